From an optimization exercise on the open Yosys and OpenROAD flow, aimed at small area, a short achievable clock period and few clock cycles; shortcuts taken in it are not production practice.
At most, simulation tests tie the RTL to the original design; equivalence was not proved.
The runs stand in the order in which they began. Some may have run side by side, so a run need not build on the results above it, and the first need not be the original design.
Some runs may be left out. An edit can pass the tests and still lose a function that they never use.
Only the layout flow was run in runs 1, 2 and 4; the RTL was not checked for function there.
Power and IR drop assume default switching activity.

### run.sh
#!/bin/bash
# synth_recipe.tcl (not shown) runs the flow's synth.tcl, then flattens the netlist and writes it again
# the make line also repeats each setting of config.mk as NAME=value (left out here)
make -C /OpenROAD-flow-scripts/flow DESIGN_CONFIG=/design/flow/config.mk WORK_HOME=/design/flow/orfs CLKGATE_MAP_FILE= SYNTH_SCRIPT=/design/flow/synth_recipe.tcl finish
### config.mk
export PLATFORM = sky130hd
export DESIGN_NAME = mandel_engine
export DESIGN_NICKNAME = mandel_engine
export VERILOG_FILES = /design/flow/design.v
export SDC_FILE = /design/flow/constraint.sdc
export NUM_CORES = 4
export LEC_CHECK = 0
export CAP_MARGIN = 20
export CORE_MARGIN = 2
export CORE_UTILIZATION = 40
export PLACE_DENSITY = 0.6
export SLEW_MARGIN = 20
### constraint.sdc
create_clock -name core_clock -period 15.0 [get_ports {clk}]
set_input_delay 3.0000 -clock core_clock [delete_from_list [all_inputs] [get_ports {clk}]]
set_output_delay 3.0000 -clock core_clock [all_outputs]
set_load 0.01 [all_outputs]
### design.v
module pixel_to_complex #(
    parameter int WORD_LENGTH = 32,
    parameter int FRAC = 28,
    parameter int SCREEN_WIDTH = 960,
    parameter int SCREEN_HEIGHT = 720
)(
    input  logic [31:0] ZOOM,
    input  logic signed [WORD_LENGTH-1:0] real_center,
    input  logic signed [WORD_LENGTH-1:0] imag_center,
    input  logic clk,
    input  logic rst,
    input  logic [10:0] x,
    input  logic [10:0] y,
    output logic signed [WORD_LENGTH-1:0] real_part,
    output logic signed [WORD_LENGTH-1:0] im_part
);
    logic signed [WORD_LENGTH-1:0] step_real, step_imag;
    logic signed [WORD_LENGTH-1:0] real_min, imag_max;
    logic signed [24:0] step_real_h, step_imag_h;
    logic signed [6:0]  step_real_l, step_imag_l;
    logic signed [WORD_LENGTH-1:0] real_width, imag_height;
    always_comb begin
        real_width = (3 * (1 <<< FRAC)) >>> ZOOM;
        imag_height = (2 * (1 <<< FRAC)) >>> ZOOM;
        real_min = real_center - (real_width >>> 1);
        imag_max = imag_center + (imag_height >>> 1);
        step_real = real_width / SCREEN_WIDTH;
        step_imag = imag_height / SCREEN_HEIGHT;
        step_real_h = step_real >>> 7;
        step_real_l = step_real[6:0];
        step_imag_h = step_imag >>> 7;
        step_imag_l = step_imag[6:0];
    end
    logic signed [42:0] dsp_prod_re, dsp_prod_im;
    logic signed [17:0] fabric_prod_re, fabric_prod_im;
    logic signed [WORD_LENGTH-1:0] real_min_reg, imag_max_reg;
    always_ff @(posedge clk) begin
        if (rst) begin
            real_part <= 0;
            im_part <= 0;
        end else begin
            dsp_prod_re    <= x * step_real_h;
            fabric_prod_re <= x * step_real_l;
            dsp_prod_im    <= y * step_imag_h;
            fabric_prod_im <= y * step_imag_l;
            real_min_reg   <= real_min;
            imag_max_reg   <= imag_max;
            real_part <= real_min_reg + ((dsp_prod_re << 7) + fabric_prod_re);
            im_part   <= imag_max_reg - ((dsp_prod_im << 7) + fabric_prod_im);
        end
    end
endmodule
module depth_engine #(
    parameter FRAC = 28,
    parameter WORD_LENGTH = 32
)(
    input logic                          sysclk,
    input logic                          start,
    input logic                          reset,
    input logic                          fifo_full,
    input logic [9:0]                   max_iter,   
    input logic signed [WORD_LENGTH-1:0] re_c,
    input logic signed [WORD_LENGTH-1:0] im_c,
    output logic [9:0]                  final_depth,
    output logic                         done,
    output logic                         fifo_wen,       
    output logic                         written  
);
typedef enum logic [2:0] {
    IDLE       = 3'd0,
    WAIT_1     = 3'd1,
    ITERATING  = 3'd2,
    FINISHED   = 3'd3,
    WAIT_FIFO  = 3'd4,
    WAIT_2     = 3'd5
} my_states;
my_states current_state, next_state;
logic signed [WORD_LENGTH-1:0] re_z;
logic signed [WORD_LENGTH-1:0] im_z;
logic signed [2*WORD_LENGTH-1:0] re_z_2;
logic signed [2*WORD_LENGTH-1:0] im_z_2;
logic signed [2*WORD_LENGTH-1:0] cp;   
logic [9:0] depth;   
localparam logic [2*WORD_LENGTH-1:0] THRESHOLD = (64'd4 << (2*FRAC));
always_ff @(posedge sysclk) begin
    if(reset) begin
        current_state <= IDLE;
        re_z <= 0;
        im_z <= 0;
        depth <= 0;
        done <= 0;
        final_depth <= 0;
        fifo_wen <= 0;
        written <= 0;
    end
    else begin
        current_state <= next_state;
        case(current_state)
            IDLE: begin
                done <= 0;
                re_z <= 0;
                im_z <= 0;
                depth <= 0;
            end
            ITERATING: begin
                re_z <= ((re_z_2 - im_z_2) >>> FRAC) + re_c;
                im_z <= (cp >>> FRAC) + im_c;
                depth <= depth + 1;
                done <= 0;
            end
        FINISHED: begin
            done <= 1;
            final_depth <= depth;
            if(fifo_full) begin
                fifo_wen <= 0;  
            end else begin
                fifo_wen <= 1;  
                written <= 1;  
            end
        end
        WAIT_FIFO: begin
            fifo_wen <= 0; 
            written <= 0;  
        end
            default: begin
                re_z <= re_z;
                im_z <= im_z;
                depth <= depth;
                done <= 1'b0;
                final_depth <= final_depth;
            end
        endcase
    end
end
always_comb begin
    re_z_2 = re_z * re_z;
    im_z_2 = im_z * im_z;
    cp = (re_z * im_z) << 1;   
end
logic escaped;
always_comb begin
    escaped = (re_z_2 + im_z_2) > THRESHOLD;
    next_state = current_state;
    case(current_state)
        IDLE: begin
            if(start) next_state = WAIT_1;
        end
        WAIT_1: next_state = WAIT_2; 
        WAIT_2: next_state = ITERATING;
        ITERATING: begin
            if(escaped || (depth >= max_iter)) next_state = FINISHED;
            else next_state = WAIT_1;
        end
        FINISHED: begin
            if(fifo_full) next_state = FINISHED; 
            else next_state = WAIT_FIFO;  
        end
        WAIT_FIFO: begin
            next_state = IDLE;
        end      
        default: next_state = IDLE;
    endcase
end
endmodule
module mandel_engine (
    input  logic        clk,
    input  logic        reset,
    input  logic        start,
    input  logic [10:0] x,
    input  logic [10:0] y,
    input  logic [31:0] zoom,
    input  logic [31:0] real_center,
    input  logic [31:0] imag_center,
    input  logic [9:0]  max_iter,
    input  logic        stall,
    output logic        valid,
    output logic [9:0]  depth
);
    logic signed [31:0] re_c, im_c;
    logic engine_done, engine_written;
    pixel_to_complex #(
        .WORD_LENGTH(32),
        .FRAC(28),
        .SCREEN_WIDTH(960),
        .SCREEN_HEIGHT(720)
    ) mapper (
        .ZOOM(zoom),
        .real_center(real_center),
        .imag_center(imag_center),
        .clk(clk),
        .rst(reset),
        .x(x),
        .y(y),
        .real_part(re_c),
        .im_part(im_c)
    );
    depth_engine #(
        .FRAC(28),
        .WORD_LENGTH(32)
    ) engine (
        .sysclk(clk),
        .start(start),
        .reset(reset),
        .fifo_full(stall),
        .max_iter(max_iter),
        .re_c(re_c),
        .im_c(im_c),
        .final_depth(depth),
        .done(engine_done),
        .fifo_wen(valid),
        .written(engine_written)
    );
endmodule
==> summary.txt, run 1 <==
Detailed routing
  • DRC Markers: 0
  • Drt pass-1 iters: 6
  • Drt initial violations: 6459
  • Vias per cell: 5.08
  • DRT Wirelength: 407000 microns
  • Via Count: 97.3k
  • Antenna Violating Nets Remaining: 0
  • WL per Instance: 21.2 microns

Yosys
  • Seq/Total Area, Yosys: 0.0554
  • Synthesized instance count: 14.8k
  • EDFF count, synth: 150
  • Share of the synthesized area in the top cell type: 0.498
  • Cell with the most instances after synthesis: inv_1
  • #FFs+latches synth: 302
  • Ys Warns: 2
  • Synth cell types: 107
  • Post-synth ARST share: 0
  • Predominant post-synthesis flop cell: dfxtp_1
  • Post-Syn Area: 136000 sq um
  • Syn avg cell area: 9.23 sq um
  • Largest cells by area after synthesis: fa_1 50%, inv_1 10%, ha_1 9.9%
  • Post-synth top cells: 3636 x inv_1, 3392 x fa_1, 1861 x nand2_1
  • Synth area leader: fa_1

Timing
  • Pins over their slew limit: 0
  • RSZ-0062 raised after global routing: no
  • Final hold violation count: 0
  • Slew @ Worst Pin: 1.16 ns
  • Setup ws final: 1.00 ns
  • Final Setup Violations: 0
  • Relative slew slack: 0.227
  • Max Fclk: 71.5 MHz
  • Post-route clock period utilization: 0.933
  • Fin crit period: 14.00 ns
  • Setup TNS: 0 ns
  • Setup Skew: 0.0321 ns

Global route
  • Vias in the first global route: 105k
  • Largest net degree at the start of global routing: 81
  • Number of antenna violations at the first check in global routing: 31
  • First-pass GRT wire length: 637000 microns
  • Overflow after GRT: 0
  • Global Route Usage Sum: 0.242

Power
  • Gate power share: 0.367
  • Sw frac: 0.396
  • Clock Power Share: 0.320
  • Sequential power share: 0.314
  • P_leak: 79.2 nW
  • Peak supply drop: 0.0000754 V
  • Pint: 2.03 mW
  • PD cells: 23.2 nW/um^2
  • Power Total: 3.35 mW
  • Psw: 1.33 mW

Worst hold path
  • Worst Hold Class: flop to flop

CTS
  • CTS tree: done
  • Clk sink count: 302
  • Clk slew on worst S/H paths: 0.07 ns
  • # H-tree levels: 2
  • Hold_buf cts: 0
  • Clock latency on the worst-skew pair: 0.67 ns
  • Root Driver: clkbuf_16
  • Post_cts resized: 0
  • Clock Path Buffers: 3
  • Setup bufs post-CTS: 0
  • TritonCTS buffer count: 41

Placement
  • DP Wirelength: 338000 microns
  • Routability-driven placement congestion ratio: 0.963
  • Port bufs: 142
  • Post-DP Area: 143000 sq um
  • Setup WS pre-CTS: 1.29 ns

Job
  • Max cap viols: 0

Finish
  • Final core utilization: 0.425
  • Reg area: 7630 sq um
  • Design area: 144000 sq um
  • Fill cell count: 33.9k
  • Footprint of the multi-input gates: 113000 sq um
  • Area Overhead vs Synth: 5.91%
  • Layout cell share with drive strength beyond 1: 0.0311
  • Nets: 19.2k

Worst setup path
  • Crit-path most repeated cell: fa_1
  • Critical-path top delay cell: dfxtp_2
  • Crit end category: flop
  • Req. time, crit path: 15.54 ns
  • Slowest stage delay, CP: 0.71 ns
  • Critical Path Start Type: flop
  • Worst setup path category: flop to flop
  • Critical Path Fanout Max: 39
  • CP arrival: 14.53 ns

Die
  • Die Y: 588 microns
  • CORE AREA: 340000 sq um
  • DIE AREA: 345000 sq um
  • Initial core utilization: 0.401
  • Standard-cell rows: 214
  • Num ports: 143
  • Die X-Extent: 588 microns

Status
  • Run status: no timing/DRC/antenna violations
worst paths after layout:
check                                           from                                   end  slack (ns)  depth (start not counted)
hold reg to reg   engine.final_depth[1]$_SDFFE_PP0P_    engine.final_depth[1]$_SDFFE_PP0P_        0.46                          2
hold / removal    engine.final_depth[1]$_SDFFE_PP0P_    engine.final_depth[1]$_SDFFE_PP0P_        0.46                          2
setup / recovery        engine.re_z[12]$_SDFFE_PP0P_  engine.current_state[1]$_SDFFE_PP0P_        1.00                         42
setup reg to reg        engine.re_z[12]$_SDFFE_PP0P_  engine.current_state[1]$_SDFFE_PP0P_        1.00                         42
critical path, delay by kind of cell, from the launching register on:
family	cells	cell delay, ns
AOI/OAI and AO/OA	18	4.92
xor gates and xnor gates	1	0.14
adders and majority gates	10	5.30
buffers and inverters	6	0.94
DFF	1	0.71
and+or+nand+nor	7	1.80
cells in the final DEF (no fill, tap or decap), drive strengths merged, types with 70 or more instances in the layout:
cell type      synthesis  final
o21bai                70     70
fa                  3392   3392
o21ai                257    257
a21o                 165    165
edfxtp               150    150
xor2                 112    112
buf                   45    213
nor3                 102    102
nand3                100    100
ha                  1078   1078
a21oi                404    404
nor2                 574    574
nor2b                106    106
nand2b               131    131
and2                 721    721
clkdlybuf4s50          0    141
dfxtp                152    152
nand2               1861   1861
and3                  70     70
o21a                  77     77
inv                 3646   3651
xnor2                376    376
per-stage QoR:
| stage | hold slack (ns) | std cells |
|---|---|---|
| 2_1_floorplan | 0.473 | 14800 |
| 3_3_place_gp | 0.447 | 19100 |
| 3_5_place_dp | 0.454 | 19100 |
| 4_1_cts | 0.463 | 19100 |
| 5_1_grt | 0.485 | 19100 |
| 6_report | 0.457 | 19100 |
final cells by class:
class,count,share of cell area
Multi-Input combinational cell,10200,0.781
Inverter,3661,0.0952
Sequential cell,302,0.0529
Tap cell,4536,0.0393
Timing Repair Buffer,354,0.0213
Clock buffer,53,0.00792
Clock inverter,22,0.00166
Antenna cell,10,0.000173
kinds of logic after synthesis:
| group | after synthesis | share of synthesized area |
|---|---|---|
| adders and majority gates | 4470 | 0.597 |
| buffers and inverters | 4268 | 0.118 |
| and+or+nand+nor | 3849 | 0.131 |
| AOI/OAI and AO/OA | 1362 | 0.0658 |
| xor gates and xnor gates | 489 | 0.0315 |
| DFF | 302 | 0.0554 |
| muxes | 17 | 0.00128 |
| other | 2 | 0.0000551 |
power by group through the flow:
stage | clock network [mW] | logic, mW | registers [mW]
global route | 1.13 | 1.34 | 1.05
floorplan | 0 | 0.812 | 1.00
global placement | 0 | 1.22 | 1.06
detailed placement | 0 | 1.21 | 1.06
CTS | 1.10 | 1.22 | 1.05
finish | 1.07 | 1.23 | 1.05
per-layer routing:
layer	track usage	part of all wire	vias to the layer above	routed length, microns
li1	-	-	43500	-
met1	0.316	0.41	50600	167000
met2	0.416	0.49	2700	199000
met3	0.0339	0.061	556	24800
met4	0.0747	0.038	24	15500
met5	0	0.00038	-	156
==> run 2: too many edits to list; what changed since run 1 <==
design.v: 213 -> 6740 lines; modules unchanged: 0
  pixel_to_complex: edited, 52 -> 1561 lines, not shown
  mandel_step: new, 5092 lines, shown in part
  depth_engine: edited, 112 -> 54 lines
  fa: new, 4 lines
  ha: new, 4 lines
  mandel_engine: edited, 49 -> 25 lines
==> module mandel_step as of run 2, first 54 of 5092 lines <==
module mandel_step (
    input  logic [31:0] re_z,
    input  logic [31:0] im_z,
    input  logic [31:0] re_c,
    input  logic [31:0] im_c,
    output logic [31:0] re_next,
    output logic [31:0] im_next,
    output logic        escaped
);
    wire s0 = re_z[0] & re_z[1];
    wire s1 = re_z[0] & re_z[2];
    wire s2 = re_z[0] & re_z[3];
    wire s3 = re_z[0] & re_z[4];
    wire s4 = re_z[0] & re_z[5];
    wire s5 = re_z[0] & re_z[6];
    wire s6 = re_z[0] & re_z[7];
    wire s7 = re_z[0] & re_z[8];
    wire s8 = re_z[0] & re_z[9];
    wire s9 = re_z[0] & re_z[10];
    wire s10 = re_z[0] & re_z[11];
    wire s11 = re_z[0] & re_z[12];
    wire s12 = re_z[0] & re_z[13];
    wire s13 = re_z[0] & re_z[14];
    wire s14 = re_z[0] & re_z[15];
    wire s15 = re_z[0] & re_z[16];
    wire s16 = re_z[0] & re_z[17];
    wire s17 = re_z[0] & re_z[18];
    wire s18 = re_z[0] & re_z[19];
    wire s19 = re_z[0] & re_z[20];
    wire s20 = re_z[0] & re_z[21];
    wire s21 = re_z[0] & re_z[22];
    wire s22 = re_z[0] & re_z[23];
    wire s23 = re_z[0] & re_z[24];
    wire s24 = re_z[0] & re_z[25];
    wire s25 = re_z[0] & re_z[26];
    wire s26 = re_z[0] & re_z[27];
    wire s27 = re_z[0] & re_z[28];
    wire s28 = re_z[0] & re_z[29];
    wire s29 = re_z[0] & re_z[30];
    wire s30 = re_z[1] & re_z[2];
    wire s31 = re_z[1] & re_z[3];
    wire s32 = re_z[1] & re_z[4];
    wire s33 = re_z[1] & re_z[5];
    wire s34 = re_z[1] & re_z[6];
    wire s35 = re_z[1] & re_z[7];
    wire s36 = re_z[1] & re_z[8];
    wire s37 = re_z[1] & re_z[9];
    wire s38 = re_z[1] & re_z[10];
    wire s39 = re_z[1] & re_z[11];
    wire s40 = re_z[1] & re_z[12];
    wire s41 = re_z[1] & re_z[13];
    wire s42 = re_z[1] & re_z[14];
    wire s43 = re_z[1] & re_z[15];
    wire s44 = re_z[1] & re_z[16];
==> module depth_engine as of run 2 <==
module depth_engine (
    input  logic        clk,
    input  logic        reset,
    input  logic        start,
    input  logic        stall,
    input  logic [9:0]  max_iter,
    input  logic [31:0] re_c,
    input  logic [31:0] im_c,
    output logic        valid,
    output logic [9:0]  depth
);
    logic [31:0] re_z, im_z, re_cr, im_cr;
    logic [9:0]  count;
    logic        running, hold;
    logic [31:0] re_next, im_next;
    logic        escaped;
    mandel_step step (
        .re_z(re_z), .im_z(im_z), .re_c(re_cr), .im_c(im_cr),
        .re_next(re_next), .im_next(im_next), .escaped(escaped)
    );
    wire active = start | running;
    wire term   = (running & escaped) | (count >= max_iter);
    always_ff @(posedge clk) begin
        re_cr <= re_c;
        im_cr <= im_c;
        re_z  <= running ? re_next : re_c;
        im_z  <= running ? im_next : im_c;
    end
    always_ff @(posedge clk) begin
        if (reset) begin
            count   <= '0;
            running <= 1'b0;
            hold    <= 1'b0;
            valid   <= 1'b0;
        end else begin
            valid <= 1'b0;
            if (active) begin
                count   <= count + 10'd1;
                running <= ~term;
                if (term) begin
                    hold  <= stall;
                    valid <= ~stall;
                end
            end else begin
                if (hold) begin
                    hold  <= stall;
                    valid <= ~stall;
                end
                if (valid) count <= '0;
            end
        end
    end
    assign depth = count;
endmodule
==> module fa as of run 2 <==
module fa (input logic a, input logic b, input logic c, output logic s, output logic co);
    assign s  = a ^ b ^ c;
    assign co = (a & b) | (a & c) | (b & c);
endmodule
==> module ha as of run 2 <==
module ha (input logic a, input logic b, output logic s, output logic co);
    assign s  = a ^ b;
    assign co = a & b;
endmodule
==> module mandel_engine as of run 2 <==
module mandel_engine (
    input  logic        clk,
    input  logic        reset,
    input  logic        start,
    input  logic [10:0] x,
    input  logic [10:0] y,
    input  logic [31:0] zoom,
    input  logic [31:0] real_center,
    input  logic [31:0] imag_center,
    input  logic [9:0]  max_iter,
    input  logic        stall,
    output logic        valid,
    output logic [9:0]  depth
);
    logic signed [31:0] re_c, im_c;
    pixel_to_complex mapper (
        .zoom(zoom), .real_center(real_center), .imag_center(imag_center),
        .x(x), .y(y), .re_c(re_c), .im_c(im_c)
    );
    depth_engine engine (
        .clk(clk), .reset(reset), .start(start), .stall(stall),
        .max_iter(max_iter), .re_c(re_c), .im_c(im_c),
        .valid(valid), .depth(depth)
    );
endmodule
--- a/config.mk
+++ b/config.mk
@@ -11,2 +11,4 @@
 export PLACE_DENSITY = 0.6
 export SLEW_MARGIN = 20
+export SYNTH_HIERARCHICAL = 1
+export SYNTH_MINIMUM_KEEP_SIZE = 0
==> run 2 against run 1 <==
  * Fmax grew 31%
  * Largest cell class unchanged
  * Still clean
  * Register-to-register slack gained 3.7 ns
  * Cell count shrank 49%
  * Synthesized cell count shrank 49%
  * Critical path type is now input port to flop
  * Highest routed layer unchanged
==> summary.txt, run 2 <==
Yosys
  • Post-synth ARST share: 0 (unchanged)
  • Synth area leader: fa_1 (unchanged)
  • #FFs+latches synth: 141 (was 302)
  • Syn avg cell area: 10.5 sq um (was 9.23 sq um)
  • Seq/Total Area, Yosys: 0.0360 (was 0.0554)
  • Post-Syn Area: 78400 sq um (was 136000 sq um)
  • Share of the synthesized area in the top cell type: 0.522 (was 0.498)
  • Largest cells by area after synthesis: fa_1 52%, and2_1 8.0%, ha_1 7.1% (was fa_1 50%, inv_1 10%, ha_1 9.9%)
  • Predominant post-synthesis flop cell: dfxtp_1 (unchanged)
  • Synth cell types: 89 (was 107)
  • Ys Warns: 8 (was 2)
  • Cell with the most instances after synthesis: fa_1 (was inv_1)
  • EDFF count, synth: 0 (was 150)
  • Post-synth top cells: 2043 x fa_1, 1003 x and2_1, 571 x clkbuf_1 (was 3636 x inv_1, 3392 x fa_1, 1861 x nand2_1)
  • Synthesized instance count: 7476 (was 14.8k)

Worst setup path
  • Crit end category: flop (unchanged)
  • Reg-to-Reg End: engine.valid$_SDFF_PP0_ (was engine.current_state[1]$_SDFFE_PP0P_)
  • Worst setup path category: input port to flop (was flop to flop)
  • Launching point of the worst reg2reg path: engine.re_z[7]$_DFF_P_ (was engine.re_z[12]$_SDFFE_PP0P_)
  • Worst path cell trace: clkdlybuf4s50_1, nor4_1, nand4_1, nor3_2, buf_4, nand2_1, nor2_1, fa_1, fa_1, fa_1, fa_1, fa_1, ha_1, nand2_1, o21ai_0, o211ai_1, o21ai_0, nand2_1, o21ai_0, and4_1, nor3_1, mux2_2
  • CP Buf/Inv Count: 2 (was 6)
  • R2R setup slack: 4.75 ns (was 1.00 ns)
  • Slowest stage delay, CP: 0.70 ns (was 0.71 ns)
  • Critical-path top delay cell: nand2_1 (was dfxtp_2)
  • Req. time, crit path: 15.39 ns (was 15.54 ns)
  • Critical Path Start Type: input port (was flop)
  • Critical path's top delay family: simple AND/OR/NAND/NOR gates (was adder cells)
  • Critical Path Fanout Max: 56 (was 39)
  • Critical Path Stages: 22 (was 42)
  • CP arrival: 11.04 ns (was 14.53 ns)
  • FF-to-FF path depth: 24 (was 42)
  • Crit-path most repeated cell: fa_1 (unchanged)

CTS
  • Setup bufs post-CTS: 0 (unchanged)
  • Clk slew on worst S/H paths: 0.07 ns (about the same)
  • CTS tree: done (unchanged)
  • Post_cts resized: 0 (unchanged)
  • Clock Path Buffers: 2 (was 3)
  • Root Driver: clkbuf_16 (unchanged)
  • Clk sink count: 141 (was 302)
  • Clock latency on the worst-skew pair: 0.54 ns (was 0.67 ns)
  • # H-tree levels: 4 (was 2)
  • TritonCTS buffer count: 17 (was 41)
  • Hold_buf cts: 0 (unchanged)

Placement
  • Post-DP Area: 82200 sq um (was 143000 sq um)
  • Routability-driven placement congestion ratio: 0.965 (was 0.963)
  • DP Wirelength: 199000 microns (was 338000 microns)
  • Dpl cells: 9823 (was 19.1k)
  • Port bufs: 142 (unchanged)

Timing
  • Relative slew slack: 0.201 (was 0.227)
  • Setup TNS: 0 ns (unchanged)
  • Final Setup Violations: 0 (unchanged)
  • Pins over their slew limit: 0 (unchanged)
  • Final hold violation count: 0 (unchanged)
  • Max Fclk: 93.9 MHz (was 71.5 MHz)
  • Post-route clock period utilization: 0.710 (was 0.933)
  • Slew @ Worst Pin: 1.20 ns (was 1.16 ns)
  • Worst Hold Slack: 0.519 ns (was 0.457 ns)
  • Fin crit period: 10.65 ns (was 14.00 ns)
  • Setup Skew: 0.0399 ns (was 0.0321 ns)
  • RSZ-0062 raised after global routing: no (unchanged)

Worst hold path
  • Hold Path Depth: 2 (unchanged)
  • Hold path endpoint: engine.valid$_SDFF_PP0_ (was engine.final_depth[1]$_SDFFE_PP0P_)
  • Hold_sp: engine.hold$_SDFFE_PP0P_ (was engine.final_depth[1]$_SDFFE_PP0P_)
  • Worst Hold Class: flop to flop (unchanged)

Job
  • Max cap viols: 0 (unchanged)

Detailed routing
  • Antenna Violating Nets Remaining: 0 (unchanged)
  • Routed length on met3: 24800 microns (about the same)
  • Drt pass-1 iters: 7 (was 6)
  • DRT Wirelength: 275000 microns (was 407000 microns)
  • Drt initial violations: 5664 (was 6459)
  • WL met1: 109000 microns (was 167000 microns)
  • DRC Markers: 0 (unchanged)
  • WL per Instance: 27.9 microns (was 21.2 microns)
  • Routed length on met2: 129000 microns (was 199000 microns)
  • Via Count: 58.9k (was 97.3k)
  • Vias per cell: 5.98 (was 5.08)
  • Top routing layer in use: met5 (unchanged)

Global route
  • Number of antenna violations at the first check in global routing: 3 (was 31)
  • Vias in the first global route: 66.6k (was 105k)
  • Overflow after GRT: 0 (unchanged)
  • First-pass GRT wire length: 420000 microns (was 637000 microns)
  • Global Route Usage Sum: 0.281 (was 0.242)
  • Largest net degree at the start of global routing: 81 (unchanged)

Finish
  • Design area: 82800 sq um (was 144000 sq um)
  • Fill cell count: 18.8k (was 33.9k)
  • Final std cells w/o fill: 9858 (was 19.1k)
  • Area Overhead vs Synth: 5.67% (was 5.91%)
  • Most common cell after layout, fill and taps aside: fa_1 (was inv_1)
  • Most frequent cells in the layout: 2043 x fa_1, 1003 x and2_1, 555 x xnor2_1 (was 3635 x inv_1, 3388 x fa_1, 1861 x nand2_1)
  • Nets: 9838 (was 19.2k)
  • Layout cell share with drive strength beyond 1: 0.0492 (was 0.0311)

Die
  • Num ports: 143 (unchanged)
  • CORE AREA: 195000 sq um (was 340000 sq um)
  • DIE AREA: 200000 sq um (was 345000 sq um)
  • Die X-Extent: 447 microns (was 588 microns)
  • Initial core utilization: 0.402 (was 0.401)
  • Standard-cell rows: 162 (was 214)
  • Die Y: 447 microns (was 588 microns)

Status
  • Run status: no timing/DRC/antenna violations (unchanged)
==> run 2: changes by cell type in the layout (fill, tap and decap cells not counted), sizes merged, moves of 66 or more <==
cell	delta
a22oi	+414
edfxtp	-150
ha	-633
fa	-1349
inv	-3466
nor2b	-80
xnor2	+179
buf	-66
a21oi	-188
nand2	-1341
o21ai	-113
and2	+283
nand2b	-116
nor2	-342
==> run 2: per-layer routing <==
| metal | global-route usage | vias to the layer above |
|---|---|---|
| li1 | - | 23900 |
| met1 | 0.363 | 31200 |
| met2 | 0.459 | 3168 |
| met3 | 0.0597 | 689 |
| met4 | 0.111 | 2 |
| met5 | 0 | - |
==> run 2: layout make-up <==
cell class,instances,area [sq um],share of cell area
Multi-Input combinational cell,6592,72800,0.879
Tap cell,2624,3280,0.0396
Sequential cell,141,2940,0.0355
Timing Repair Buffer,289,2520,0.0305
Inverter,177,664,0.00802
Clock buffer,20,458,0.00553
Clock inverter,12,121,0.00147
Antenna cell,3,7.51,0.0000906
==> run 2: cell families after synthesis <==
| family | count (synthesis) | share of synthesized area |
|---|---|---|
| adders and majority gates | 2488 | 0.593 |
| and+or+nand+nor | 2105 | 0.143 |
| AOI/OAI and AO/OA | 1194 | 0.105 |
| buffers and inverters | 829 | 0.0404 |
| xor gates and xnor gates | 644 | 0.0719 |
| DFF | 141 | 0.0360 |
| muxes | 72 | 0.0102 |
| other | 3 | 0.000144 |
==> run 2: worst max-delay path by stage <==
| stage | start | to | slack [ns] |
|---|---|---|---|
| floorplan | zoom[1] | engine.im_z[29]$_DFF_P_ | 5.72 |
| global placement | zoom[1] | engine.im_z[29]$_DFF_P_ | 3.84 |
| detailed placement | zoom[1] | engine.im_z[29]$_DFF_P_ | 3.94 |
| CTS | zoom[1] | engine.im_z[29]$_DFF_P_ | 4.50 |
| global route | zoom[11] | engine.re_z[31]$_DFF_P_ | 3.81 |
| finish | zoom[26] | engine.re_z[31]$_DFF_P_ | 4.35 |
==> run 2: worst register-to-register path: cells and delay by family (launching register included) <==
kind                     cells  cell delay, ns
XOR/XNOR                     1            0.59
AND/OR/NAND/NOR              7            2.51
AO/OA/AOI/OAI                5            1.17
flip-flops                   1            0.67
buffers and inverters        1            0.77
adder cells (fa/ha/maj)     10            4.41
==> run 2: metrics by stage <==
| step | setup slack (ns) | util |
|---|---|---|
| 2_1_floorplan | 5.72 | - |
| 3_3_place_gp | 3.84 | 0.422 |
| 3_5_place_dp | 3.94 | 0.422 |
| 4_1_cts | 4.50 | 0.425 |
| 5_1_grt | 3.81 | 0.425 |
| 6_report | 4.35 | 0.425 |
==> run 2: per-module statistics from Yosys (local to each module, per instance), a selection <==
module            copies in the design  flip-flops and latches
depth_engine                         1                     141
pixel_to_complex                     1                       0
mandel_step                          1                       0
fa                                2041                       0
ha                                 177                       0
Power of run 2 is not shown: default switching activity piles up to over one toggle a cycle in this logic, so the estimate is an artifact.
==> inputs of run 3 (changes only) <==
--- a/design.v
+++ b/design.v
@@ -5,10 +5,13 @@
     input  logic [10:0] x,
     input  logic [10:0] y,
-    output logic [31:0] re_c,
-    output logic [31:0] im_c
+    output logic [31:0] op_re_a,
+    output logic [31:0] op_re_b,
+    output logic [31:0] add_re,
+    output logic [31:0] op_im_a,
+    output logic [31:0] op_im_b,
+    output logic [31:0] add_im
 );
     logic        big;
     logic [19:0] step_re, step_im;
-    logic [31:0] half_re, half_im;
     logic        b_re, b_im;
     always_comb begin
@@ -16,6 +19,4 @@
         step_re = big ? 20'd0 : 20'(20'd838860 >> zoom[4:0]);
         step_im = big ? 20'd0 : 20'(20'd745654 >> zoom[4:0]);
-        half_re = big ? 32'd0 : (32'd402653184 >> zoom[4:0]);
-        half_im = big ? 32'd0 : (32'd268435456 >> zoom[4:0]);
     end
     always_comb begin
@@ -95,1468 +96,275 @@
         if (big) b_im = 1'b0;
     end
-    wire m0 = x[0] & step_re[0];
-    wire m1 = x[0] & step_re[1];
-    wire m2 = x[0] & step_re[2];
-    wire m3 = x[0] & step_re[3];
-    wire m4 = x[0] & step_re[4];
-    wire m5 = x[0] & step_re[5];
-    wire m6 = x[0] & step_re[6];
-    wire m7 = x[0] & step_re[7];
-    wire m8 = x[0] & step_re[8];
-    wire m9 = x[0] & step_re[9];
-    wire m10 = x[0] & step_re[10];
-    wire m11 = x[0] & step_re[11];
-    wire m12 = x[0] & step_re[12];
-    wire m13 = x[0] & step_re[13];
-    wire m14 = x[0] & step_re[14];
-    wire m15 = x[0] & step_re[15];
-    wire m16 = x[0] & step_re[16];
-    wire m17 = x[0] & step_re[17];
-    wire m18 = x[0] & step_re[18];
-    wire m19 = x[0] & step_re[19];
-    wire m20 = x[1] & step_re[0];
-    wire m21 = x[1] & step_re[1];
-    wire m22 = x[1] & step_re[2];
-    wire m23 = x[1] & step_re[3];
-    wire m24 = x[1] & step_re[4];
-    wire m25 = x[1] & step_re[5];
-    wire m26 = x[1] & step_re[6];
-    wire m27 = x[1] & step_re[7];
-    wire m28 = x[1] & step_re[8];
-    wire m29 = x[1] & step_re[9];
-    wire m30 = x[1] & step_re[10];
-    wire m31 = x[1] & step_re[11];
-    wire m32 = x[1] & step_re[12];
-    wire m33 = x[1] & step_re[13];
-    wire m34 = x[1] & step_re[14];
-    wire m35 = x[1] & step_re[15];
-    wire m36 = x[1] & step_re[16];
-    wire m37 = x[1] & step_re[17];
-    wire m38 = x[1] & step_re[18];
-    wire m39 = x[1] & step_re[19];
-    wire m40 = x[2] & step_re[0];
-    wire m41 = x[2] & step_re[1];
-    wire m42 = x[2] & step_re[2];
-    wire m43 = x[2] & step_re[3];
-    wire m44 = x[2] & step_re[4];
-    wire m45 = x[2] & step_re[5];
-    wire m46 = x[2] & step_re[6];
-    wire m47 = x[2] & step_re[7];
-    wire m48 = x[2] & step_re[8];
-    wire m49 = x[2] & step_re[9];
-    wire m50 = x[2] & step_re[10];
-    wire m51 = x[2] & step_re[11];
-    wire m52 = x[2] & step_re[12];
-    wire m53 = x[2] & step_re[13];
-    wire m54 = x[2] & step_re[14];
-    wire m55 = x[2] & step_re[15];
-    wire m56 = x[2] & step_re[16];
-    wire m57 = x[2] & step_re[17];
-    wire m58 = x[2] & step_re[18];
-    wire m59 = x[2] & step_re[19];
-    wire m60 = x[3] & step_re[0];
-    wire m61 = x[3] & step_re[1];
-    wire m62 = x[3] & step_re[2];
-    wire m63 = x[3] & step_re[3];
-    wire m64 = x[3] & step_re[4];
-    wire m65 = x[3] & step_re[5];
-    wire m66 = x[3] & step_re[6];
-    wire m67 = x[3] & step_re[7];
-    wire m68 = x[3] & step_re[8];
-    wire m69 = x[3] & step_re[9];
-    wire m70 = x[3] & step_re[10];
-    wire m71 = x[3] & step_re[11];
-    wire m72 = x[3] & step_re[12];
-    wire m73 = x[3] & step_re[13];
-    wire m74 = x[3] & step_re[14];
-    wire m75 = x[3] & step_re[15];
-    wire m76 = x[3] & step_re[16];
-    wire m77 = x[3] & step_re[17];
-    wire m78 = x[3] & step_re[18];
-    wire m79 = x[3] & step_re[19];
-    wire m80 = x[4] & step_re[0];
-    wire m81 = x[4] & step_re[1];
-    wire m82 = x[4] & step_re[2];
-    wire m83 = x[4] & step_re[3];
-    wire m84 = x[4] & step_re[4];
-    wire m85 = x[4] & step_re[5];
-    wire m86 = x[4] & step_re[6];
-    wire m87 = x[4] & step_re[7];
-    wire m88 = x[4] & step_re[8];
-    wire m89 = x[4] & step_re[9];
-    wire m90 = x[4] & step_re[10];
-    wire m91 = x[4] & step_re[11];
-    wire m92 = x[4] & step_re[12];
-    wire m93 = x[4] & step_re[13];
-    wire m94 = x[4] & step_re[14];
-    wire m95 = x[4] & step_re[15];
-    wire m96 = x[4] & step_re[16];
-    wire m97 = x[4] & step_re[17];
-    wire m98 = x[4] & step_re[18];
-    wire m99 = x[4] & step_re[19];
-    wire m100 = x[5] & step_re[0];
-    wire m101 = x[5] & step_re[1];
-    wire m102 = x[5] & step_re[2];
-    wire m103 = x[5] & step_re[3];
-    wire m104 = x[5] & step_re[4];
-    wire m105 = x[5] & step_re[5];
-    wire m106 = x[5] & step_re[6];
-    wire m107 = x[5] & step_re[7];
-    wire m108 = x[5] & step_re[8];
-    wire m109 = x[5] & step_re[9];
-    wire m110 = x[5] & step_re[10];
-    wire m111 = x[5] & step_re[11];
-    wire m112 = x[5] & step_re[12];
-    wire m113 = x[5] & step_re[13];
-    wire m114 = x[5] & step_re[14];
-    wire m115 = x[5] & step_re[15];
-    wire m116 = x[5] & step_re[16];
-    wire m117 = x[5] & step_re[17];
-    wire m118 = x[5] & step_re[18];
-    wire m119 = x[5] & step_re[19];
-    wire m120 = x[6] & step_re[0];
-    wire m121 = x[6] & step_re[1];
-    wire m122 = x[6] & step_re[2];
-    wire m123 = x[6] & step_re[3];
-    wire m124 = x[6] & step_re[4];
-    wire m125 = x[6] & step_re[5];
-    wire m126 = x[6] & step_re[6];
-    wire m127 = x[6] & step_re[7];
-    wire m128 = x[6] & step_re[8];
-    wire m129 = x[6] & step_re[9];
-    wire m130 = x[6] & step_re[10];
-    wire m131 = x[6] & step_re[11];
-    wire m132 = x[6] & step_re[12];
-    wire m133 = x[6] & step_re[13];
-    wire m134 = x[6] & step_re[14];
-    wire m135 = x[6] & step_re[15];
-    wire m136 = x[6] & step_re[16];
-    wire m137 = x[6] & step_re[17];
-    wire m138 = x[6] & step_re[18];
-    wire m139 = x[6] & step_re[19];
-    wire m140 = x[7] & step_re[0];
-    wire m141 = x[7] & step_re[1];
-    wire m142 = x[7] & step_re[2];
-    wire m143 = x[7] & step_re[3];
-    wire m144 = x[7] & step_re[4];
-    wire m145 = x[7] & step_re[5];
-    wire m146 = x[7] & step_re[6];
-    wire m147 = x[7] & step_re[7];
-    wire m148 = x[7] & step_re[8];
-    wire m149 = x[7] & step_re[9];
-    wire m150 = x[7] & step_re[10];
-    wire m151 = x[7] & step_re[11];
-    wire m152 = x[7] & step_re[12];
-    wire m153 = x[7] & step_re[13];
-    wire m154 = x[7] & step_re[14];
-    wire m155 = x[7] & step_re[15];
-    wire m156 = x[7] & step_re[16];
-    wire m157 = x[7] & step_re[17];
-    wire m158 = x[7] & step_re[18];
-    wire m159 = x[7] & step_re[19];
-    wire m160 = x[8] & step_re[0];
-    wire m161 = x[8] & step_re[1];
-    wire m162 = x[8] & step_re[2];
-    wire m163 = x[8] & step_re[3];
-    wire m164 = x[8] & step_re[4];
-    wire m165 = x[8] & step_re[5];
-    wire m166 = x[8] & step_re[6];
-    wire m167 = x[8] & step_re[7];
-    wire m168 = x[8] & step_re[8];
-    wire m169 = x[8] & step_re[9];
-    wire m170 = x[8] & step_re[10];
-    wire m171 = x[8] & step_re[11];
-    wire m172 = x[8] & step_re[12];
-    wire m173 = x[8] & step_re[13];
-    wire m174 = x[8] & step_re[14];
-    wire m175 = x[8] & step_re[15];
-    wire m176 = x[8] & step_re[16];
-    wire m177 = x[8] & step_re[17];
-    wire m178 = x[8] & step_re[18];
-    wire m179 = x[8] & step_re[19];
-    wire m180 = x[9] & step_re[0];
-    wire m181 = x[9] & step_re[1];
-    wire m182 = x[9] & step_re[2];
-    wire m183 = x[9] & step_re[3];
-    wire m184 = x[9] & step_re[4];
-    wire m185 = x[9] & step_re[5];
-    wire m186 = x[9] & step_re[6];
-    wire m187 = x[9] & step_re[7];
-    wire m188 = x[9] & step_re[8];
-    wire m189 = x[9] & step_re[9];
-    wire m190 = x[9] & step_re[10];
-    wire m191 = x[9] & step_re[11];
-    wire m192 = x[9] & step_re[12];
-    wire m193 = x[9] & step_re[13];
-    wire m194 = x[9] & step_re[14];
-    wire m195 = x[9] & step_re[15];
-    wire m196 = x[9] & step_re[16];
-    wire m197 = x[9] & step_re[17];
-    wire m198 = x[9] & step_re[18];
-    wire m199 = x[9] & step_re[19];
-    wire m200 = x[10] & step_re[0];
-    wire m201 = x[10] & step_re[1];
-    wire m202 = x[10] & step_re[2];
-    wire m203 = x[10] & step_re[3];
-    wire m204 = x[10] & step_re[4];
-    wire m205 = x[10] & step_re[5];
-    wire m206 = x[10] & step_re[6];
-    wire m207 = x[10] & step_re[7];
-    wire m208 = x[10] & step_re[8];
-    wire m209 = x[10] & step_re[9];
-    wire m210 = x[10] & step_re[10];
-    wire m211 = x[10] & step_re[11];
-    wire m212 = x[10] & step_re[12];
-    wire m213 = x[10] & step_re[13];
-    wire m214 = x[10] & step_re[14];
-    wire m215 = x[10] & step_re[15];
-    wire m216 = x[10] & step_re[16];
-    wire m217 = x[10] & step_re[17];
-    wire m218 = x[10] & step_re[18];
-    wire m219 = x[10] & step_re[19];
-    wire m220, m221;
-    fa um220 (.a(real_center[18]), .b(1'b1), .c(m18), .s(m220), .co(m221));
-    wire m222, m223;
-    fa um222 (.a(real_center[19]), .b(1'b1), .c(m19), .s(m222), .co(m223));
-    wire m224, m225;
-    ha um224 (.a(real_center[20]), .b(1'b1), .s(m224), .co(m225));
-    wire m226, m227;
-    ha um226 (.a(real_center[7]), .b(m7), .s(m226), .co(m227));
-    wire m228, m229;
-    fa um228 (.a(real_center[8]), .b(m8), .c(m27), .s(m228), .co(m229));
-    wire m230, m231;
-    ha um230 (.a(m46), .b(m65), .s(m230), .co(m231));
-    wire m232, m233;
-    fa um232 (.a(real_center[9]), .b(m9), .c(m28), .s(m232), .co(m233));
-    wire m234, m235;
-    fa um234 (.a(m47), .b(m66), .c(m85), .s(m234), .co(m235));
-    wire m236, m237;
-    ha um236 (.a(m104), .b(m123), .s(m236), .co(m237));
-    wire m238, m239;
-    fa um238 (.a(real_center[10]), .b(m10), .c(m29), .s(m238), .co(m239));
-    wire m240, m241;
-    fa um240 (.a(m48), .b(m67), .c(m86), .s(m240), .co(m241));
-    wire m242, m243;
-    fa um242 (.a(m105), .b(m124), .c(m143), .s(m242), .co(m243));
-    wire m244, m245;
-    ha um244 (.a(m162), .b(m181), .s(m244), .co(m245));
-    wire m246, m247;
-    fa um246 (.a(real_center[11]), .b(m11), .c(m30), .s(m246), .co(m247));
-    wire m248, m249;
-    fa um248 (.a(m49), .b(m68), .c(m87), .s(m248), .co(m249));
-    wire m250, m251;
-    fa um250 (.a(m106), .b(m125), .c(m144), .s(m250), .co(m251));
-    wire m252, m253;
-    fa um252 (.a(m163), .b(m182), .c(m201), .s(m252), .co(m253));
-    wire m254, m255;
-    fa um254 (.a(real_center[12]), .b(m12), .c(m31), .s(m254), .co(m255));
-    wire m256, m257;
-    fa um256 (.a(m50), .b(m69), .c(m88), .s(m256), .co(m257));
-    wire m258, m259;
-    fa um258 (.a(m107), .b(m126), .c(m145), .s(m258), .co(m259));
-    wire m260, m261;
-    fa um260 (.a(m164), .b(m183), .c(m202), .s(m260), .co(m261));
-    wire m262, m263;
-    fa um262 (.a(real_center[13]), .b(m13), .c(m32), .s(m262), .co(m263));
-    wire m264, m265;
-    fa um264 (.a(m51), .b(m70), .c(m89), .s(m264), .co(m265));
-    wire m266, m267;
-    fa um266 (.a(m108), .b(m127), .c(m146), .s(m266), .co(m267));
-    wire m268, m269;
-    fa um268 (.a(m165), .b(m184), .c(m203), .s(m268), .co(m269));
-    wire m270, m271;
-    fa um270 (.a(real_center[14]), .b(m14), .c(m33), .s(m270), .co(m271));
-    wire m272, m273;
-    fa um272 (.a(m52), .b(m71), .c(m90), .s(m272), .co(m273));
-    wire m274, m275;
-    fa um274 (.a(m109), .b(m128), .c(m147), .s(m274), .co(m275));
-    wire m276, m277;
-    fa um276 (.a(m166), .b(m185), .c(m204), .s(m276), .co(m277));
-    wire m278, m279;
-    fa um278 (.a(real_center[15]), .b(m15), .c(m34), .s(m278), .co(m279));
-    wire m280, m281;
-    fa um280 (.a(m53), .b(m72), .c(m91), .s(m280), .co(m281));
-    wire m282, m283;
-    fa um282 (.a(m110), .b(m129), .c(m148), .s(m282), .co(m283));
-    wire m284, m285;
-    fa um284 (.a(m167), .b(m186), .c(m205), .s(m284), .co(m285));
-    wire m286, m287;
-    fa um286 (.a(real_center[16]), .b(m16), .c(m35), .s(m286), .co(m287));
-    wire m288, m289;
-    fa um288 (.a(m54), .b(m73), .c(m92), .s(m288), .co(m289));
-    wire m290, m291;
-    fa um290 (.a(m111), .b(m130), .c(m149), .s(m290), .co(m291));
-    wire m292, m293;
-    fa um292 (.a(m168), .b(m187), .c(m206), .s(m292), .co(m293));
-    wire m294, m295;
-    fa um294 (.a(real_center[17]), .b(m17), .c(m36), .s(m294), .co(m295));
-    wire m296, m297;
-    fa um296 (.a(m55), .b(m74), .c(m93), .s(m296), .co(m297));
-    wire m298, m299;
-    fa um298 (.a(m112), .b(m131), .c(m150), .s(m298), .co(m299));
-    wire m300, m301;
-    fa um300 (.a(m169), .b(m188), .c(m207), .s(m300), .co(m301));
-    wire m302, m303;
-    fa um302 (.a(m37), .b(m56), .c(m75), .s(m302), .co(m303));
-    wire m304, m305;
-    fa um304 (.a(m94), .b(m113), .c(m132), .s(m304), .co(m305));
-    wire m306, m307;
-    fa um306 (.a(m151), .b(m170), .c(m189), .s(m306), .co(m307));
-    wire m308, m309;
-    fa um308 (.a(m208), .b(~half_re[18]), .c(~b_re), .s(m308), .co(m309));
-    wire m310, m311;
-    fa um310 (.a(m38), .b(m57), .c(m76), .s(m310), .co(m311));
-    wire m312, m313;
-    fa um312 (.a(m95), .b(m114), .c(m133), .s(m312), .co(m313));
-    wire m314, m315;
-    fa um314 (.a(m152), .b(m171), .c(m190), .s(m314), .co(m315));
-    wire m316, m317;
-    fa um316 (.a(m209), .b(~half_re[19]), .c(m221), .s(m316), .co(m317));
-    wire m318, m319;
-    fa um318 (.a(m39), .b(m58), .c(m77), .s(m318), .co(m319));
-    wire m320, m321;
-    fa um320 (.a(m96), .b(m115), .c(m134), .s(m320), .co(m321));
-    wire m322, m323;
-    fa um322 (.a(m153), .b(m172), .c(m191), .s(m322), .co(m323));
-    wire m324, m325;
-    fa um324 (.a(m210), .b(~half_re[20]), .c(m224), .s(m324), .co(m325));
-    wire m326, m327;
-    fa um326 (.a(real_center[21]), .b(1'b1), .c(m225), .s(m326), .co(m327));
-    wire m328, m329;
-    fa um328 (.a(m59), .b(m78), .c(m97), .s(m328), .co(m329));
-    wire m330, m331;
-    fa um330 (.a(m116), .b(m135), .c(m154), .s(m330), .co(m331));
-    wire m332, m333;
-    fa um332 (.a(m173), .b(m192), .c(m211), .s(m332), .co(m333));
-    wire m334, m335;
-    fa um334 (.a(real_center[22]), .b(1'b1), .c(m79), .s(m334), .co(m335));
-    wire m336, m337;
-    fa um336 (.a(m98), .b(m117), .c(m136), .s(m336), .co(m337));
-    wire m338, m339;
-    fa um338 (.a(m155), .b(m174), .c(m193), .s(m338), .co(m339));
-    wire m340, m341;
-    fa um340 (.a(real_center[23]), .b(1'b1), .c(m99), .s(m340), .co(m341));
-    wire m342, m343;
-    fa um342 (.a(m118), .b(m137), .c(m156), .s(m342), .co(m343));
-    wire m344, m345;
-    fa um344 (.a(real_center[24]), .b(1'b1), .c(m119), .s(m344), .co(m345));
-    wire m346, m347;
-    ha um346 (.a(real_center[4]), .b(m4), .s(m346), .co(m347));
-    wire m348, m349;
-    fa um348 (.a(real_center[5]), .b(m5), .c(m24), .s(m348), .co(m349));
-    wire m350, m351;
-    ha um350 (.a(m43), .b(m62), .s(m350), .co(m351));
-    wire m352, m353;
-    fa um352 (.a(real_center[6]), .b(m6), .c(m25), .s(m352), .co(m353));
-    wire m354, m355;
-    fa um354 (.a(m44), .b(m63), .c(m82), .s(m354), .co(m355));
-    wire m356, m357;
-    ha um356 (.a(m101), .b(m120), .s(m356), .co(m357));
-    wire m358, m359;
-    fa um358 (.a(m26), .b(m45), .c(m64), .s(m358), .co(m359));
-    wire m360, m361;
-    fa um360 (.a(m83), .b(m102), .c(m121), .s(m360), .co(m361));
-    wire m362, m363;
-    fa um362 (.a(m140), .b(~half_re[7]), .c(m226), .s(m362), .co(m363));
-    wire m364, m365;
-    fa um364 (.a(m84), .b(m103), .c(m122), .s(m364), .co(m365));
-    wire m366, m367;
-    fa um366 (.a(m141), .b(m160), .c(~half_re[8]), .s(m366), .co(m367));
-    wire m368, m369;
-    fa um368 (.a(m227), .b(m228), .c(m230), .s(m368), .co(m369));
-    wire m370, m371;
-    fa um370 (.a(m142), .b(m161), .c(m180), .s(m370), .co(m371));
-    wire m372, m373;
-    fa um372 (.a(~half_re[9]), .b(m229), .c(m231), .s(m372), .co(m373));
-    wire m374, m375;
-    fa um374 (.a(m232), .b(m234), .c(m236), .s(m374), .co(m375));
-    wire m376, m377;
-    fa um376 (.a(m200), .b(~half_re[10]), .c(m233), .s(m376), .co(m377));
-    wire m378, m379;
-    fa um378 (.a(m235), .b(m237), .c(m238), .s(m378), .co(m379));
-    wire m380, m381;
-    fa um380 (.a(m240), .b(m242), .c(m244), .s(m380), .co(m381));
-    wire m382, m383;
-    fa um382 (.a(~half_re[11]), .b(m239), .c(m241), .s(m382), .co(m383));
-    wire m384, m385;
-    fa um384 (.a(m243), .b(m245), .c(m246), .s(m384), .co(m385));
-    wire m386, m387;
-    fa um386 (.a(m248), .b(m250), .c(m252), .s(m386), .co(m387));
-    wire m388, m389;
-    fa um388 (.a(~half_re[12]), .b(m247), .c(m249), .s(m388), .co(m389));
-    wire m390, m391;
-    fa um390 (.a(m251), .b(m253), .c(m254), .s(m390), .co(m391));
-    wire m392, m393;
-    fa um392 (.a(m256), .b(m258), .c(m260), .s(m392), .co(m393));
-    wire m394, m395;
-    fa um394 (.a(~half_re[13]), .b(m255), .c(m257), .s(m394), .co(m395));
-    wire m396, m397;
-    fa um396 (.a(m259), .b(m261), .c(m262), .s(m396), .co(m397));
-    wire m398, m399;
-    fa um398 (.a(m264), .b(m266), .c(m268), .s(m398), .co(m399));
-    wire m400, m401;
-    fa um400 (.a(~half_re[14]), .b(m263), .c(m265), .s(m400), .co(m401));
-    wire m402, m403;
-    fa um402 (.a(m267), .b(m269), .c(m270), .s(m402), .co(m403));
-    wire m404, m405;
-    fa um404 (.a(m272), .b(m274), .c(m276), .s(m404), .co(m405));
-    wire m406, m407;
-    fa um406 (.a(~half_re[15]), .b(m271), .c(m273), .s(m406), .co(m407));
-    wire m408, m409;
-    fa um408 (.a(m275), .b(m277), .c(m278), .s(m408), .co(m409));
-    wire m410, m411;
-    fa um410 (.a(m280), .b(m282), .c(m284), .s(m410), .co(m411));
-    wire m412, m413;
-    fa um412 (.a(~half_re[16]), .b(m279), .c(m281), .s(m412), .co(m413));
-    wire m414, m415;
-    fa um414 (.a(m283), .b(m285), .c(m286), .s(m414), .co(m415));
-    wire m416, m417;
-    fa um416 (.a(m288), .b(m290), .c(m292), .s(m416), .co(m417));
-    wire m418, m419;
-    fa um418 (.a(~half_re[17]), .b(m287), .c(m289), .s(m418), .co(m419));
-    wire m420, m421;
-    fa um420 (.a(m291), .b(m293), .c(m294), .s(m420), .co(m421));
-    wire m422, m423;
-    fa um422 (.a(m296), .b(m298), .c(m300), .s(m422), .co(m423));
-    wire m424, m425;
-    fa um424 (.a(m295), .b(m297), .c(m299), .s(m424), .co(m425));
-    wire m426, m427;
-    fa um426 (.a(m301), .b(m220), .c(m302), .s(m426), .co(m427));
-    wire m428, m429;
-    fa um428 (.a(m304), .b(m306), .c(m308), .s(m428), .co(m429));
-    wire m430, m431;
-    fa um430 (.a(m303), .b(m305), .c(m307), .s(m430), .co(m431));
-    wire m432, m433;
-    fa um432 (.a(m222), .b(m310), .c(m312), .s(m432), .co(m433));
-    wire m434, m435;
-    fa um434 (.a(m314), .b(m309), .c(m316), .s(m434), .co(m435));
-    wire m436, m437;
-    fa um436 (.a(m311), .b(m313), .c(m315), .s(m436), .co(m437));
-    wire m438, m439;
-    fa um438 (.a(m223), .b(m318), .c(m320), .s(m438), .co(m439));
-    wire m440, m441;
-    fa um440 (.a(m322), .b(m324), .c(m317), .s(m440), .co(m441));
-    wire m442, m443;
-    fa um442 (.a(~half_re[21]), .b(m319), .c(m321), .s(m442), .co(m443));
-    wire m444, m445;
-    fa um444 (.a(m323), .b(m325), .c(m326), .s(m444), .co(m445));
-    wire m446, m447;
-    fa um446 (.a(m328), .b(m330), .c(m332), .s(m446), .co(m447));
-    wire m448, m449;
-    fa um448 (.a(m212), .b(~half_re[22]), .c(m327), .s(m448), .co(m449));
-    wire m450, m451;
-    fa um450 (.a(m329), .b(m331), .c(m333), .s(m450), .co(m451));
-    wire m452, m453;
-    fa um452 (.a(m334), .b(m336), .c(m338), .s(m452), .co(m453));
-    wire m454, m455;
-    fa um454 (.a(m175), .b(m194), .c(m213), .s(m454), .co(m455));
-    wire m456, m457;
-    fa um456 (.a(~half_re[23]), .b(m335), .c(m337), .s(m456), .co(m457));
-    wire m458, m459;
-    fa um458 (.a(m339), .b(m340), .c(m342), .s(m458), .co(m459));
-    wire m460, m461;
-    fa um460 (.a(m138), .b(m157), .c(m176), .s(m460), .co(m461));
-    wire m462, m463;
-    fa um462 (.a(m195), .b(m214), .c(~half_re[24]), .s(m462), .co(m463));
-    wire m464, m465;
-    fa um464 (.a(m341), .b(m343), .c(m344), .s(m464), .co(m465));
-    wire m466, m467;
-    fa um466 (.a(real_center[25]), .b(1'b1), .c(m139), .s(m466), .co(m467));
-    wire m468, m469;
-    fa um468 (.a(m158), .b(m177), .c(m196), .s(m468), .co(m469));
-    wire m470, m471;
-    fa um470 (.a(m215), .b(~half_re[25]), .c(m345), .s(m470), .co(m471));
-    wire m472, m473;
-    fa um472 (.a(real_center[26]), .b(1'b1), .c(m159), .s(m472), .co(m473));
-    wire m474, m475;
-    fa um474 (.a(m178), .b(m197), .c(m216), .s(m474), .co(m475));
-    wire m476, m477;
-    fa um476 (.a(real_center[27]), .b(1'b1), .c(m179), .s(m476), .co(m477));
-    wire m478, m479;
-    ha um478 (.a(real_center[2]), .b(m2), .s(m478), .co(m479));
-    wire m480, m481;
-    fa um480 (.a(real_center[3]), .b(m3), .c(m22), .s(m480), .co(m481));
-    wire m482, m483;
-    ha um482 (.a(m41), .b(m60), .s(m482), .co(m483));
-    wire m484, m485;
-    fa um484 (.a(m23), .b(m42), .c(m61), .s(m484), .co(m485));
-    wire m486, m487;
-    fa um486 (.a(m80), .b(~half_re[4]), .c(m346), .s(m486), .co(m487));
-    wire m488, m489;
-    fa um488 (.a(m81), .b(m100), .c(~half_re[5]), .s(m488), .co(m489));
-    wire m490, m491;
-    fa um490 (.a(m347), .b(m348), .c(m350), .s(m490), .co(m491));
-    wire m492, m493;
-    fa um492 (.a(~half_re[6]), .b(m349), .c(m351), .s(m492), .co(m493));
-    wire m494, m495;
-    fa um494 (.a(m352), .b(m354), .c(m356), .s(m494), .co(m495));
-    wire m496, m497;
-    fa um496 (.a(m353), .b(m355), .c(m357), .s(m496), .co(m497));
-    wire m498, m499;
-    fa um498 (.a(m358), .b(m360), .c(m362), .s(m498), .co(m499));
-    wire m500, m501;
-    fa um500 (.a(m359), .b(m361), .c(m364), .s(m500), .co(m501));
-    wire m502, m503;
-    fa um502 (.a(m366), .b(m363), .c(m368), .s(m502), .co(m503));
-    wire m504, m505;
-    fa um504 (.a(m365), .b(m367), .c(m370), .s(m504), .co(m505));
-    wire m506, m507;
-    fa um506 (.a(m369), .b(m372), .c(m374), .s(m506), .co(m507));
-    wire m508, m509;
-    fa um508 (.a(m371), .b(m373), .c(m375), .s(m508), .co(m509));
-    wire m510, m511;
-    fa um510 (.a(m376), .b(m378), .c(m380), .s(m510), .co(m511));
-    wire m512, m513;
-    fa um512 (.a(m377), .b(m379), .c(m381), .s(m512), .co(m513));
-    wire m514, m515;
-    fa um514 (.a(m382), .b(m384), .c(m386), .s(m514), .co(m515));
-    wire m516, m517;
-    fa um516 (.a(m383), .b(m385), .c(m387), .s(m516), .co(m517));
-    wire m518, m519;
-    fa um518 (.a(m388), .b(m390), .c(m392), .s(m518), .co(m519));
-    wire m520, m521;
-    fa um520 (.a(m389), .b(m391), .c(m393), .s(m520), .co(m521));
-    wire m522, m523;
-    fa um522 (.a(m394), .b(m396), .c(m398), .s(m522), .co(m523));
-    wire m524, m525;
-    fa um524 (.a(m395), .b(m397), .c(m399), .s(m524), .co(m525));
-    wire m526, m527;
-    fa um526 (.a(m400), .b(m402), .c(m404), .s(m526), .co(m527));
-    wire m528, m529;
-    fa um528 (.a(m401), .b(m403), .c(m405), .s(m528), .co(m529));
-    wire m530, m531;
-    fa um530 (.a(m406), .b(m408), .c(m410), .s(m530), .co(m531));
-    wire m532, m533;
-    fa um532 (.a(m407), .b(m409), .c(m411), .s(m532), .co(m533));
-    wire m534, m535;
-    fa um534 (.a(m412), .b(m414), .c(m416), .s(m534), .co(m535));
-    wire m536, m537;
-    fa um536 (.a(m413), .b(m415), .c(m417), .s(m536), .co(m537));
-    wire m538, m539;
-    fa um538 (.a(m418), .b(m420), .c(m422), .s(m538), .co(m539));
-    wire m540, m541;
-    fa um540 (.a(m419), .b(m421), .c(m423), .s(m540), .co(m541));
-    wire m542, m543;
-    fa um542 (.a(m424), .b(m426), .c(m428), .s(m542), .co(m543));
-    wire m544, m545;
-    fa um544 (.a(m425), .b(m427), .c(m430), .s(m544), .co(m545));
-    wire m546, m547;
-    fa um546 (.a(m432), .b(m429), .c(m434), .s(m546), .co(m547));
-    wire m548, m549;
-    fa um548 (.a(m431), .b(m433), .c(m436), .s(m548), .co(m549));
-    wire m550, m551;
-    fa um550 (.a(m438), .b(m435), .c(m440), .s(m550), .co(m551));
-    wire m552, m553;
-    fa um552 (.a(m437), .b(m439), .c(m442), .s(m552), .co(m553));
-    wire m554, m555;
-    fa um554 (.a(m444), .b(m446), .c(m441), .s(m554), .co(m555));
-    wire m556, m557;
-    fa um556 (.a(m443), .b(m445), .c(m447), .s(m556), .co(m557));
-    wire m558, m559;
-    fa um558 (.a(m448), .b(m450), .c(m452), .s(m558), .co(m559));
-    wire m560, m561;
-    fa um560 (.a(m454), .b(m449), .c(m451), .s(m560), .co(m561));
-    wire m562, m563;
-    fa um562 (.a(m453), .b(m456), .c(m458), .s(m562), .co(m563));
-    wire m564, m565;
-    fa um564 (.a(m455), .b(m460), .c(m462), .s(m564), .co(m565));
-    wire m566, m567;
-    fa um566 (.a(m457), .b(m459), .c(m464), .s(m566), .co(m567));
-    wire m568, m569;
-    fa um568 (.a(m461), .b(m463), .c(m466), .s(m568), .co(m569));
-    wire m570, m571;
-    fa um570 (.a(m468), .b(m465), .c(m470), .s(m570), .co(m571));
-    wire m572, m573;
-    fa um572 (.a(~half_re[26]), .b(m467), .c(m469), .s(m572), .co(m573));
-    wire m574, m575;
-    fa um574 (.a(m472), .b(m474), .c(m471), .s(m574), .co(m575));
-    wire m576, m577;
-    fa um576 (.a(m198), .b(m217), .c(~half_re[27]), .s(m576), .co(m577));
-    wire m578, m579;
-    fa um578 (.a(m473), .b(m475), .c(m476), .s(m578), .co(m579));
-    wire m580, m581;
-    fa um580 (.a(real_center[28]), .b(1'b1), .c(m199), .s(m580), .co(m581));
-    wire m582, m583;
-    fa um582 (.a(m218), .b(~half_re[28]), .c(m477), .s(m582), .co(m583));
-    wire m584, m585;
-    fa um584 (.a(real_center[29]), .b(1'b1), .c(m219), .s(m584), .co(m585));
-    wire m586, m587;
-    ha um586 (.a(real_center[0]), .b(1'b1), .s(m586), .co(m587));
-    wire m588, m589;
-    fa um588 (.a(real_center[1]), .b(m1), .c(m20), .s(m588), .co(m589));
-    wire m590, m591;
-    fa um590 (.a(m21), .b(m40), .c(~half_re[2]), .s(m590), .co(m591));
-    wire m592, m593;
-    fa um592 (.a(~half_re[3]), .b(m479), .c(m480), .s(m592), .co(m593));
-    wire m594, m595;
-    fa um594 (.a(m481), .b(m483), .c(m484), .s(m594), .co(m595));
-    wire m596, m597;
-    fa um596 (.a(m485), .b(m488), .c(m487), .s(m596), .co(m597));
-    wire m598, m599;
-    fa um598 (.a(m489), .b(m491), .c(m492), .s(m598), .co(m599));
-    wire m600, m601;
-    fa um600 (.a(m493), .b(m495), .c(m496), .s(m600), .co(m601));
-    wire m602, m603;
-    fa um602 (.a(m497), .b(m500), .c(m499), .s(m602), .co(m603));
-    wire m604, m605;
-    fa um604 (.a(m501), .b(m504), .c(m503), .s(m604), .co(m605));
-    wire m606, m607;
-    fa um606 (.a(m505), .b(m507), .c(m508), .s(m606), .co(m607));
-    wire m608, m609;
-    fa um608 (.a(m509), .b(m511), .c(m512), .s(m608), .co(m609));
-    wire m610, m611;
-    fa um610 (.a(m513), .b(m515), .c(m516), .s(m610), .co(m611));
-    wire m612, m613;
-    fa um612 (.a(m517), .b(m519), .c(m520), .s(m612), .co(m613));
-    wire m614, m615;
-    fa um614 (.a(m521), .b(m523), .c(m524), .s(m614), .co(m615));
-    wire m616, m617;
-    fa um616 (.a(m525), .b(m527), .c(m528), .s(m616), .co(m617));
-    wire m618, m619;
-    fa um618 (.a(m529), .b(m531), .c(m532), .s(m618), .co(m619));
-    wire m620, m621;
-    fa um620 (.a(m533), .b(m535), .c(m536), .s(m620), .co(m621));
-    wire m622, m623;
-    fa um622 (.a(m537), .b(m539), .c(m540), .s(m622), .co(m623));
-    wire m624, m625;
-    fa um624 (.a(m541), .b(m544), .c(m543), .s(m624), .co(m625));
-    wire m626, m627;
-    fa um626 (.a(m545), .b(m548), .c(m547), .s(m626), .co(m627));
-    wire m628, m629;
-    fa um628 (.a(m549), .b(m552), .c(m551), .s(m628), .co(m629));
-    wire m630, m631;
-    fa um630 (.a(m553), .b(m556), .c(m558), .s(m630), .co(m631));
-    wire m632, m633;
-    fa um632 (.a(m557), .b(m559), .c(m560), .s(m632), .co(m633));
-    wire m634, m635;
-    fa um634 (.a(m564), .b(m561), .c(m563), .s(m634), .co(m635));
-    wire m636, m637;
-    fa um636 (.a(m565), .b(m568), .c(m567), .s(m636), .co(m637));
-    wire m638, m639;
-    fa um638 (.a(m569), .b(m572), .c(m571), .s(m638), .co(m639));
-    wire m640, m641;
-    fa um640 (.a(m576), .b(m573), .c(m578), .s(m640), .co(m641));
-    wire m642, m643;
-    fa um642 (.a(m577), .b(m580), .c(m579), .s(m642), .co(m643));
-    wire m644, m645;
-    fa um644 (.a(~half_re[29]), .b(m581), .c(m584), .s(m644), .co(m645));
-    wire m646, m647;
-    fa um646 (.a(real_center[30]), .b(1'b1), .c(~half_re[30]), .s(m646), .co(m647));
-    wire m648, m649;
-    ha um648 (.a(real_center[31]), .b(1'b1), .s(m648), .co(m649));
-    wire m650, m651;
-    ha um650 (.a(m0), .b(~half_re[0]), .s(m650), .co(m651));
-    wire m652, m653;
-    fa um652 (.a(m587), .b(~half_re[1]), .c(m588), .s(m652), .co(m653));
-    wire m654, m655;
-    fa um654 (.a(m589), .b(m478), .c(m590), .s(m654), .co(m655));
-    wire m656, m657;
-    fa um656 (.a(m591), .b(m482), .c(m592), .s(m656), .co(m657));
-    wire m658, m659;
-    fa um658 (.a(m593), .b(m486), .c(m594), .s(m658), .co(m659));
-    wire m660, m661;
-    fa um660 (.a(m595), .b(m490), .c(m596), .s(m660), .co(m661));
-    wire m662, m663;
-    fa um662 (.a(m494), .b(m597), .c(m598), .s(m662), .co(m663));
-    wire m664, m665;
-    fa um664 (.a(m599), .b(m498), .c(m600), .s(m664), .co(m665));
-    wire m666, m667;
-    fa um666 (.a(m601), .b(m502), .c(m602), .s(m666), .co(m667));
-    wire m668, m669;
-    fa um668 (.a(m506), .b(m603), .c(m604), .s(m668), .co(m669));
-    wire m670, m671;
-    fa um670 (.a(m510), .b(m605), .c(m606), .s(m670), .co(m671));
-    wire m672, m673;
-    fa um672 (.a(m514), .b(m607), .c(m608), .s(m672), .co(m673));
-    wire m674, m675;
-    fa um674 (.a(m518), .b(m609), .c(m610), .s(m674), .co(m675));
-    wire m676, m677;
-    fa um676 (.a(m522), .b(m611), .c(m612), .s(m676), .co(m677));
-    wire m678, m679;
-    fa um678 (.a(m526), .b(m613), .c(m614), .s(m678), .co(m679));
-    wire m680, m681;
-    fa um680 (.a(m530), .b(m615), .c(m616), .s(m680), .co(m681));
-    wire m682, m683;
-    fa um682 (.a(m534), .b(m617), .c(m618), .s(m682), .co(m683));
-    wire m684, m685;
-    fa um684 (.a(m538), .b(m619), .c(m620), .s(m684), .co(m685));
-    wire m686, m687;
-    fa um686 (.a(m621), .b(m542), .c(m622), .s(m686), .co(m687));
-    wire m688, m689;
-    fa um688 (.a(m623), .b(m546), .c(m624), .s(m688), .co(m689));
-    wire m690, m691;
-    fa um690 (.a(m550), .b(m625), .c(m626), .s(m690), .co(m691));
-    wire m692, m693;
-    fa um692 (.a(m554), .b(m627), .c(m628), .s(m692), .co(m693));
-    wire m694, m695;
-    fa um694 (.a(m555), .b(m630), .c(m629), .s(m694), .co(m695));
-    wire m696, m697;
-    fa um696 (.a(m562), .b(m631), .c(m632), .s(m696), .co(m697));
-    wire m698, m699;
-    fa um698 (.a(m566), .b(m633), .c(m634), .s(m698), .co(m699));
-    wire m700, m701;
-    fa um700 (.a(m570), .b(m635), .c(m636), .s(m700), .co(m701));
-    wire m702, m703;
-    fa um702 (.a(m574), .b(m637), .c(m638), .s(m702), .co(m703));
-    wire m704, m705;
-    fa um704 (.a(m575), .b(m640), .c(m639), .s(m704), .co(m705));
-    wire m706, m707;
-    fa um706 (.a(m582), .b(m641), .c(m642), .s(m706), .co(m707));
-    wire m708, m709;
-    fa um708 (.a(m583), .b(m644), .c(m643), .s(m708), .co(m709));
-    wire m710, m711;
-    fa um710 (.a(m585), .b(m646), .c(m645), .s(m710), .co(m711));
-    wire m712, m713;
-    fa um712 (.a(~half_re[31]), .b(m648), .c(m647), .s(m712), .co(m713));
-    wire m714 = ~(y[0] & step_im[0]);
-    wire m715 = ~(y[0] & step_im[1]);
-    wire m716 = ~(y[0] & step_im[2]);
-    wire m717 = ~(y[0] & step_im[3]);
-    wire m718 = ~(y[0] & step_im[4]);
-    wire m719 = ~(y[0] & step_im[5]);
-    wire m720 = ~(y[0] & step_im[6]);
-    wire m721 = ~(y[0] & step_im[7]);
-    wire m722 = ~(y[0] & step_im[8]);
-    wire m723 = ~(y[0] & step_im[9]);
-    wire m724 = ~(y[0] & step_im[10]);
-    wire m725 = ~(y[0] & step_im[11]);
-    wire m726 = ~(y[0] & step_im[12]);
-    wire m727 = ~(y[0] & step_im[13]);
-    wire m728 = ~(y[0] & step_im[14]);
-    wire m729 = ~(y[0] & step_im[15]);
-    wire m730 = ~(y[0] & step_im[16]);
-    wire m731 = ~(y[0] & step_im[17]);
-    wire m732 = ~(y[0] & step_im[18]);
-    wire m733 = ~(y[0] & step_im[19]);
-    wire m734 = ~(y[1] & step_im[0]);
-    wire m735 = ~(y[1] & step_im[1]);
-    wire m736 = ~(y[1] & step_im[2]);
-    wire m737 = ~(y[1] & step_im[3]);
-    wire m738 = ~(y[1] & step_im[4]);
-    wire m739 = ~(y[1] & step_im[5]);
-    wire m740 = ~(y[1] & step_im[6]);
-    wire m741 = ~(y[1] & step_im[7]);
-    wire m742 = ~(y[1] & step_im[8]);
-    wire m743 = ~(y[1] & step_im[9]);
-    wire m744 = ~(y[1] & step_im[10]);
-    wire m745 = ~(y[1] & step_im[11]);
-    wire m746 = ~(y[1] & step_im[12]);
-    wire m747 = ~(y[1] & step_im[13]);
-    wire m748 = ~(y[1] & step_im[14]);
-    wire m749 = ~(y[1] & step_im[15]);
-    wire m750 = ~(y[1] & step_im[16]);
-    wire m751 = ~(y[1] & step_im[17]);
-    wire m752 = ~(y[1] & step_im[18]);
-    wire m753 = ~(y[1] & step_im[19]);
-    wire m754 = ~(y[2] & step_im[0]);
-    wire m755 = ~(y[2] & step_im[1]);
-    wire m756 = ~(y[2] & step_im[2]);
-    wire m757 = ~(y[2] & step_im[3]);
-    wire m758 = ~(y[2] & step_im[4]);
-    wire m759 = ~(y[2] & step_im[5]);
-    wire m760 = ~(y[2] & step_im[6]);
-    wire m761 = ~(y[2] & step_im[7]);
-    wire m762 = ~(y[2] & step_im[8]);
-    wire m763 = ~(y[2] & step_im[9]);
-    wire m764 = ~(y[2] & step_im[10]);
-    wire m765 = ~(y[2] & step_im[11]);
-    wire m766 = ~(y[2] & step_im[12]);
-    wire m767 = ~(y[2] & step_im[13]);
-    wire m768 = ~(y[2] & step_im[14]);
-    wire m769 = ~(y[2] & step_im[15]);
-    wire m770 = ~(y[2] & step_im[16]);
-    wire m771 = ~(y[2] & step_im[17]);
-    wire m772 = ~(y[2] & step_im[18]);
-    wire m773 = ~(y[2] & step_im[19]);
-    wire m774 = ~(y[3] & step_im[0]);
-    wire m775 = ~(y[3] & step_im[1]);
-    wire m776 = ~(y[3] & step_im[2]);
-    wire m777 = ~(y[3] & step_im[3]);
-    wire m778 = ~(y[3] & step_im[4]);
-    wire m779 = ~(y[3] & step_im[5]);
-    wire m780 = ~(y[3] & step_im[6]);
-    wire m781 = ~(y[3] & step_im[7]);
-    wire m782 = ~(y[3] & step_im[8]);
-    wire m783 = ~(y[3] & step_im[9]);
-    wire m784 = ~(y[3] & step_im[10]);
-    wire m785 = ~(y[3] & step_im[11]);
-    wire m786 = ~(y[3] & step_im[12]);
-    wire m787 = ~(y[3] & step_im[13]);
-    wire m788 = ~(y[3] & step_im[14]);
-    wire m789 = ~(y[3] & step_im[15]);
-    wire m790 = ~(y[3] & step_im[16]);
-    wire m791 = ~(y[3] & step_im[17]);
-    wire m792 = ~(y[3] & step_im[18]);
-    wire m793 = ~(y[3] & step_im[19]);
-    wire m794 = ~(y[4] & step_im[0]);
-    wire m795 = ~(y[4] & step_im[1]);
-    wire m796 = ~(y[4] & step_im[2]);
-    wire m797 = ~(y[4] & step_im[3]);
-    wire m798 = ~(y[4] & step_im[4]);
-    wire m799 = ~(y[4] & step_im[5]);
-    wire m800 = ~(y[4] & step_im[6]);
-    wire m801 = ~(y[4] & step_im[7]);
-    wire m802 = ~(y[4] & step_im[8]);
-    wire m803 = ~(y[4] & step_im[9]);
-    wire m804 = ~(y[4] & step_im[10]);
-    wire m805 = ~(y[4] & step_im[11]);
-    wire m806 = ~(y[4] & step_im[12]);
-    wire m807 = ~(y[4] & step_im[13]);
-    wire m808 = ~(y[4] & step_im[14]);
-    wire m809 = ~(y[4] & step_im[15]);
-    wire m810 = ~(y[4] & step_im[16]);
-    wire m811 = ~(y[4] & step_im[17]);
-    wire m812 = ~(y[4] & step_im[18]);
-    wire m813 = ~(y[4] & step_im[19]);
-    wire m814 = ~(y[5] & step_im[0]);
-    wire m815 = ~(y[5] & step_im[1]);
-    wire m816 = ~(y[5] & step_im[2]);
-    wire m817 = ~(y[5] & step_im[3]);
-    wire m818 = ~(y[5] & step_im[4]);
-    wire m819 = ~(y[5] & step_im[5]);
-    wire m820 = ~(y[5] & step_im[6]);
-    wire m821 = ~(y[5] & step_im[7]);
-    wire m822 = ~(y[5] & step_im[8]);
-    wire m823 = ~(y[5] & step_im[9]);
-    wire m824 = ~(y[5] & step_im[10]);
-    wire m825 = ~(y[5] & step_im[11]);
-    wire m826 = ~(y[5] & step_im[12]);
-    wire m827 = ~(y[5] & step_im[13]);
-    wire m828 = ~(y[5] & step_im[14]);
-    wire m829 = ~(y[5] & step_im[15]);
-    wire m830 = ~(y[5] & step_im[16]);
-    wire m831 = ~(y[5] & step_im[17]);
-    wire m832 = ~(y[5] & step_im[18]);
-    wire m833 = ~(y[5] & step_im[19]);
-    wire m834 = ~(y[6] & step_im[0]);
-    wire m835 = ~(y[6] & step_im[1]);
-    wire m836 = ~(y[6] & step_im[2]);
-    wire m837 = ~(y[6] & step_im[3]);
-    wire m838 = ~(y[6] & step_im[4]);
-    wire m839 = ~(y[6] & step_im[5]);
-    wire m840 = ~(y[6] & step_im[6]);
-    wire m841 = ~(y[6] & step_im[7]);
-    wire m842 = ~(y[6] & step_im[8]);
-    wire m843 = ~(y[6] & step_im[9]);
-    wire m844 = ~(y[6] & step_im[10]);
-    wire m845 = ~(y[6] & step_im[11]);
-    wire m846 = ~(y[6] & step_im[12]);
-    wire m847 = ~(y[6] & step_im[13]);
-    wire m848 = ~(y[6] & step_im[14]);
-    wire m849 = ~(y[6] & step_im[15]);
-    wire m850 = ~(y[6] & step_im[16]);
-    wire m851 = ~(y[6] & step_im[17]);
-    wire m852 = ~(y[6] & step_im[18]);
-    wire m853 = ~(y[6] & step_im[19]);
-    wire m854 = ~(y[7] & step_im[0]);
-    wire m855 = ~(y[7] & step_im[1]);
-    wire m856 = ~(y[7] & step_im[2]);
-    wire m857 = ~(y[7] & step_im[3]);
-    wire m858 = ~(y[7] & step_im[4]);
-    wire m859 = ~(y[7] & step_im[5]);
-    wire m860 = ~(y[7] & step_im[6]);
-    wire m861 = ~(y[7] & step_im[7]);
-    wire m862 = ~(y[7] & step_im[8]);
-    wire m863 = ~(y[7] & step_im[9]);
-    wire m864 = ~(y[7] & step_im[10]);
-    wire m865 = ~(y[7] & step_im[11]);
-    wire m866 = ~(y[7] & step_im[12]);
-    wire m867 = ~(y[7] & step_im[13]);
-    wire m868 = ~(y[7] & step_im[14]);
-    wire m869 = ~(y[7] & step_im[15]);
-    wire m870 = ~(y[7] & step_im[16]);
-    wire m871 = ~(y[7] & step_im[17]);
-    wire m872 = ~(y[7] & step_im[18]);
-    wire m873 = ~(y[7] & step_im[19]);
-    wire m874 = ~(y[8] & step_im[0]);
-    wire m875 = ~(y[8] & step_im[1]);
-    wire m876 = ~(y[8] & step_im[2]);
-    wire m877 = ~(y[8] & step_im[3]);
-    wire m878 = ~(y[8] & step_im[4]);
-    wire m879 = ~(y[8] & step_im[5]);
-    wire m880 = ~(y[8] & step_im[6]);
-    wire m881 = ~(y[8] & step_im[7]);
-    wire m882 = ~(y[8] & step_im[8]);
-    wire m883 = ~(y[8] & step_im[9]);
-    wire m884 = ~(y[8] & step_im[10]);
-    wire m885 = ~(y[8] & step_im[11]);
-    wire m886 = ~(y[8] & step_im[12]);
-    wire m887 = ~(y[8] & step_im[13]);
-    wire m888 = ~(y[8] & step_im[14]);
-    wire m889 = ~(y[8] & step_im[15]);
-    wire m890 = ~(y[8] & step_im[16]);
-    wire m891 = ~(y[8] & step_im[17]);
-    wire m892 = ~(y[8] & step_im[18]);
-    wire m893 = ~(y[8] & step_im[19]);
-    wire m894 = ~(y[9] & step_im[0]);
-    wire m895 = ~(y[9] & step_im[1]);
-    wire m896 = ~(y[9] & step_im[2]);
-    wire m897 = ~(y[9] & step_im[3]);
-    wire m898 = ~(y[9] & step_im[4]);
-    wire m899 = ~(y[9] & step_im[5]);
-    wire m900 = ~(y[9] & step_im[6]);
-    wire m901 = ~(y[9] & step_im[7]);
-    wire m902 = ~(y[9] & step_im[8]);
-    wire m903 = ~(y[9] & step_im[9]);
-    wire m904 = ~(y[9] & step_im[10]);
-    wire m905 = ~(y[9] & step_im[11]);
-    wire m906 = ~(y[9] & step_im[12]);
-    wire m907 = ~(y[9] & step_im[13]);
-    wire m908 = ~(y[9] & step_im[14]);
-    wire m909 = ~(y[9] & step_im[15]);
-    wire m910 = ~(y[9] & step_im[16]);
-    wire m911 = ~(y[9] & step_im[17]);
-    wire m912 = ~(y[9] & step_im[18]);
-    wire m913 = ~(y[9] & step_im[19]);
-    wire m914 = ~(y[10] & step_im[0]);
-    wire m915 = ~(y[10] & step_im[1]);
-    wire m916 = ~(y[10] & step_im[2]);
-    wire m917 = ~(y[10] & step_im[3]);
-    wire m918 = ~(y[10] & step_im[4]);
-    wire m919 = ~(y[10] & step_im[5]);
-    wire m920 = ~(y[10] & step_im[6]);
-    wire m921 = ~(y[10] & step_im[7]);
-    wire m922 = ~(y[10] & step_im[8]);
-    wire m923 = ~(y[10] & step_im[9]);
-    wire m924 = ~(y[10] & step_im[10]);
-    wire m925 = ~(y[10] & step_im[11]);
-    wire m926 = ~(y[10] & step_im[12]);
-    wire m927 = ~(y[10] & step_im[13]);
-    wire m928 = ~(y[10] & step_im[14]);
-    wire m929 = ~(y[10] & step_im[15]);
-    wire m930 = ~(y[10] & step_im[16]);
-    wire m931 = ~(y[10] & step_im[17]);
-    wire m932 = ~(y[10] & step_im[18]);
-    wire m933 = ~(y[10] & step_im[19]);
-    wire m934, m935;
-    ha um934 (.a(imag_center[10]), .b(1'b1), .s(m934), .co(m935));
-    wire m936, m937;
-    ha um936 (.a(imag_center[11]), .b(m725), .s(m936), .co(m937));
-    wire m938, m939;
-    ha um938 (.a(imag_center[12]), .b(m726), .s(m938), .co(m939));
-    wire m940, m941;
-    ha um940 (.a(imag_center[13]), .b(m727), .s(m940), .co(m941));
-    wire m942, m943;
-    ha um942 (.a(imag_center[14]), .b(m728), .s(m942), .co(m943));
-    wire m944, m945;
-    ha um944 (.a(imag_center[15]), .b(m729), .s(m944), .co(m945));
-    wire m946, m947;
-    ha um946 (.a(imag_center[16]), .b(m730), .s(m946), .co(m947));
-    wire m948, m949;
-    ha um948 (.a(imag_center[17]), .b(m731), .s(m948), .co(m949));
-    wire m950, m951;
-    fa um950 (.a(imag_center[18]), .b(m732), .c(m751), .s(m950), .co(m951));
-    wire m952, m953;
-    ha um952 (.a(imag_center[19]), .b(m733), .s(m952), .co(m953));
-    wire m954, m955;
-    ha um954 (.a(imag_center[20]), .b(1'b1), .s(m954), .co(m955));
-    wire m956, m957;
-    ha um956 (.a(imag_center[6]), .b(1'b1), .s(m956), .co(m957));
-    wire m958, m959;
-    fa um958 (.a(imag_center[7]), .b(1'b1), .c(m721), .s(m958), .co(m959));
-    wire m960, m961;
-    ha um960 (.a(m740), .b(m759), .s(m960), .co(m961));
-    wire m962, m963;
-    fa um962 (.a(imag_center[8]), .b(1'b1), .c(m722), .s(m962), .co(m963));
-    wire m964, m965;
-    fa um964 (.a(m741), .b(m760), .c(m779), .s(m964), .co(m965));
-    wire m966, m967;
-    ha um966 (.a(m798), .b(m817), .s(m966), .co(m967));
-    wire m968, m969;
-    fa um968 (.a(imag_center[9]), .b(1'b1), .c(m723), .s(m968), .co(m969));
-    wire m970, m971;
-    fa um970 (.a(m742), .b(m761), .c(m780), .s(m970), .co(m971));
-    wire m972, m973;
-    fa um972 (.a(m799), .b(m818), .c(m837), .s(m972), .co(m973));
-    wire m974, m975;
-    ha um974 (.a(m856), .b(m875), .s(m974), .co(m975));
-    wire m976, m977;
-    fa um976 (.a(m724), .b(m743), .c(m762), .s(m976), .co(m977));
-    wire m978, m979;
-    fa um978 (.a(m781), .b(m800), .c(m819), .s(m978), .co(m979));
-    wire m980, m981;
-    fa um980 (.a(m838), .b(m857), .c(m876), .s(m980), .co(m981));
-    wire m982, m983;
-    fa um982 (.a(m895), .b(m914), .c(half_im[10]), .s(m982), .co(m983));
-    wire m984, m985;
-    fa um984 (.a(m935), .b(m744), .c(m763), .s(m984), .co(m985));
-    wire m986, m987;
-    fa um986 (.a(m782), .b(m801), .c(m820), .s(m986), .co(m987));
-    wire m988, m989;
-    fa um988 (.a(m839), .b(m858), .c(m877), .s(m988), .co(m989));
-    wire m990, m991;
-    fa um990 (.a(m896), .b(m915), .c(half_im[11]), .s(m990), .co(m991));
-    wire m992, m993;
-    fa um992 (.a(m745), .b(m764), .c(m783), .s(m992), .co(m993));
-    wire m994, m995;
-    fa um994 (.a(m802), .b(m821), .c(m840), .s(m994), .co(m995));
-    wire m996, m997;
-    fa um996 (.a(m859), .b(m878), .c(m897), .s(m996), .co(m997));
-    wire m998, m999;
-    fa um998 (.a(m916), .b(half_im[12]), .c(m937), .s(m998), .co(m999));
-    wire m1000, m1001;
-    fa um1000 (.a(m746), .b(m765), .c(m784), .s(m1000), .co(m1001));
-    wire m1002, m1003;
-    fa um1002 (.a(m803), .b(m822), .c(m841), .s(m1002), .co(m1003));
-    wire m1004, m1005;
-    fa um1004 (.a(m860), .b(m879), .c(m898), .s(m1004), .co(m1005));
-    wire m1006, m1007;
-    fa um1006 (.a(m917), .b(half_im[13]), .c(m939), .s(m1006), .co(m1007));
-    wire m1008, m1009;
-    fa um1008 (.a(m747), .b(m766), .c(m785), .s(m1008), .co(m1009));
-    wire m1010, m1011;
-    fa um1010 (.a(m804), .b(m823), .c(m842), .s(m1010), .co(m1011));
-    wire m1012, m1013;
-    fa um1012 (.a(m861), .b(m880), .c(m899), .s(m1012), .co(m1013));
-    wire m1014, m1015;
-    fa um1014 (.a(m918), .b(half_im[14]), .c(m941), .s(m1014), .co(m1015));
-    wire m1016, m1017;
-    fa um1016 (.a(m748), .b(m767), .c(m786), .s(m1016), .co(m1017));
-    wire m1018, m1019;
-    fa um1018 (.a(m805), .b(m824), .c(m843), .s(m1018), .co(m1019));
-    wire m1020, m1021;
-    fa um1020 (.a(m862), .b(m881), .c(m900), .s(m1020), .co(m1021));
-    wire m1022, m1023;
-    fa um1022 (.a(m919), .b(half_im[15]), .c(m943), .s(m1022), .co(m1023));
-    wire m1024, m1025;
-    fa um1024 (.a(m749), .b(m768), .c(m787), .s(m1024), .co(m1025));
-    wire m1026, m1027;
-    fa um1026 (.a(m806), .b(m825), .c(m844), .s(m1026), .co(m1027));
-    wire m1028, m1029;
-    fa um1028 (.a(m863), .b(m882), .c(m901), .s(m1028), .co(m1029));
-    wire m1030, m1031;
-    fa um1030 (.a(m920), .b(half_im[16]), .c(m945), .s(m1030), .co(m1031));
-    wire m1032, m1033;
-    fa um1032 (.a(m750), .b(m769), .c(m788), .s(m1032), .co(m1033));
-    wire m1034, m1035;
-    fa um1034 (.a(m807), .b(m826), .c(m845), .s(m1034), .co(m1035));
-    wire m1036, m1037;
-    fa um1036 (.a(m864), .b(m883), .c(m902), .s(m1036), .co(m1037));
-    wire m1038, m1039;
-    fa um1038 (.a(m921), .b(half_im[17]), .c(m947), .s(m1038), .co(m1039));
-    wire m1040, m1041;
-    fa um1040 (.a(m770), .b(m789), .c(m808), .s(m1040), .co(m1041));
-    wire m1042, m1043;
-    fa um1042 (.a(m827), .b(m846), .c(m865), .s(m1042), .co(m1043));
-    wire m1044, m1045;
-    fa um1044 (.a(m884), .b(m903), .c(m922), .s(m1044), .co(m1045));
-    wire m1046, m1047;
-    fa um1046 (.a(half_im[18]), .b(m949), .c(b_im), .s(m1046), .co(m1047));
-    wire m1048, m1049;
-    fa um1048 (.a(m752), .b(m771), .c(m790), .s(m1048), .co(m1049));
-    wire m1050, m1051;
-    fa um1050 (.a(m809), .b(m828), .c(m847), .s(m1050), .co(m1051));
-    wire m1052, m1053;
-    fa um1052 (.a(m866), .b(m885), .c(m904), .s(m1052), .co(m1053));
-    wire m1054, m1055;
-    fa um1054 (.a(m923), .b(half_im[19]), .c(m951), .s(m1054), .co(m1055));
-    wire m1056, m1057;
-    fa um1056 (.a(m753), .b(m772), .c(m791), .s(m1056), .co(m1057));
-    wire m1058, m1059;
-    fa um1058 (.a(m810), .b(m829), .c(m848), .s(m1058), .co(m1059));
-    wire m1060, m1061;
-    fa um1060 (.a(m867), .b(m886), .c(m905), .s(m1060), .co(m1061));
-    wire m1062, m1063;
-    fa um1062 (.a(m924), .b(half_im[20]), .c(m954), .s(m1062), .co(m1063));
-    wire m1064, m1065;
-    fa um1064 (.a(imag_center[21]), .b(m955), .c(m773), .s(m1064), .co(m1065));
-    wire m1066, m1067;
-    fa um1066 (.a(m792), .b(m811), .c(m830), .s(m1066), .co(m1067));
-    wire m1068, m1069;
-    fa um1068 (.a(m849), .b(m868), .c(m887), .s(m1068), .co(m1069));
-    wire m1070, m1071;
-    ha um1070 (.a(m906), .b(m925), .s(m1070), .co(m1071));
-    wire m1072, m1073;
-    fa um1072 (.a(imag_center[22]), .b(m793), .c(m812), .s(m1072), .co(m1073));
-    wire m1074, m1075;
-    fa um1074 (.a(m831), .b(m850), .c(m869), .s(m1074), .co(m1075));
-    wire m1076, m1077;
-    ha um1076 (.a(m888), .b(m907), .s(m1076), .co(m1077));
-    wire m1078, m1079;
-    fa um1078 (.a(imag_center[23]), .b(m813), .c(m832), .s(m1078), .co(m1079));
-    wire m1080, m1081;
-    ha um1080 (.a(m851), .b(m870), .s(m1080), .co(m1081));
-    wire m1082, m1083;
-    ha um1082 (.a(imag_center[24]), .b(m833), .s(m1082), .co(m1083));
-    wire m1084, m1085;
-    ha um1084 (.a(imag_center[3]), .b(1'b1), .s(m1084), .co(m1085));
-    wire m1086, m1087;
-    fa um1086 (.a(imag_center[4]), .b(1'b1), .c(m718), .s(m1086), .co(m1087));
-    wire m1088, m1089;
-    ha um1088 (.a(m737), .b(m756), .s(m1088), .co(m1089));
-    wire m1090, m1091;
-    fa um1090 (.a(imag_center[5]), .b(1'b1), .c(m719), .s(m1090), .co(m1091));
-    wire m1092, m1093;
-    fa um1092 (.a(m738), .b(m757), .c(m776), .s(m1092), .co(m1093));
-    wire m1094, m1095;
-    ha um1094 (.a(m795), .b(m814), .s(m1094), .co(m1095));
-    wire m1096, m1097;
-    fa um1096 (.a(m720), .b(m739), .c(m758), .s(m1096), .co(m1097));
-    wire m1098, m1099;
-    fa um1098 (.a(m777), .b(m796), .c(m815), .s(m1098), .co(m1099));
-    wire m1100, m1101;
-    fa um1100 (.a(m834), .b(half_im[6]), .c(m956), .s(m1100), .co(m1101));
-    wire m1102, m1103;
-    fa um1102 (.a(m957), .b(m778), .c(m797), .s(m1102), .co(m1103));
-    wire m1104, m1105;
-    fa um1104 (.a(m816), .b(m835), .c(m854), .s(m1104), .co(m1105));
-    wire m1106, m1107;
-    fa um1106 (.a(half_im[7]), .b(m958), .c(m960), .s(m1106), .co(m1107));
-    wire m1108, m1109;
-    fa um1108 (.a(m836), .b(m855), .c(m874), .s(m1108), .co(m1109));
-    wire m1110, m1111;
-    fa um1110 (.a(half_im[8]), .b(m959), .c(m961), .s(m1110), .co(m1111));
-    wire m1112, m1113;
-    fa um1112 (.a(m962), .b(m964), .c(m966), .s(m1112), .co(m1113));
-    wire m1114, m1115;
-    fa um1114 (.a(m894), .b(half_im[9]), .c(m963), .s(m1114), .co(m1115));
-    wire m1116, m1117;
-    fa um1116 (.a(m965), .b(m967), .c(m968), .s(m1116), .co(m1117));
-    wire m1118, m1119;
-    fa um1118 (.a(m970), .b(m972), .c(m974), .s(m1118), .co(m1119));
-    wire m1120, m1121;
-    fa um1120 (.a(m934), .b(m969), .c(m971), .s(m1120), .co(m1121));
-    wire m1122, m1123;
-    fa um1122 (.a(m973), .b(m975), .c(m976), .s(m1122), .co(m1123));
-    wire m1124, m1125;
-    fa um1124 (.a(m978), .b(m980), .c(m982), .s(m1124), .co(m1125));
-    wire m1126, m1127;
-    fa um1126 (.a(m977), .b(m979), .c(m981), .s(m1126), .co(m1127));
-    wire m1128, m1129;
-    fa um1128 (.a(m983), .b(m936), .c(m984), .s(m1128), .co(m1129));
-    wire m1130, m1131;
-    fa um1130 (.a(m986), .b(m988), .c(m990), .s(m1130), .co(m1131));
-    wire m1132, m1133;
-    fa um1132 (.a(m985), .b(m987), .c(m989), .s(m1132), .co(m1133));
-    wire m1134, m1135;
-    fa um1134 (.a(m991), .b(m938), .c(m992), .s(m1134), .co(m1135));
-    wire m1136, m1137;
-    fa um1136 (.a(m994), .b(m996), .c(m998), .s(m1136), .co(m1137));
-    wire m1138, m1139;
-    fa um1138 (.a(m993), .b(m995), .c(m997), .s(m1138), .co(m1139));
-    wire m1140, m1141;
-    fa um1140 (.a(m940), .b(m1000), .c(m1002), .s(m1140), .co(m1141));
-    wire m1142, m1143;
-    fa um1142 (.a(m1004), .b(m999), .c(m1006), .s(m1142), .co(m1143));
-    wire m1144, m1145;
-    fa um1144 (.a(m1001), .b(m1003), .c(m1005), .s(m1144), .co(m1145));
-    wire m1146, m1147;
-    fa um1146 (.a(m942), .b(m1008), .c(m1010), .s(m1146), .co(m1147));
-    wire m1148, m1149;
-    fa um1148 (.a(m1012), .b(m1007), .c(m1014), .s(m1148), .co(m1149));
-    wire m1150, m1151;
-    fa um1150 (.a(m1009), .b(m1011), .c(m1013), .s(m1150), .co(m1151));
-    wire m1152, m1153;
-    fa um1152 (.a(m944), .b(m1016), .c(m1018), .s(m1152), .co(m1153));
-    wire m1154, m1155;
-    fa um1154 (.a(m1020), .b(m1015), .c(m1022), .s(m1154), .co(m1155));
-    wire m1156, m1157;
-    fa um1156 (.a(m1017), .b(m1019), .c(m1021), .s(m1156), .co(m1157));
-    wire m1158, m1159;
-    fa um1158 (.a(m946), .b(m1024), .c(m1026), .s(m1158), .co(m1159));
-    wire m1160, m1161;
-    fa um1160 (.a(m1028), .b(m1023), .c(m1030), .s(m1160), .co(m1161));
-    wire m1162, m1163;
-    fa um1162 (.a(m1025), .b(m1027), .c(m1029), .s(m1162), .co(m1163));
-    wire m1164, m1165;
-    fa um1164 (.a(m948), .b(m1032), .c(m1034), .s(m1164), .co(m1165));
-    wire m1166, m1167;
-    fa um1166 (.a(m1036), .b(m1031), .c(m1038), .s(m1166), .co(m1167));
-    wire m1168, m1169;
-    fa um1168 (.a(m1033), .b(m1035), .c(m1037), .s(m1168), .co(m1169));
-    wire m1170, m1171;
-    fa um1170 (.a(m950), .b(m1040), .c(m1042), .s(m1170), .co(m1171));
-    wire m1172, m1173;
-    fa um1172 (.a(m1044), .b(m1039), .c(m1046), .s(m1172), .co(m1173));
-    wire m1174, m1175;
-    fa um1174 (.a(m1041), .b(m1043), .c(m1045), .s(m1174), .co(m1175));
-    wire m1176, m1177;
-    fa um1176 (.a(m952), .b(m1048), .c(m1050), .s(m1176), .co(m1177));
-    wire m1178, m1179;
-    fa um1178 (.a(m1052), .b(m1047), .c(m1054), .s(m1178), .co(m1179));
-    wire m1180, m1181;
-    fa um1180 (.a(m1049), .b(m1051), .c(m1053), .s(m1180), .co(m1181));
-    wire m1182, m1183;
-    fa um1182 (.a(m953), .b(m1056), .c(m1058), .s(m1182), .co(m1183));
-    wire m1184, m1185;
-    fa um1184 (.a(m1060), .b(m1062), .c(m1055), .s(m1184), .co(m1185));
-    wire m1186, m1187;
-    fa um1186 (.a(half_im[21]), .b(m1057), .c(m1059), .s(m1186), .co(m1187));
-    wire m1188, m1189;
-    fa um1188 (.a(m1061), .b(m1063), .c(m1064), .s(m1188), .co(m1189));
-    wire m1190, m1191;
-    fa um1190 (.a(m1066), .b(m1068), .c(m1070), .s(m1190), .co(m1191));
-    wire m1192, m1193;
-    fa um1192 (.a(m926), .b(half_im[22]), .c(m1065), .s(m1192), .co(m1193));
-    wire m1194, m1195;
-    fa um1194 (.a(m1067), .b(m1069), .c(m1071), .s(m1194), .co(m1195));
-    wire m1196, m1197;
-    fa um1196 (.a(m1072), .b(m1074), .c(m1076), .s(m1196), .co(m1197));
-    wire m1198, m1199;
-    fa um1198 (.a(m889), .b(m908), .c(m927), .s(m1198), .co(m1199));
-    wire m1200, m1201;
-    fa um1200 (.a(half_im[23]), .b(m1073), .c(m1075), .s(m1200), .co(m1201));
-    wire m1202, m1203;
-    fa um1202 (.a(m1077), .b(m1078), .c(m1080), .s(m1202), .co(m1203));
-    wire m1204, m1205;
-    fa um1204 (.a(m852), .b(m871), .c(m890), .s(m1204), .co(m1205));
-    wire m1206, m1207;
-    fa um1206 (.a(m909), .b(m928), .c(half_im[24]), .s(m1206), .co(m1207));
-    wire m1208, m1209;
-    fa um1208 (.a(m1079), .b(m1081), .c(m1082), .s(m1208), .co(m1209));
-    wire m1210, m1211;
-    fa um1210 (.a(imag_center[25]), .b(m853), .c(m872), .s(m1210), .co(m1211));
-    wire m1212, m1213;
-    fa um1212 (.a(m891), .b(m910), .c(m929), .s(m1212), .co(m1213));
-    wire m1214, m1215;
-    ha um1214 (.a(half_im[25]), .b(m1083), .s(m1214), .co(m1215));
-    wire m1216, m1217;
-    fa um1216 (.a(imag_center[26]), .b(m873), .c(m892), .s(m1216), .co(m1217));
-    wire m1218, m1219;
-    ha um1218 (.a(m911), .b(m930), .s(m1218), .co(m1219));
-    wire m1220, m1221;
-    ha um1220 (.a(imag_center[27]), .b(m893), .s(m1220), .co(m1221));
-    wire m1222, m1223;
-    ha um1222 (.a(imag_center[1]), .b(1'b1), .s(m1222), .co(m1223));
-    wire m1224, m1225;
-    fa um1224 (.a(imag_center[2]), .b(1'b1), .c(m716), .s(m1224), .co(m1225));
-    wire m1226, m1227;
-    ha um1226 (.a(m735), .b(m754), .s(m1226), .co(m1227));
-    wire m1228, m1229;
-    fa um1228 (.a(m717), .b(m736), .c(m755), .s(m1228), .co(m1229));
-    wire m1230, m1231;
-    fa um1230 (.a(m774), .b(half_im[3]), .c(m1084), .s(m1230), .co(m1231));
-    wire m1232, m1233;
-    fa um1232 (.a(m1085), .b(m775), .c(m794), .s(m1232), .co(m1233));
-    wire m1234, m1235;
-    fa um1234 (.a(half_im[4]), .b(m1086), .c(m1088), .s(m1234), .co(m1235));
-    wire m1236, m1237;
-    fa um1236 (.a(half_im[5]), .b(m1087), .c(m1089), .s(m1236), .co(m1237));
-    wire m1238, m1239;
-    fa um1238 (.a(m1090), .b(m1092), .c(m1094), .s(m1238), .co(m1239));
-    wire m1240, m1241;
-    fa um1240 (.a(m1091), .b(m1093), .c(m1095), .s(m1240), .co(m1241));
-    wire m1242, m1243;
-    fa um1242 (.a(m1096), .b(m1098), .c(m1100), .s(m1242), .co(m1243));
-    wire m1244, m1245;
-    fa um1244 (.a(m1097), .b(m1099), .c(m1101), .s(m1244), .co(m1245));
-    wire m1246, m1247;
-    fa um1246 (.a(m1102), .b(m1104), .c(m1106), .s(m1246), .co(m1247));
-    wire m1248, m1249;
-    fa um1248 (.a(m1103), .b(m1105), .c(m1108), .s(m1248), .co(m1249));
-    wire m1250, m1251;
-    fa um1250 (.a(m1107), .b(m1110), .c(m1112), .s(m1250), .co(m1251));
-    wire m1252, m1253;
-    fa um1252 (.a(m1109), .b(m1111), .c(m1113), .s(m1252), .co(m1253));
-    wire m1254, m1255;
-    fa um1254 (.a(m1114), .b(m1116), .c(m1118), .s(m1254), .co(m1255));
-    wire m1256, m1257;
-    fa um1256 (.a(m1115), .b(m1117), .c(m1119), .s(m1256), .co(m1257));
-    wire m1258, m1259;
-    fa um1258 (.a(m1120), .b(m1122), .c(m1124), .s(m1258), .co(m1259));
-    wire m1260, m1261;
-    fa um1260 (.a(m1121), .b(m1123), .c(m1125), .s(m1260), .co(m1261));
-    wire m1262, m1263;
-    fa um1262 (.a(m1126), .b(m1128), .c(m1130), .s(m1262), .co(m1263));
-    wire m1264, m1265;
-    fa um1264 (.a(m1127), .b(m1129), .c(m1131), .s(m1264), .co(m1265));
-    wire m1266, m1267;
-    fa um1266 (.a(m1132), .b(m1134), .c(m1136), .s(m1266), .co(m1267));
-    wire m1268, m1269;
-    fa um1268 (.a(m1133), .b(m1135), .c(m1138), .s(m1268), .co(m1269));
-    wire m1270, m1271;
-    fa um1270 (.a(m1140), .b(m1137), .c(m1142), .s(m1270), .co(m1271));
-    wire m1272, m1273;
-    fa um1272 (.a(m1139), .b(m1141), .c(m1144), .s(m1272), .co(m1273));
-    wire m1274, m1275;
-    fa um1274 (.a(m1146), .b(m1143), .c(m1148), .s(m1274), .co(m1275));
-    wire m1276, m1277;
-    fa um1276 (.a(m1145), .b(m1147), .c(m1150), .s(m1276), .co(m1277));
-    wire m1278, m1279;
-    fa um1278 (.a(m1152), .b(m1149), .c(m1154), .s(m1278), .co(m1279));
-    wire m1280, m1281;
-    fa um1280 (.a(m1151), .b(m1153), .c(m1156), .s(m1280), .co(m1281));
-    wire m1282, m1283;
-    fa um1282 (.a(m1158), .b(m1155), .c(m1160), .s(m1282), .co(m1283));
-    wire m1284, m1285;
-    fa um1284 (.a(m1157), .b(m1159), .c(m1162), .s(m1284), .co(m1285));
-    wire m1286, m1287;
-    fa um1286 (.a(m1164), .b(m1161), .c(m1166), .s(m1286), .co(m1287));
-    wire m1288, m1289;
-    fa um1288 (.a(m1163), .b(m1165), .c(m1168), .s(m1288), .co(m1289));
-    wire m1290, m1291;
-    fa um1290 (.a(m1170), .b(m1167), .c(m1172), .s(m1290), .co(m1291));
-    wire m1292, m1293;
-    fa um1292 (.a(m1169), .b(m1171), .c(m1174), .s(m1292), .co(m1293));
-    wire m1294, m1295;
-    fa um1294 (.a(m1176), .b(m1173), .c(m1178), .s(m1294), .co(m1295));
-    wire m1296, m1297;
-    fa um1296 (.a(m1175), .b(m1177), .c(m1180), .s(m1296), .co(m1297));
-    wire m1298, m1299;
-    fa um1298 (.a(m1182), .b(m1179), .c(m1184), .s(m1298), .co(m1299));
-    wire m1300, m1301;
-    fa um1300 (.a(m1181), .b(m1183), .c(m1186), .s(m1300), .co(m1301));
-    wire m1302, m1303;
-    fa um1302 (.a(m1188), .b(m1190), .c(m1185), .s(m1302), .co(m1303));
-    wire m1304, m1305;
-    fa um1304 (.a(m1187), .b(m1189), .c(m1191), .s(m1304), .co(m1305));
-    wire m1306, m1307;
-    fa um1306 (.a(m1192), .b(m1194), .c(m1196), .s(m1306), .co(m1307));
-    wire m1308, m1309;
-    fa um1308 (.a(m1198), .b(m1193), .c(m1195), .s(m1308), .co(m1309));
-    wire m1310, m1311;
-    fa um1310 (.a(m1197), .b(m1200), .c(m1202), .s(m1310), .co(m1311));
-    wire m1312, m1313;
-    fa um1312 (.a(m1199), .b(m1204), .c(m1206), .s(m1312), .co(m1313));
-    wire m1314, m1315;
-    fa um1314 (.a(m1201), .b(m1203), .c(m1208), .s(m1314), .co(m1315));
-    wire m1316, m1317;
-    fa um1316 (.a(m1205), .b(m1207), .c(m1210), .s(m1316), .co(m1317));
-    wire m1318, m1319;
-    fa um1318 (.a(m1212), .b(m1209), .c(m1214), .s(m1318), .co(m1319));
-    wire m1320, m1321;
-    fa um1320 (.a(half_im[26]), .b(m1211), .c(m1213), .s(m1320), .co(m1321));
-    wire m1322, m1323;
-    fa um1322 (.a(m1216), .b(m1218), .c(m1215), .s(m1322), .co(m1323));
-    wire m1324, m1325;
-    fa um1324 (.a(m912), .b(m931), .c(half_im[27]), .s(m1324), .co(m1325));
-    wire m1326, m1327;
-    fa um1326 (.a(m1217), .b(m1219), .c(m1220), .s(m1326), .co(m1327));
-    wire m1328, m1329;
-    fa um1328 (.a(imag_center[28]), .b(m913), .c(m932), .s(m1328), .co(m1329));
-    wire m1330, m1331;
-    ha um1330 (.a(half_im[28]), .b(m1221), .s(m1330), .co(m1331));
-    wire m1332, m1333;
-    ha um1332 (.a(imag_center[29]), .b(m933), .s(m1332), .co(m1333));
-    wire m1334, m1335;
-    ha um1334 (.a(imag_center[0]), .b(1'b1), .s(m1334), .co(m1335));
-    wire m1336, m1337;
-    fa um1336 (.a(m715), .b(m734), .c(half_im[1]), .s(m1336), .co(m1337));
-    wire m1338, m1339;
-    fa um1338 (.a(m1223), .b(half_im[2]), .c(m1224), .s(m1338), .co(m1339));
-    wire m1340, m1341;
-    fa um1340 (.a(m1225), .b(m1227), .c(m1228), .s(m1340), .co(m1341));
-    wire m1342, m1343;
-    fa um1342 (.a(m1229), .b(m1231), .c(m1232), .s(m1342), .co(m1343));
-    wire m1344, m1345;
-    fa um1344 (.a(m1233), .b(m1235), .c(m1236), .s(m1344), .co(m1345));
-    wire m1346, m1347;
-    fa um1346 (.a(m1237), .b(m1239), .c(m1240), .s(m1346), .co(m1347));
-    wire m1348, m1349;
-    fa um1348 (.a(m1241), .b(m1243), .c(m1244), .s(m1348), .co(m1349));
-    wire m1350, m1351;
-    fa um1350 (.a(m1245), .b(m1248), .c(m1247), .s(m1350), .co(m1351));
-    wire m1352, m1353;
-    fa um1352 (.a(m1249), .b(m1251), .c(m1252), .s(m1352), .co(m1353));
-    wire m1354, m1355;
-    fa um1354 (.a(m1253), .b(m1255), .c(m1256), .s(m1354), .co(m1355));
-    wire m1356, m1357;
-    fa um1356 (.a(m1257), .b(m1259), .c(m1260), .s(m1356), .co(m1357));
-    wire m1358, m1359;
-    fa um1358 (.a(m1261), .b(m1263), .c(m1264), .s(m1358), .co(m1359));
-    wire m1360, m1361;
-    fa um1360 (.a(m1265), .b(m1268), .c(m1267), .s(m1360), .co(m1361));
-    wire m1362, m1363;
-    fa um1362 (.a(m1269), .b(m1272), .c(m1271), .s(m1362), .co(m1363));
-    wire m1364, m1365;
-    fa um1364 (.a(m1273), .b(m1276), .c(m1275), .s(m1364), .co(m1365));
-    wire m1366, m1367;
-    fa um1366 (.a(m1277), .b(m1280), .c(m1279), .s(m1366), .co(m1367));
-    wire m1368, m1369;
-    fa um1368 (.a(m1281), .b(m1284), .c(m1283), .s(m1368), .co(m1369));
-    wire m1370, m1371;
-    fa um1370 (.a(m1285), .b(m1288), .c(m1287), .s(m1370), .co(m1371));
-    wire m1372, m1373;
-    fa um1372 (.a(m1289), .b(m1292), .c(m1291), .s(m1372), .co(m1373));
-    wire m1374, m1375;
-    fa um1374 (.a(m1293), .b(m1296), .c(m1295), .s(m1374), .co(m1375));
-    wire m1376, m1377;
-    fa um1376 (.a(m1297), .b(m1300), .c(m1299), .s(m1376), .co(m1377));
-    wire m1378, m1379;
-    fa um1378 (.a(m1301), .b(m1304), .c(m1306), .s(m1378), .co(m1379));
-    wire m1380, m1381;
-    fa um1380 (.a(m1305), .b(m1307), .c(m1308), .s(m1380), .co(m1381));
-    wire m1382, m1383;
-    fa um1382 (.a(m1312), .b(m1309), .c(m1311), .s(m1382), .co(m1383));
-    wire m1384, m1385;
-    fa um1384 (.a(m1313), .b(m1316), .c(m1315), .s(m1384), .co(m1385));
-    wire m1386, m1387;
-    fa um1386 (.a(m1317), .b(m1320), .c(m1319), .s(m1386), .co(m1387));
-    wire m1388, m1389;
-    fa um1388 (.a(m1324), .b(m1321), .c(m1326), .s(m1388), .co(m1389));
-    wire m1390, m1391;
-    fa um1390 (.a(m1325), .b(m1328), .c(m1327), .s(m1390), .co(m1391));
-    wire m1392, m1393;
-    fa um1392 (.a(half_im[29]), .b(m1329), .c(m1332), .s(m1392), .co(m1393));
-    wire m1394, m1395;
-    ha um1394 (.a(imag_center[30]), .b(half_im[30]), .s(m1394), .co(m1395));
-    wire m1396, m1397;
-    ha um1396 (.a(imag_center[31]), .b(1'b1), .s(m1396), .co(m1397));
-    wire m1398, m1399;
-    ha um1398 (.a(m714), .b(half_im[0]), .s(m1398), .co(m1399));
-    wire m1400, m1401;
-    fa um1400 (.a(m1335), .b(m1222), .c(m1336), .s(m1400), .co(m1401));
-    wire m1402, m1403;
-    fa um1402 (.a(m1337), .b(m1226), .c(m1338), .s(m1402), .co(m1403));
-    wire m1404, m1405;
-    fa um1404 (.a(m1230), .b(m1339), .c(m1340), .s(m1404), .co(m1405));
-    wire m1406, m1407;
-    fa um1406 (.a(m1341), .b(m1234), .c(m1342), .s(m1406), .co(m1407));
-    wire m1408, m1409;
-    fa um1408 (.a(m1343), .b(m1238), .c(m1344), .s(m1408), .co(m1409));
-    wire m1410, m1411;
-    fa um1410 (.a(m1242), .b(m1345), .c(m1346), .s(m1410), .co(m1411));
-    wire m1412, m1413;
-    fa um1412 (.a(m1347), .b(m1246), .c(m1348), .s(m1412), .co(m1413));
-    wire m1414, m1415;
-    fa um1414 (.a(m1349), .b(m1250), .c(m1350), .s(m1414), .co(m1415));
-    wire m1416, m1417;
-    fa um1416 (.a(m1254), .b(m1351), .c(m1352), .s(m1416), .co(m1417));
-    wire m1418, m1419;
-    fa um1418 (.a(m1258), .b(m1353), .c(m1354), .s(m1418), .co(m1419));
-    wire m1420, m1421;
-    fa um1420 (.a(m1262), .b(m1355), .c(m1356), .s(m1420), .co(m1421));
-    wire m1422, m1423;
-    fa um1422 (.a(m1357), .b(m1266), .c(m1358), .s(m1422), .co(m1423));
-    wire m1424, m1425;
-    fa um1424 (.a(m1359), .b(m1270), .c(m1360), .s(m1424), .co(m1425));
-    wire m1426, m1427;
-    fa um1426 (.a(m1274), .b(m1361), .c(m1362), .s(m1426), .co(m1427));
-    wire m1428, m1429;
-    fa um1428 (.a(m1278), .b(m1363), .c(m1364), .s(m1428), .co(m1429));
-    wire m1430, m1431;
-    fa um1430 (.a(m1282), .b(m1365), .c(m1366), .s(m1430), .co(m1431));
-    wire m1432, m1433;
-    fa um1432 (.a(m1286), .b(m1367), .c(m1368), .s(m1432), .co(m1433));
-    wire m1434, m1435;
-    fa um1434 (.a(m1290), .b(m1369), .c(m1370), .s(m1434), .co(m1435));
-    wire m1436, m1437;
-    fa um1436 (.a(m1294), .b(m1371), .c(m1372), .s(m1436), .co(m1437));
-    wire m1438, m1439;
-    fa um1438 (.a(m1298), .b(m1373), .c(m1374), .s(m1438), .co(m1439));
-    wire m1440, m1441;
-    fa um1440 (.a(m1302), .b(m1375), .c(m1376), .s(m1440), .co(m1441));
-    wire m1442, m1443;
-    fa um1442 (.a(m1303), .b(m1378), .c(m1377), .s(m1442), .co(m1443));
-    wire m1444, m1445;
-    fa um1444 (.a(m1310), .b(m1379), .c(m1380), .s(m1444), .co(m1445));
-    wire m1446, m1447;
-    fa um1446 (.a(m1314), .b(m1381), .c(m1382), .s(m1446), .co(m1447));
-    wire m1448, m1449;
-    fa um1448 (.a(m1318), .b(m1383), .c(m1384), .s(m1448), .co(m1449));
-    wire m1450, m1451;
-    fa um1450 (.a(m1322), .b(m1385), .c(m1386), .s(m1450), .co(m1451));
-    wire m1452, m1453;
-    fa um1452 (.a(m1323), .b(m1388), .c(m1387), .s(m1452), .co(m1453));
-    wire m1454, m1455;
-    fa um1454 (.a(m1330), .b(m1389), .c(m1390), .s(m1454), .co(m1455));
-    wire m1456, m1457;
-    fa um1456 (.a(m1331), .b(m1392), .c(m1391), .s(m1456), .co(m1457));
-    wire m1458, m1459;
-    fa um1458 (.a(m1333), .b(m1394), .c(m1393), .s(m1458), .co(m1459));
-    wire m1460, m1461;
-    fa um1460 (.a(half_im[31]), .b(m1396), .c(m1395), .s(m1460), .co(m1461));
-    assign re_c = {m711, m709, m707, m705, m703, m701, m699, m697, m695, m693, m691, m689, m687, m685, m683, m681, m679, m677, m675, m673, m671, m669, m667, m665, m663, m661, m659, m657, m655, m653, m651, m586} + {m712, m710, m708, m706, m704, m702, m700, m698, m696, m694, m692, m690, m688, m686, m684, m682, m680, m678, m676, m674, m672, m670, m668, m666, m664, m662, m660, m658, m656, m654, m652, m650};
-    assign im_c = {m1459, m1457, m1455, m1453, m1451, m1449, m1447, m1445, m1443, m1441, m1439, m1437, m1435, m1433, m1431, m1429, m1427, m1425, m1423, m1421, m1419, m1417, m1415, m1413, m1411, m1409, m1407, m1405, m1403, m1401, m1399, m1334} + {m1460, m1458, m1456, m1454, m1452, m1450, m1448, m1446, m1444, m1442, m1440, m1438, m1436, m1434, m1432, m1430, m1428, m1426, m1424, m1422, m1420, m1418, m1416, m1414, m1412, m1410, m1408, m1406, m1404, m1402, m1400, m1398};
+    assign op_re_a = {1'b0, step_re, 11'd0};
+    assign op_re_b = {5'd0, x, 16'd0};
+    assign op_im_a = {1'b0, step_im, 11'd0};
+    assign op_im_b = -{5'd0, y, 16'd0};
+    logic [31:0] off_re, off_im;
+    always_comb begin
+        case ({big, zoom[4:0], b_re})
+            7'd0: off_re = 32'he8000000;
+            7'd1: off_re = 32'he7fc0000;
+            7'd2: off_re = 32'hf4000000;
+            7'd3: off_re = 32'hf3fc0000;
+            7'd4: off_re = 32'hfa000000;
+            7'd5: off_re = 32'hf9fc0000;
+            7'd6: off_re = 32'hfd000000;
+            7'd7: off_re = 32'hfcfc0000;
+            7'd8: off_re = 32'hfe800000;
+            7'd9: off_re = 32'hfe7c0000;
+            7'd10: off_re = 32'hff400000;
+            7'd11: off_re = 32'hff3c0000;
+            7'd12: off_re = 32'hffa00000;
+            7'd13: off_re = 32'hff9c0000;
+            7'd14: off_re = 32'hffd00000;
+            7'd15: off_re = 32'hffcc0000;
+            7'd16: off_re = 32'hffe80000;
+            7'd17: off_re = 32'hffe40000;
+            7'd18: off_re = 32'hfff40000;
+            7'd19: off_re = 32'hfff00000;
+            7'd20: off_re = 32'hfffa0000;
+            7'd21: off_re = 32'hfff60000;
+            7'd22: off_re = 32'hfffd0000;
+            7'd23: off_re = 32'hfff90000;
+            7'd24: off_re = 32'hfffe8000;
+            7'd25: off_re = 32'hfffa8000;
+            7'd26: off_re = 32'hffff4000;
+            7'd27: off_re = 32'hfffb4000;
+            7'd28: off_re = 32'hffffa000;
+            7'd29: off_re = 32'hfffba000;
+            7'd30: off_re = 32'hffffd000;
+            7'd31: off_re = 32'hfffbd000;
+            7'd32: off_re = 32'hffffe800;
+            7'd33: off_re = 32'hfffbe800;
+            7'd34: off_re = 32'hfffff400;
+            7'd35: off_re = 32'hfffbf400;
+            7'd36: off_re = 32'hfffffa00;
+            7'd37: off_re = 32'hfffbfa00;
+            7'd38: off_re = 32'hfffffd00;
+            7'd39: off_re = 32'hfffbfd00;
+            7'd40: off_re = 32'hfffffe80;
+            7'd41: off_re = 32'hfffbfe80;
+            7'd42: off_re = 32'hffffff40;
+            7'd43: off_re = 32'hfffbff40;
+            7'd44: off_re = 32'hffffffa0;
+            7'd45: off_re = 32'hfffbffa0;
+            7'd46: off_re = 32'hffffffd0;
+            7'd47: off_re = 32'hfffbffd0;
+            7'd48: off_re = 32'hffffffe8;
+            7'd49: off_re = 32'hfffbffe8;
+            7'd50: off_re = 32'hfffffff4;
+            7'd51: off_re = 32'hfffbfff4;
+            7'd52: off_re = 32'hfffffffa;
+            7'd53: off_re = 32'hfffbfffa;
+            7'd54: off_re = 32'hfffffffd;
+            7'd55: off_re = 32'hfffbfffd;
+            7'd56: off_re = 32'hffffffff;
+            7'd57: off_re = 32'hfffbffff;
+            7'd58: off_re = 32'h00000000;
+            7'd59: off_re = 32'hfffc0000;
+            7'd60: off_re = 32'h00000000;
+            7'd61: off_re = 32'hfffc0000;
+            7'd62: off_re = 32'h00000000;
+            7'd63: off_re = 32'hfffc0000;
+            7'd64: off_re = 32'h00000000;
+            7'd65: off_re = 32'hfffc0000;
+            7'd66: off_re = 32'h00000000;
+            7'd67: off_re = 32'hfffc0000;
+            7'd68: off_re = 32'h00000000;
+            7'd69: off_re = 32'hfffc0000;
+            7'd70: off_re = 32'h00000000;
+            7'd71: off_re = 32'hfffc0000;
+            7'd72: off_re = 32'h00000000;
+            7'd73: off_re = 32'hfffc0000;
+            7'd74: off_re = 32'h00000000;
+            7'd75: off_re = 32'hfffc0000;
+            7'd76: off_re = 32'h00000000;
+            7'd77: off_re = 32'hfffc0000;
+            7'd78: off_re = 32'h00000000;
+            7'd79: off_re = 32'hfffc0000;
+            7'd80: off_re = 32'h00000000;
+            7'd81: off_re = 32'hfffc0000;
+            7'd82: off_re = 32'h00000000;
+            7'd83: off_re = 32'hfffc0000;
+            7'd84: off_re = 32'h00000000;
+            7'd85: off_re = 32'hfffc0000;
+            7'd86: off_re = 32'h00000000;
+            7'd87: off_re = 32'hfffc0000;
+            7'd88: off_re = 32'h00000000;
+            7'd89: off_re = 32'hfffc0000;
+            7'd90: off_re = 32'h00000000;
+            7'd91: off_re = 32'hfffc0000;
+            7'd92: off_re = 32'h00000000;
+            7'd93: off_re = 32'hfffc0000;
+            7'd94: off_re = 32'h00000000;
+            7'd95: off_re = 32'hfffc0000;
+            7'd96: off_re = 32'h00000000;
+            7'd97: off_re = 32'hfffc0000;
+            7'd98: off_re = 32'h00000000;
+            7'd99: off_re = 32'hfffc0000;
+            7'd100: off_re = 32'h00000000;
+            7'd101: off_re = 32'hfffc0000;
+            7'd102: off_re = 32'h00000000;
+            7'd103: off_re = 32'hfffc0000;
+            7'd104: off_re = 32'h00000000;
+            7'd105: off_re = 32'hfffc0000;
+            7'd106: off_re = 32'h00000000;
+            7'd107: off_re = 32'hfffc0000;
+            7'd108: off_re = 32'h00000000;
+            7'd109: off_re = 32'hfffc0000;
+            7'd110: off_re = 32'h00000000;
+            7'd111: off_re = 32'hfffc0000;
+            7'd112: off_re = 32'h00000000;
+            7'd113: off_re = 32'hfffc0000;
+            7'd114: off_re = 32'h00000000;
+            7'd115: off_re = 32'hfffc0000;
+            7'd116: off_re = 32'h00000000;
+            7'd117: off_re = 32'hfffc0000;
+            7'd118: off_re = 32'h00000000;
+            7'd119: off_re = 32'hfffc0000;
+            7'd120: off_re = 32'h00000000;
+            7'd121: off_re = 32'hfffc0000;
+            7'd122: off_re = 32'h00000000;
+            7'd123: off_re = 32'hfffc0000;
+            7'd124: off_re = 32'h00000000;
+            7'd125: off_re = 32'hfffc0000;
+            7'd126: off_re = 32'h00000000;
+            7'd127: off_re = 32'hfffc0000;
+            default: off_re = 32'h0;
+        endcase
+        case ({big, zoom[4:0], b_im})
+            7'd0: off_im = 32'h10000000;
+            7'd1: off_im = 32'h10040000;
+            7'd2: off_im = 32'h08000000;
+            7'd3: off_im = 32'h08040000;
+            7'd4: off_im = 32'h04000000;
+            7'd5: off_im = 32'h04040000;
+            7'd6: off_im = 32'h02000000;
+            7'd7: off_im = 32'h02040000;
+            7'd8: off_im = 32'h01000000;
+            7'd9: off_im = 32'h01040000;
+            7'd10: off_im = 32'h00800000;
+            7'd11: off_im = 32'h00840000;
+            7'd12: off_im = 32'h00400000;
+            7'd13: off_im = 32'h00440000;
+            7'd14: off_im = 32'h00200000;
+            7'd15: off_im = 32'h00240000;
+            7'd16: off_im = 32'h00100000;
+            7'd17: off_im = 32'h00140000;
+            7'd18: off_im = 32'h00080000;
+            7'd19: off_im = 32'h000c0000;
+            7'd20: off_im = 32'h00040000;
+            7'd21: off_im = 32'h00080000;
+            7'd22: off_im = 32'h00020000;
+            7'd23: off_im = 32'h00060000;
+            7'd24: off_im = 32'h00010000;
+            7'd25: off_im = 32'h00050000;
+            7'd26: off_im = 32'h00008000;
+            7'd27: off_im = 32'h00048000;
+            7'd28: off_im = 32'h00004000;
+            7'd29: off_im = 32'h00044000;
+            7'd30: off_im = 32'h00002000;
+            7'd31: off_im = 32'h00042000;
+            7'd32: off_im = 32'h00001000;
+            7'd33: off_im = 32'h00041000;
+            7'd34: off_im = 32'h00000800;
+            7'd35: off_im = 32'h00040800;
+            7'd36: off_im = 32'h00000400;
+            7'd37: off_im = 32'h00040400;
+            7'd38: off_im = 32'h00000200;
+            7'd39: off_im = 32'h00040200;
+            7'd40: off_im = 32'h00000100;
+            7'd41: off_im = 32'h00040100;
+            7'd42: off_im = 32'h00000080;
+            7'd43: off_im = 32'h00040080;
+            7'd44: off_im = 32'h00000040;
+            7'd45: off_im = 32'h00040040;
+            7'd46: off_im = 32'h00000020;
+            7'd47: off_im = 32'h00040020;
+            7'd48: off_im = 32'h00000010;
+            7'd49: off_im = 32'h00040010;
+            7'd50: off_im = 32'h00000008;
+            7'd51: off_im = 32'h00040008;
+            7'd52: off_im = 32'h00000004;
+            7'd53: off_im = 32'h00040004;
+            7'd54: off_im = 32'h00000002;
+            7'd55: off_im = 32'h00040002;
+            7'd56: off_im = 32'h00000001;
+            7'd57: off_im = 32'h00040001;
+            7'd58: off_im = 32'h00000000;
+            7'd59: off_im = 32'h00040000;
+            7'd60: off_im = 32'h00000000;
+            7'd61: off_im = 32'h00040000;
+            7'd62: off_im = 32'h00000000;
+            7'd63: off_im = 32'h00040000;
+            7'd64: off_im = 32'h00000000;
+            7'd65: off_im = 32'h00040000;
+            7'd66: off_im = 32'h00000000;
+            7'd67: off_im = 32'h00040000;
+            7'd68: off_im = 32'h00000000;
+            7'd69: off_im = 32'h00040000;
+            7'd70: off_im = 32'h00000000;
+            7'd71: off_im = 32'h00040000;
+            7'd72: off_im = 32'h00000000;
+            7'd73: off_im = 32'h00040000;
+            7'd74: off_im = 32'h00000000;
+            7'd75: off_im = 32'h00040000;
+            7'd76: off_im = 32'h00000000;
+            7'd77: off_im = 32'h00040000;
+            7'd78: off_im = 32'h00000000;
+            7'd79: off_im = 32'h00040000;
+            7'd80: off_im = 32'h00000000;
+            7'd81: off_im = 32'h00040000;
+            7'd82: off_im = 32'h00000000;
+            7'd83: off_im = 32'h00040000;
+            7'd84: off_im = 32'h00000000;
+            7'd85: off_im = 32'h00040000;
+            7'd86: off_im = 32'h00000000;
+            7'd87: off_im = 32'h00040000;
+            7'd88: off_im = 32'h00000000;
+            7'd89: off_im = 32'h00040000;
+            7'd90: off_im = 32'h00000000;
+            7'd91: off_im = 32'h00040000;
+            7'd92: off_im = 32'h00000000;
+            7'd93: off_im = 32'h00040000;
+            7'd94: off_im = 32'h00000000;
+            7'd95: off_im = 32'h00040000;
+            7'd96: off_im = 32'h00000000;
+            7'd97: off_im = 32'h00040000;
+            7'd98: off_im = 32'h00000000;
+            7'd99: off_im = 32'h00040000;
+            7'd100: off_im = 32'h00000000;
+            7'd101: off_im = 32'h00040000;
+            7'd102: off_im = 32'h00000000;
+            7'd103: off_im = 32'h00040000;
+            7'd104: off_im = 32'h00000000;
+            7'd105: off_im = 32'h00040000;
+            7'd106: off_im = 32'h00000000;
+            7'd107: off_im = 32'h00040000;
+            7'd108: off_im = 32'h00000000;
+            7'd109: off_im = 32'h00040000;
+            7'd110: off_im = 32'h00000000;
+            7'd111: off_im = 32'h00040000;
+            7'd112: off_im = 32'h00000000;
+            7'd113: off_im = 32'h00040000;
+            7'd114: off_im = 32'h00000000;
+            7'd115: off_im = 32'h00040000;
+            7'd116: off_im = 32'h00000000;
+            7'd117: off_im = 32'h00040000;
+            7'd118: off_im = 32'h00000000;
+            7'd119: off_im = 32'h00040000;
+            7'd120: off_im = 32'h00000000;
+            7'd121: off_im = 32'h00040000;
+            7'd122: off_im = 32'h00000000;
+            7'd123: off_im = 32'h00040000;
+            7'd124: off_im = 32'h00000000;
+            7'd125: off_im = 32'h00040000;
+            7'd126: off_im = 32'h00000000;
+            7'd127: off_im = 32'h00040000;
+            default: off_im = 32'h0;
+        endcase
+    end
+    assign add_re  = real_center + off_re;
+    assign add_im  = imag_center + off_im;
 endmodule
 module mandel_step (
@@ -6658,6 +5466,10 @@
     input  logic        stall,
     input  logic [9:0]  max_iter,
-    input  logic [31:0] re_c,
-    input  logic [31:0] im_c,
+    input  logic [31:0] op_re_a,
+    input  logic [31:0] op_re_b,
+    input  logic [31:0] add_re,
+    input  logic [31:0] op_im_a,
+    input  logic [31:0] op_im_b,
+    input  logic [31:0] add_im,
     output logic        valid,
     output logic [9:0]  depth
@@ -6665,5 +5477,5 @@
     logic [31:0] re_z, im_z, re_cr, im_cr;
     logic [9:0]  count;
-    logic        running, hold;
+    logic        running, map1, map2, hold;
     logic [31:0] re_next, im_next;
     logic        escaped;
@@ -6675,8 +5487,21 @@
     wire term   = (running & escaped) | (count >= max_iter);
     always_ff @(posedge clk) begin
-        re_cr <= re_c;
-        im_cr <= im_c;
-        re_z  <= running ? re_next : re_c;
-        im_z  <= running ? im_next : im_c;
+        if (running) begin
+            re_z <= re_next;
+            im_z <= im_next;
+        end else if (map2) begin
+            re_z <= re_cr;
+            im_z <= im_next;
+        end else if (map1) begin
+            re_z <= op_im_a;
+            im_z <= op_im_b;
+        end else begin
+            re_z <= op_re_a;
+            im_z <= op_re_b;
+        end
+        if (map1) re_cr <= im_next;
+        if (map2) im_cr <= im_next;
+        else if (map1) im_cr <= add_im;
+        else if (!running) im_cr <= add_re;
     end
     always_ff @(posedge clk) begin
@@ -6684,14 +5509,21 @@
             count   <= '0;
             running <= 1'b0;
+            map1    <= 1'b0;
+            map2    <= 1'b0;
             hold    <= 1'b0;
             valid   <= 1'b0;
         end else begin
             valid <= 1'b0;
+            map1  <= 1'b0;
+            map2  <= map1;
+            if (map2) running <= 1'b1;
             if (active) begin
-                count   <= count + 10'd1;
-                running <= ~term;
+                count <= count + 10'd1;
                 if (term) begin
-                    hold  <= stall;
-                    valid <= ~stall;
+                    running <= 1'b0;
+                    hold    <= stall;
+                    valid   <= ~stall;
+                end else if (start) begin
+                    map1 <= 1'b1;
                 end
             end else begin
@@ -6728,12 +5560,16 @@
     output logic [9:0]  depth
 );
-    logic signed [31:0] re_c, im_c;
+    logic [31:0] op_re_a, op_re_b, add_re, op_im_a, op_im_b, add_im;
     pixel_to_complex mapper (
         .zoom(zoom), .real_center(real_center), .imag_center(imag_center),
-        .x(x), .y(y), .re_c(re_c), .im_c(im_c)
+        .x(x), .y(y),
+        .op_re_a(op_re_a), .op_re_b(op_re_b), .add_re(add_re),
+        .op_im_a(op_im_a), .op_im_b(op_im_b), .add_im(add_im)
     );
     depth_engine engine (
         .clk(clk), .reset(reset), .start(start), .stall(stall),
-        .max_iter(max_iter), .re_c(re_c), .im_c(im_c),
+        .max_iter(max_iter),
+        .op_re_a(op_re_a), .op_re_b(op_re_b), .add_re(add_re),
+        .op_im_a(op_im_a), .op_im_b(op_im_b), .add_im(add_im),
         .valid(valid), .depth(depth)
     );
--- a/config.mk
+++ b/config.mk
@@ -8,6 +8,7 @@
 export CAP_MARGIN = 20
 export CORE_MARGIN = 2
-export CORE_UTILIZATION = 40
-export PLACE_DENSITY = 0.6
+export CORE_UTILIZATION = 50
+export PLACE_DENSITY = 0.65
+export SETUP_SLACK_MARGIN = 5
 export SLEW_MARGIN = 20
 export SYNTH_HIERARCHICAL = 1
==> run 3 against run 2 <==
  * Synthesized area fell by 13%
  * Sequential share of layout area rose by 1.5 points
  * Fmax rose by 9.0%
  * Critical path depth rose by 3
  * Hold slack got worse by 0.022 ns
  * Largest cell class unchanged
  * Non-clock buffer count fell by 13
  * Highest routed layer unchanged
  * Setup slack improved by 0.88 ns
  * Global-route usage rose by 5.4 points
==> summary.txt, run 3 <==
Status
  • Run status: no timing/DRC/antenna violations (unchanged)

Detailed routing
  • Antenna Violating Nets Remaining: 0 (unchanged)
  • DRT Wirelength: 230000 microns (was 275000 microns)
  • Via Count: 52.3k (was 58.9k)
  • DRC Markers: 0 (unchanged)
  • Drt initial violations: 4566 (was 5664)
  • WL per Instance: 27.8 microns (was 27.9 microns)
  • Vias per cell: 6.32 (was 5.98)
  • Drt pass-1 iters: 6 (was 7)

Worst setup path
  • Critical Path Fanout Max: 39 (was 56)
  • CP arrival: 10.20 ns (was 11.04 ns)
  • Critical Path Start Type: flop (was input port)
  • Worst setup path category: flop to flop (was input port to flop)
  • Crit end category: flop (unchanged)
  • Req. time, crit path: 15.43 ns (was 15.39 ns)

Yosys
  • Largest cells by area after synthesis: fa_1 46%, and2_1 8.4%, ha_1 7.4% (was fa_1 52%, and2_1 8.0%, ha_1 7.1%)
  • Post-synth top cells: 1577 x fa_1, 922 x and2_1, 549 x xnor2_1 (was 2043 x fa_1, 1003 x and2_1, 571 x clkbuf_1)
  • Predominant post-synthesis flop cell: dfxtp_1 (unchanged)
  • Synth cell types: 87 (was 89)
  • Share of the synthesized area in the top cell type: 0.462 (was 0.522)
  • Post-Syn Area: 68300 sq um (was 78400 sq um)
  • Syn avg cell area: 10.1 sq um (was 10.5 sq um)
  • Seq/Total Area, Yosys: 0.0513 (was 0.0360)
  • EDFF count, synth: 64 (was 0)
  • Synth area leader: fa_1 (unchanged)
  • Synthesized instance count: 6742 (was 7476)
  • Post-synth ARST share: 0 (unchanged)
  • Ys Warns: 8 (unchanged)
  • #FFs+latches synth: 143 (was 141)
  • Cell with the most instances after synthesis: fa_1 (unchanged)

Timing
  • Slew @ Worst Pin: 1.21 ns (was 1.20 ns)
  • Post-route clock period utilization: 0.651 (was 0.710)
  • Setup TNS: 0 ns (unchanged)
  • Fin crit period: 9.77 ns (was 10.65 ns)
  • Final hold violation count: 0 (unchanged)
  • RSZ-0062 raised after global routing: no (unchanged)
  • Max Fclk: 102 MHz (was 93.9 MHz)
  • Final Setup Violations: 0 (unchanged)
  • Pins over their slew limit: 0 (unchanged)
  • Setup Skew: 0.0164 ns (was 0.0399 ns)
  • Relative slew slack: 0.192 (was 0.201)

CTS
  • TritonCTS buffer count: 17 (unchanged)
  • # H-tree levels: 4 (unchanged)
  • Hold_buf cts: 0 (unchanged)
  • Root Driver: clkbuf_16 (unchanged)
  • Clock Path Buffers: 2 (unchanged)
  • Setup bufs post-CTS: 0 (unchanged)
  • Clk slew on worst S/H paths: 0.08 ns (was 0.07 ns)
  • Clock latency on the worst-skew pair: 0.51 ns (was 0.54 ns)
  • Clk sink count: 143 (was 141)
  • CTS tree: done (unchanged)
  • Post_cts resized: 0 (unchanged)

Global route
  • First-pass GRT wire length: 353000 microns (was 420000 microns)
  • Number of antenna violations at the first check in global routing: 6 (was 3)
  • Global Route Usage Sum: 0.334 (was 0.281)
  • Largest net degree at the start of global routing: 80 (was 81)
  • Met1 Use GR: 0.406 (was 0.363)
  • Vias in the first global route: 57.6k (was 66.6k)
  • GR peak layer: met2 (unchanged)
  • Met2 Use GR: 0.559 (was 0.459)
  • Overflow after GRT: 0 (unchanged)
  • Met3 Usage GRT: 0.0644 (was 0.0597)

Die
  • Die Y: 374 microns (was 447 microns)
  • Standard-cell rows: 135 (was 162)
  • Num ports: 143 (unchanged)
  • CORE AREA: 136000 sq um (was 195000 sq um)
  • Die X-Extent: 374 microns (was 447 microns)
  • Initial core utilization: 0.504 (was 0.402)
  • DIE AREA: 140000 sq um (was 200000 sq um)

Placement
  • DP Wirelength: 164000 microns (was 199000 microns)
  • Port bufs: 142 (unchanged)
  • Post-DP Area: 70800 sq um (was 82200 sq um)
  • Routability-driven placement congestion ratio: 0.963 (was 0.965)

Finish
  • Layout cell share with drive strength beyond 1: 0.0428 (was 0.0492)
  • Fill cell count: 12.2k (was 18.8k)
  • Design area: 71400 sq um (was 82800 sq um)
  • Area Overhead vs Synth: 4.48% (was 5.67%)
  • Nets: 8600 (was 9838)
  • Most common cell after layout, fill and taps aside: fa_1 (unchanged)
  • Most frequent cells in the layout: 1577 x fa_1, 922 x and2_1, 549 x xnor2_1 (was 2043 x fa_1, 1003 x and2_1, 555 x xnor2_1)

Worst hold path
  • Worst Hold Class: flop to flop (unchanged)

Job
  • Max cap viols: 0 (unchanged)
-- run 3: cell types whose count changed in the layout (fill, tap and decap cells not counted), moves of 37 or more --
cell      delta
fa_1       -466
nand2_1    -141
mux2i_1     +98
and2_1      -81
o21ai_0     +78
and3_1      -70
edfxtp_1    +64
dfxtp_1     -62
mux2_2      -62
ha_1        -37
-- run 3: path summary, 6_finish.rpt --
kind / depth (start not counted) / from / slack [ns] / end
min: 2 / engine.hold$_SDFFE_PP0P_ / 0.50 / engine.hold$_SDFFE_PP0P_
min reg2reg: 2 / engine.hold$_SDFFE_PP0P_ / 0.50 / engine.hold$_SDFFE_PP0P_
max: 25 / engine.re_z[14]$_DFF_P_ / 5.23 / engine.hold$_SDFFE_PP0P_
max reg2reg: 25 / engine.re_z[14]$_DFF_P_ / 5.23 / engine.hold$_SDFFE_PP0P_
-- run 3: Yosys stat by module (local to each module, per instance), a selection --
module,cell area [sq um],flip-flops and latches,copies in the design,cells inside
pixel_to_complex,5630,0,1,857
fa,20.0,0,1575,1
mandel_step,23200,0,1,3549
depth_engine,6350,143,1,629
ha,12.5,0,132,1
-- run 3: worst max-delay path, stage by stage (launching register included) --
cell and delay (ns):
dfxtp_2 0.75, buf_4 0.61, fa_1 0.52, fa_1 0.41, fa_1 0.44, fa_1 0.43
fa_1 0.51, fa_1 0.46, fa_1 0.43, fa_1 0.52, fa_1 0.42, ha_1 0.32
a21o_1 0.19, a21o_1 0.17, a21o_1 0.17, a21oi_1 0.14, nor2b_1 0.06, o21ai_0 0.16
nand2b_1 0.07, a221o_1 0.34, a211oi_1 0.85, xnor2_1 0.48, a221oi_2 0.36, o21ai_1 0.14
or4_1 0.53, a31oi_1 0.16
-- run 3: logic make-up after synthesis --
group                      count (synthesis)  share of synthesized area
other                                      2                   0.000110
adders and majority gates               1982                      0.536
buffers and inverters                    841                     0.0506
AOI/OAI and AO/OA                       1245                      0.123
and+or+nand+nor                         1778                      0.141
muxes                                    106                     0.0156
xor gates and xnor gates                 645                     0.0827
DFF                                      143                     0.0513
-- run 3: per-stage QoR --
step | cells | hold slack (ns) | worst slack, ns | utilization
6_report | 8283 | 0.498 | 5.23 | 0.527
3_3_place_gp | 8248 | 0.494 | 5.36 | 0.522
3_5_place_dp | 8248 | 0.486 | 5.37 | 0.522
2_1_floorplan | 6856 | 0.460 | 7.17 | -
5_1_grt | 8280 | 0.508 | 5.03 | 0.526
4_1_cts | 8280 | 0.495 | 5.35 | 0.526
-- run 3: area by class of cell --
cell class / instances / area, sq um / area share
Clock inverter: 11 / 87.6 / 0.00123
Sequential cell: 143 / 3630 / 0.0508
Antenna cell: 3 / 7.51 / 0.000105
Multi-Input combinational cell: 5872 / 61900 / 0.867
Inverter: 176 / 661 / 0.00925
Timing Repair Buffer: 276 / 2430 / 0.0340
Tap cell: 1781 / 2230 / 0.0312
Clock buffer: 21 / 493 / 0.00690
-- run 3: metal layers --
layer,share of wire,vias up
met5,0.00039,-
met4,0.067,9
met3,0.088,719
met2,0.48,2858
met1,0.36,27100
li1,-,21600
Testbench counts for the RTL of run 3, summed over its fixed seeds: cycles 76,739.
Power of run 3 is left out for the same reason.
## Run 4: large edit since run 3, in outline
design.v: 5576 -> 5690 lines; modules unchanged: 4
  mandel_step: edited, 5092 -> 5203 lines, shown in part
  depth_engine: edited, 78 -> 81 lines
==> module mandel_step as of run 4, first 60 of 5203 lines <==
module mandel_step (
    input  logic [31:0] re_z,
    input  logic [31:0] im_z,
    input  logic [31:0] re_c,
    input  logic [31:0] im_c,
    output logic [31:0] re_next,
    output logic [31:0] im_next,
    output logic        escaped
);
    wire s0 = ~re_z[0];
    wire s1 = ~re_z[1];
    wire s2 = ~re_z[2];
    wire s3 = ~re_z[3];
    wire s4 = ~re_z[4];
    wire s5 = ~re_z[5];
    wire s6 = ~re_z[6];
    wire s7 = ~re_z[7];
    wire s8 = ~re_z[8];
    wire s9 = ~re_z[9];
    wire s10 = ~re_z[10];
    wire s11 = ~re_z[11];
    wire s12 = ~re_z[12];
    wire s13 = ~re_z[13];
    wire s14 = ~re_z[14];
    wire s15 = ~re_z[15];
    wire s16 = ~re_z[16];
    wire s17 = ~re_z[17];
    wire s18 = ~re_z[18];
    wire s19 = ~re_z[19];
    wire s20 = ~re_z[20];
    wire s21 = ~re_z[21];
    wire s22 = ~re_z[22];
    wire s23 = ~re_z[23];
    wire s24 = ~re_z[24];
    wire s25 = ~re_z[25];
    wire s26 = ~re_z[26];
    wire s27 = ~re_z[27];
    wire s28 = ~re_z[28];
    wire s29 = ~re_z[29];
    wire s30 = ~re_z[30];
    wire s31 = ~(re_z[0] & re_z[1]);
    wire s32 = ~(re_z[0] & re_z[2]);
    wire s33 = ~(re_z[0] & re_z[3]);
    wire s34 = ~(re_z[0] & re_z[4]);
    wire s35 = ~(re_z[0] & re_z[5]);
    wire s36 = ~(re_z[0] & re_z[6]);
    wire s37 = ~(re_z[0] & re_z[7]);
    wire s38 = ~(re_z[0] & re_z[8]);
    wire s39 = ~(re_z[0] & re_z[9]);
    wire s40 = ~(re_z[0] & re_z[10]);
    wire s41 = ~(re_z[0] & re_z[11]);
    wire s42 = ~(re_z[0] & re_z[12]);
    wire s43 = ~(re_z[0] & re_z[13]);
    wire s44 = ~(re_z[0] & re_z[14]);
    wire s45 = ~(re_z[0] & re_z[15]);
    wire s46 = ~(re_z[0] & re_z[16]);
    wire s47 = ~(re_z[0] & re_z[17]);
    wire s48 = ~(re_z[0] & re_z[18]);
    wire s49 = ~(re_z[0] & re_z[19]);
    wire s50 = ~(re_z[0] & re_z[20]);
==> module depth_engine, changes in run 4 <==
@@ -23,6 +23,7 @@
         .re_next(re_next), .im_next(im_next), .escaped(escaped)
     );
+    logic escv;
     wire active = start | running;
-    wire term   = (running & escaped) | (count >= max_iter);
+    wire term   = escv | (count >= max_iter);
     always_ff @(posedge clk) begin
         if (running) begin
@@ -47,4 +48,5 @@
         if (reset) begin
             count   <= '0;
+            escv    <= 1'b0;
             running <= 1'b0;
             map1    <= 1'b0;
@@ -57,6 +59,7 @@
             map2  <= map1;
             if (map2) running <= 1'b1;
+            escv  <= running & ~term & escaped;
             if (active) begin
-                count <= count + 10'd1;
+                if (!escv) count <= count + 10'd1;
                 if (term) begin
                     running <= 1'b0;
==> run 4 against run 3 <==
  * Register-to-register slack improved by 0.20 ns
  * Fmax rose by 2.1%
  * Largest cell class unchanged
  * Critical endpoint is now engine.re_z[28]$_DFF_P_
  * Highest routed layer unchanged
  * Hold slack worse by 0.022 ns
  * Synthesized area shrank 1.1%
==> summary.txt, run 4 <==
Detailed routing
  • Antenna Violating Nets Remaining: 0 (unchanged)
  • Vias per cell: 6.51 (was 6.32)
  • Drt pass-1 iters: 9 (was 6)
  • DRT Wirelength: 255000 microns (was 230000 microns)
  • Via Count: 55.9k (was 52.3k)
  • DRC Markers: 0 (unchanged)
  • WL per Instance: 29.7 microns (was 27.8 microns)
  • Drt initial violations: 6381 (was 4566)

Timing
  • Final hold violation count: 0 (unchanged)
  • Final Setup Violations: 0 (unchanged)
  • Setup ws final: 5.43 ns (was 5.23 ns)
  • RSZ-0062 raised after global routing: no (unchanged)
  • Max Fclk: 105 MHz (was 102 MHz)
  • Pins over their slew limit: 0 (unchanged)
  • Setup TNS: 0 ns (unchanged)
  • Fin crit period: 9.57 ns (was 9.77 ns)
  • Post-route clock period utilization: 0.638 (was 0.651)
  • Relative slew slack: 0.163 (was 0.192)
  • Setup Skew: 0.0198 ns (was 0.0164 ns)
  • Slew @ Worst Pin: 1.25 ns (was 1.21 ns)

Finish
  • Area Overhead vs Synth: 4.35% (was 4.48%)
  • Design area: 70600 sq um (was 71400 sq um)
  • Layout cell share with drive strength beyond 1: 0.0409 (was 0.0428)
  • Nets: 8934 (was 8600)
  • Most common cell after layout, fill and taps aside: fa_1 (unchanged)
  • Final core utilization: 0.527 (about the same)
  • Most frequent cells in the layout: 1532 x fa_1, 1167 x nand2_1, 599 x xnor2_1 (was 1577 x fa_1, 922 x and2_1, 549 x xnor2_1)

CTS
  • TritonCTS buffer count: 17 (unchanged)
  • Root Driver: clkbuf_16 (unchanged)
  • Post_cts resized: 0 (unchanged)
  • Clk sink count: 144 (was 143)
  • Setup bufs post-CTS: 0 (unchanged)
  • Clock latency on the worst-skew pair: 0.51 ns (about the same)
  • Clock Path Buffers: 2 (unchanged)
  • CTS tree: done (unchanged)
  • Hold_buf cts: 0 (unchanged)
  • # H-tree levels: 4 (unchanged)
  • Clk slew on worst S/H paths: 0.08 ns (about the same)

Worst hold path
  • Worst Hold Class: flop to flop (unchanged)
  • Hold Path Depth: 2 (unchanged)

Status
  • Run status: no timing/DRC/antenna violations (unchanged)

Placement
  • Port bufs: 142 (unchanged)
  • Routability-driven placement congestion ratio: 1.01 (was 0.963)
  • Setup WS pre-CTS: 5.65 ns (was 5.37 ns)
  • DP Wirelength: 188000 microns (was 164000 microns)
  • Post-DP Area: 69900 sq um (was 70800 sq um)

Yosys
  • Post-Syn Area: 67600 sq um (was 68300 sq um)
  • Largest cells by area after synthesis: fa_1 45%, ha_1 8.6%, xnor2_1 7.8% (was fa_1 46%, and2_1 8.4%, ha_1 7.4%)
  • Share of the synthesized area in the top cell type: 0.454 (was 0.462)
  • Seq/Total Area, Yosys: 0.0521 (was 0.0513)
  • Ys Warns: 8 (unchanged)
  • Syn avg cell area: 9.51 sq um (was 10.1 sq um)
  • Cell with the most instances after synthesis: fa_1 (unchanged)
  • Synth cell types: 91 (was 87)
  • EDFF count, synth: 64 (unchanged)
  • Post-synth ARST share: 0 (unchanged)
  • Predominant post-synthesis flop cell: dfxtp_1 (unchanged)
  • Post-synth top cells: 1532 x fa_1, 1167 x nand2_1, 602 x xnor2_1 (was 1577 x fa_1, 922 x and2_1, 549 x xnor2_1)
  • #FFs+latches synth: 144 (was 143)
  • Synthesized instance count: 7110 (was 6742)
  • Synth area leader: fa_1 (unchanged)

Worst setup path
  • CP arrival: 9.99 ns (was 10.20 ns)
  • Crit end category: flop (unchanged)
  • Critical Path Fanout Max: 30 (was 39)
  • Worst setup path category: flop to flop (unchanged)
  • FF-to-FF path depth: 22 (was 25)
  • Critical Path Start Type: flop (unchanged)
  • Req. time, crit path: 15.42 ns (was 15.43 ns)

Die
  • Die Y: 372 microns (was 374 microns)
  • DIE AREA: 138000 sq um (was 140000 sq um)
  • CORE AREA: 134000 sq um (was 136000 sq um)
  • Initial core utilization: 0.505 (was 0.504)
  • Die X-Extent: 372 microns (was 374 microns)
  • Num ports: 143 (unchanged)
  • Standard-cell rows: 134 (was 135)

Global route
  • First-pass GRT wire length: 383000 microns (was 353000 microns)
  • Vias in the first global route: 59.8k (was 57.6k)
  • Global Route Usage Sum: 0.376 (was 0.334)
  • Number of antenna violations at the first check in global routing: 14 (was 6)
  • Largest net degree at the start of global routing: 91 (was 80)
  • Overflow after GRT: 0 (unchanged)

Job
  • Max cap viols: 0 (unchanged)
## run 4: cell types whose count changed in the layout (fill, tap and decap cells not counted), moves of 57 or more
| cell | previous run | this run |
|---|---|---|
| o21ai_1 | 10 | 88 |
| and2_1 | 922 | 19 |
| nor2_1 | 205 | 303 |
| nand2_1 | 378 | 1167 |
| inv_1 | 174 | 379 |
| xor2_1 | 96 | 39 |
| ha_1 | 402 | 466 |
## run 4: worst max-delay path, cell delays in order, from the launching register on
cell	delay, ns
dfxtp_2	1.09
buf_4	0.67
nand2_1	0.18
fa_1	0.54
fa_1	0.59
fa_1	0.45
fa_1	0.52
fa_1	0.67
inv_1	0.09
fa_1	0.46
fa_1	0.52
fa_1	0.42
ha_1	0.45
nand3_1	0.15
nor3_1	0.48
nand4_1	0.16
a211oi_1	0.72
o21ai_1	0.33
o21ai_0	0.39
a2111oi_0	0.18
a311oi_1	0.22
nand2_1	0.07
o21ai_1	0.12
## run 4: cells by family after synthesis
family	count (synthesis)	synth area share
compound gates	1346	0.133
fa+ha+maj	1999	0.540
buf+inv	1047	0.0627
flops	144	0.0521
simple gates	1827	0.114
xor+xnor	642	0.0832
other cells	2	0.000111
mux	103	0.0153
## run 4: per-module statistics from Yosys, one instance, submodules excluded, excerpt
module,cells inside,area [sq um],times used,flip-flops and latches
fa,1,20.0,1530,0
depth_engine,631,6420,1,144
mandel_step,3944,23100,1,0
ha,1,12.5,154,0
pixel_to_complex,851,5580,1,0
## run 4: metal layers
metal | GRT usage | vias to the layer above | wire [microns]
met2 | 0.590 | 3725 | 115000
li1 | - | 22800 | -
met5 | 0 | - | 145
met4 | 0.230 | 14 | 19200
met3 | 0.111 | 1008 | 29900
met1 | 0.455 | 28400 | 90300
## run 4: cell type report
type                       instances  area [sq um]
antenna                           13          32.5
clock buffer                      19           475
clock inverter                    13           136
fill                           12100         63200
inverter                         382          1430
multi-input combinational       5979         60200
sequential                       144          3630
tap                             1768          2210
timing repair buffer             279          2450
## run 4: final timing paths
check	start	to	slack, ns
min reg2reg	engine.running$_SDFF_PP0_	engine.escv$_SDFF_PP0_	0.48
max reg2reg	engine.re_z[11]$_DFF_P_	engine.re_z[28]$_DFF_P_	5.43
max	engine.re_z[11]$_DFF_P_	engine.re_z[28]$_DFF_P_	5.43
min	engine.running$_SDFF_PP0_	engine.escv$_SDFF_PP0_	0.48
## run 4: stage by stage
stage,std cells,hold WS (ns)
final,8597,0.476
after global routing,8584,0.509
after CTS,8583,0.478
after detailed placement,8551,0.463
after global placement,8550,0.476
after floorplan,7170,0.460
Power of run 4 is left out for the same reason.
## Run 5: large edit since run 4, in outline
design.v: 5690 -> 5508 lines; modules unchanged: 2
  pixel_to_complex: edited, 369 -> 175 lines
  mandel_step: edited, 5203 -> 5195 lines, shown in part
  depth_engine: edited, 81 -> 98 lines
  mandel_engine: edited, 29 -> 32 lines
==> module pixel_to_complex as of run 5 <==
module pixel_to_complex (
    input  logic [31:0] zoom,
    input  logic [31:0] real_center,
    input  logic [31:0] imag_center,
    input  logic [10:0] x,
    input  logic [10:0] y,
    output logic [31:0] op_re_a,
    output logic [31:0] op_re_b,
    output logic [31:0] add_re,
    output logic [31:0] op_im_a,
    output logic [31:0] op_im_b,
    output logic [31:0] add_im,
    output logic        b_re,
    output logic        b_im
);
    logic        big;
    logic [19:0] step_re, step_im;
    always_comb begin
        big     = |zoom[31:5];
        step_re = big ? 20'd0 : 20'(20'd838860 >> zoom[4:0]);
        step_im = big ? 20'd0 : 20'(20'd745654 >> zoom[4:0]);
    end
    always_comb begin
        case (zoom[4:0])
            5'd0: b_re = x >= 11'd1725;
            5'd1: b_re = x >= 11'd1286;
            5'd2: b_re = 1'b0;
            5'd3: b_re = 1'b0;
            5'd4: b_re = x >= 11'd1725;
            5'd5: b_re = x >= 11'd1286;
            5'd6: b_re = 1'b0;
            5'd7: b_re = 1'b0;
            5'd8: b_re = x >= 11'd1725;
            5'd9: b_re = x >= 11'd1286;
            5'd10: b_re = 1'b0;
            5'd11: b_re = 1'b0;
            5'd12: b_re = x >= 11'd1725;
            5'd13: b_re = x >= 11'd1286;
            5'd14: b_re = 1'b0;
            5'd15: b_re = 1'b0;
            5'd16: b_re = 1'b0;
            5'd17: b_re = 1'b0;
            5'd18: b_re = 1'b0;
            5'd19: b_re = 1'b0;
            5'd20: b_re = 1'b0;
            5'd21: b_re = 1'b0;
            5'd22: b_re = 1'b0;
            5'd23: b_re = 1'b0;
            5'd24: b_re = 1'b0;
            5'd25: b_re = 1'b0;
            5'd26: b_re = 1'b0;
            5'd27: b_re = 1'b0;
            5'd28: b_re = 1'b0;
            5'd29: b_re = 1'b0;
            5'd30: b_re = 1'b0;
            5'd31: b_re = 1'b0;
            default: b_re = 1'b0;
        endcase
        if (big) b_re = 1'b0;
    end
    always_comb begin
        case (zoom[4:0])
            5'd0: b_im = 1'b0;
            5'd1: b_im = y >= 11'd1441;
            5'd2: b_im = 1'b0;
            5'd3: b_im = 1'b0;
            5'd4: b_im = 1'b0;
            5'd5: b_im = 1'b0;
            5'd6: b_im = 1'b0;
            5'd7: b_im = y >= 11'd2017;
            5'd8: b_im = y >= 11'd1366;
            5'd9: b_im = 1'b0;
            5'd10: b_im = y >= 11'd1490;
            5'd11: b_im = y >= 11'd1214;
            5'd12: b_im = 1'b0;
            5'd13: b_im = y >= 11'd1441;
            5'd14: b_im = 1'b0;
            5'd15: b_im = 1'b0;
            5'd16: b_im = 1'b0;
            5'd17: b_im = 1'b0;
            5'd18: b_im = 1'b0;
            5'd19: b_im = 1'b0;
            5'd20: b_im = 1'b0;
            5'd21: b_im = 1'b0;
            5'd22: b_im = 1'b0;
            5'd23: b_im = 1'b0;
            5'd24: b_im = 1'b0;
            5'd25: b_im = 1'b0;
            5'd26: b_im = 1'b0;
            5'd27: b_im = 1'b0;
            5'd28: b_im = 1'b0;
            5'd29: b_im = 1'b0;
            5'd30: b_im = 1'b0;
            5'd31: b_im = 1'b0;
            default: b_im = 1'b0;
        endcase
        if (big) b_im = 1'b0;
    end
    assign op_re_a = {1'b0, step_re, 11'd0};
    assign op_re_b = {5'd0, x, 16'd0};
    assign op_im_a = {1'b0, step_im, 11'd0};
    assign op_im_b = -{5'd0, y, 16'd0};
    logic [31:0] off_re, off_im;
    always_comb begin
        case ({big, zoom[4:0]})
            6'd0: begin off_re = 32'he8000000; off_im = 32'h10000000; end
            6'd1: begin off_re = 32'hf4000000; off_im = 32'h08000000; end
            6'd2: begin off_re = 32'hfa000000; off_im = 32'h04000000; end
            6'd3: begin off_re = 32'hfd000000; off_im = 32'h02000000; end
            6'd4: begin off_re = 32'hfe800000; off_im = 32'h01000000; end
            6'd5: begin off_re = 32'hff400000; off_im = 32'h00800000; end
            6'd6: begin off_re = 32'hffa00000; off_im = 32'h00400000; end
            6'd7: begin off_re = 32'hffd00000; off_im = 32'h00200000; end
            6'd8: begin off_re = 32'hffe80000; off_im = 32'h00100000; end
            6'd9: begin off_re = 32'hfff40000; off_im = 32'h00080000; end
            6'd10: begin off_re = 32'hfffa0000; off_im = 32'h00040000; end
            6'd11: begin off_re = 32'hfffd0000; off_im = 32'h00020000; end
            6'd12: begin off_re = 32'hfffe8000; off_im = 32'h00010000; end
            6'd13: begin off_re = 32'hffff4000; off_im = 32'h00008000; end
            6'd14: begin off_re = 32'hffffa000; off_im = 32'h00004000; end
            6'd15: begin off_re = 32'hffffd000; off_im = 32'h00002000; end
            6'd16: begin off_re = 32'hffffe800; off_im = 32'h00001000; end
            6'd17: begin off_re = 32'hfffff400; off_im = 32'h00000800; end
            6'd18: begin off_re = 32'hfffffa00; off_im = 32'h00000400; end
            6'd19: begin off_re = 32'hfffffd00; off_im = 32'h00000200; end
            6'd20: begin off_re = 32'hfffffe80; off_im = 32'h00000100; end
            6'd21: begin off_re = 32'hffffff40; off_im = 32'h00000080; end
            6'd22: begin off_re = 32'hffffffa0; off_im = 32'h00000040; end
            6'd23: begin off_re = 32'hffffffd0; off_im = 32'h00000020; end
            6'd24: begin off_re = 32'hffffffe8; off_im = 32'h00000010; end
            6'd25: begin off_re = 32'hfffffff4; off_im = 32'h00000008; end
            6'd26: begin off_re = 32'hfffffffa; off_im = 32'h00000004; end
            6'd27: begin off_re = 32'hfffffffd; off_im = 32'h00000002; end
            6'd28: begin off_re = 32'hffffffff; off_im = 32'h00000001; end
            6'd29: begin off_re = 32'h00000000; off_im = 32'h00000000; end
            6'd30: begin off_re = 32'h00000000; off_im = 32'h00000000; end
            6'd31: begin off_re = 32'h00000000; off_im = 32'h00000000; end
            6'd32: begin off_re = 32'h00000000; off_im = 32'h00000000; end
            6'd33: begin off_re = 32'h00000000; off_im = 32'h00000000; end
            6'd34: begin off_re = 32'h00000000; off_im = 32'h00000000; end
            6'd35: begin off_re = 32'h00000000; off_im = 32'h00000000; end
            6'd36: begin off_re = 32'h00000000; off_im = 32'h00000000; end
            6'd37: begin off_re = 32'h00000000; off_im = 32'h00000000; end
            6'd38: begin off_re = 32'h00000000; off_im = 32'h00000000; end
            6'd39: begin off_re = 32'h00000000; off_im = 32'h00000000; end
            6'd40: begin off_re = 32'h00000000; off_im = 32'h00000000; end
            6'd41: begin off_re = 32'h00000000; off_im = 32'h00000000; end
            6'd42: begin off_re = 32'h00000000; off_im = 32'h00000000; end
            6'd43: begin off_re = 32'h00000000; off_im = 32'h00000000; end
            6'd44: begin off_re = 32'h00000000; off_im = 32'h00000000; end
            6'd45: begin off_re = 32'h00000000; off_im = 32'h00000000; end
            6'd46: begin off_re = 32'h00000000; off_im = 32'h00000000; end
            6'd47: begin off_re = 32'h00000000; off_im = 32'h00000000; end
            6'd48: begin off_re = 32'h00000000; off_im = 32'h00000000; end
            6'd49: begin off_re = 32'h00000000; off_im = 32'h00000000; end
            6'd50: begin off_re = 32'h00000000; off_im = 32'h00000000; end
            6'd51: begin off_re = 32'h00000000; off_im = 32'h00000000; end
            6'd52: begin off_re = 32'h00000000; off_im = 32'h00000000; end
            6'd53: begin off_re = 32'h00000000; off_im = 32'h00000000; end
            6'd54: begin off_re = 32'h00000000; off_im = 32'h00000000; end
            6'd55: begin off_re = 32'h00000000; off_im = 32'h00000000; end
            6'd56: begin off_re = 32'h00000000; off_im = 32'h00000000; end
            6'd57: begin off_re = 32'h00000000; off_im = 32'h00000000; end
            6'd58: begin off_re = 32'h00000000; off_im = 32'h00000000; end
            6'd59: begin off_re = 32'h00000000; off_im = 32'h00000000; end
            6'd60: begin off_re = 32'h00000000; off_im = 32'h00000000; end
            6'd61: begin off_re = 32'h00000000; off_im = 32'h00000000; end
            6'd62: begin off_re = 32'h00000000; off_im = 32'h00000000; end
            6'd63: begin off_re = 32'h00000000; off_im = 32'h00000000; end
            default: begin off_re = 32'h0; off_im = 32'h0; end
        endcase
    end
    assign add_re  = real_center + off_re;
    assign add_im  = imag_center + off_im;
endmodule
==> module mandel_step, changes in run 5, first 44 of 7232 lines <==
@@ -4,4 +4,6 @@
     input  logic [31:0] re_c,
     input  logic [31:0] im_c,
+    input  logic        corr1,
+    input  logic        corr2,
     output logic [31:0] re_next,
     output logic [31:0] im_next,
@@ -1064,4138 +1066,4128 @@
     wire s1054 = im_z[31] & im_z[30];
     wire s1055 = ~im_z[31];
-    wire s1056, s1057;
-    ha us1056 (.a(s12), .b(s53), .s(s1056), .co(s1057));
-    wire s1058, s1059;
-    ha us1058 (.a(s54), .b(s82), .s(s1058), .co(s1059));
-    wire s1060, s1061;
-    fa us1060 (.a(s13), .b(s55), .c(s83), .s(s1060), .co(s1061));
-    wire s1062, s1063;
-    ha us1062 (.a(s110), .b(s136), .s(s1062), .co(s1063));
-    wire s1064, s1065;
-    fa us1064 (.a(s56), .b(s84), .c(s111), .s(s1064), .co(s1065));
-    wire s1066, s1067;
-    ha us1066 (.a(s137), .b(s162), .s(s1066), .co(s1067));
-    wire s1068, s1069;
-    fa us1068 (.a(s14), .b(s57), .c(s85), .s(s1068), .co(s1069));
-    wire s1070, s1071;
-    fa us1070 (.a(s112), .b(s138), .c(s163), .s(s1070), .co(s1071));
-    wire s1072, s1073;
-    ha us1072 (.a(s187), .b(s210), .s(s1072), .co(s1073));
-    wire s1074, s1075;
-    fa us1074 (.a(s58), .b(s86), .c(s113), .s(s1074), .co(s1075));
-    wire s1076, s1077;
-    fa us1076 (.a(s139), .b(s164), .c(s188), .s(s1076), .co(s1077));
-    wire s1078, s1079;
-    ha us1078 (.a(s211), .b(s233), .s(s1078), .co(s1079));
-    wire s1080, s1081;
-    fa us1080 (.a(s15), .b(s59), .c(s87), .s(s1080), .co(s1081));
-    wire s1082, s1083;
-    fa us1082 (.a(s114), .b(s140), .c(s165), .s(s1082), .co(s1083));
-    wire s1084, s1085;
-    fa us1084 (.a(s189), .b(s212), .c(s234), .s(s1084), .co(s1085));
-    wire s1086, s1087;
-    ha us1086 (.a(s255), .b(s275), .s(s1086), .co(s1087));
+    wire s1056 = ~re_c[0];
+    wire s1057 = ~re_c[1];
==> module depth_engine, changes in run 5 <==
@@ -11,4 +11,6 @@
     input  logic [31:0] op_im_b,
     input  logic [31:0] add_im,
+    input  logic        b_re,
+    input  logic        b_im,
     output logic        valid,
     output logic [9:0]  depth
@@ -19,11 +21,26 @@
     logic [31:0] re_next, im_next;
     logic        escaped;
+    logic b_re_r, b_im_r;
+    always_ff @(posedge clk) begin
+        b_re_r <= b_re;
+        b_im_r <= b_im;
+    end
     mandel_step step (
         .re_z(re_z), .im_z(im_z), .re_c(re_cr), .im_c(im_cr),
+        .corr1(~(map1 & b_re_r)), .corr2(map2 & b_im_r),
         .re_next(re_next), .im_next(im_next), .escaped(escaped)
     );
     logic escv;
+    logic [31:0] re_s, im_s;
+    wire periodic = running & (count != 10'd1) & (re_z == re_s) & (im_z == im_s);
+    wire save     = running & ((count[2:0] == 3'd0) | (count == 10'd1));
     wire active = start | running;
-    wire term   = escv | (count >= max_iter);
+    wire term   = escv | periodic | (count >= max_iter);
+    always_ff @(posedge clk) begin
+        if (save) begin
+            re_s <= re_z;
+            im_s <= im_z;
+        end
+    end
     always_ff @(posedge clk) begin
         if (running) begin
@@ -61,5 +78,5 @@
             escv  <= running & ~term & escaped;
             if (active) begin
-                if (!escv) count <= count + 10'd1;
+                if (!escv) count <= periodic ? max_iter + 10'd1 : count + 10'd1;
                 if (term) begin
                     running <= 1'b0;
==> module mandel_engine, changes in run 5 <==
@@ -14,9 +14,11 @@
 );
     logic [31:0] op_re_a, op_re_b, add_re, op_im_a, op_im_b, add_im;
+    logic        b_re, b_im;
     pixel_to_complex mapper (
         .zoom(zoom), .real_center(real_center), .imag_center(imag_center),
         .x(x), .y(y),
         .op_re_a(op_re_a), .op_re_b(op_re_b), .add_re(add_re),
-        .op_im_a(op_im_a), .op_im_b(op_im_b), .add_im(add_im)
+        .op_im_a(op_im_a), .op_im_b(op_im_b), .add_im(add_im),
+        .b_re(b_re), .b_im(b_im)
     );
     depth_engine engine (
@@ -25,4 +27,5 @@
         .op_re_a(op_re_a), .op_re_b(op_re_b), .add_re(add_re),
         .op_im_a(op_im_a), .op_im_b(op_im_b), .add_im(add_im),
+        .b_re(b_re), .b_im(b_im),
         .valid(valid), .depth(depth)
     );
==> run 5 against run 4 <==
  * Register-to-register slack worse by 0.19 ns
  * Synthesized cell count up 1.9%
  * Cell area increased by 4.3%
  * Highest routed layer unchanged
  * Critical path depth grew 1
  * Setup slack lost 0.19 ns
  * Utilization about the same
  * Critical path type unchanged
  * Hold slack got worse by 0.038 ns
==> summary.txt, run 5 <==
Status
  • Run status: no timing/DRC/antenna violations (unchanged)

Detailed routing
  • DRT Wirelength: 269000 microns (was 255000 microns)
  • Antenna Violating Nets Remaining: 0 (unchanged)
  • DRC Markers: 0 (unchanged)
  • Drt initial violations: 6684 (was 6381)
  • Drt pass-1 iters: 8 (was 9)
  • Via Count: 57.5k (was 55.9k)
  • Vias per cell: 6.50 (was 6.51)
  • WL per Instance: 30.5 microns (was 29.7 microns)

Timing
  • Pins over their slew limit: 0 (unchanged)
  • Max Fclk: 102 MHz (was 105 MHz)
  • Setup TNS: 0 ns (unchanged)
  • Final hold violation count: 0 (unchanged)
  • Relative slew slack: 0.152 (was 0.163)
  • RSZ-0062 raised after global routing: no (unchanged)
  • Final Setup Violations: 0 (unchanged)
  • Fin crit period: 9.76 ns (was 9.57 ns)
  • Setup Skew: 0.0299 ns (was 0.0198 ns)
  • Slew @ Worst Pin: 1.26 ns (was 1.25 ns)
  • Post-route clock period utilization: 0.651 (was 0.638)
  • Setup ws final: 5.24 ns (was 5.43 ns)

Worst setup path
  • Worst setup path category: flop to flop (unchanged)
  • Critical Path Start Type: flop (unchanged)
  • Slowest stage delay, CP: 0.86 ns (was 1.09 ns)
  • Critical-path top delay cell: a2111oi_0 (was dfxtp_2)
  • CP arrival: 10.26 ns (was 9.99 ns)
  • Crit-path most repeated cell: fa_1 (unchanged)
  • Worst path cell trace: buf_4, nand2_1, fa_1, fa_1, fa_1, fa_1, fa_1, fa_1, fa_1, fa_1, ha_1, a21o_1, a21o_1, a21oi_1, o211ai_1, a2111oi_0, nor2_1, nand2_1, o211ai_1, a21oi_1, xnor2_1, nand2_1, nor3_1 (was buf_4, nand2_1, fa_1, fa_1, fa_1, fa_1, fa_1, inv_1, fa_1, fa_1, fa_1, ha_1, nand3_1, nor3_1, nand4_1, a211oi_1, o21ai_1, o21ai_0, a2111oi_0, a311oi_1, nand2_1, o21ai_1)
  • Req. time, crit path: 15.50 ns (was 15.42 ns)
  • Crit end category: flop (unchanged)
  • Critical Path Fanout Max: 43 (was 30)

CTS
  • TritonCTS buffer count: 28 (was 17)
  • CTS tree: done (unchanged)
  • Clock latency on the worst-skew pair: 0.60 ns (was 0.51 ns)
  • Clk sink count: 210 (was 144)
  • Post_cts resized: 0 (unchanged)
  • Setup bufs post-CTS: 0 (unchanged)
  • Clock Path Buffers: 3 (was 2)
  • # H-tree levels: 1 (was 4)
  • Root Driver: clkbuf_16 (unchanged)
  • Hold_buf cts: 0 (unchanged)
  • Clk slew on worst S/H paths: 0.06 ns (was 0.08 ns)

Die
  • Die X-Extent: 379 microns (was 372 microns)
  • CORE AREA: 140000 sq um (was 134000 sq um)
  • DIE AREA: 144000 sq um (was 138000 sq um)
  • Initial core utilization: 0.504 (was 0.505)
  • Standard-cell rows: 137 (was 134)
  • Die Y: 379 microns (was 372 microns)
  • Num ports: 143 (unchanged)

Placement
  • Dpl cells: 8795 (was 8551)
  • Port bufs: 142 (unchanged)
  • Setup WS pre-CTS: 5.47 ns (was 5.65 ns)
  • DP Wirelength: 197000 microns (was 188000 microns)
  • Routability-driven placement congestion ratio: 1.01 (about the same)

Yosys
  • Predominant post-synthesis flop cell: edfxtp_1 (was dfxtp_1)
  • Post-synth ARST share: 0 (unchanged)
  • Seq/Total Area, Yosys: 0.0780 (was 0.0521)
  • #FFs+latches synth: 210 (was 144)
  • Largest cells by area after synthesis: fa_1 45%, xnor2_1 8.0%, ha_1 7.2% (was fa_1 45%, ha_1 8.6%, xnor2_1 7.8%)
  • Share of the synthesized area in the top cell type: 0.447 (was 0.454)
  • EDFF count, synth: 128 (was 64)
  • Post-Syn Area: 70300 sq um (was 67600 sq um)
  • Synthesized instance count: 7244 (was 7110)
  • Syn avg cell area: 9.70 sq um (was 9.51 sq um)
  • Synth cell types: 103 (was 91)
  • Cell with the most instances after synthesis: fa_1 (unchanged)
  • Synth area leader: fa_1 (unchanged)
  • Ys Warns: 8 (unchanged)
  • Post-synth top cells: 1569 x fa_1, 1197 x nand2_1, 638 x xnor2_1 (was 1532 x fa_1, 1167 x nand2_1, 602 x xnor2_1)

Global route
  • Number of antenna violations at the first check in global routing: 19 (was 14)
  • First-pass GRT wire length: 401000 microns (was 383000 microns)
  • Global Route Usage Sum: 0.381 (was 0.376)
  • Largest net degree at the start of global routing: 87 (was 91)
  • Vias in the first global route: 62.1k (was 59.8k)
  • Overflow after GRT: 0 (unchanged)

Finish
  • Nets: 9056 (was 8934)
  • Most common cell after layout, fill and taps aside: fa_1 (unchanged)
  • Final std cells w/o fill: 8849 (was 8597)
  • Area Overhead vs Synth: 4.71% (was 4.35%)
  • Layout cell share with drive strength beyond 1: 0.0458 (was 0.0409)
  • Most frequent cells in the layout: 1569 x fa_1, 1197 x nand2_1, 637 x xnor2_1 (was 1532 x fa_1, 1167 x nand2_1, 599 x xnor2_1)
  • Fill cell count: 12.7k (was 12.1k)
  • Final core utilization: 0.527 (about the same)

Worst hold path
  • Worst Hold Class: flop to flop (unchanged)

Job
  • Max cap viols: 0 (unchanged)
-- run 5: logic make-up (layout without fill, tap and decap cells) --
group,count (synthesis),after routing,synth area share
AO/OA/AOI/OAI,1352,1352,0.129
XOR/XNOR,697,697,0.0869
adder cells (fa/ha/maj),1975,1975,0.519
buffers and inverters,1062,729,0.0613
flip-flops,210,210,0.0780
multiplexers,103,103,0.0147
other,2,64,0.000107
AND/OR/NAND/NOR,1843,1843,0.111
-- run 5: critical path, delay by kind of cell, from the launching register on --
family / cells / cell delay, ns
fa+ha+maj: 9 / 4.21
compound gates: 7 / 2.30
simple gates: 5 / 1.22
flops: 1 / 0.78
buf+inv: 1 / 0.76
xor+xnor: 1 / 0.34
-- run 5: area by class of cell --
| cell class | count | area (sq um) | area share |
|---|---|---|---|
| Tap cell | 1876 | 2350 | 0.0319 |
| Multi-Input combinational cell | 6032 | 60800 | 0.826 |
| Inverter | 398 | 1490 | 0.0203 |
| Sequential cell | 210 | 5600 | 0.0760 |
| Clock buffer | 40 | 827 | 0.0112 |
| Clock inverter | 12 | 85.1 | 0.00116 |
| Timing Repair Buffer | 279 | 2450 | 0.0333 |
| Antenna cell | 2 | 5.00 | 0.0000680 |
-- run 5: layer usage --
layer | vias up | global-route usage | wire length, microns
met5 | - | 0 | 176
met4 | 26 | 0.284 | 25900
met3 | 1245 | 0.109 | 32100
met2 | 4044 | 0.596 | 121000
met1 | 29000 | 0.447 | 90400
li1 | 23200 | - | -
-- run 5: per-module statistics from Yosys, one instance, submodules excluded, a selection --
module            area [sq um]  flip-flops and latches  cells
fa                        20.0                       0      1
ha                        12.5                       0      1
pixel_to_complex          5720                       0    881
depth_engine              9550                     210    870
mandel_step              22400                       0   3826
-- run 5: worst paths after layout --
path | startpoint | cells after the start | slack, ns | endpoint
setup / recovery | engine.re_z[21]$_DFF_P_ | 23 | 5.24 | engine.escv$_SDFF_PP0_
hold / removal | engine.im_z[2]$_DFF_P_ | 0 | 0.44 | engine.im_s[2]$_DFFE_PP_
setup reg to reg | engine.re_z[21]$_DFF_P_ | 23 | 5.24 | engine.escv$_SDFF_PP0_
hold reg to reg | engine.im_z[2]$_DFF_P_ | 0 | 0.44 | engine.im_s[2]$_DFFE_PP_
-- run 5: per-stage QoR --
stage | hold WS (ns) | area (sq um)
global placement | 0.411 | 72700
finish | 0.438 | 73600
global route | 0.464 | 73600
floorplan | 0.428 | 70500
detailed placement | 0.419 | 72700
CTS | 0.433 | 73600
Testbench counts for the RTL of run 5, summed over its fixed seeds: cycles 49,389.
Power of run 5 is left out for the same reason.
==> inputs of run 6 (changes only) <==
==> flow/run.sh (new file) <==
#!/bin/bash
set -euo pipefail
export SETUP_SLACK_MARGIN=7
bash standard.sh > standard.log 2>&1
==> standard.sh (new file) <==
#!/bin/bash
# synth_recipe.tcl (not shown) runs the flow's synth.tcl, then flattens the netlist and writes it again
# the make line also repeats each setting of config.mk as NAME=value (left out here)
make -C /OpenROAD-flow-scripts/flow DESIGN_CONFIG=/design/flow/config.mk WORK_HOME=/design/flow/orfs CLKGATE_MAP_FILE= SYNTH_SCRIPT=/design/flow/synth_recipe.tcl "${@:-finish}"
--- a/config.mk
+++ b/config.mk
@@ -10,5 +10,4 @@
 export CORE_UTILIZATION = 50
 export PLACE_DENSITY = 0.65
-export SETUP_SLACK_MARGIN = 5
 export SLEW_MARGIN = 20
 export SYNTH_HIERARCHICAL = 1
removed: run.sh
==> run 6 against run 5 <==
  * Cell area increased by 3.2%
  * Fmax rose by 23%
  * Largest cell class unchanged
  * Highest routed layer unchanged
  * Clock skew increased by 0.0039 ns
==> summary.txt, run 6 <==
Status
  • Run status: no timing/DRC/antenna violations (unchanged)

Finish
  • Layout cell share with drive strength beyond 1: 0.0669 (was 0.0458)
  • Most common cell after layout, fill and taps aside: fa_1 (unchanged)
  • Area Overhead vs Synth: 8.07% (was 4.71%)
  • Nets: 9155 (was 9056)
  • Final std cells w/o fill: 8960 (was 8849)
  • Design area: 76000 sq um (was 73600 sq um)
  • Final core utilization: 0.544 (was 0.527)
  • Most frequent cells in the layout: 1565 x fa_1, 1193 x nand2_1, 634 x xnor2_1 (was 1569 x fa_1, 1197 x nand2_1, 637 x xnor2_1)

Global route
  • Overflow after GRT: 0 (unchanged)
  • Global Route Usage Sum: 0.388 (was 0.381)
  • Largest net degree at the start of global routing: 87 (unchanged)
  • Vias in the first global route: 62.3k (was 62.1k)
  • Number of antenna violations at the first check in global routing: 20 (was 19)
  • First-pass GRT wire length: 406000 microns (was 401000 microns)

Yosys
  • Ys Warns: 8 (unchanged)
  • Cell with the most instances after synthesis: fa_1 (unchanged)
  • Synth area leader: fa_1 (unchanged)
  • Seq/Total Area, Yosys: 0.0780 (unchanged)
  • Share of the synthesized area in the top cell type: 0.447 (unchanged)
  • EDFF count, synth: 128 (unchanged)
  • Synth cell types: 103 (unchanged)
  • Post-synth ARST share: 0 (unchanged)
  • Post-Syn Area: 70300 sq um (unchanged)
  • Post-synth top cells: 1569 x fa_1, 1197 x nand2_1, 638 x xnor2_1 (unchanged)
  • Predominant post-synthesis flop cell: edfxtp_1 (unchanged)
  • #FFs+latches synth: 210 (unchanged)
  • Syn avg cell area: 9.70 sq um (unchanged)
  • Synthesized instance count: 7244 (unchanged)
  • Largest cells by area after synthesis: fa_1 45%, xnor2_1 8.0%, ha_1 7.2% (unchanged)

Timing
  • Final Setup Violations: 0 (unchanged)
  • Setup TNS: 0 ns (unchanged)
  • Post-route clock period utilization: 0.529 (was 0.651)
  • Fin crit period: 7.93 ns (was 9.76 ns)
  • Setup Skew: 0.0338 ns (was 0.0299 ns)
  • RSZ-0062 raised after global routing: yes (was no)
  • Pins over their slew limit: 0 (unchanged)
  • Final hold violation count: 0 (unchanged)
  • Relative slew slack: 0.119 (was 0.152)
  • Max Fclk: 126 MHz (was 102 MHz)
  • Slew @ Worst Pin: 1.31 ns (was 1.26 ns)

Die
  • Die Y: 379 microns (unchanged)
  • Standard-cell rows: 137 (unchanged)
  • Initial core utilization: 0.504 (unchanged)
  • CORE AREA: 140000 sq um (unchanged)
  • DIE AREA: 144000 sq um (unchanged)
  • Num ports: 143 (unchanged)
  • Die X-Extent: 379 microns (unchanged)

Placement
  • DP Wirelength: 197000 microns (unchanged)
  • Post-DP Area: 72700 sq um (unchanged)
  • Dpl cells: 8795 (unchanged)
  • Routability-driven placement congestion ratio: 1.01 (unchanged)
  • Port bufs: 142 (unchanged)

Detailed routing
  • Vias per cell: 6.53 (was 6.50)
  • DRT Wirelength: 280000 microns (was 269000 microns)
  • DRC Markers: 0 (unchanged)
  • Via Count: 58.5k (was 57.5k)
  • WL per Instance: 31.2 microns (was 30.5 microns)
  • Drt initial violations: 7086 (was 6684)
  • Drt pass-1 iters: 10 (was 8)
  • Antenna Violating Nets Remaining: 0 (unchanged)

CTS
  • Clock latency on the worst-skew pair: 0.62 ns (was 0.60 ns)
  • CTS tree: done (unchanged)
  • Root Driver: clkbuf_16 (unchanged)
  • Hold_buf cts: 0 (unchanged)
  • # H-tree levels: 1 (unchanged)
  • Clock Path Buffers: 3 (unchanged)
  • Clk slew on worst S/H paths: 0.07 ns (was 0.06 ns)
  • Clk sink count: 210 (unchanged)
  • TritonCTS buffer count: 28 (unchanged)

Worst setup path
  • Worst setup path category: flop to flop (unchanged)
  • Critical Path Start Type: flop (unchanged)
  • Crit end category: flop (unchanged)
  • Crit path from: engine.im_z[20]$_DFF_P_ (was engine.re_z[21]$_DFF_P_)
  • CP arrival: 8.26 ns (was 10.26 ns)
  • Critical Path Fanout Max: 34 (was 43)
  • Req. time, crit path: 15.33 ns (was 15.50 ns)
  • Launching point of the worst reg2reg path: engine.im_z[20]$_DFF_P_ (was engine.re_z[21]$_DFF_P_)

Worst hold path
  • Hold_sp: engine.im_z[2]$_DFF_P_ (unchanged)
  • Worst Hold Class: flop to flop (unchanged)

Job
  • Max cap viols: 0 (unchanged)
run 6: Yosys stat by module (local to each module, per instance), excerpt:
module,cells inside,copies in the design
depth_engine,870,1
fa,1,1567
ha,1,100
mandel_step,3826,1
pixel_to_complex,881,1
run 6: kinds of logic (layout without fill, tap and decap cells):
group / after synthesis / count (layout) / share of synthesized area
adder cells (fa/ha/maj): 1975 / 1975 / 0.519
AND/OR/NAND/NOR: 1843 / 1843 / 0.111
AO/OA/AOI/OAI: 1352 / 1352 / 0.129
buffers and inverters: 1062 / 828 / 0.0613
XOR/XNOR: 697 / 697 / 0.0869
flip-flops: 210 / 210 / 0.0780
multiplexers: 103 / 103 / 0.0147
other: 2 / 76 / 0.000107
run 6: layer usage:
| layer | vias to the layer above | share of wire | track usage |
|---|---|---|---|
| met5 | - | 0.0010 | 0 |
| met4 | 20 | 0.10 | 0.294 |
| met3 | 1332 | 0.12 | 0.116 |
| met2 | 4267 | 0.44 | 0.602 |
| met1 | 29500 | 0.33 | 0.453 |
| li1 | 23500 | - | - |
run 6: final cells by class:
class                           count  area [sq um]
Inverter                          398          1530
Antenna cell                       14          35.0
Clock inverter                     12          85.1
Tap cell                         1876          2350
Clock buffer                       40           827
Fill cell                       12400         63600
Timing Repair Buffer              378          4440
Multi-Input combinational cell   6032         61000
Sequential cell                   210          5650
run 6: worst paths after layout:
path	endpoint	slack (ns)	depth (start not counted)
hold / removal	engine.im_s[2]$_DFFE_PP_	0.50	0
setup / recovery	engine.im_cr[31]$_DFFE_PP_	7.07	24
hold reg to reg	engine.im_s[2]$_DFFE_PP_	0.50	0
setup reg to reg	engine.im_cr[31]$_DFFE_PP_	7.07	24
run 6: through the flow:
stage	setup slack, ns	hold WS [ns]
floorplan	7.53	0.428
global placement	5.55	0.411
detailed placement	5.47	0.419
CTS	6.93	0.454
global route	6.97	0.514
finish	7.07	0.502
run 6: worst max-delay path, stage by stage, from the launching register on:
cell and delay, ns:
dfxtp_1 0.32, buf_4 0.55, inv_1 0.28, nand3_1 0.17, o21ai_2 0.06, buf_4 0.33, a22oi_1 0.30, xnor2_1 0.11
fa_1 0.47, fa_1 0.57, fa_1 0.45, fa_1 0.41, fa_1 0.55, fa_1 0.42, ha_1 0.40, a21oi_1 0.20
o21ai_0 0.15, a21oi_1 0.33, o21bai_2 0.20, o21ai_1 0.23, a31oi_2 0.22, or4_1 0.45, and3_1 0.21, nand2_1 0.07
o21ai_0 0.10
run 6: timing repair:
action | CTS | global route
gates cloned | 3 | 14
buffers inserted | 23 | 59
endpoints found under the setup margin | 83 | 68
resized for setup | 129 | 128
pin swaps | 0 | 9
Power of run 6 is left out for the same reason.
==> inputs of run 7 (changes only) <==
--- a/design.v
+++ b/design.v
@@ -5407,4 +5407,5 @@
     wire active = start | running;
     wire term   = escv | periodic | (count >= max_iter);
+    wire fire   = active & term;        
     always_ff @(posedge clk) begin
         if (save) begin
@@ -5413,4 +5414,18 @@
         end
     end
+    logic       stall_r;
+    logic [9:0] limit1;                 
+    logic [9:0] result;
+    always_comb begin
+        if (hold || escv) result = count;
+        else if (periodic) result = limit1;
+        else result = count + 10'd1;
+    end
+    assign valid = ~reset & ~stall_r & ((running & term) | hold);
+    assign depth = result;
+    always_ff @(posedge clk) begin
+        stall_r <= stall;
+        limit1  <= max_iter + 10'd1;
+    end
     always_ff @(posedge clk) begin
         if (running) begin
@@ -5440,30 +5455,20 @@
             map2    <= 1'b0;
             hold    <= 1'b0;
-            valid   <= 1'b0;
         end else begin
-            valid <= 1'b0;
-            map1  <= 1'b0;
-            map2  <= map1;
-            if (map2) running <= 1'b1;
-            escv  <= running & ~term & escaped;
-            if (active) begin
-                if (!escv) count <= periodic ? max_iter + 10'd1 : count + 10'd1;
-                if (term) begin
-                    running <= 1'b0;
-                    hold    <= stall;
-                    valid   <= ~stall;
-                end else if (start) begin
-                    map1 <= 1'b1;
-                end
-            end else begin
-                if (hold) begin
-                    hold  <= stall;
-                    valid <= ~stall;
-                end
-                if (valid) count <= '0;
+            map1    <= start & ~term;
+            map2    <= map1;
+            running <= map2 | (running & ~term);
+            escv    <= running & ~term & escaped;
+            if (valid) begin
+                count <= '0;
+                hold  <= 1'b0;
+            end else if (fire) begin           
+                count <= result;
+                hold  <= 1'b1;
+            end else if (active) begin
+                count <= count + 10'd1;
             end
         end
     end
-    assign depth = count;
 endmodule
 module fa (input logic a, input logic b, input logic c, output logic s, output logic co);
==> run 7 against run 6 <==
  * Still clean
  * Count of clock-buffer cells in the layout down 2
  * Via count rose by 2.1%
  * Routed wire length grew 2.4%
  * Cell area grew 0.35%
  * Non-clock buffer count fell by 18
  * Critical endpoint is now engine.im_cr[18]$_DFFE_PP_
==> summary.txt, run 7 <==
Status
  • Run status: no timing/DRC/antenna violations (unchanged)

Yosys
  • Seq/Total Area, Yosys: 0.0804 (was 0.0780)
  • Cell with the most instances after synthesis: fa_1 (unchanged)
  • Synth cell types: 98 (was 103)
  • Ys Warns: 8 (unchanged)
  • Post-synth ARST share: 0 (unchanged)
  • Predominant post-synthesis flop cell: edfxtp_1 (unchanged)
  • EDFF count, synth: 128 (unchanged)
  • #FFs+latches synth: 220 (was 210)
  • Share of the synthesized area in the top cell type: 0.444 (was 0.447)
  • Synthesized instance count: 7317 (was 7244)
  • Post-synth top cells: 1569 x fa_1, 1214 x nand2_1, 632 x xnor2_1 (was 1569 x fa_1, 1197 x nand2_1, 638 x xnor2_1)
  • Synth area leader: fa_1 (unchanged)
  • Largest cells by area after synthesis: fa_1 44%, xnor2_1 7.8%, ha_1 7.2% (was fa_1 45%, xnor2_1 8.0%, ha_1 7.2%)
  • Post-Syn Area: 70700 sq um (was 70300 sq um)
  • Syn avg cell area: 9.66 sq um (was 9.70 sq um)

Placement
  • Setup WS pre-CTS: 5.94 ns (was 5.47 ns)
  • DP Wirelength: 201000 microns (was 197000 microns)
  • Port bufs: 142 (unchanged)
  • Routability-driven placement congestion ratio: 0.982 (was 1.01)

Timing
  • Final hold violation count: 0 (unchanged)
  • Post-route clock period utilization: 0.528 (was 0.529)
  • Setup ws final: 7.07 ns (about the same)
  • Pins over their slew limit: 0 (unchanged)
  • Relative slew slack: 0.198 (was 0.119)
  • Setup TNS: 0 ns (unchanged)
  • Setup Skew: 0.0181 ns (was 0.0338 ns)
  • Fin crit period: 7.93 ns (about the same)
  • RSZ-0062 raised after global routing: no (was yes)
  • Max Fclk: 126 MHz (about the same)
  • Slew @ Worst Pin: 1.19 ns (was 1.31 ns)
  • Worst Hold Slack: 0.493 ns (was 0.502 ns)
  • Final Setup Violations: 0 (unchanged)

Die
  • Die Y: 380 microns (was 379 microns)
  • Die X-Extent: 380 microns (was 379 microns)
  • Standard-cell rows: 137 (unchanged)
  • Num ports: 143 (unchanged)
  • DIE AREA: 144000 sq um (about the same)
  • Initial core utilization: 0.505 (was 0.504)
  • CORE AREA: 140000 sq um (about the same)

Detailed routing
  • Via Count: 59.8k (was 58.5k)
  • DRC Markers: 0 (unchanged)
  • WL per Instance: 31.8 microns (was 31.2 microns)
  • DRT Wirelength: 286000 microns (was 280000 microns)
  • Drt initial violations: 7294 (was 7086)
  • Vias per cell: 6.63 (was 6.53)
  • Antenna Violating Nets Remaining: 0 (unchanged)
  • Drt pass-1 iters: 10 (unchanged)

Worst setup path
  • Critical Path Fanout Max: 32 (was 34)
  • Worst setup path category: flop to flop (unchanged)
  • FF-to-FF path depth: 26 (was 24)
  • CP arrival: 8.25 ns (was 8.26 ns)
  • R2R setup slack: 7.07 ns (about the same)
  • Crit end category: flop (unchanged)
  • Req. time, crit path: 15.32 ns (was 15.33 ns)
  • Reg-to-Reg End: engine.im_cr[18]$_DFFE_PP_ (was engine.im_cr[31]$_DFFE_PP_)
  • Critical Path Start Type: flop (unchanged)
  • Launching point of the worst reg2reg path: engine.im_z[13]$_DFF_P_ (was engine.im_z[20]$_DFF_P_)

CTS
  • Clk sink count: 220 (was 210)
  • # H-tree levels: 1 (unchanged)
  • Clock latency on the worst-skew pair: 0.62 ns (about the same)
  • TritonCTS buffer count: 30 (was 28)
  • Root Driver: clkbuf_16 (unchanged)
  • CTS tree: done (unchanged)
  • Clk slew on worst S/H paths: 0.07 ns (about the same)
  • Clock Path Buffers: 3 (unchanged)

Global route
  • First-pass GRT wire length: 422000 microns (was 406000 microns)
  • Overflow after GRT: 0 (unchanged)
  • Largest net degree at the start of global routing: 74 (was 87)
  • Global Route Usage Sum: 0.395 (was 0.388)
  • Number of antenna violations at the first check in global routing: 18 (was 20)
  • Vias in the first global route: 64.2k (was 62.3k)

Worst hold path
  • Hold Path Depth: 0 (unchanged)
  • Hold_sp: engine.re_z[6]$_DFF_P_ (was engine.im_z[2]$_DFF_P_)
  • Worst Hold Class: flop to flop (unchanged)
  • Hold path endpoint: engine.re_s[6]$_DFFE_PP_ (was engine.im_s[2]$_DFFE_PP_)

Finish
  • Most frequent cells in the layout: 1567 x fa_1, 1212 x nand2_1, 628 x xnor2_1 (was 1565 x fa_1, 1193 x nand2_1, 634 x xnor2_1)
  • Nets: 9214 (was 9155)
  • Area Overhead vs Synth: 7.81% (was 8.07%)
  • Layout cell share with drive strength beyond 1: 0.0655 (was 0.0669)
  • Most common cell after layout, fill and taps aside: fa_1 (unchanged)

Job
  • Max cap viols: 0 (unchanged)
[run 7: cell types whose count changed in the layout (fill, tap and decap cells not counted), moves of 13 or more]
cell | before | now
nand2_1 | 1193 | 1212
buf_4 | 131 | 115
nor4_1 | 18 | 33
xor2_1 | 58 | 74
nor2b_1 | 40 | 25
a21oi_1 | 284 | 312
o21ai_1 | 15 | 2
nand2b_1 | 28 | 50
nand4_1 | 57 | 71
[run 7: logic make-up after synthesis]
group	Yosys count	share of synthesized area
adder cells (fa/ha/maj)	1978	0.517
AND/OR/NAND/NOR	1920	0.116
multiplexers	98	0.0139
flip-flops	220	0.0804
other	2	0.000106
AO/OA/AOI/OAI	1328	0.125
buffers and inverters	1063	0.0606
XOR/XNOR	708	0.0877
[run 7: how the worst max path moves through the flow]
stage,from,to,slack (ns),cells past startpoint
finish,engine.im_z[13]$_DFF_P_,engine.im_cr[18]$_DFFE_PP_,7.07,26
global route,engine.im_z[13]$_DFF_P_,engine.im_cr[18]$_DFFE_PP_,6.94,26
CTS,engine.re_z[20]$_DFF_P_,engine.re_z[29]$_DFF_P_,7.00,23
detailed placement,engine.re_z[25]$_DFF_P_,engine.escv$_SDFF_PP0_,5.94,24
global placement,engine.re_z[25]$_DFF_P_,engine.escv$_SDFF_PP0_,6.05,24
floorplan,max_iter[0],valid,7.27,9
[run 7: worst max-delay path: stages (launching register included)]
cell and delay, ns:
dfxtp_4 0.36, buf_4 0.31, clkinvlp_4 0.41, nand3_1 0.32
o21ai_2 0.08, buf_4 0.31, a22oi_1 0.24, xnor2_1 0.17
fa_1 0.47, fa_1 0.52, fa_1 0.43, fa_1 0.43
fa_1 0.54, fa_1 0.44, ha_1 0.39, a21o_1 0.22
a21oi_1 0.20, o21ai_0 0.10, o211ai_1 0.11, a21oi_1 0.09
or2_2 0.32, or2_4 0.30, a31o_2 0.28, a21oi_1 0.17
xnor2_1 0.21, nand2_1 0.11, o21ai_0 0.08
[run 7: what timing repair did]
item | in CTS | in global routing
setup endpoints to repair | 113 | 83
resized for setup | 158 | 134
hold buffers | 0 | 0
pin swaps | 1 | 9
buffers inserted | 16 | 54
cloned | 1 | 6
[run 7: modules after synthesis (local to each module, per instance), excerpt]
module,flip-flops and latches,copies in the design,cells inside
depth_engine,220,1,967
fa,0,1567,1
ha,0,100,1
mandel_step,0,1,3826
pixel_to_complex,0,1,857
[run 7: stage by stage]
| stage | area [sq um] | utilization | instances |
|---|---|---|---|
| global placement | 73100 | 0.523 | 8871 |
| detailed placement | 73100 | 0.523 | 8871 |
| finish | 76200 | 0.545 | 9012 |
| CTS | 75100 | 0.537 | 8944 |
| floorplan | 70900 | - | 7377 |
| global route | 76200 | 0.545 | 9004 |
[run 7: layer usage]
layer,global-route usage,vias to the layer above,wire length (microns)
li1,-,23700,-
met1,0.471,29900,97000
met2,0.602,4659,124000
met3,0.126,1496,37300
met4,0.287,18,28100
met5,0,-,115
[run 7: cell type report]
class | count | area (sq um)
flip-flops and latches | 220 | 5850
well taps | 1876 | 2350
clock inverters | 18 | 205
inverters | 398 | 1560
fillers | 12500 | 63700
clock buffers | 38 | 832
repair buffers | 360 | 4080
diodes | 8 | 20.0
multi-input cells | 6094 | 61300
Testbench counts for the RTL of run 7, summed over its fixed seeds: cycles 48,109.
Power of run 7 is left out for the same reason.
==> inputs of run 8 (changes only) <==
--- a/config.mk
+++ b/config.mk
@@ -8,6 +8,6 @@
 export CAP_MARGIN = 20
 export CORE_MARGIN = 2
-export CORE_UTILIZATION = 50
-export PLACE_DENSITY = 0.65
+export CORE_UTILIZATION = 60
+export PLACE_DENSITY = 0.72
 export SLEW_MARGIN = 20
 export SYNTH_HIERARCHICAL = 1
==> run 8 against run 7 <==
  * Cell area decreased by 0.24%
  * Routed wire length down 0.42%
  * Still clean
  * Global-route usage up 7.8 points
  * Highest routed layer unchanged
  * Die area fell by 16%
  * Non-clock buffer count is 11 higher
==> summary.txt, run 8 <==
Status
  • Run status: no timing/DRC/antenna violations (unchanged)

Yosys
  • Ys Warns: 8 (unchanged)
  • Syn avg cell area: 9.66 sq um (unchanged)
  • Share of the synthesized area in the top cell type: 0.444 (unchanged)
  • #FFs+latches synth: 220 (unchanged)
  • Post-synth top cells: 1569 x fa_1, 1214 x nand2_1, 632 x xnor2_1 (unchanged)
  • Cell with the most instances after synthesis: fa_1 (unchanged)
  • Synth area leader: fa_1 (unchanged)
  • Post-Syn Area: 70700 sq um (unchanged)
  • Post-synth ARST share: 0 (unchanged)
  • Seq/Total Area, Yosys: 0.0804 (unchanged)
  • Predominant post-synthesis flop cell: edfxtp_1 (unchanged)
  • Largest cells by area after synthesis: fa_1 44%, xnor2_1 7.8%, ha_1 7.2% (unchanged)
  • Synthesized instance count: 7317 (unchanged)
  • EDFF count, synth: 128 (unchanged)
  • Synth cell types: 98 (unchanged)

Worst setup path
  • Crit path to: depth[2] (was engine.im_cr[18]$_DFFE_PP_)
  • R2R setup slack: 7.07 ns (about the same)
  • Req. time, crit path: 12.00 ns (was 15.32 ns)
  • FF-to-FF path depth: 23 (was 26)
  • Launching point of the worst reg2reg path: engine.re_z[11]$_DFF_P_ (was engine.im_z[13]$_DFF_P_)
  • Crit end category: output pin (was flop)
  • Crit path from: engine.im_z[15]$_DFF_P_ (was engine.im_z[13]$_DFF_P_)
  • Reg-to-Reg End: engine.re_z[9]$_DFF_P_ (was engine.im_cr[18]$_DFFE_PP_)
  • Critical Path Start Type: flop (unchanged)
  • Worst setup path category: flop to output pin (was flop to flop)
  • Critical Path Fanout Max: 24 (was 32)
  • CP arrival: 5.09 ns (was 8.25 ns)

Timing
  • Post-route clock period utilization: 0.540 (was 0.528)
  • Pins over their slew limit: 0 (unchanged)
  • Final hold violation count: 0 (unchanged)
  • Setup Skew: 0.0399 ns (was 0.0181 ns)
  • Final Setup Violations: 0 (unchanged)
  • Max Fclk: 124 MHz (was 126 MHz)
  • Setup TNS: 0 ns (unchanged)
  • Fin crit period: 8.09 ns (was 7.93 ns)
  • Slew @ Worst Pin: 1.29 ns (was 1.19 ns)
  • Relative slew slack: 0.135 (was 0.198)
  • RSZ-0062 raised after global routing: yes (was no)

CTS
  • # H-tree levels: 1 (unchanged)
  • Clock Path Buffers: 3 (unchanged)
  • Clk sink count: 220 (unchanged)
  • Root Driver: clkbuf_16 (unchanged)
  • TritonCTS buffer count: 31 (was 30)
  • Clk slew on worst S/H paths: 0.06 ns (was 0.07 ns)
  • Clock latency on the worst-skew pair: 0.66 ns (was 0.62 ns)
  • CTS tree: done (unchanged)

Die
  • Die X-Extent: 347 microns (was 380 microns)
  • Num ports: 143 (unchanged)
  • Standard-cell rows: 125 (was 137)
  • CORE AREA: 117000 sq um (was 140000 sq um)
  • DIE AREA: 121000 sq um (was 144000 sq um)
  • Initial core utilization: 0.607 (was 0.505)
  • Die Y: 347 microns (was 380 microns)

Detailed routing
  • Via Count: 59.8k (about the same)
  • WL met1: 90500 microns (was 97000 microns)
  • DRT Wirelength: 285000 microns (was 286000 microns)
  • Routed length on met2: 123000 microns (was 124000 microns)
  • Antenna Violating Nets Remaining: 0 (unchanged)
  • DRC Markers: 0 (unchanged)
  • Drt pass-1 iters: 11 (was 10)
  • Routed length on met3: 37800 microns (was 37300 microns)
  • Vias per cell: 6.90 (was 6.63)
  • Top routing layer in use: met5 (unchanged)
  • WL per Instance: 32.9 microns (was 31.8 microns)
  • Drt initial violations: 7767 (was 7294)

Global route
  • Largest net degree at the start of global routing: 113 (was 74)
  • First-pass GRT wire length: 416000 microns (was 422000 microns)
  • Global Route Usage Sum: 0.473 (was 0.395)
  • Vias in the first global route: 63.8k (was 64.2k)
  • Overflow after GRT: 0 (unchanged)
  • Number of antenna violations at the first check in global routing: 15 (was 18)

Finish
  • Area Overhead vs Synth: 7.55% (was 7.81%)
  • Nets: 9226 (was 9214)
  • Footprint of the multi-input gates: 61400 sq um (was 61300 sq um)
  • Final core utilization: 0.653 (was 0.545)
  • Layout cell share with drive strength beyond 1: 0.0681 (was 0.0655)
  • Fill cell count: 9343 (was 12.5k)
  • Most common cell after layout, fill and taps aside: fa_1 (unchanged)
  • Most frequent cells in the layout: 1565 x fa_1, 1210 x nand2_1, 623 x xnor2_1 (was 1567 x fa_1, 1212 x nand2_1, 628 x xnor2_1)
  • Reg area: 5870 sq um (was 5850 sq um)

Placement
  • DP Wirelength: 202000 microns (was 201000 microns)
  • Routability-driven placement congestion ratio: 1.06 (was 0.982)
  • Port bufs: 142 (unchanged)

Worst hold path
  • Worst Hold Class: flop to flop (unchanged)

Job
  • Max cap viols: 0 (unchanged)
==> run 8: cell counts after synthesis <==
Identical to the previous run, type by type.
==> run 8: logic make-up (layout without fill, tap and decap cells) <==
kind of cell	Yosys count	in the layout	synth area share
compound gates	1328	1328	0.125
flops	220	220	0.0804
xor+xnor	708	708	0.0877
buf+inv	1063	827	0.0606
simple gates	1920	1920	0.116
other cells	2	75	0.000106
mux	98	98	0.0139
fa+ha+maj	1978	1978	0.517
==> run 8: worst min path at each step <==
stage,start,to,slack (ns),depth (start not counted)
6_report,engine.limit1[0]$_DFF_P_,engine.count[0]$_SDFFE_PP0P_,0.58,2
4_1_cts,engine.hold$_SDFFE_PP0P_,engine.hold$_SDFFE_PP0P_,0.56,2
3_3_place_gp,engine.hold$_SDFFE_PP0P_,engine.hold$_SDFFE_PP0P_,0.55,2
3_5_place_dp,engine.limit1[0]$_DFF_P_,engine.count[0]$_SDFFE_PP0P_,0.55,2
5_1_grt,engine.limit1[0]$_DFF_P_,engine.count[0]$_SDFFE_PP0P_,0.59,2
2_1_floorplan,engine.re_z[15]$_DFF_P_,engine.re_s[15]$_DFFE_PP_,0.44,0
==> run 8: worst max-delay path, cell delays in order (launching register included) <==
cell and delay (ns):
dfxtp_4 0.62, buf_4 0.58, xnor2_1 0.21, nand4_1 0.15, nor4_1 0.73, nand4_1 0.55
nor2_4 0.53, nor3_1 0.10, nor3_1 0.34, inv_1 0.11, clkdlybuf4s50_1 0.49
==> run 8: modules after synthesis (local to each module, per instance), excerpt <==
module	times used	cell area [sq um]
mandel_step	1	22400
depth_engine	1	10300
ha	100	12.5
fa	1567	20.0
pixel_to_complex	1	5400
==> run 8: final cells by class <==
cell class / count / share of cell area
Inverter: 398 / 0.0204
Multi-Input combinational cell: 6094 / 0.807
Sequential cell: 220 / 0.0772
Clock buffer: 35 / 0.0105
Tap cell: 1524 / 0.0251
Clock inverter: 23 / 0.00280
Timing Repair Buffer: 371 / 0.0565
Antenna cell: 13 / 0.000428
==> run 8: repair_timing <==
item | 4_1_cts | 5_1_grt
gates resized for setup | 158 | 176
endpoints found under the hold margin | 0 | 0
pin swaps | 3 | 12
hold buffers | 0 | 0
cloned | 1 | 10
setup buffers | 30 | 55
endpoints found under the setup margin | 87 | 100
==> run 8: metal layers <==
| metal | GRT usage | vias up |
|---|---|---|
| li1 | - | 23700 |
| met1 | 0.543 | 29800 |
| met2 | 0.712 | 4779 |
| met3 | 0.157 | 1559 |
| met4 | 0.407 | 8 |
| met5 | 0.00520 | - |
==> run 8: metrics by stage <==
step	hold WS [ns]	setup slack (ns)	instance area, sq um	cells
2_1_floorplan	0.443	7.27	70900	7377
3_3_place_gp	0.545	5.39	72600	8510
3_5_place_dp	0.550	5.29	72600	8510
4_1_cts	0.564	6.81	74500	8599
5_1_grt	0.588	6.83	76000	8671
6_report	0.576	6.91	76000	8678
Power of run 8 is left out for the same reason.
==> inputs of run 9 (changes only) <==
==> flow/run.sh (replaced) <==
#!/bin/bash
set -euo pipefail
export SETUP_SLACK_MARGIN=8
bash standard.sh > standard.log 2>&1
--- a/config.mk
+++ b/config.mk
@@ -6,8 +6,9 @@
 export NUM_CORES = 4
 export LEC_CHECK = 0
+export ABC_AREA = 1
 export CAP_MARGIN = 20
 export CORE_MARGIN = 2
-export CORE_UTILIZATION = 60
-export PLACE_DENSITY = 0.72
+export CORE_UTILIZATION = 50
+export PLACE_DENSITY = 0.65
 export SLEW_MARGIN = 20
 export SYNTH_HIERARCHICAL = 1
==> run 9 against run 8 <==
  * Routed wire length grew 12%
  * Sequential share of layout area shrank 0.68 points
  * Synthesized cell count grew 26%
  * Hold slack lost 0.020 ns
  * Cell count grew 28%
  * Count of clock-buffer cells in the layout is the same
  * Critical path depth grew 1
  * Global-route usage shrank 6.0 points
  * First-iteration DRC count grew 17%
  * Setup slack gained 0.61 ns
  * Synthesized area grew 6.5%
  * Cell area grew 8.4%
  * Largest cell class unchanged
==> summary.txt, run 9 <==
Detailed routing
  • Antenna Violating Nets Remaining: 0 (unchanged)
  • Drt initial violations: 9081 (was 7767)
  • Drt pass-1 iters: 17 (was 11)
  • Via Count: 69.8k (was 59.8k)
  • DRC Markers: 0 (unchanged)
  • DRT Wirelength: 320000 microns (was 285000 microns)
  • WL per Instance: 28.8 microns (was 32.9 microns)
  • Vias per cell: 6.28 (was 6.90)

CTS
  • Clock latency on the worst-skew pair: 0.68 ns (was 0.66 ns)
  • Root Driver: clkbuf_16 (unchanged)
  • Clk sink count: 220 (unchanged)
  • CTS tree: done (unchanged)
  • Clk slew on worst S/H paths: 0.07 ns (was 0.06 ns)
  • TritonCTS buffer count: 30 (was 31)
  • Clock Path Buffers: 3 (unchanged)
  • Hold_buf cts: 0 (unchanged)
  • # H-tree levels: 1 (unchanged)

Yosys
  • Ys Warns: 8 (unchanged)
  • Post-synth top cells: 2317 x nand2_1, 1569 x fa_1, 1031 x inv_1 (was 1569 x fa_1, 1214 x nand2_1, 632 x xnor2_1)
  • Synth area leader: fa_1 (unchanged)
  • EDFF count, synth: 128 (unchanged)
  • Predominant post-synthesis flop cell: edfxtp_1 (unchanged)
  • Cell with the most instances after synthesis: nand2_1 (was fa_1)
  • Synthesized instance count: 9186 (was 7317)
  • Share of the synthesized area in the top cell type: 0.417 (was 0.444)
  • Post-Syn Area: 75300 sq um (was 70700 sq um)
  • Post-synth ARST share: 0 (unchanged)
  • Syn avg cell area: 8.19 sq um (was 9.66 sq um)
  • Largest cells by area after synthesis: fa_1 42%, nand2_1 12%, xor2_1 6.9% (was fa_1 44%, xnor2_1 7.8%, ha_1 7.2%)
  • Seq/Total Area, Yosys: 0.0755 (was 0.0804)
  • #FFs+latches synth: 220 (unchanged)
  • Synth cell types: 57 (was 98)

Timing
  • Max Fclk: 134 MHz (was 124 MHz)
  • Final Setup Violations: 0 (unchanged)
  • RSZ-0062 raised after global routing: yes (unchanged)
  • Relative slew slack: 0.171 (was 0.135)
  • Final hold violation count: 0 (unchanged)
  • Slew @ Worst Pin: 1.24 ns (was 1.29 ns)
  • Post-route clock period utilization: 0.499 (was 0.540)
  • Setup Skew: 0.0482 ns (was 0.0399 ns)
  • Fin crit period: 7.48 ns (was 8.09 ns)
  • Setup TNS: 0 ns (unchanged)
  • Pins over their slew limit: 0 (unchanged)

Finish
  • Area Overhead vs Synth: 9.49% (was 7.55%)
  • Layout cell share with drive strength beyond 1: 0.0667 (was 0.0681)
  • Most common cell after layout, fill and taps aside: nand2_1 (was fa_1)
  • Final std cells w/o fill: 11.1k (was 8678)
  • Nets: 11.2k (was 9226)
  • Most frequent cells in the layout: 2290 x nand2_1, 1558 x fa_1, 1003 x inv_1 (was 1565 x fa_1, 1210 x nand2_1, 623 x xnor2_1)
  • Design area: 82400 sq um (was 76000 sq um)

Global route
  • First-pass GRT wire length: 464000 microns (was 416000 microns)
  • Number of antenna violations at the first check in global routing: 11 (was 15)
  • Largest net degree at the start of global routing: 72 (was 113)
  • Vias in the first global route: 71.8k (was 63.8k)
  • Global Route Usage Sum: 0.413 (was 0.473)
  • Overflow after GRT: 0 (unchanged)

Worst hold path
  • Hold Path Depth: 2 (unchanged)
  • Worst Hold Class: flop to flop (unchanged)

Die
  • DIE AREA: 154000 sq um (was 121000 sq um)
  • Standard-cell rows: 142 (was 125)
  • Num ports: 143 (unchanged)
  • Initial core utilization: 0.503 (was 0.607)
  • Die X-Extent: 392 microns (was 347 microns)
  • CORE AREA: 150000 sq um (was 117000 sq um)
  • Die Y: 392 microns (was 347 microns)

Worst setup path
  • FF-to-FF path depth: 24 (was 23)
  • Critical Path Start Type: input port (was flop)
  • Crit end category: output pin (unchanged)
  • Critical Path Fanout Max: 2 (was 24)
  • Crit-path most repeated cell: nand2_4
  • Critical-path top delay cell: ha_1 (was nor4_1)
  • CP arrival: 4.48 ns (was 5.09 ns)
  • Worst path cell trace: dlygate4sd2_1, inv_1, ha_1, a211o_1, inv_2, nand3_4, nand2_4, nand2_4, nand2_4, nor2_4, buf_6 (was buf_4, xnor2_1, nand4_1, nor4_1, nand4_1, nor2_4, nor3_1, nor3_1, inv_1, clkdlybuf4s50_1)
  • Worst setup path category: input port to output pin (was flop to output pin)
  • Slowest stage delay, CP: 0.30 ns (was 0.73 ns)
  • Req. time, crit path: 12.00 ns (about the same)

Status
  • Run status: no timing/DRC/antenna violations (unchanged)

Placement
  • Routability-driven placement congestion ratio: 1.06 (about the same)
  • Port bufs: 142 (unchanged)
  • Post-DP Area: 78000 sq um (was 72600 sq um)
  • DP Wirelength: 227000 microns (was 202000 microns)
  • Dpl cells: 10.9k (was 8510)

Job
  • Max cap viols: 0 (unchanged)
## run 9: cell types whose count changed in the layout (fill, tap and decap cells not counted), moves of 98 or more
cell     before   now
a22oi_1     462     0
inv_1       380  1003
mux2i_1      98     0
nand2_1    1210  2290
nand3_1      82   218
nor2_1      279   653
o22ai_1       3   490
xnor2_1     623    13
xor2_1       73   577
## run 9: layout make-up
| cell class | count | area, sq um |
|---|---|---|
| Fill cell | 13900 | 67200 |
| Multi-Input combinational cell | 7376 | 64100 |
| Sequential cell | 220 | 5800 |
| Timing Repair Buffer | 376 | 4790 |
| Inverter | 1058 | 4050 |
| Tap cell | 2016 | 2520 |
| Clock buffer | 35 | 811 |
| Clock inverter | 21 | 274 |
| Antenna cell | 9 | 22.5 |
## run 9: kinds of logic after synthesis
kind of cell,synth area share
flops,0.0755
buf+inv,0.0882
simple gates,0.181
other cells,0.0000998
compound gates,0.0999
fa+ha+maj,0.485
xor+xnor,0.0701
## run 9: worst paths after layout
kind         slack, ns                startpoint                  endpoint
min reg2reg       0.56  engine.hold$_SDFFE_PP0P_  engine.hold$_SDFFE_PP0P_
max reg2reg       7.99    engine.im_z[7]$_DFF_P_   engine.re_z[16]$_DFF_P_
max               7.52               max_iter[9]                     valid
min               0.56  engine.hold$_SDFFE_PP0P_  engine.hold$_SDFFE_PP0P_
## run 9: critical path, delay by kind of cell
| family | cells | cell delay (ns) |
|---|---|---|
| AND/OR/NAND/NOR | 5 | 0.38 |
| adder cells (fa/ha/maj) | 1 | 0.30 |
| AO/OA/AOI/OAI | 1 | 0.30 |
| buffers and inverters | 4 | 0.48 |
## run 9: metrics by stage
stage                     setup WS (ns)  hold slack (ns)   util
after global placement             6.25            0.487  0.521
final                              7.52            0.556  0.551
after detailed placement           6.25            0.487  0.521
after CTS                          7.53            0.519  0.539
after floorplan                    7.86            0.440      -
after global routing               7.40            0.583  0.551
## run 9: what timing repair did
action / CTS / global route
buffers inserted: 49 / 34
cloned: 7 / 13
endpoints found under the setup margin: 139 / 135
pin swaps: 18 / 29
resized for setup: 251 / 324
## run 9: Yosys stat by module (local to each module, per instance), excerpt
module,cells,area (sq um),flops+latches
mandel_step,5090,26000,0
depth_engine,1225,10400,220
pixel_to_complex,1204,6310,0
fa,1,20.0,0
ha,1,12.5,0
## run 9: routing by layer
metal  up-vias  track usage  routed length, microns
met5         -      0.00383                     292
met4        14        0.284                   27900
met3      1476        0.142                   44700
met2      5327        0.599                  134000
met1     34300        0.518                  113000
li1      28600            -                       -
Power of run 9 is left out for the same reason.
==> inputs of run 10 (changes only) <==
==> flow/run.sh (replaced) <==
#!/bin/bash
set -euo pipefail
export SETUP_SLACK_MARGIN=7
bash standard.sh > standard.log 2>&1
==> run 10 against run 9 <==
  * Sequential share of layout area rose by 0.24 points
  * Setup slack worse by 0.32 ns
  * Count of clock-buffer cells in the layout fell by 2
  * Highest routed layer unchanged
  * Synthesized area is the same
  * Synthesized cell count stayed put
  * Critical path depth is 13 higher
  * Clock skew is 0.0037 ns higher
  * Non-clock buffer count decreased by 83
  * Fmax decreased by 4.1%
==> summary.txt, run 10 <==
Worst setup path
  • Critical-path top delay cell: dfxtp_4 (was ha_1)
  • CP arrival: 8.13 ns (was 4.48 ns)
  • Worst setup path category: flop to flop (was input port to output pin)
  • Crit end category: flop (was output pin)
  • Slowest stage delay, CP: 0.68 ns (was 0.30 ns)
  • Worst path cell trace: buf_8, ha_1, inv_1, buf_4, o22ai_1, xor2_1, fa_1, fa_1, fa_1, fa_1, fa_1, fa_1, ha_1, nand2_1, nor2_1, inv_1, nor2_1, nand2_1, nor4_1, nand2_1, nand3_1, nand2_1, nor2_1, a21oi_1 (was dlygate4sd2_1, inv_1, ha_1, a211o_1, inv_2, nand3_4, nand2_4, nand2_4, nand2_4, nor2_4, buf_6)
  • Req. time, crit path: 15.33 ns (was 12.00 ns)
  • Critical Path Fanout Max: 46 (was 2)
  • Crit-path most repeated cell: fa_1 (was nand2_4)
  • Critical Path Start Type: flop (was input port)

Global route
  • Global Route Usage Sum: 0.397 (was 0.413)
  • Met3 Usage GRT: 0.112 (was 0.142)
  • Overflow after GRT: 0 (unchanged)
  • First-pass GRT wire length: 450000 microns (was 464000 microns)
  • Met2 Use GR: 0.604 (was 0.599)
  • GR peak layer: met2 (unchanged)
  • Largest net degree at the start of global routing: 129 (was 72)
  • Number of antenna violations at the first check in global routing: 10 (was 11)
  • Met1 Use GR: 0.510 (was 0.518)
  • Vias in the first global route: 70.0k (was 71.8k)

Timing
  • RSZ-0062 raised after global routing: no (was yes)
  • Pins over their slew limit: 0 (unchanged)
  • Setup Skew: 0.0519 ns (was 0.0482 ns)
  • Relative slew slack: 0.201 (was 0.171)
  • Setup TNS: 0 ns (unchanged)
  • Fin crit period: 7.80 ns (was 7.48 ns)
  • Post-route clock period utilization: 0.520 (was 0.499)
  • Worst Hold Slack: 0.473 ns (was 0.556 ns)
  • Final hold violation count: 0 (unchanged)
  • Slew @ Worst Pin: 1.20 ns (was 1.24 ns)
  • Final Setup Violations: 0 (unchanged)
  • Max Fclk: 128 MHz (was 134 MHz)

Status
  • Run status: no timing/DRC/antenna violations (unchanged)

CTS
  • Hold_buf cts: 0 (unchanged)
  • Clock Path Buffers: 3 (unchanged)
  • TritonCTS buffer count: 29 (was 30)
  • Root Driver: clkbuf_16 (unchanged)
  • CTS tree: done (unchanged)
  • Clk sink count: 220 (unchanged)
  • # H-tree levels: 1 (unchanged)
  • Clk slew on worst S/H paths: 0.09 ns (was 0.07 ns)
  • Clock latency on the worst-skew pair: 0.64 ns (was 0.68 ns)

Placement
  • Dpl cells: 11.0k (was 10.9k)
  • Port bufs: 142 (unchanged)
  • Routability-driven placement congestion ratio: 1.02 (was 1.06)
  • DP Wirelength: 228000 microns (was 227000 microns)

Finish
  • Most common cell after layout, fill and taps aside: nand2_1 (unchanged)
  • Layout cell share with drive strength beyond 1: 0.0363 (was 0.0667)
  • Most frequent cells in the layout: 2313 x nand2_1, 1569 x fa_1, 1021 x inv_1 (was 2290 x nand2_1, 1558 x fa_1, 1003 x inv_1)
  • Nets: 11.1k (was 11.2k)
  • Fill cell count: 14.3k (was 13.9k)
  • Area Overhead vs Synth: 5.20% (was 9.49%)
  • Final std cells w/o fill: 11.0k (was 11.1k)
  • Reg area: 5760 sq um (was 5800 sq um)
  • Footprint of the multi-input gates: 63200 sq um (was 64100 sq um)

Yosys
  • Synth area leader: fa_1 (unchanged)
  • Seq/Total Area, Yosys: 0.0755 (unchanged)
  • Cell with the most instances after synthesis: nand2_1 (unchanged)
  • Predominant post-synthesis flop cell: edfxtp_1 (unchanged)
  • Post-synth top cells: 2317 x nand2_1, 1569 x fa_1, 1031 x inv_1 (unchanged)
  • Share of the synthesized area in the top cell type: 0.417 (unchanged)
  • Synth cell types: 57 (unchanged)
  • Syn avg cell area: 8.19 sq um (unchanged)
  • EDFF count, synth: 128 (unchanged)
  • Post-Syn Area: 75300 sq um (unchanged)
  • Post-synth ARST share: 0 (unchanged)
  • Ys Warns: 8 (unchanged)
  • #FFs+latches synth: 220 (unchanged)
  • Synthesized instance count: 9186 (unchanged)
  • Largest cells by area after synthesis: fa_1 42%, nand2_1 12%, xor2_1 6.9% (unchanged)

Die
  • DIE AREA: 154000 sq um (unchanged)
  • Initial core utilization: 0.503 (unchanged)
  • CORE AREA: 150000 sq um (unchanged)
  • Die X-Extent: 392 microns (unchanged)
  • Die Y: 392 microns (unchanged)
  • Standard-cell rows: 142 (unchanged)
  • Num ports: 143 (unchanged)

Worst hold path
  • Worst Hold Class: flop to flop (unchanged)

Detailed routing
  • Drt initial violations: 7957 (was 9081)
  • DRT Wirelength: 304000 microns (was 320000 microns)
  • Antenna Violating Nets Remaining: 0 (unchanged)
  • Via Count: 67.8k (was 69.8k)
  • DRC Markers: 0 (unchanged)
  • WL per Instance: 27.5 microns (was 28.8 microns)
  • Drt pass-1 iters: 8 (was 17)
  • Vias per cell: 6.15 (was 6.28)

Job
  • Max cap viols: 0 (unchanged)
==> run 10: cell counts after synthesis <==
Identical to the previous run, type by type.
==> run 10: final timing paths <==
check	end	slack (ns)	from	cells past startpoint
worst max register to register	engine.im_cr[20]$_DFFE_PP_	7.20	engine.im_z[15]$_DFF_P_	24
worst min register to register	engine.hold$_SDFFE_PP0P_	0.47	engine.hold$_SDFFE_PP0P_	2
worst max-delay path	engine.im_cr[20]$_DFFE_PP_	7.20	engine.im_z[15]$_DFF_P_	24
worst min-delay path	engine.hold$_SDFFE_PP0P_	0.47	engine.hold$_SDFFE_PP0P_	2
==> run 10: worst max-delay path, delay by kind of cell (launching register included) <==
| family | cells | cell delay, ns |
|---|---|---|
| xor gates and xnor gates | 1 | 0.21 |
| DFF | 1 | 0.68 |
| AOI/OAI and AO/OA | 2 | 0.26 |
| adders and majority gates | 8 | 3.68 |
| and+or+nand+nor | 9 | 1.54 |
| buffers and inverters | 4 | 1.07 |
==> run 10: modules after synthesis (local to each module, per instance), excerpt <==
module,flops+latches,cells,cell area [sq um]
fa,0,1,20.0
pixel_to_complex,0,1204,6310
depth_engine,220,1225,10400
ha,0,1,12.5
mandel_step,0,5090,26000
==> run 10: routing by layer <==
| metal | up-vias | part of all wire |
|---|---|---|
| met4 | 12 | 0.071 |
| met3 | 1162 | 0.12 |
| met5 | - | 0.00040 |
| met2 | 4578 | 0.44 |
| met1 | 33600 | 0.37 |
| li1 | 28400 | - |
==> run 10: layout make-up <==
class / instances / share of cell area
diodes: 8 / 0.000253
clock buffers: 33 / 0.00935
clock inverters: 21 / 0.00324
inverters: 1058 / 0.0502
multi-input cells: 7371 / 0.799
flip-flops and latches: 220 / 0.0728
well taps: 2016 / 0.0319
repair buffers: 293 / 0.0335
==> run 10: per-stage QoR <==
stage	cell area, sq um	util	setup WS (ns)
after floorplan	75500	-	7.79
after global placement	78000	0.521	6.31
after detailed placement	78000	0.521	6.35
after CTS	79000	0.528	7.03
after global routing	79200	0.529	7.00
final	79200	0.529	7.20
==> run 10: cells by family (layout without fill, tap and decap cells) <==
group / count (synthesis) / after routing / synth area share
other cells: 2 / 70 / 0.0000998
xor+xnor: 602 / 602 / 0.0701
buf+inv: 1655 / 1405 / 0.0882
simple gates: 3413 / 3413 / 0.181
flops: 220 / 220 / 0.0755
compound gates: 1316 / 1316 / 0.0999
fa+ha+maj: 1978 / 1978 / 0.485
==> run 10: what timing repair did <==
item / in CTS / in global routing
endpoints found under the setup margin: 8 / 50
pin swaps: 3 / 1
buffers inserted: 3 / 4
gates resized for setup: 16 / 21
Power of run 10 is left out for the same reason.

[static timing again, ports no longer ideal]
No port has a modelled driver above. Below, the same layouts with a new extraction and two added sets of constraints.
Step 1: set_driving_cell puts a clkbuf_16 on clk and a buf_2 on each other input, an assumption about the parent block.
Step 2 also shifts input and output timing later by t, the mid clock arrival at the registers, as if the neighbouring blocks saw the same clock.
Three values: ideal, step 1, step 2; two values: the first two.
| run | t (ns) | setup WS [ns] | worst hold slack (ns) | worst setup path at the end | worst data-port slew with drivers (ns) |
|---|---|---|---|---|---|
| run 1 | 0.738 | 1.005 / 1.005 / 1.005 | 0.457 / 0.457 / 0.457 | register to register | 0.08 |
| run 2 | 0.586 | 4.348 / 4.391 / 3.805 | 0.519 / 0.519 / 0.519 | input to register | 0.10 |
| run 3 | 0.569 | 5.230 / 5.230 / 5.230 | 0.498 / 0.498 / 0.498 | register to register | 0.06 |
| run 4 | 0.577 | 5.431 / 5.431 / 5.431 | 0.476 / 0.476 / 0.476 | register to register | 0.08 |
| run 5 | 0.653 | 5.237 / 5.237 / 5.237 | 0.438 / 0.438 / 0.438 | register to register | 0.06 |
| run 6 | 0.669 | 7.070 / 7.070 / 6.909 | 0.502 / 0.502 / 0.502 | input to register | 0.06 |
| run 7 | 0.675 | 7.075 / 7.075 / 6.604 | 0.493 / 0.493 / 0.493 | input to register | 0.08 |
| run 8 | 0.722 | 6.907 / 6.828 / 6.573 | 0.576 / 0.576 / 0.576 | input to register | 0.14 |
| run 9 | 0.742 | 7.522 / 7.488 / 7.371 | 0.556 / 0.556 / 0.556 | input to register | 0.16 |
| run 10 | 0.699 | 7.200 / 7.188 / 7.188 | 0.473 / 0.473 / 0.473 | input to output | 0.12 |
After both steps every run listed still meets setup and hold. The setup slack of run 2, which loses most, moves by +0.043 ns with the drivers and by -0.543 ns with both steps.
